This design comes from an exercise in tuning for small area, a short achievable clock period and few clock cycles per item on the open sky130 flow, not from production work.
Where RTL was checked, it was by simulation tests only, not by an equivalence proof against the original.
Runs are listed by start time; runs that overlapped did not see each other's results, and the first one shown may already differ from the original design.
Not every run is shown, and edits may drop behaviour that the tests do not exercise.
For runs 4, 9, 14, 16 and 19, only the layout was checked, not whether the RTL still works.

==> design.v <==
module full_adder(x, y, cin, s, cout);
	input x,y,cin;
	output s,cout;
   assign s = (x^y) ^ cin;
   assign cout = (y&cin)| (x&y) | (x&cin);
endmodule  
module add_sub #(parameter N=32) (opA, opB, cin, sum, cout, ovfl);
	input [N-1:0] opA, opB;
	input cin;
	output [N-1:0] sum;
	output cout, ovfl;
	wire [N-1:0] carry;
	wire overflow;
	genvar i;
	generate
	    for(i=0;i<N;i=i+1)
	    begin : loop_adder
		    if(i==0) begin
			    full_adder f(opA[i], opB[i], cin, sum[i], carry[i]);
		    end
		    else begin
			    full_adder f(opA[i], opB[i], carry[i-1], sum[i], carry[i]);
		    end
	    end
	endgenerate
	assign ovfl = carry[N-2] ^ carry[N-1];
	assign cout = carry[N-1];
endmodule
module multiply_32 #(parameter N=32) (clk, reset, enable, multiplier, multiplicand, ready, product_upper, product_lower); 
   input clk;
   input reset;  
   input enable;
   input [N-1:0] multiplier;  
   input [N-1:0] multiplicand;  
   output reg [N-1:0] product_upper;  
   output reg [N-1:0] product_lower;  
   output reg ready;  
   integer cycle_counter;
   reg [N-1:0] multiplicand_reg;
   reg [N*2:0] product_reg;  
   wire [N-1:0] adder_out;  
   wire adder_cout;  
   wire ovfl;
   add_sub add_sub0(product_reg[63:32], multiplicand_reg, 1'b0, adder_out, adder_cout, ovfl);
   always @(posedge clk)
   begin
      if(reset)  
      begin
         cycle_counter <= 0;
         multiplicand_reg <= {N{1'b0}};
         product_reg <= {65{1'b0}};  
         ready <= 0;
         product_upper <= {N{1'b0}};
         product_lower <= {N{1'b0}};
      end
      else if (enable)  
      begin
          if (cycle_counter == 0) begin
              ready <= 0;
              product_reg <= {{(N+1){1'b0}}, multiplier};  
              multiplicand_reg <= multiplicand;
              cycle_counter <= cycle_counter + 1;
          end
          else
          begin
             if (product_reg[0] == 1)
             begin
                 product_reg <= {adder_cout, adder_out, product_reg[N-1:1]};
             end
             else
             begin
                 product_reg <= product_reg >> 1;
             end
             cycle_counter <= cycle_counter + 1;
             if (cycle_counter == 33)  
             begin
                 product_upper <= product_reg[63:N];
                 product_lower <= product_reg[N-1:0];
                 ready <= 1;
                 cycle_counter <= 0;
             end
          end
      end
   end
endmodule  
==> run.sh <==
#!/bin/bash
# synth_recipe.tcl (not shown) runs the flow's synth.tcl, then flattens the netlist and writes it again
# the make line also repeats each setting of config.mk as NAME=value (left out here)
make -C /OpenROAD-flow-scripts/flow DESIGN_CONFIG=/design/flow/config.mk WORK_HOME=/design/flow/orfs CLKGATE_MAP_FILE= SYNTH_SCRIPT=/design/flow/synth_recipe.tcl finish
==> config.mk <==
export PLATFORM = sky130hd
export DESIGN_NAME = multiply_32
export DESIGN_NICKNAME = multiply_32
export VERILOG_FILES = /design/flow/design.v
export SDC_FILE = /design/flow/constraint.sdc
export NUM_CORES = 4
export LEC_CHECK = 0
export CAP_MARGIN = 20
export CORE_MARGIN = 2
export CORE_UTILIZATION = 40
export SLEW_MARGIN = 20
==> constraint.sdc <==
create_clock -name core_clock -period 14.0 [get_ports {clk}]
set_input_delay 2.8000 -clock core_clock [delete_from_list [all_inputs] [get_ports {clk}]]
set_output_delay 2.8000 -clock core_clock [all_outputs]
set_load 0.01 [all_outputs]
==> results of run 1 <==
[synthesized netlist by cell type (3+ instances only)]
master / number / share of area (%)
buf_6: 10 / 1.4
a221o_1: 31 / 3.8
xor2_1: 24 / 2.6
nand2_1: 201 / 9.2
nand4_1: 14 / 1.1
and4_1: 7 / 0.75
nor2_1: 70 / 3.2
and3_1: 7 / 0.53
dfxtp_1: 193 / 47
buf_4: 3 / 0.27
buf_2: 15 / 0.91
fa_1: 31 / 7.5
and2_1: 31 / 2.4
ha_1: 4 / 0.61
nand3_1: 10 / 0.61
nor4_1: 4 / 0.30
a22oi_1: 31 / 2.8
mux2_2: 31 / 4.2
xnor2_1: 5 / 0.53
a21oi_1: 98 / 6.0
inv_1: 3 / 0.14
clkbuf_1: 32 / 1.5
[worst paths after layout]
check / startpoint / slack [ns] / to / depth (start not counted)
worst max-delay path: product_reg[32] / 0.61 / product_reg[62] / 35
worst min-delay path: product_lower[25] / 0.45 / product_lower[25] / 2
worst max register to register: product_reg[32] / 0.61 / product_reg[62] / 35
worst min register to register: product_lower[25] / 0.45 / product_lower[25] / 2
[worst max-delay path, delay by kind of cell, from the launching register on]
family | cells | cell delay [ns]
AO/OA/AOI/OAI | 1 | 0.14
adder cells (fa/ha/maj) | 32 | 12.38
AND/OR/NAND/NOR | 1 | 0.07
flip-flops | 1 | 0.34
multiplexers | 1 | 0.27
[logic make-up (layout without fill, tap and decap cells)]
group / after synthesis / after routing / synth area share, %
simple gates: 361 / 361 / 19.9
buf+inv: 64 / 176 / 4.20
xor+xnor: 29 / 29 / 3.09
fa+ha+maj: 35 / 35 / 8.15
mux: 33 / 33 / 4.49
flops: 193 / 193 / 47.0
compound gates: 166 / 166 / 13.2
[area by class of cell]
type	count	share of cell area [%]
Tap cell	270	3.31
Clock buffer	21	4.61
Multi-Input combinational cell	624	39.3
Sequential cell	193	37.9
Timing Repair Buffer	141	13.6
Clock inverter	11	1.24
Inverter	3	0.110
[metal layers]
metal,GRT usage [%],vias to the layer above,part of all wire [%]
met5,0,-,0.059
li1,-,3196,-
met2,28.2,123,46
met4,3.89,2,0.67
met1,24.6,3049,49
met3,3.92,11,4.1
[through the flow]
| step | hold slack, ns | instances |
|---|---|---|
| final | 0.448 | 1263 |
| after detailed placement | 0.444 | 1231 |
| after CTS | 0.453 | 1263 |
| after floorplan | 0.436 | 881 |
| after global placement | 0.439 | 1231 |
| after global routing | 0.466 | 1263 |
==> run summary, run 1 <==
# TYPE chip_impl_metric gauge
chip_impl_info{name="run_status",value="complete, no violations"} 1
chip_impl_metric{name="final-setup-viol-count",unit=""} 0
chip_impl_metric{name="leftover_overflow_at_the_end_of_global_routing",unit=""} 0
chip_impl_metric{name="num-fill-cells",unit=""} 1926
chip_impl_metric{name="setup_tns",unit="ns"} 0
chip_impl_info{name="worst_path_most_repeated_cell",value="fa_1"} 1
chip_impl_metric{name="clock_latency",unit="ns"} 0.43
chip_impl_info{name="crit_slowest_cell",value="fa_1"} 1
chip_impl_metric{name="final_core_util",unit="%"} 50.5
chip_impl_metric{name="critical_path.max_fanout",unit=""} 4
chip_impl_metric{name="grt_pass1_vias",unit=""} 6223
chip_impl_metric{name="period_share",unit="%"} 95.7
chip_impl_metric{name="arrival",unit="ns"} 13.67
chip_impl_metric{name="critical-path-max-stage-delay",unit="ns"} 0.42
chip_impl_info{name="worstSetupPathType",value="reg2reg"} 1
chip_impl_metric{name="cts.path.max_buffers",unit=""} 2
chip_impl_metric{name="final_cell_area",unit="sq um"} 10200
chip_impl_metric{name="floorplan.initialDensity",unit="%"} 40.6
chip_impl_metric{name="maxCapViolations",unit=""} 0
chip_impl_metric{name="io_pins",unit=""} 132
chip_impl_metric{name="vias",unit=""} 6381
chip_impl_metric{name="finalCriticalPeriod",unit="ns"} 13.39
chip_impl_metric{name="final.setup.worst_slack",unit="ns"} 0.607
chip_impl_metric{name="syn-mean-instance-area",unit="sq um"} 9.34
chip_impl_metric{name="seq_area_frac_synth",unit="%"} 47.0
chip_impl_metric{name="critPathRequiredTime",unit="ns"} 14.27
chip_impl_metric{name="fraction_of_registers_with_async_set_or_reset_after_synthesis",unit="%"} 0
chip_impl_metric{name="synth_cells",unit=""} 881
chip_impl_metric{name="seq_area",unit="sq um"} 3860
chip_impl_metric{name="synth_seq_cells",unit=""} 193
chip_impl_metric{name="dpl-instance-area",unit="sq um"} 9610
chip_impl_info{name="final_cell_mix",value="201 x nand2_1, 192 x dfxtp_1, 130 x clkdlybuf4s50_1"} 1
chip_impl_metric{name="cts_post_setup_buffers_inserted",unit=""} 0
chip_impl_metric{name="tightest_slew",unit="ns"} 1.01
chip_impl_metric{name="clock_sink_count",unit=""} 193
chip_impl_metric{name="largest_register_ffs",unit=""} 64
chip_impl_metric{name="worst_clock_skew",unit="ns"} 0.0115
chip_impl_metric{name="place_hpwl",unit="mm"} 12.0
chip_impl_metric{name="multi_input_comb_area",unit="sq um"} 4020
chip_impl_metric{name="grt_antenna_before_repair",unit=""} 1
chip_impl_metric{name="synth_edf_count",unit=""} 0
chip_impl_metric{name="yosys.cell_types.count",unit=""} 42
chip_impl_metric{name="max_freq",unit="MHz"} 74.7
chip_impl_metric{name="die_height",unit="um"} 147
chip_impl_metric{name="die_span_in_x",unit="um"} 147
chip_impl_info{name="holdCritPathClass",value="reg2reg"} 1
chip_impl_info{name="synth-main-ff-cell",value="dfxtp_1"} 1
chip_impl_metric{name="route.detailed.vias_per_inst",unit=""} 5.05
chip_impl_metric{name="maxSlewHeadroom",unit="%"} 33.0
chip_impl_metric{name="detail_route.wl_per_cell",unit="um"} 14.8
chip_impl_metric{name="ys.warnings.count",unit=""} 1
chip_impl_metric{name="drive_gt1_share",unit="%"} 8.46
chip_impl_info{name="crit_path_start_kind",value="register"} 1
chip_impl_metric{name="synth.cell_area",unit="sq um"} 8220
chip_impl_metric{name="timing_max_transition_violations_final",unit=""} 0
chip_impl_metric{name="post_cts.resized_instances",unit=""} 0
chip_impl_metric{name="detail_route.drc_violations",unit=""} 0
chip_impl_metric{name="place.gp.congestion",unit=""} 0.774
chip_impl_metric{name="clkTransAtPathRegs",unit="ns"} 0.07
chip_impl_metric{name="diodes",unit=""} 0
chip_impl_metric{name="fp.coreArea",unit="sq um"} 20200
chip_impl_info{name="layout.cells.most_common",value="nand2_1"} 1
chip_impl_metric{name="grt_first_pass_wirelength",unit="mm"} 31.2
chip_impl_metric{name="drt_iter0_drc",unit=""} 294
chip_impl_info{name="endpoint_kind",value="register"} 1
chip_impl_metric{name="grt.total_usage",unit="%"} 17.6
chip_impl_metric{name="drt-total-wl",unit="mm"} 18.7
chip_impl_metric{name="cts_hold_repair.buffers",unit=""} 0
chip_impl_metric{name="num_rows",unit=""} 52
chip_impl_metric{name="ant_nets",unit=""} 0
chip_impl_metric{name="detail_route.first_pass.iterations",unit=""} 4
chip_impl_metric{name="placement.setup.worst_slack",unit="ns"} 0.634
chip_impl_metric{name="floorplan.die_area",unit="sq um"} 21700
chip_impl_metric{name="flow.area_growth_from_synthesis",unit="%"} 24.2
chip_impl_metric{name="placement.io_buffers",unit=""} 131
chip_impl_metric{name="hold_violations",unit=""} 0
chip_impl_metric{name="htree_num_levels",unit=""} 4
chip_impl_info{name="cts_tree",value="built"} 1
chip_impl_metric{name="cts-buffers-inserted",unit=""} 17
chip_impl_metric{name="num-nets-final",unit=""} 1082
chip_impl_info{name="rsz_0062_raised_after_global_routing",value="false"} 1
chip_impl_metric{name="largest_net_degree_at_the_start_of_global_routing",unit=""} 73
chip_impl_info{name="root_buffer",value="clkbuf_16"} 1
Testbench counts, summed over its fixed seeds: cycles 81,600, items 2,400.
Power of run 1 is not shown: the default activity estimate is doubtful for this run.
--- run 2: outline of the changes from run 1 ---
design.v: 85 -> 2774 lines; modules unchanged: 2
  multiply_32: edited, 57 -> 2725 lines, shown in part
  half_adder_n: new, 6 lines
  ha_sum_n: new, 5 lines
  ha_carry_n: new, 5 lines
  booth_sel: new, 5 lines
==> module multiply_32 as of run 2, first 46 of 2725 lines <==
module multiply_32 #(parameter N=32) (clk, reset, enable, multiplier, multiplicand, ready, product_upper, product_lower);
   input clk;
   input reset;
   input enable;
   input [N-1:0] multiplier;
   input [N-1:0] multiplicand;
   output reg ready;
   output [N-1:0] product_upper;
   output [N-1:0] product_lower;
   wire [31:0] a = multiplicand;
   wire [31:0] b = multiplier;
   wire neg_0 = b[1];
   wire one_0 = b[0] ^ 1'b0;
   wire two_0 = (b[1] & ~b[0] & ~1'b0) | (~b[1] & b[0] & 1'b0);
   wire pp_0_0;
   booth_sel bs_0_0 (one_0, two_0, neg_0, a[0], 1'b0, pp_0_0);
   wire pp_0_1;
   booth_sel bs_0_1 (one_0, two_0, neg_0, a[1], a[0], pp_0_1);
   wire pp_0_2;
   booth_sel bs_0_2 (one_0, two_0, neg_0, a[2], a[1], pp_0_2);
   wire pp_0_3;
   booth_sel bs_0_3 (one_0, two_0, neg_0, a[3], a[2], pp_0_3);
   wire pp_0_4;
   booth_sel bs_0_4 (one_0, two_0, neg_0, a[4], a[3], pp_0_4);
   wire pp_0_5;
   booth_sel bs_0_5 (one_0, two_0, neg_0, a[5], a[4], pp_0_5);
   wire pp_0_6;
   booth_sel bs_0_6 (one_0, two_0, neg_0, a[6], a[5], pp_0_6);
   wire pp_0_7;
   booth_sel bs_0_7 (one_0, two_0, neg_0, a[7], a[6], pp_0_7);
   wire pp_0_8;
   booth_sel bs_0_8 (one_0, two_0, neg_0, a[8], a[7], pp_0_8);
   wire pp_0_9;
   booth_sel bs_0_9 (one_0, two_0, neg_0, a[9], a[8], pp_0_9);
   wire pp_0_10;
   booth_sel bs_0_10 (one_0, two_0, neg_0, a[10], a[9], pp_0_10);
   wire pp_0_11;
   booth_sel bs_0_11 (one_0, two_0, neg_0, a[11], a[10], pp_0_11);
   wire pp_0_12;
   booth_sel bs_0_12 (one_0, two_0, neg_0, a[12], a[11], pp_0_12);
   wire pp_0_13;
   booth_sel bs_0_13 (one_0, two_0, neg_0, a[13], a[12], pp_0_13);
   wire pp_0_14;
   booth_sel bs_0_14 (one_0, two_0, neg_0, a[14], a[13], pp_0_14);
   wire pp_0_15;
   booth_sel bs_0_15 (one_0, two_0, neg_0, a[15], a[14], pp_0_15);
==> module half_adder_n as of run 2 <==
module half_adder_n (xn, yn, sn, cn);
   input xn, yn;
   output sn, cn;
   ha_sum_n s (xn, yn, sn);
   ha_carry_n c (xn, yn, cn);
endmodule
==> module ha_sum_n as of run 2 <==
module ha_sum_n (xn, yn, sn);
   input xn, yn;
   output sn;
   assign sn = ~(xn ^ yn);
endmodule
==> module ha_carry_n as of run 2 <==
module ha_carry_n (xn, yn, cn);
   input xn, yn;
   output cn;
   assign cn = xn | yn;
endmodule
==> module booth_sel as of run 2 <==
module booth_sel (one, two, neg, aj, ajm1, ppn);
   input one, two, neg, aj, ajm1;
   output ppn;
   assign ppn = ~(((one & aj) | (two & ajm1)) ^ neg);
endmodule
--- a/config.mk
+++ b/config.mk
@@ -9,3 +9,5 @@
 export CORE_MARGIN = 2
 export CORE_UTILIZATION = 40
 export SLEW_MARGIN = 20
+export SYNTH_HIERARCHICAL = 1
+export SYNTH_MINIMUM_KEEP_SIZE = 0
==> run 2 against run 1 <==
  * Sequential share of layout area decreased by 27 points
  * Wire length increased to 5.7 times the previous value
  * Cell area increased to 3.3 times the previous value
  * First-iteration DRC count increased to 8.4 times the previous value
  * Global-route usage increased by 10 points
  * Critical path depth decreased by 21
  * Die area increased to 3.5 times the previous value
  * Cell count increased to 2.9 times the previous value
  * Count of clock-buffer cells in the layout decreased by 4
  * Still clean
  * Fmax increased by 68%
==> run summary, run 2 <==
# TYPE chip_impl_metric gauge
chip_impl_metric{name="die_height",unit="um"} 276
chip_impl_metric{name="flow.area_growth_from_synthesis",unit="%"} 13.2
chip_impl_metric{name="final.setup.worst_slack",unit="ns"} 6.05
chip_impl_metric{name="ant_nets",unit=""} 0
chip_impl_metric{name="fraction_of_registers_with_async_set_or_reset_after_synthesis",unit="%"} 0
chip_impl_metric{name="grt_first_pass_wirelength",unit="mm"} 160
chip_impl_metric{name="synth_cells",unit=""} 2439
chip_impl_metric{name="hold_violations",unit=""} 0
chip_impl_info{name="synth_top_cells_by_area",value="fa_1 32%, a22oi_2 22%, xor2_1 17%, edfxtp_1 13%, ha_1 3.0%"} 1
chip_impl_metric{name="placement.io_buffers",unit=""} 131
chip_impl_metric{name="diodes",unit=""} 0
chip_impl_metric{name="detail_route.first_pass.iterations",unit=""} 16
chip_impl_metric{name="drive_gt1_share",unit="%"} 27.7
chip_impl_metric{name="synth_largest_type_area_fraction",unit="%"} 31.9
chip_impl_metric{name="tightest_slew",unit="ns"} 0.988
chip_impl_metric{name="io_pins",unit=""} 132
chip_impl_metric{name="largest_register_ffs",unit=""} 126
chip_impl_metric{name="vias",unit=""} 23100
chip_impl_info{name="worstSetupPathType",value="in2reg"} 1
chip_impl_metric{name="cts_post_setup_buffers_inserted",unit=""} 0
chip_impl_metric{name="final-setup-viol-count",unit=""} 0
chip_impl_metric{name="synth.cell_area",unit="sq um"} 29600
chip_impl_info{name="crit_path_start_kind",value="input port"} 1
chip_impl_info{name="worst_path_most_repeated_cell",value="fa_1"} 1
chip_impl_metric{name="period_share",unit="%"} 56.8
chip_impl_metric{name="dpl-instance-area",unit="sq um"} 32900
chip_impl_metric{name="leftover_overflow_at_the_end_of_global_routing",unit=""} 0
chip_impl_metric{name="hold-path-cell-count",unit=""} 2
chip_impl_metric{name="maxSlewHeadroom",unit="%"} 32.4
chip_impl_metric{name="floorplan.initialDensity",unit="%"} 40.5
chip_impl_metric{name="seq_area_frac_synth",unit="%"} 12.8
chip_impl_metric{name="critical-path-max-stage-delay",unit="ns"} 0.59
chip_impl_metric{name="place.gp.congestion",unit=""} 0.946
chip_impl_metric{name="synth_mux_area_share",unit="%"} 0.0676
chip_impl_metric{name="synth_seq_cells",unit=""} 127
chip_impl_metric{name="final_core_util",unit="%"} 45.9
chip_impl_metric{name="clkTransAtPathRegs",unit="ns"} 0.07
chip_impl_metric{name="post_synth_fa_ha_maj_area_fraction",unit="%"} 34.9
chip_impl_metric{name="cts-buffers-inserted",unit=""} 17
chip_impl_info{name="yosys.area.top_type",value="fa_1"} 1
chip_impl_metric{name="cts_hold_repair.buffers",unit=""} 0
chip_impl_metric{name="r2r_cells",unit=""} 2
chip_impl_info{name="synth-main-ff-cell",value="edfxtp_1"} 1
chip_impl_metric{name="place_hpwl",unit="mm"} 70.5
chip_impl_metric{name="syn-mean-instance-area",unit="sq um"} 12.1
chip_impl_metric{name="placement.setup.worst_slack",unit="ns"} 5.63
chip_impl_metric{name="maxCapViolations",unit=""} 0
chip_impl_metric{name="synth_edf_count",unit=""} 126
chip_impl_info{name="holdCritPathClass",value="reg2reg"} 1
chip_impl_info{name="final_cell_mix",value="550 x xor2_1, 528 x a22oi_2, 472 x fa_1"} 1
chip_impl_metric{name="detail_route.wl_per_cell",unit="um"} 29.5
chip_impl_metric{name="fp.coreArea",unit="sq um"} 73100
chip_impl_metric{name="post_cts.resized_instances",unit=""} 0
chip_impl_metric{name="floorplan.die_area",unit="sq um"} 76200
chip_impl_metric{name="drt-total-wl",unit="mm"} 107
chip_impl_info{name="yosys.cell_count.top_type",value="xor2_1"} 1
chip_impl_metric{name="synthXorXnorAreaFrac",unit="%"} 18.8
chip_impl_info{name="endpoint_kind",value="register"} 1
chip_impl_info{name="ys_top_cells_by_count",value="565 x xor2_1, 528 x a22oi_2, 472 x fa_1, 126 x edfxtp_1, 97 x nand2_1"} 1
chip_impl_metric{name="ys.warnings.count",unit=""} 7
chip_impl_metric{name="arrival",unit="ns"} 8.14
chip_impl_info{name="critical_path.cell_chain",value="buf_2 > buf_4 > inv_1 > or3_1 > o21ai_4 > buf_4 > a22oi_2 > xor2_1 > fa_1 > fa_1 > fa_1 > fa_1 > fa_1 > fa_1"} 1
chip_impl_metric{name="critPathRequiredTime",unit="ns"} 14.18
chip_impl_metric{name="synth_compound_gate_area_share",unit="%"} 27.6
chip_impl_info{name="crit_slowest_cell",value="buf_4"} 1
chip_impl_metric{name="grt_antenna_before_repair",unit=""} 0
chip_impl_metric{name="cp_num_cells",unit=""} 14
chip_impl_metric{name="cts.path.max_buffers",unit=""} 2
chip_impl_metric{name="clock_sink_count",unit=""} 127
chip_impl_metric{name="die_span_in_x",unit="um"} 276
chip_impl_metric{name="detail_route.drc_violations",unit=""} 0
chip_impl_metric{name="final_cell_area",unit="sq um"} 33500
chip_impl_info{name="cts_tree",value="built"} 1
chip_impl_metric{name="grt_pass1_vias",unit=""} 24600
chip_impl_metric{name="drt_iter0_drc",unit=""} 2465
chip_impl_metric{name="num_rows",unit=""} 99
chip_impl_info{name="layout.cells.most_common",value="xor2_1"} 1
chip_impl_metric{name="max_freq",unit="MHz"} 126
chip_impl_metric{name="clock_latency",unit="ns"} 0.45
chip_impl_info{name="crit_family",value="adder cells"} 1
chip_impl_metric{name="yosys.cell_types.count",unit=""} 68
chip_impl_metric{name="htree_num_levels",unit=""} 4
chip_impl_metric{name="grt.total_usage",unit="%"} 27.9
chip_impl_info{name="dominant_combinational_cell_family_by_area_after_synthesis",value="adder cells"} 1
chip_impl_metric{name="synth_simple_gate_area_share",unit="%"} 4.73
chip_impl_metric{name="crit_buf_inv",unit=""} 4
chip_impl_metric{name="critical_path.max_fanout",unit=""} 39
chip_impl_info{name="largestRegisters",value="r: 126 flops, ready: 1 flops"} 1
chip_impl_info{name="rsz_0062_raised_after_global_routing",value="false"} 1
chip_impl_metric{name="timing_max_transition_violations_final",unit=""} 0
chip_impl_metric{name="worst_clock_skew",unit="ns"} 0
chip_impl_metric{name="setup_tns",unit="ns"} 0
chip_impl_metric{name="largest_net_degree_at_the_start_of_global_routing",unit=""} 83
chip_impl_metric{name="finalCriticalPeriod",unit="ns"} 7.95
chip_impl_metric{name="route.detailed.vias_per_inst",unit=""} 6.36
chip_impl_metric{name="num-nets-final",unit=""} 3280
chip_impl_info{name="run_status",value="complete, no violations"} 1
chip_impl_info{name="root_buffer",value="clkbuf_16"} 1
==> run 2: stage by stage <==
step           cells  hold slack (ns)
2_1_floorplan   2470            0.503
3_5_place_dp    3609            0.482
3_3_place_gp    3609            0.451
5_1_grt         3642            0.527
4_1_cts         3641            0.497
6_report        3642            0.490
==> run 2: worst register-to-register path: cells and delay by family, from the launching register on <==
family	cells	cell delay (ns)
simple gates	2	0.16
flops	1	0.31
==> run 2: cells by family after synthesis <==
group	Yosys count
DFF	127
buffers and inverters	76
other	1
and+or+nand+nor	282
AOI/OAI and AO/OA	771
xor gates and xnor gates	637
adders and majority gates	543
muxes	2
==> run 2: metal layers <==
layer / GRT usage [%] / wire (um)
met1: 36.7 / 43300
met2: 45.1 / 50000
met3: 6.00 / 9840
met5: 0 / 0
met4: 10.7 / 4230
==> run 2: cell type report <==
type                    count  area [sq um]
fillers                  6680         39600
clock buffers              17           425
repair buffers            215          1710
flip-flops and latches    127          3800
well taps                 959          1200
clock inverters            15           139
inverters                  42           158
multi-input cells        2267         26100
==> run 2: path summary, 6_finish.rpt <==
kind | startpoint | to | slack [ns]
worst max register to register | ready | ready | 13.42
worst max-delay path | multiplier[27] | r[64] | 6.05
worst min-delay path | ready | ready | 0.49
worst min register to register | ready | ready | 0.49
==> run 2: modules after synthesis, one instance, submodules excluded, excerpt <==
module,flip-flops and latches,cells inside,cell area (sq um),copies in the design
multiply_32,127,835,8360,1
ha_sum_n,0,1,8.76,38
ha_carry_n,0,1,6.26,38
booth_sel,0,2,21.3,528
full_adder,0,1,20.0,472
Testbench counts for the RTL of run 2, summed over its fixed seeds: cycles 2,400, items 2,400.
Power of run 2 is not shown: the default activity estimate is doubtful for this run.
## Run 3: large edit since run 2, in outline
design.v: 2774 -> 3881 lines; modules unchanged: 5
  multiply_32: edited, 2725 -> 3837 lines, shown in part
  removed: booth_sel
==> module multiply_32 as of run 3, first 52 of 3837 lines <==
module multiply_32 #(parameter N=32) (clk, reset, enable, multiplier, multiplicand, ready, product_upper, product_lower);
   input clk;
   input reset;
   input enable;
   input [N-1:0] multiplier;
   input [N-1:0] multiplicand;
   output reg ready;
   output [N-1:0] product_upper;
   output [N-1:0] product_lower;
   wire [31:0] a = multiplicand;
   wire [31:0] b = multiplier;
   wire pp_0_0 = ~(b[0] & a[0]);
   wire pp_0_1 = ~(b[0] & a[1]);
   wire pp_0_2 = ~(b[0] & a[2]);
   wire pp_0_3 = ~(b[0] & a[3]);
   wire pp_0_4 = ~(b[0] & a[4]);
   wire pp_0_5 = ~(b[0] & a[5]);
   wire pp_0_6 = ~(b[0] & a[6]);
   wire pp_0_7 = ~(b[0] & a[7]);
   wire pp_0_8 = ~(b[0] & a[8]);
   wire pp_0_9 = ~(b[0] & a[9]);
   wire pp_0_10 = ~(b[0] & a[10]);
   wire pp_0_11 = ~(b[0] & a[11]);
   wire pp_0_12 = ~(b[0] & a[12]);
   wire pp_0_13 = ~(b[0] & a[13]);
   wire pp_0_14 = ~(b[0] & a[14]);
   wire pp_0_15 = ~(b[0] & a[15]);
   wire pp_0_16 = ~(b[0] & a[16]);
   wire pp_0_17 = ~(b[0] & a[17]);
   wire pp_0_18 = ~(b[0] & a[18]);
   wire pp_0_19 = ~(b[0] & a[19]);
   wire pp_0_20 = ~(b[0] & a[20]);
   wire pp_0_21 = ~(b[0] & a[21]);
   wire pp_0_22 = ~(b[0] & a[22]);
   wire pp_0_23 = ~(b[0] & a[23]);
   wire pp_0_24 = ~(b[0] & a[24]);
   wire pp_0_25 = ~(b[0] & a[25]);
   wire pp_0_26 = ~(b[0] & a[26]);
   wire pp_0_27 = ~(b[0] & a[27]);
   wire pp_0_28 = ~(b[0] & a[28]);
   wire pp_0_29 = ~(b[0] & a[29]);
   wire pp_0_30 = ~(b[0] & a[30]);
   wire pp_0_31 = ~(b[0] & a[31]);
   wire pp_1_0 = ~(b[1] & a[0]);
   wire pp_1_1 = ~(b[1] & a[1]);
   wire pp_1_2 = ~(b[1] & a[2]);
   wire pp_1_3 = ~(b[1] & a[3]);
   wire pp_1_4 = ~(b[1] & a[4]);
   wire pp_1_5 = ~(b[1] & a[5]);
   wire pp_1_6 = ~(b[1] & a[6]);
   wire pp_1_7 = ~(b[1] & a[7]);
   wire pp_1_8 = ~(b[1] & a[8]);
==> run 3 against run 2 <==
  * Still clean on timing, DRC and antenna
  * Count of clock-buffer cells in the layout is the same
  * Via count rose by 1.0%
  * Synthesized cell count is 17% higher
  * Setup slack improved by 0.0028 ns
  * Area after synthesis rose by 2.9%
  * Die area up 2.8%
  * Cell area fell by 0.69%
  * Critical endpoint is now product_upper[30]
  * Highest routed layer is now met5
==> run summary, run 3 <==
# TYPE chip_impl_metric gauge
chip_impl_metric{name="drt_iter0_drc",unit=""} 2568
chip_impl_metric{name="final-setup-viol-count",unit=""} 0
chip_impl_metric{name="critical_path.max_fanout",unit=""} 10
chip_impl_metric{name="drt-total-wl",unit="mm"} 108
chip_impl_info{name="critical_path.cell_chain",value="ha_1 > nand4_1 > a21oi_1 > o21ai_0 > buf_4 > a2111oi_0 > o31ai_1 > o21ai_1 > xnor2_1 > clkdlybuf4s50_1"} 1
chip_impl_info{name="crit_slowest_cell",value="a2111oi_0"} 1
chip_impl_info{name="crit_path_start_kind",value="register"} 1
chip_impl_metric{name="num-fill-cells",unit=""} 6961
chip_impl_info{name="synth-main-ff-cell",value="edfxtp_1"} 1
chip_impl_metric{name="critPathRequiredTime",unit="ns"} 11.20
chip_impl_metric{name="seq_area_frac_synth",unit="%"} 12.3
chip_impl_metric{name="drive_gt1_share",unit="%"} 3.96
chip_impl_metric{name="period_share",unit="%"} 56.8
chip_impl_metric{name="detail_route.wl_per_cell",unit="um"} 27.9
chip_impl_metric{name="maxSlewHeadroom",unit="%"} 27.5
chip_impl_info{name="ys_top_cells_by_count",value="1,089 x nand2_1, 900 x fa_1, 217 x clkbuf_1, 124 x edfxtp_1, 86 x a21oi_1"} 1
chip_impl_info{name="rsz_0062_raised_after_global_routing",value="false"} 1
chip_impl_metric{name="largest_register_ffs",unit=""} 124
chip_impl_metric{name="floorplan.die_area",unit="sq um"} 78400
chip_impl_info{name="layout.cells.most_common",value="nand2_1"} 1
chip_impl_metric{name="fraction_of_registers_with_async_set_or_reset_after_synthesis",unit="%"} 0
chip_impl_info{name="largestRegisters",value="r: 124 flops, ready: 1 flops"} 1
chip_impl_metric{name="fp.coreArea",unit="sq um"} 75700
chip_impl_info{name="holdCritPathClass",value="reg2reg"} 1
chip_impl_metric{name="synth.cell_area",unit="sq um"} 30500
chip_impl_info{name="crit_family",value="compound AO/OA/AOI/OAI gates"} 1
chip_impl_info{name="critPathLaunch",value="r[67]"} 1
chip_impl_metric{name="flow.area_growth_from_synthesis",unit="%"} 9.26
chip_impl_info{name="root_buffer",value="clkbuf_16"} 1
chip_impl_metric{name="synth_largest_type_area_fraction",unit="%"} 59.1
chip_impl_info{name="cts_tree",value="built"} 1
chip_impl_metric{name="htree_num_levels",unit=""} 4
chip_impl_metric{name="maxCapViolations",unit=""} 0
chip_impl_metric{name="place.gp.congestion",unit=""} 0.944
chip_impl_metric{name="ant_nets",unit=""} 0
chip_impl_metric{name="largest_net_degree_at_the_start_of_global_routing",unit=""} 75
chip_impl_info{name="yosys.cell_count.top_type",value="nand2_1"} 1
chip_impl_metric{name="synth_cells",unit=""} 2865
chip_impl_metric{name="setup_tns",unit="ns"} 0
chip_impl_metric{name="place_hpwl",unit="mm"} 72.5
chip_impl_metric{name="leftover_overflow_at_the_end_of_global_routing",unit=""} 0
chip_impl_info{name="worstSetupPathType",value="reg2out"} 1
chip_impl_metric{name="num-nets-final",unit=""} 3892
chip_impl_info{name="endpoint_kind",value="output port"} 1
chip_impl_metric{name="route.detailed.vias_per_inst",unit=""} 6.07
chip_impl_metric{name="hold_violations",unit=""} 0
chip_impl_metric{name="detail_route.first_pass.iterations",unit=""} 7
chip_impl_info{name="run_status",value="complete, no violations"} 1
chip_impl_metric{name="max_freq",unit="MHz"} 126
chip_impl_metric{name="cts.path.max_buffers",unit=""} 2
chip_impl_metric{name="cts_hold_repair.buffers",unit=""} 0
chip_impl_metric{name="die_height",unit="um"} 280
chip_impl_metric{name="clock_latency",unit="ns"} 0.49
chip_impl_metric{name="grt_pass1_vias",unit=""} 26800
chip_impl_info{name="final_cell_mix",value="1,089 x nand2_1, 900 x fa_1, 130 x clkdlybuf4s50_1"} 1
chip_impl_metric{name="critical-path-max-stage-delay",unit="ns"} 0.92
chip_impl_metric{name="synth_seq_cells",unit=""} 125
chip_impl_metric{name="placement.io_buffers",unit=""} 131
chip_impl_metric{name="detail_route.drc_violations",unit=""} 0
chip_impl_metric{name="yosys.cell_types.count",unit=""} 57
chip_impl_metric{name="worst_clock_skew",unit="ns"} 0
chip_impl_metric{name="clock_sink_count",unit=""} 125
chip_impl_metric{name="post_cts.resized_instances",unit=""} 0
chip_impl_metric{name="vias",unit=""} 23400
chip_impl_info{name="regToRegStartpoint",value="ready"} 1
chip_impl_metric{name="syn-mean-instance-area",unit="sq um"} 10.6
chip_impl_metric{name="tightest_slew",unit="ns"} 1.08
chip_impl_metric{name="cts_post_setup_buffers_inserted",unit=""} 0
chip_impl_metric{name="cts-buffers-inserted",unit=""} 17
chip_impl_info{name="yosys.area.top_type",value="fa_1"} 1
chip_impl_metric{name="timing_max_transition_violations_final",unit=""} 0
chip_impl_metric{name="grt_antenna_before_repair",unit=""} 2
chip_impl_metric{name="seq_area",unit="sq um"} 3740
chip_impl_metric{name="die_span_in_x",unit="um"} 280
chip_impl_metric{name="clkTransAtPathRegs",unit="ns"} 0.07
chip_impl_metric{name="io_pins",unit=""} 132
chip_impl_metric{name="arrival",unit="ns"} 5.15
chip_impl_metric{name="grt_first_pass_wirelength",unit="mm"} 165
chip_impl_metric{name="multi_input_comb_area",unit="sq um"} 25800
chip_impl_metric{name="floorplan.initialDensity",unit="%"} 40.3
chip_impl_metric{name="finalCriticalPeriod",unit="ns"} 7.95
chip_impl_info{name="hold_start",value="ready"} 1
chip_impl_metric{name="crit_buf_inv",unit=""} 2
chip_impl_metric{name="ys.warnings.count",unit=""} 7
chip_impl_metric{name="num_rows",unit=""} 101
chip_impl_metric{name="synth_edf_count",unit=""} 124
chip_impl_metric{name="grt.total_usage",unit="%"} 28.7
chip_impl_info{name="synth_top_cells_by_area",value="fa_1 59%, nand2_1 13%, edfxtp_1 12%, clkbuf_1 2.7%, ha_1 2.5%"} 1
## run 3: changes by cell type after synthesis, sizes merged, moves of 10 or more
cell / before / now
fa: 472 / 900
nand2: 98 / 1090
nand2b: 17 / 6
inv: 42 / 20
o21ai: 53 / 43
xor2: 565 / 24
clkbuf: 30 / 217
a22oi: 528 / 2
nand3: 26 / 9
nor2: 42 / 32
## run 3: worst reg2reg max path, delay by kind of cell, from the launching register on
family	cells	cell delay (ns)
simple gates	2	0.14
flops	1	0.31
## run 3: layout make-up
cell class,instances,area share [%]
clock buffer,17,1.28
sequential,125,11.2
timing repair buffer,201,5.52
antenna,1,0.00752
inverter,20,0.225
tap,978,3.68
clock inverter,15,0.519
multi-input combinational,2498,77.5
## run 3: per-module statistics from Yosys, one instance, submodules excluded, a selection
module	cells inside	cell area, sq um
multiply_32	1905	12000
full_adder	1	20.0
ha_sum_n	1	8.76
ha_carry_n	1	6.26
## run 3: stage by stage
| stage | utilization (%) | hold slack [ns] | setup slack [ns] | cell area (sq um) | cells |
|---|---|---|---|---|---|
| CTS | 44.0 | 0.491 | 6.26 | 33300 | 3854 |
| finish | 44.0 | 0.486 | 6.05 | 33300 | 3855 |
| global route | 44.0 | 0.506 | 5.94 | 33300 | 3854 |
| detailed placement | 43.2 | 0.474 | 5.80 | 32700 | 3822 |
| floorplan | - | 0.503 | 6.74 | 30500 | 2865 |
| global placement | 43.2 | 0.455 | 5.91 | 32700 | 3822 |
## run 3: logic make-up (layout without fill, tap and decap cells)
group	count (synthesis)	after routing	synth area share, %
AND/OR/NAND/NOR	1226	1226	15.9
adder cells (fa/ha/maj)	962	962	61.7
buffers and inverters	242	253	3.00
AO/OA/AOI/OAI	221	221	4.55
flip-flops	125	125	12.3
XOR/XNOR	89	89	2.56
other	0	1	0
## run 3: final timing paths
| kind | to | slack (ns) | depth (start not counted) |
|---|---|---|---|
| worst min-delay path | ready | 0.49 | 2 |
| worst max register to register | ready | 13.44 | 2 |
| worst max-delay path | product_upper[30] | 6.05 | 10 |
| worst min register to register | ready | 0.49 | 2 |
## run 3: metal layers
metal | vias up | track usage, % | part of all wire (%)
met5 | - | 0 | 0.016
met4 | 4 | 14.9 | 5.9
met3 | 379 | 7.91 | 13
met2 | 1809 | 45.0 | 46
met1 | 12200 | 36.4 | 35
li1 | 8949 | - | -
Testbench counts for the RTL of run 3, summed over its fixed seeds: cycles 2,400, items 2,400.
Power of run 3 is not shown: the default activity estimate is doubtful for this run.
==> run 4: too many edits to list; what changed since run 3 <==
design.v: 3881 -> 5012 lines; modules unchanged: 5
  multiply_32: edited, 3837 -> 4933 lines, shown in part
  cpa_aoi21: new, 5 lines
  cpa_inv: new, 5 lines
  cpa_nand2: new, 5 lines
  cpa_nor2: new, 5 lines
  cpa_oai21: new, 5 lines
  cpa_xnor2: new, 5 lines
  cpa_xor2: new, 5 lines
==> module multiply_32, changes in run 4, first 53 of 4839 lines <==
@@ -1035,2803 +1035,3899 @@
    wire pp_31_31 = ~(b[31] & a[31]);
    wire t1;
    wire t2;
-   full_adder fa0 (pp_0_28, pp_1_27, pp_2_26, t1, t2);
+   full_adder fa0 (pp_0_2, pp_1_1, pp_2_0, t1, t2);
    wire t3;
    wire t4;
-   full_adder fa1 (pp_0_29, pp_1_28, pp_2_27, t3, t4);
+   full_adder fa1 (pp_0_3, pp_1_2, pp_2_1, t3, t4);
    wire t5;
    wire t6;
-   full_adder fa2 (pp_3_26, pp_4_25, pp_5_24, t5, t6);
+   full_adder fa2 (pp_3_0, t2, t3, t5, t6);
    wire t7;
    wire t8;
-   full_adder fa3 (pp_0_30, pp_1_29, pp_2_28, t7, t8);
+   full_adder fa3 (pp_0_4, pp_1_3, pp_2_2, t7, t8);
    wire t9;
    wire t10;
-   full_adder fa4 (pp_3_27, pp_4_26, pp_5_25, t9, t10);
+   full_adder fa4 (pp_3_1, pp_4_0, t4, t9, t10);
    wire t11;
    wire t12;
-   full_adder fa5 (pp_6_24, pp_7_23, pp_8_22, t11, t12);
+   full_adder fa5 (t7, t6, t9, t11, t12);
    wire t13;
    wire t14;
-   full_adder fa6 (pp_0_31, pp_1_30, pp_2_29, t13, t14);
+   full_adder fa6 (pp_0_5, pp_1_4, pp_2_3, t13, t14);
    wire t15;
    wire t16;
-   full_adder fa7 (pp_3_28, pp_4_27, pp_5_26, t15, t16);
+   full_adder fa7 (pp_3_2, pp_4_1, pp_5_0, t15, t16);
    wire t17;
    wire t18;
-   full_adder fa8 (pp_6_25, pp_7_24, pp_8_23, t17, t18);
+   full_adder fa8 (t8, t13, t15, t17, t18);
    wire t19;
    wire t20;
-   full_adder fa9 (pp_9_22, pp_10_21, pp_11_20, t19, t20);
+   full_adder fa9 (t10, t17, t12, t19, t20);
    wire t21;
    wire t22;
-   full_adder fa10 (pp_1_31, pp_2_30, pp_3_29, t21, t22);
+   full_adder fa10 (pp_0_6, pp_1_5, pp_2_4, t21, t22);
    wire t23;
    wire t24;
-   full_adder fa11 (pp_4_28, pp_5_27, pp_6_26, t23, t24);
+   full_adder fa11 (pp_3_3, pp_4_2, pp_5_1, t23, t24);
    wire t25;
    wire t26;
-   full_adder fa12 (pp_7_25, pp_8_24, pp_9_23, t25, t26);
==> module cpa_aoi21 as of run 4 <==
module cpa_aoi21 (a1, a2, b1, y);
   input a1, a2, b1;
   output y;
   assign y = ~((a1 & a2) | b1);
endmodule
==> module cpa_inv as of run 4 <==
module cpa_inv (a, y);
   input a;
   output y;
   assign y = ~a;
endmodule
==> module cpa_nand2 as of run 4 <==
module cpa_nand2 (a, b, y);
   input a, b;
   output y;
   assign y = ~(a & b);
endmodule
==> module cpa_nor2 as of run 4 <==
module cpa_nor2 (a, b, y);
   input a, b;
   output y;
   assign y = ~(a | b);
endmodule
==> module cpa_oai21 as of run 4 <==
module cpa_oai21 (a1, a2, b1, y);
   input a1, a2, b1;
   output y;
   assign y = ~((a1 | a2) & b1);
endmodule
==> module cpa_xnor2 as of run 4 <==
module cpa_xnor2 (a, b, y);
   input a, b;
   output y;
   assign y = ~(a ^ b);
endmodule
==> module cpa_xor2 as of run 4 <==
module cpa_xor2 (a, b, y);
   input a, b;
   output y;
   assign y = a ^ b;
endmodule
removed: run.sh
==> flow/run.sh (new file) <==
#!/bin/bash
set -e
cp standard.sh standard_sh_copy.txt
export BUFFER_PORTS_ARGS="-buffer_cell sky130_fd_sc_hd__buf_2"
bash standard.sh > standard.log 2>&1
==> standard.sh (new file) <==
#!/bin/bash
# synth_recipe.tcl (not shown) runs the flow's synth.tcl, then flattens the netlist and writes it again
# the make line also repeats each setting of config.mk as NAME=value (left out here)
make -C /OpenROAD-flow-scripts/flow DESIGN_CONFIG=/design/flow/config.mk WORK_HOME=/design/flow/orfs CLKGATE_MAP_FILE= SYNTH_SCRIPT=/design/flow/synth_recipe.tcl "${@:-finish}"
==> run 4 against run 3 <==
  * Area after synthesis increased by 3.2%
  * Setup slack better by 0.28 ns
  * Cell count increased by 0.70%
  * Worst hold slack worse by 0.0044 ns
  * Critical endpoint is now r[57]
  * Largest cell class unchanged
==> run summary, run 4 <==
# TYPE chip_impl_metric gauge
chip_impl_info{name="run_status",value="complete, no violations"} 1
chip_impl_metric{name="floorplan.die_area",unit="sq um"} 80900
chip_impl_metric{name="final-setup-viol-count",unit=""} 0
chip_impl_metric{name="seq_area",unit="sq um"} 3500
chip_impl_metric{name="syn-mean-instance-area",unit="sq um"} 10.9
chip_impl_metric{name="post_cts.resized_instances",unit=""} 0
chip_impl_info{name="yosys.area.top_type",value="fa_1"} 1
chip_impl_info{name="endpoint_kind",value="register"} 1
chip_impl_metric{name="critPathRequiredTime",unit="ns"} 14.19
chip_impl_metric{name="hold-path-cell-count",unit=""} 1
chip_impl_metric{name="drt-total-wl",unit="mm"} 103
chip_impl_metric{name="placement.io_buffers",unit=""} 131
chip_impl_metric{name="floorplan.initialDensity",unit="%"} 40.5
chip_impl_metric{name="die_height",unit="um"} 284
chip_impl_info{name="min_delay_worst_endpoint",value="ready"} 1
chip_impl_metric{name="leftover_overflow_at_the_end_of_global_routing",unit=""} 0
chip_impl_info{name="root_buffer",value="clkbuf_16"} 1
chip_impl_metric{name="synth_edf_count",unit=""} 116
chip_impl_metric{name="num-fill-cells",unit=""} 7553
chip_impl_info{name="largestRegisters",value="r: 116 flops, ready: 1 flops"} 1
chip_impl_metric{name="max_freq",unit="MHz"} 130
chip_impl_metric{name="critical_path.max_fanout",unit=""} 32
chip_impl_metric{name="fp.coreArea",unit="sq um"} 77600
chip_impl_metric{name="arrival",unit="ns"} 7.86
chip_impl_metric{name="final_core_util",unit="%"} 41.0
chip_impl_metric{name="fraction_of_registers_with_async_set_or_reset_after_synthesis",unit="%"} 0
chip_impl_info{name="rsz_0062_raised_after_global_routing",value="false"} 1
chip_impl_metric{name="finalCriticalPeriod",unit="ns"} 7.67
chip_impl_metric{name="detail_route.drc_violations",unit=""} 0
chip_impl_metric{name="flow.area_growth_from_synthesis",unit="%"} 1.25
chip_impl_metric{name="yosys.cell_types.count",unit=""} 15
chip_impl_info{name="crit_path_start_kind",value="input port"} 1
chip_impl_metric{name="synth_seq_cells",unit=""} 117
chip_impl_metric{name="seq_area_frac_synth",unit="%"} 11.1
chip_impl_metric{name="m1WireLength",unit="mm"} 38.7
chip_impl_info{name="hold_start",value="ready"} 1
chip_impl_metric{name="grt_pass1_vias",unit=""} 24400
chip_impl_metric{name="cts-buffers-inserted",unit=""} 17
chip_impl_metric{name="cts.path.max_buffers",unit=""} 2
chip_impl_metric{name="ant_nets",unit=""} 0
chip_impl_metric{name="maxSlewHeadroom",unit="%"} 24.1
chip_impl_metric{name="htree_num_levels",unit=""} 4
chip_impl_info{name="worst_r2r_endpoint",value="ready"} 1
chip_impl_metric{name="r2r_setup_slack",unit="ns"} 13.39
chip_impl_metric{name="r2r_cells",unit=""} 1
chip_impl_info{name="top_layer",value="met5"} 1
chip_impl_metric{name="setup_tns",unit="ns"} 0
chip_impl_metric{name="detail_route.wl_per_cell",unit="um"} 26.6
chip_impl_metric{name="largest_net_degree_at_the_start_of_global_routing",unit=""} 67
chip_impl_metric{name="clock_sink_count",unit=""} 117
chip_impl_info{name="final_cell_mix",value="1,147 x nand2_1, 909 x fa_1, 130 x buf_2"} 1
chip_impl_metric{name="wl_met3",unit="mm"} 13.1
chip_impl_metric{name="period_share",unit="%"} 54.8
chip_impl_metric{name="detail_route.first_pass.iterations",unit=""} 5
chip_impl_metric{name="worst_clock_skew",unit="ns"} 0
chip_impl_info{name="cts_tree",value="built"} 1
chip_impl_info{name="layout.cells.most_common",value="nand2_1"} 1
chip_impl_metric{name="synth_cells",unit=""} 2896
chip_impl_metric{name="cts_hold_repair.buffers",unit=""} 0
chip_impl_metric{name="num_rows",unit=""} 102
chip_impl_metric{name="clkTransAtPathRegs",unit="ns"} 0.07
chip_impl_metric{name="largest_register_ffs",unit=""} 116
chip_impl_metric{name="cts_post_setup_buffers_inserted",unit=""} 0
chip_impl_metric{name="num-nets-final",unit=""} 3804
chip_impl_metric{name="clock_latency",unit="ns"} 0.43
chip_impl_metric{name="drt_iter0_drc",unit=""} 1991
chip_impl_info{name="ys_top_cells_by_count",value="1,147 x nand2_1, 909 x fa_1, 153 x buf_6, 116 x edfxtp_1, 114 x nor2_1"} 1
chip_impl_metric{name="multi_input_comb_area",unit="sq um"} 25400
chip_impl_metric{name="place.gp.congestion",unit=""} 0.913
chip_impl_metric{name="hold_violations",unit=""} 0
chip_impl_metric{name="synth.cell_area",unit="sq um"} 31400
chip_impl_metric{name="met2_length",unit="mm"} 46.6
chip_impl_metric{name="grt_first_pass_wirelength",unit="mm"} 156
chip_impl_metric{name="timing_max_transition_violations_final",unit=""} 0
chip_impl_info{name="synth-main-ff-cell",value="edfxtp_1"} 1
chip_impl_metric{name="maxCapViolations",unit=""} 0
chip_impl_metric{name="grt_antenna_before_repair",unit=""} 7
chip_impl_metric{name="drive_gt1_share",unit="%"} 10.3
chip_impl_info{name="yosys.cell_count.top_type",value="nand2_1"} 1
chip_impl_metric{name="ys.warnings.count",unit=""} 7
chip_impl_metric{name="grt.total_usage",unit="%"} 26.4
chip_impl_metric{name="place_hpwl",unit="mm"} 72.2
chip_impl_info{name="synth_top_cells_by_area",value="fa_1 58%, nand2_1 14%, edfxtp_1 11%, buf_6 5.5%, a21oi_2 2.7%"} 1
chip_impl_metric{name="die_span_in_x",unit="um"} 284
chip_impl_metric{name="tightest_slew",unit="ns"} 1.14
chip_impl_metric{name="vias",unit=""} 21900
chip_impl_info{name="worstSetupPathType",value="in2reg"} 1
chip_impl_metric{name="synth_largest_type_area_fraction",unit="%"} 57.9
chip_impl_info{name="holdCritPathClass",value="reg2reg"} 1
chip_impl_metric{name="io_pins",unit=""} 132
chip_impl_metric{name="route.detailed.vias_per_inst",unit=""} 5.64
chip_impl_info{name="regToRegStartpoint",value="ready"} 1
run 4: changes by cell type after synthesis, moves of 64 or more:
cell | before | now
a21oi_1 | 86 | 0
a21oi_2 | 1 | 96
buf_4 | 0 | 64
buf_6 | 0 | 153
clkbuf_1 | 217 | 0
nor2_1 | 32 | 114
run 4: worst max path at each step:
stage             to  cells after the start  slack (ns)       startpoint
6_report       r[57]                     10        6.33   multiplier[13]
5_1_grt        r[57]                     10        6.24   multiplier[13]
4_1_cts        r[57]                     10        6.43   multiplier[13]
3_5_place_dp   r[57]                     10        5.95   multiplier[13]
3_3_place_gp   r[59]                     10        6.01   multiplier[13]
2_1_floorplan  r[11]                     11        6.84  multiplicand[0]
run 4: per-stage QoR:
step | cell area [sq um] | std cells | hold slack, ns | worst slack, ns
floorplan | 31400 | 2896 | 0.525 | 6.84
global placement | 31300 | 3849 | 0.461 | 6.01
detailed placement | 31300 | 3849 | 0.474 | 5.95
CTS | 31800 | 3881 | 0.487 | 6.43
global route | 31800 | 3882 | 0.519 | 6.24
finish | 31800 | 3882 | 0.481 | 6.33
run 4: logic make-up (layout without fill, tap and decap cells):
| kind of cell | Yosys count | in the layout | synth area share [%] |
|---|---|---|---|
| compound gates | 160 | 160 | 3.71 |
| xor+xnor | 134 | 134 | 3.73 |
| fa+ha+maj | 909 | 909 | 57.9 |
| buf+inv | 294 | 239 | 8.08 |
| flops | 117 | 117 | 11.1 |
| other cells | 0 | 1 | 0 |
| simple gates | 1282 | 1282 | 15.5 |
run 4: metal layers:
layer / GRT usage (%) / vias to the layer above
met5: 0 / -
met2: 41.3 / 1547
li1: - / 8565
met3: 7.22 / 310
met1: 35.3 / 11500
met4: 10.2 / 2
run 4: per-module statistics from Yosys (local to each module, per instance), a selection:
| module | cell area [sq um] | flip-flops and latches | times used |
|---|---|---|---|
| cpa_aoi21 | 8.76 | 0 | 96 |
| cpa_inv | 3.75 | 0 | 38 |
| cpa_nand2 | 3.75 | 0 | 123 |
| cpa_nor2 | 3.75 | 0 | 114 |
| cpa_oai21 | 5.00 | 0 | 63 |
| cpa_xnor2 | 8.76 | 0 | 41 |
| cpa_xor2 | 8.76 | 0 | 72 |
| full_adder | 20.0 | 0 | 909 |
| ha_carry_n | 6.26 | 0 | 21 |
| ha_sum_n | 8.76 | 0 | 21 |
| multiply_32 | 9760 | 117 | 1 |
run 4: area by class of cell:
class                           count  share of cell area, %
Timing Repair Buffer              169                   2.96
Antenna cell                        1                0.00786
Tap cell                         1040                   4.09
Inverter                           38                  0.448
Clock inverter                     12                  0.334
Clock buffer                       20                   1.37
Multi-Input combinational cell   2485                   79.8
Sequential cell                   117                   11.0
run 4: worst max-delay path, stage by stage:
cell     delay, ns
buf_2         0.84
nand2_1       0.19
fa_1          0.55
fa_1          0.48
fa_1          0.46
fa_1          0.57
fa_1          0.44
fa_1          0.52
fa_1          0.49
fa_1          0.49
Power of run 4 is not shown: the default activity estimate is doubtful for this run.
==> run 5: too many edits to list; what changed since run 4 <==
design.v: 5012 -> 5026 lines; modules unchanged: 12
  multiply_32: edited, 4933 -> 4947 lines, shown in part
==> module multiply_32, changes in run 5, first 52 of 5219 lines <==
@@ -1167,2668 +1167,2668 @@
    full_adder fa43 (t68, t83, t85, t87, t88);
    wire t89;
    wire t90;
-   full_adder fa44 (t70, t87, t72, t89, t90);
+   full_adder fa44 (pp_0_11, pp_1_10, pp_2_9, t89, t90);
    wire t91;
    wire t92;
-   full_adder fa45 (pp_0_11, pp_1_10, pp_2_9, t91, t92);
+   full_adder fa45 (pp_3_8, pp_4_7, pp_5_6, t91, t92);
    wire t93;
    wire t94;
-   full_adder fa46 (pp_3_8, pp_4_7, pp_5_6, t93, t94);
+   full_adder fa46 (pp_6_5, pp_7_4, pp_8_3, t93, t94);
    wire t95;
    wire t96;
-   full_adder fa47 (pp_6_5, pp_7_4, pp_8_3, t95, t96);
+   full_adder fa47 (pp_9_2, pp_10_1, pp_11_0, t95, t96);
    wire t97;
    wire t98;
-   full_adder fa48 (pp_9_2, pp_10_1, pp_11_0, t97, t98);
+   full_adder fa48 (t74, t76, t78, t97, t98);
    wire t99;
    wire t100;
-   full_adder fa49 (t74, t76, t78, t99, t100);
+   full_adder fa49 (t89, t91, t93, t99, t100);
    wire t101;
    wire t102;
-   full_adder fa50 (t91, t93, t95, t101, t102);
+   full_adder fa50 (t95, t80, t82, t101, t102);
    wire t103;
    wire t104;
-   full_adder fa51 (t97, t80, t82, t103, t104);
+   full_adder fa51 (t97, t99, t84, t103, t104);
    wire t105;
    wire t106;
-   full_adder fa52 (t99, t101, t84, t105, t106);
+   full_adder fa52 (t86, t101, t103, t105, t106);
    wire t107;
    wire t108;
-   full_adder fa53 (t86, t103, t105, t107, t108);
+   full_adder fa53 (pp_0_12, pp_1_11, pp_2_10, t107, t108);
    wire t109;
    wire t110;
-   full_adder fa54 (pp_0_12, pp_1_11, pp_2_10, t109, t110);
+   full_adder fa54 (pp_3_9, pp_4_8, pp_5_7, t109, t110);
    wire t111;
    wire t112;
-   full_adder fa55 (pp_3_9, pp_4_8, pp_5_7, t111, t112);
+   full_adder fa55 (pp_6_6, pp_7_5, pp_8_4, t111, t112);
    wire t113;
    wire t114;
==> flow/run.sh (replaced) <==
#!/bin/bash
set -e
export DONT_BUFFER_PORTS=1
export PRE_GLOBAL_PLACE_TCL=$PWD/flow/io_buffers.tcl
bash standard.sh > standard.log 2>&1
==> flow/io_buffers.tcl (new file) <==
buffer_ports -inputs -buffer_cell sky130_fd_sc_hd__buf_6
buffer_ports -outputs -buffer_cell sky130_fd_sc_hd__buf_2
==> run 5 against run 4 <==
  * Cell count shrank 3.7%
  * Die area grew 0.70%
  * Via count shrank 2.6%
  * Global-route usage grew 0.23 points
  * Critical path type is now reg2out
==> run summary, run 5 <==
# TYPE chip_impl_metric gauge
chip_impl_info{name="run_status",value="complete, no violations"} 1
chip_impl_metric{name="cts_hold_repair.buffers",unit=""} 0
chip_impl_metric{name="grt_first_pass_wirelength",unit="mm"} 157
chip_impl_metric{name="synth_cells",unit=""} 2910
chip_impl_metric{name="worst_clock_skew",unit="ns"} 0
chip_impl_info{name="layout.cells.most_common",value="nand2_1"} 1
chip_impl_metric{name="floorplan.initialDensity",unit="%"} 40.2
chip_impl_metric{name="finalCriticalPeriod",unit="ns"} 7.01
chip_impl_info{name="synth-main-ff-cell",value="edfxtp_1"} 1
chip_impl_metric{name="num-fill-cells",unit=""} 7538
chip_impl_metric{name="ys.warnings.count",unit=""} 7
chip_impl_metric{name="clkTransAtPathRegs",unit="ns"} 0.06
chip_impl_metric{name="detail_route.wl_per_cell",unit="um"} 28.1
chip_impl_metric{name="cts.path.max_buffers",unit=""} 2
chip_impl_metric{name="place.gp.congestion",unit=""} 0.973
chip_impl_metric{name="die_span_in_x",unit="um"} 285
chip_impl_metric{name="tightest_slew",unit="ns"} 1.10
chip_impl_metric{name="grt_pass1_vias",unit=""} 23500
chip_impl_metric{name="critPathRequiredTime",unit="ns"} 11.20
chip_impl_metric{name="cts_post_setup_buffers_inserted",unit=""} 0
chip_impl_metric{name="synth_seq_cells",unit=""} 123
chip_impl_metric{name="yosys.cell_types.count",unit=""} 15
chip_impl_info{name="final_cell_mix",value="1,148 x nand2_1, 908 x fa_1, 122 x edfxtp_1"} 1
chip_impl_metric{name="route.detailed.vias_per_inst",unit=""} 5.71
chip_impl_metric{name="max_freq",unit="MHz"} 143
chip_impl_metric{name="largest_net_degree_at_the_start_of_global_routing",unit=""} 124
chip_impl_info{name="cts_tree",value="built"} 1
chip_impl_metric{name="detail_route.drc_violations",unit=""} 0
chip_impl_metric{name="arrival",unit="ns"} 4.21
chip_impl_metric{name="timing_max_transition_violations_final",unit=""} 0
chip_impl_metric{name="period_share",unit="%"} 50.1
chip_impl_metric{name="htree_num_levels",unit=""} 4
chip_impl_metric{name="synth.cell_area",unit="sq um"} 31700
chip_impl_info{name="synth_top_cells_by_area",value="fa_1 57%, nand2_1 14%, edfxtp_1 12%, buf_6 5.4%, a21oi_2 2.7%"} 1
chip_impl_metric{name="drt_iter0_drc",unit=""} 2266
chip_impl_metric{name="cts-buffers-inserted",unit=""} 17
chip_impl_metric{name="placement.io_buffers",unit=""} 131
chip_impl_metric{name="drive_gt1_share",unit="%"} 4.84
chip_impl_metric{name="num-nets-final",unit=""} 3649
chip_impl_metric{name="grt_antenna_before_repair",unit=""} 4
chip_impl_info{name="yosys.area.top_type",value="fa_1"} 1
chip_impl_metric{name="flow.area_growth_from_synthesis",unit="%"} -1.43
chip_impl_metric{name="clock_sink_count",unit=""} 123
chip_impl_metric{name="post_cts.resized_instances",unit=""} 0
chip_impl_metric{name="diodes",unit=""} 0
chip_impl_metric{name="drt-total-wl",unit="mm"} 105
chip_impl_info{name="root_buffer",value="clkbuf_16"} 1
chip_impl_metric{name="setup_tns",unit="ns"} 0
chip_impl_metric{name="critical_path.max_fanout",unit=""} 7
chip_impl_info{name="crit_path_start_kind",value="register"} 1
chip_impl_metric{name="final-setup-viol-count",unit=""} 0
chip_impl_metric{name="synth_edf_count",unit=""} 122
chip_impl_info{name="endpoint_kind",value="output port"} 1
chip_impl_metric{name="syn-mean-instance-area",unit="sq um"} 10.9
chip_impl_metric{name="ant_nets",unit=""} 0
chip_impl_metric{name="synth_largest_type_area_fraction",unit="%"} 57.4
chip_impl_info{name="rsz_0062_raised_after_global_routing",value="false"} 1
chip_impl_info{name="largestRegisters",value="r: 122 flops, ready: 1 flops"} 1
chip_impl_metric{name="grt.total_usage",unit="%"} 26.7
chip_impl_metric{name="leftover_overflow_at_the_end_of_global_routing",unit=""} 0
chip_impl_metric{name="fraction_of_registers_with_async_set_or_reset_after_synthesis",unit="%"} 0
chip_impl_metric{name="maxSlewHeadroom",unit="%"} 26.5
chip_impl_metric{name="detail_route.first_pass.iterations",unit=""} 6
chip_impl_metric{name="place_hpwl",unit="mm"} 76.7
chip_impl_info{name="yosys.cell_count.top_type",value="nand2_1"} 1
chip_impl_metric{name="vias",unit=""} 21300
chip_impl_info{name="holdCritPathClass",value="reg2reg"} 1
chip_impl_metric{name="clock_latency",unit="ns"} 0.44
chip_impl_metric{name="maxCapViolations",unit=""} 0
chip_impl_metric{name="io_pins",unit=""} 132
chip_impl_metric{name="seq_area_frac_synth",unit="%"} 11.6
chip_impl_metric{name="fp.coreArea",unit="sq um"} 78700
chip_impl_metric{name="floorplan.die_area",unit="sq um"} 81400
chip_impl_metric{name="num_rows",unit=""} 103
chip_impl_metric{name="largest_register_ffs",unit=""} 122
chip_impl_metric{name="hold_violations",unit=""} 0
chip_impl_info{name="worstSetupPathType",value="reg2out"} 1
chip_impl_info{name="ys_top_cells_by_count",value="1,148 x nand2_1, 908 x fa_1, 153 x buf_6, 122 x edfxtp_1, 114 x nor2_1"} 1
chip_impl_metric{name="die_height",unit="um"} 285
[run 5: cell families after synthesis]
kind of cell	count (synthesis)	synth area share, %
fa+ha+maj	908	57.4
buf+inv	295	8.04
flops	123	11.6
xor+xnor	136	3.76
compound gates	164	3.78
simple gates	1284	15.4
[run 5: modules after synthesis, one instance, submodules excluded, a selection]
module	copies in the design	cells inside	cell area [sq um]
ha_carry_n	22	1	6.26
ha_sum_n	22	1	8.76
cpa_nor2	114	1	3.75
full_adder	908	1	20.0
multiply_32	1	1404	9940
cpa_inv	39	1	3.75
cpa_xnor2	41	1	8.76
cpa_oai21	64	1	5.00
cpa_aoi21	99	1	8.76
cpa_xor2	73	1	8.76
cpa_nand2	124	1	3.75
[run 5: path summary, 6_finish.rpt]
| kind | startpoint | end | slack (ns) | depth (start not counted) |
|---|---|---|---|---|
| max | r[1] | product_upper[17] | 6.99 | 9 |
| min | ready | ready | 0.56 | 1 |
| max reg2reg | ready | ready | 13.35 | 1 |
| min reg2reg | ready | ready | 0.56 | 1 |
[run 5: area by class of cell]
| class | count | area, sq um | share of cell area, % |
|---|---|---|---|
| Multi-Input combinational cell | 2492 | 25400 | 81.5 |
| Clock inverter | 13 | 190 | 0.609 |
| Clock buffer | 19 | 433 | 1.39 |
| Inverter | 39 | 146 | 0.469 |
| Sequential cell | 123 | 3680 | 11.8 |
| Tap cell | 1050 | 1310 | 4.21 |
| Timing Repair Buffer | 1 | 7.51 | 0.0241 |
[run 5: metal layers]
metal  wire (um)  global-route usage [%]
met5          31                       0
met1       40000                    35.2
met3       13900                    9.34
met4        3990                    9.10
met2       47200                    41.1
[run 5: stage by stage]
stage	instances	hold slack (ns)	instance area, sq um	setup WS, ns	util, %
after CTS	3737	0.559	31200	7.01	39.6
after detailed placement	3705	0.544	30600	7.13	38.9
after global placement	3705	0.538	30600	7.14	38.9
final	3737	0.555	31200	6.99	39.6
after global routing	3737	0.580	31200	6.90	39.6
after floorplan	2910	0.525	31700	7.10	-
[run 5: critical path, cell delays in order, from the launching register on]
cell and delay, ns:
edfxtp_1 0.42, nor2_1 0.59, nand2_1 0.47, nor2_1 0.66, inv_1 0.08, o21ai_1 0.53
inv_1 0.09, o21ai_1 0.50, a21oi_2 0.12, xnor2_1 0.29
Testbench counts for the RTL of run 5, summed over its fixed seeds: cycles 2,400, items 2,400.
Power of run 5 is not shown: the default activity estimate is doubtful for this run.
==> inputs of run 6 (changes only) <==
==> flow/run.sh (replaced) <==
#!/bin/bash
set -e
export DONT_BUFFER_PORTS=1
export PRE_GLOBAL_PLACE_TCL=$PWD/flow/io_buffers.tcl
export SETUP_SLACK_MARGIN=7.5
bash standard.sh > standard.log 2>&1
==> run 6 against run 5 <==
  * Critical path type unchanged
  * Largest cell class unchanged
  * Non-clock buffer count rose by 1
  * Utilization grew 0.46 points
  * Count of clock-buffer cells in the layout fell by 2
  * Worst hold slack worse by 0.0018 ns
==> run summary, run 6 <==
# TYPE chip_impl_metric gauge
chip_impl_metric{name="largest_net_degree_at_the_start_of_global_routing",unit=""} 124
chip_impl_info{name="worst_r2r_endpoint",value="ready"} 1
chip_impl_metric{name="cts.path.max_buffers",unit=""} 2
chip_impl_metric{name="flow.area_growth_from_synthesis",unit="%"} -0.285
chip_impl_metric{name="final_cell_area",unit="sq um"} 31600
chip_impl_metric{name="drt_iter0_drc",unit=""} 2020
chip_impl_metric{name="fp.coreArea",unit="sq um"} 78700
chip_impl_metric{name="hold_violations",unit=""} 0
chip_impl_metric{name="detail_route.first_pass.iterations",unit=""} 5
chip_impl_metric{name="tightest_slew",unit="ns"} 0.708
chip_impl_metric{name="num_rows",unit=""} 103
chip_impl_metric{name="placedCellCount",unit=""} 3705
chip_impl_info{name="synth-main-ff-cell",value="edfxtp_1"} 1
chip_impl_metric{name="synth_cells",unit=""} 2910
chip_impl_metric{name="place.gp.congestion",unit=""} 0.901
chip_impl_metric{name="die_height",unit="um"} 285
chip_impl_metric{name="grt_pass1_vias",unit=""} 24000
chip_impl_metric{name="detail_route.drc_violations",unit=""} 0
chip_impl_metric{name="layoutNonFillerInstCount",unit=""} 3738
chip_impl_metric{name="grt_first_pass_wirelength",unit="mm"} 157
chip_impl_metric{name="floorplan.die_area",unit="sq um"} 81400
chip_impl_metric{name="ys.warnings.count",unit=""} 7
chip_impl_metric{name="diodes",unit=""} 0
chip_impl_metric{name="drt-total-wl",unit="mm"} 104
chip_impl_metric{name="worst_clock_skew",unit="ns"} 0
chip_impl_metric{name="dpl-instance-area",unit="sq um"} 30900
chip_impl_metric{name="yosys.cell_types.count",unit=""} 15
chip_impl_metric{name="critPathRequiredTime",unit="ns"} 11.20
chip_impl_metric{name="finalCriticalPeriod",unit="ns"} 6.37
chip_impl_metric{name="fraction_of_registers_with_async_set_or_reset_after_synthesis",unit="%"} 0
chip_impl_metric{name="critical_path.max_fanout",unit=""} 3
chip_impl_metric{name="final.setup.worst_slack",unit="ns"} 7.63
chip_impl_metric{name="clkTransAtPathRegs",unit="ns"} 0.07
chip_impl_metric{name="clock_latency",unit="ns"} 0.48
chip_impl_metric{name="die_span_in_x",unit="um"} 285
chip_impl_info{name="root_buffer",value="clkbuf_16"} 1
chip_impl_info{name="cts_tree",value="built"} 1
chip_impl_metric{name="final-setup-viol-count",unit=""} 0
chip_impl_metric{name="r2r_cells",unit=""} 1
chip_impl_info{name="run_status",value="complete, no violations"} 1
chip_impl_metric{name="floorplan.initialDensity",unit="%"} 40.2
chip_impl_info{name="yosys.area.top_type",value="fa_1"} 1
chip_impl_metric{name="htree_num_levels",unit=""} 4
chip_impl_metric{name="syn-mean-instance-area",unit="sq um"} 10.9
chip_impl_info{name="critPathLaunch",value="r[68]"} 1
chip_impl_info{name="crit_path_start_kind",value="register"} 1
chip_impl_info{name="synth_top_cells_by_area",value="fa_1 57%, nand2_1 14%, edfxtp_1 12%, buf_6 5.4%, a21oi_2 2.7%"} 1
chip_impl_info{name="regToRegStartpoint",value="ready"} 1
chip_impl_info{name="ys_top_cells_by_count",value="1,148 x nand2_1, 908 x fa_1, 153 x buf_6, 122 x edfxtp_1, 114 x nor2_1"} 1
chip_impl_metric{name="arrival",unit="ns"} 3.57
chip_impl_metric{name="maxCapViolations",unit=""} 0
chip_impl_info{name="layout.cells.most_common",value="nand2_1"} 1
chip_impl_info{name="rsz_0062_raised_after_global_routing",value="false"} 1
chip_impl_metric{name="synth_largest_type_area_fraction",unit="%"} 57.4
chip_impl_metric{name="synth_seq_cells",unit=""} 123
chip_impl_metric{name="grt.total_usage",unit="%"} 26.6
chip_impl_metric{name="timing_max_transition_violations_final",unit=""} 0
chip_impl_info{name="worstSetupPathType",value="reg2out"} 1
chip_impl_metric{name="place_hpwl",unit="mm"} 72.9
chip_impl_info{name="worst_setup_path_endpoint",value="product_upper[15]"} 1
chip_impl_metric{name="cts-buffers-inserted",unit=""} 17
chip_impl_info{name="largestRegisters",value="r: 122 flops, ready: 1 flops"} 1
chip_impl_metric{name="leftover_overflow_at_the_end_of_global_routing",unit=""} 0
chip_impl_metric{name="placement.setup.worst_slack",unit="ns"} 7.29
chip_impl_metric{name="num-nets-final",unit=""} 3650
chip_impl_metric{name="io_pins",unit=""} 132
chip_impl_metric{name="r2r_setup_slack",unit="ns"} 13.35
chip_impl_metric{name="drive_gt1_share",unit="%"} 9.75
chip_impl_metric{name="detail_route.wl_per_cell",unit="um"} 27.9
chip_impl_metric{name="ant_nets",unit=""} 0
chip_impl_metric{name="period_share",unit="%"} 45.5
chip_impl_info{name="holdCritPathClass",value="reg2reg"} 1
chip_impl_metric{name="maxSlewHeadroom",unit="%"} 52.6
chip_impl_metric{name="setup_tns",unit="ns"} 0
chip_impl_metric{name="placement.io_buffers",unit=""} 131
chip_impl_metric{name="largest_register_ffs",unit=""} 122
chip_impl_metric{name="num-fill-cells",unit=""} 7488
chip_impl_metric{name="clock_sink_count",unit=""} 123
chip_impl_metric{name="synth_edf_count",unit=""} 122
chip_impl_info{name="endpoint_kind",value="output port"} 1
chip_impl_metric{name="synth.cell_area",unit="sq um"} 31700
chip_impl_metric{name="grt_antenna_before_repair",unit=""} 0
chip_impl_info{name="final_cell_mix",value="1,139 x nand2_1, 805 x fa_1, 122 x edfxtp_1"} 1
chip_impl_metric{name="seq_area_frac_synth",unit="%"} 11.6
chip_impl_metric{name="max_freq",unit="MHz"} 157
chip_impl_metric{name="hold-path-cell-count",unit=""} 1
chip_impl_metric{name="vias",unit=""} 21100
chip_impl_info{name="yosys.cell_count.top_type",value="nand2_1"} 1
chip_impl_metric{name="route.detailed.vias_per_inst",unit=""} 5.66
==> run 6: cell counts after synthesis <==
Identical to the previous run, type by type.
==> run 6: kinds of logic (layout without fill, tap and decap cells) <==
group | count (synthesis) | in the layout | share of synthesized area [%]
XOR/XNOR | 136 | 136 | 3.76
AND/OR/NAND/NOR | 1284 | 1284 | 15.4
buffers and inverters | 295 | 73 | 8.04
flip-flops | 123 | 123 | 11.6
AO/OA/AOI/OAI | 164 | 164 | 3.78
adder cells (fa/ha/maj) | 908 | 908 | 57.4
==> run 6: through the flow <==
stage / util (%) / hold slack (ns)
final: 40.1 / 0.553
after global routing: 40.1 / 0.570
after CTS: 40.0 / 0.557
after detailed placement: 39.2 / 0.541
after global placement: 39.2 / 0.538
after floorplan: - / 0.525
==> run 6: layout make-up <==
| class | count | area [sq um] | area share (%) |
|---|---|---|---|
| multi-input combinational | 2492 | 25800 | 81.8 |
| timing repair buffer | 2 | 27.5 | 0.0872 |
| clock buffer | 17 | 425 | 1.35 |
| sequential | 123 | 3680 | 11.7 |
| tap | 1050 | 1310 | 4.16 |
| clock inverter | 15 | 156 | 0.495 |
| inverter | 39 | 146 | 0.464 |
==> run 6: worst min path at each step <==
stage	start	to	slack (ns)
2_1_floorplan	ready	ready	0.53
6_report	ready	ready	0.55
4_1_cts	ready	ready	0.56
3_3_place_gp	ready	ready	0.54
3_5_place_dp	ready	ready	0.54
5_1_grt	ready	ready	0.57
==> run 6: routing by layer <==
layer  GRT usage, %  up-vias  wire [um]
met4           9.76        0       3570
met2           41.6     1418      47900
met5              0        -          0
met3           10.0      239      13800
li1               -     8286          -
met1           33.9    11200      39100
==> run 6: worst max-delay path: stages (launching register included) <==
cell and delay, ns:
edfxtp_1 0.46, fa_1 0.57, nand2_1 0.14, nand2_1 0.33, nor2_2 0.26, nand2_1 0.15
nor2_1 0.24, nand2_1 0.08, o21ai_1 0.39, a21oi_2 0.12, xnor2_1 0.32
==> run 6: repair_timing <==
action	CTS	global route
setup buffers	0	1
pin swaps	0	1
gates resized for setup	6	16
hold buffers	0	0
setup endpoints to repair	11	25
endpoints found under the hold margin	0	0
==> run 6: Yosys stat by module (local to each module, per instance), excerpt <==
module      cells  flops+latches
cpa_xnor2       1              0
ha_carry_n      1              0
ha_sum_n        1              0
cpa_aoi21       1              0
full_adder      1              0
cpa_oai21       1              0
cpa_nand2       1              0
cpa_inv         1              0
Power of run 6 is not shown: the default activity estimate is doubtful for this run.
==> inputs of run 7 (changes only) <==
==> flow/run.sh (replaced) <==
#!/bin/bash
set -e
export BUFFER_PORTS_ARGS="-buffer_cell sky130_fd_sc_hd__buf_2"
export SKIP_BUFFER_REMOVAL=1
export SETUP_SLACK_MARGIN=7.5
bash standard.sh > standard.log 2>&1
removed: flow/io_buffers.tcl
==> run 7 against run 6 <==
  * Die area unchanged
  * Cell area up 9.4%
  * Global-route usage up 0.48 points
  * Critical path depth up 1
  * Clock skew unchanged
  * Sequential share of layout area down 1.0 points
  * Setup slack worse by 0.099 ns
  * Utilization up 3.8 points
==> run summary, run 7 <==
# TYPE chip_impl_metric gauge
chip_impl_info{name="run_status",value="complete, no violations"} 1
chip_impl_metric{name="diodes",unit=""} 0
chip_impl_metric{name="fraction_of_registers_with_async_set_or_reset_after_synthesis",unit="%"} 0
chip_impl_metric{name="detail_route.wl_per_cell",unit="um"} 28.7
chip_impl_metric{name="grt_pass1_vias",unit=""} 24600
chip_impl_info{name="cts_tree",value="built"} 1
chip_impl_metric{name="period_share",unit="%"} 46.2
chip_impl_metric{name="num-nets-final",unit=""} 3872
chip_impl_metric{name="grt.total_usage",unit="%"} 27.1
chip_impl_metric{name="clock_sink_count",unit=""} 123
chip_impl_metric{name="arrival",unit="ns"} 6.71
chip_impl_info{name="min_delay_worst_endpoint",value="ready"} 1
chip_impl_metric{name="critPathRequiredTime",unit="ns"} 14.24
chip_impl_metric{name="io_pins",unit=""} 132
chip_impl_info{name="largestRegisters",value="r: 122 flops, ready: 1 flops"} 1
chip_impl_metric{name="setup_tns",unit="ns"} 0
chip_impl_metric{name="vias",unit=""} 22700
chip_impl_metric{name="hold-path-cell-count",unit=""} 1
chip_impl_metric{name="num_rows",unit=""} 103
chip_impl_metric{name="largest_net_degree_at_the_start_of_global_routing",unit=""} 67
chip_impl_metric{name="multi_input_comb_area",unit="sq um"} 25900
chip_impl_metric{name="max_freq",unit="MHz"} 155
chip_impl_metric{name="final-setup-viol-count",unit=""} 0
chip_impl_metric{name="r2r_cells",unit=""} 1
chip_impl_metric{name="cts.path.max_buffers",unit=""} 2
chip_impl_metric{name="num-fill-cells",unit=""} 7196
chip_impl_metric{name="drive_gt1_share",unit="%"} 17.9
chip_impl_metric{name="synth_seq_cells",unit=""} 123
chip_impl_info{name="worst_r2r_endpoint",value="ready"} 1
chip_impl_info{name="endpoint_kind",value="register"} 1
chip_impl_metric{name="maxSlewHeadroom",unit="%"} 44.5
chip_impl_metric{name="layoutNonFillerInstCount",unit=""} 3960
chip_impl_metric{name="final_core_util",unit="%"} 43.9
chip_impl_metric{name="floorplan.die_area",unit="sq um"} 81400
chip_impl_metric{name="timing_max_transition_violations_final",unit=""} 0
chip_impl_metric{name="synthXorXnorAreaFrac",unit="%"} 3.76
chip_impl_info{name="dominant_combinational_cell_family_by_area_after_synthesis",value="adder cells"} 1
chip_impl_info{name="layout.cells.most_common",value="nand2_1"} 1
chip_impl_metric{name="drt_iter0_drc",unit=""} 2450
chip_impl_metric{name="ys.warnings.count",unit=""} 7
chip_impl_metric{name="grt_first_pass_wirelength",unit="mm"} 160
chip_impl_metric{name="synth_largest_type_area_fraction",unit="%"} 57.4
chip_impl_metric{name="seq_area_frac_synth",unit="%"} 11.6
chip_impl_metric{name="synth.cell_area",unit="sq um"} 31700
chip_impl_info{name="regToRegStartpoint",value="ready"} 1
chip_impl_metric{name="place.gp.congestion",unit=""} 0.924
chip_impl_metric{name="tightest_slew",unit="ns"} 0.833
chip_impl_metric{name="clkTransAtPathRegs",unit="ns"} 0.07
chip_impl_metric{name="r2r_setup_slack",unit="ns"} 13.40
chip_impl_metric{name="hold_violations",unit=""} 0
chip_impl_info{name="rsz_0062_raised_after_global_routing",value="true"} 1
chip_impl_metric{name="grt_antenna_before_repair",unit=""} 2
chip_impl_metric{name="post_synth_fa_ha_maj_area_fraction",unit="%"} 57.4
chip_impl_metric{name="synth_simple_gate_area_share",unit="%"} 15.4
chip_impl_info{name="synth-main-ff-cell",value="edfxtp_1"} 1
chip_impl_info{name="ys_top_cells_by_count",value="1,148 x nand2_1, 908 x fa_1, 153 x buf_6, 122 x edfxtp_1, 114 x nor2_1"} 1
chip_impl_metric{name="maxCapViolations",unit=""} 0
chip_impl_metric{name="cts-buffers-inserted",unit=""} 17
chip_impl_metric{name="htree_num_levels",unit=""} 4
chip_impl_metric{name="largest_register_ffs",unit=""} 122
chip_impl_info{name="final_cell_mix",value="1,137 x nand2_1, 767 x fa_1, 141 x fa_2"} 1
chip_impl_metric{name="place_hpwl",unit="mm"} 72.1
chip_impl_metric{name="placement.io_buffers",unit=""} 131
chip_impl_metric{name="route.detailed.vias_per_inst",unit=""} 5.73
chip_impl_metric{name="detail_route.drc_violations",unit=""} 0
chip_impl_metric{name="synth_cells",unit=""} 2910
chip_impl_metric{name="synth_mux_area_share",unit="%"} 0
chip_impl_metric{name="flow.area_growth_from_synthesis",unit="%"} 9.11
chip_impl_metric{name="detail_route.first_pass.iterations",unit=""} 6
chip_impl_metric{name="synth_compound_gate_area_share",unit="%"} 3.78
chip_impl_metric{name="synth_edf_count",unit=""} 122
chip_impl_info{name="synth_top_cells_by_area",value="fa_1 57%, nand2_1 14%, edfxtp_1 12%, buf_6 5.4%, a21oi_2 2.7%"} 1
chip_impl_info{name="hold_start",value="ready"} 1
chip_impl_info{name="worstSetupPathType",value="in2reg"} 1
chip_impl_metric{name="die_span_in_x",unit="um"} 285
chip_impl_info{name="holdCritPathClass",value="reg2reg"} 1
chip_impl_metric{name="syn-mean-instance-area",unit="sq um"} 10.9
chip_impl_metric{name="leftover_overflow_at_the_end_of_global_routing",unit=""} 0
chip_impl_metric{name="fp.coreArea",unit="sq um"} 78700
chip_impl_metric{name="placedCellCount",unit=""} 3855
chip_impl_metric{name="critical_path.max_fanout",unit=""} 7
chip_impl_metric{name="yosys.cell_types.count",unit=""} 15
chip_impl_metric{name="worst_clock_skew",unit="ns"} 0
chip_impl_metric{name="floorplan.initialDensity",unit="%"} 40.2
chip_impl_metric{name="finalCriticalPeriod",unit="ns"} 6.47
chip_impl_metric{name="seq_area",unit="sq um"} 3680
chip_impl_metric{name="clock_latency",unit="ns"} 0.49
chip_impl_metric{name="die_height",unit="um"} 285
chip_impl_info{name="yosys.cell_count.top_type",value="nand2_1"} 1
chip_impl_info{name="root_buffer",value="clkbuf_16"} 1
chip_impl_info{name="yosys.area.top_type",value="fa_1"} 1
chip_impl_info{name="crit_path_start_kind",value="input port"} 1
chip_impl_info{name="critPathLaunch",value="multiplicand[10]"} 1
chip_impl_metric{name="drt-total-wl",unit="mm"} 114
chip_impl_metric{name="ant_nets",unit=""} 0
## run 7: per-stage QoR
stage / hold WS [ns] / setup WS (ns) / instance area (sq um)
after global routing: 0.490 / 7.46 / 34600
after global placement: 0.459 / 6.47 / 31700
after CTS: 0.479 / 7.50 / 32900
final: 0.477 / 7.53 / 34600
after detailed placement: 0.464 / 6.45 / 31700
after floorplan: 0.525 / 7.47 / 32000
## run 7: final cells by class
class,count,area share (%)
clock buffer,17,1.23
tap,1050,3.80
timing repair buffer,224,8.36
multi-input combinational,2492,75.0
sequential,123,10.7
inverter,39,0.424
clock inverter,15,0.500
## run 7: routing by layer
layer  global-route usage, %  routed length (um)  vias to the layer above
met4                    10.8                6620                        6
met3                    10.1               17000                      382
li1                        -                   -                     8755
met1                    34.1               39800                    11800
met5                       0                  61                        -
met2                    42.6               50400                     1743
## run 7: worst max-delay path, cell delays in order
cell     delay, ns
buf_4         0.14
buf_12        0.14
buf_8         0.17
nand2_1       0.09
fa_2          0.37
fa_1          0.48
fa_1          0.57
fa_1          0.45
fa_2          0.59
fa_1          0.44
fa_1          0.45
## run 7: modules after synthesis, one instance, submodules excluded, a selection
module / flops+latches / copies in the design / cells / area, sq um
cpa_nand2: 0 / 124 / 1 / 3.75
multiply_32: 123 / 1 / 1404 / 9940
full_adder: 0 / 908 / 1 / 20.0
ha_sum_n: 0 / 22 / 1 / 8.76
cpa_nor2: 0 / 114 / 1 / 3.75
cpa_inv: 0 / 39 / 1 / 3.75
ha_carry_n: 0 / 22 / 1 / 6.26
cpa_aoi21: 0 / 99 / 1 / 8.76
cpa_oai21: 0 / 64 / 1 / 5.00
cpa_xnor2: 0 / 41 / 1 / 8.76
cpa_xor2: 0 / 73 / 1 / 8.76
## run 7: worst max path at each step
| stage | to | slack [ns] | depth (start not counted) |
|---|---|---|---|
| global route | product_upper[3] | 7.46 | 11 |
| CTS | r[73] | 7.50 | 9 |
| global placement | r[55] | 6.47 | 9 |
| floorplan | r[73] | 7.47 | 10 |
| detailed placement | r[73] | 6.45 | 9 |
| finish | r[73] | 7.53 | 11 |
## run 7: kinds of logic after synthesis
logic type | count (synthesis)
adders and majority gates | 908
and+or+nand+nor | 1284
buffers and inverters | 295
xor gates and xnor gates | 136
AOI/OAI and AO/OA | 164
DFF | 123
## run 7: timing repair
action | in CTS | in global routing
pin swaps | 0 | 30
endpoints found under the hold margin | 0 | 0
setup buffers | 3 | 46
cloned | 1 | 23
endpoints found under the setup margin | 81 | 61
hold buffers | 0 | 0
gates resized for setup | 149 | 206
Power of run 7 is not shown: the default activity estimate is doubtful for this run.
==> inputs of run 8 (changes only) <==
==> flow/run.sh (replaced) <==
#!/bin/bash
set -e
export BUFFER_PORTS_ARGS="-buffer_cell sky130_fd_sc_hd__buf_2"
export SKIP_BUFFER_REMOVAL=1
export SETUP_SLACK_MARGIN=8.5
bash standard.sh > standard.log 2>&1
==> run 8 against run 7 <==
  * Setup slack got worse by 0.11 ns
  * Highest routed layer unchanged
  * Non-clock buffer count increased by 415
  * Still clean on timing, DRC and antenna
  * Cell count is 11% higher
  * Die area is the same
  * Area after synthesis unchanged
  * Largest cell class unchanged
==> run summary, run 8 <==
# TYPE chip_impl_metric gauge
chip_impl_info{name="run_status",value="complete, no violations"} 1
chip_impl_metric{name="place_hpwl",unit="mm"} 72.3
chip_impl_metric{name="clock_latency",unit="ns"} 0.45
chip_impl_metric{name="largest_register_ffs",unit=""} 122
chip_impl_metric{name="leftover_overflow_at_the_end_of_global_routing",unit=""} 0
chip_impl_metric{name="flow.area_growth_from_synthesis",unit="%"} 41.2
chip_impl_metric{name="drt-total-wl",unit="mm"} 156
chip_impl_metric{name="synth_cells",unit=""} 2910
chip_impl_metric{name="arrival",unit="ns"} 6.76
chip_impl_metric{name="max_freq",unit="MHz"} 152
chip_impl_metric{name="die_height",unit="um"} 285
chip_impl_metric{name="io_pins",unit=""} 132
chip_impl_info{name="hold_start",value="ready"} 1
chip_impl_info{name="layout.cells.most_common",value="nand2_1"} 1
chip_impl_metric{name="drive_gt1_share",unit="%"} 54.0
chip_impl_metric{name="grt.total_usage",unit="%"} 37.7
chip_impl_metric{name="r2r_setup_slack",unit="ns"} 13.39
chip_impl_info{name="root_buffer",value="clkbuf_16"} 1
chip_impl_metric{name="crit_buf_inv",unit=""} 2
chip_impl_metric{name="critical_path.max_fanout",unit=""} 6
chip_impl_metric{name="grt_pass1_vias",unit=""} 29200
chip_impl_metric{name="grt_first_pass_wirelength",unit="mm"} 213
chip_impl_metric{name="die_span_in_x",unit="um"} 285
chip_impl_info{name="endpoint_kind",value="register"} 1
chip_impl_info{name="worstSetupPathType",value="in2reg"} 1
chip_impl_metric{name="timing_max_transition_violations_final",unit=""} 0
chip_impl_metric{name="placement.io_buffers",unit=""} 131
chip_impl_metric{name="worst_clock_skew",unit="ns"} 0
chip_impl_metric{name="vias",unit=""} 27300
chip_impl_info{name="synth_top_cells_by_area",value="fa_1 57%, nand2_1 14%, edfxtp_1 12%, buf_6 5.4%, a21oi_2 2.7%"} 1
chip_impl_info{name="cts_tree",value="built"} 1
chip_impl_metric{name="seq_area_frac_synth",unit="%"} 11.6
chip_impl_metric{name="floorplan.initialDensity",unit="%"} 40.2
chip_impl_metric{name="finalCriticalPeriod",unit="ns"} 6.57
chip_impl_metric{name="fraction_of_registers_with_async_set_or_reset_after_synthesis",unit="%"} 0
chip_impl_metric{name="ant_nets",unit=""} 0
chip_impl_info{name="ys_top_cells_by_count",value="1,148 x nand2_1, 908 x fa_1, 153 x buf_6, 122 x edfxtp_1, 114 x nor2_1"} 1
chip_impl_metric{name="htree_num_levels",unit=""} 4
chip_impl_metric{name="synth.cell_area",unit="sq um"} 31700
chip_impl_metric{name="cts_hold_repair.buffers",unit=""} 0
chip_impl_info{name="regToRegStartpoint",value="ready"} 1
chip_impl_metric{name="drt_iter0_drc",unit=""} 4442
chip_impl_metric{name="detail_route.wl_per_cell",unit="um"} 35.7
chip_impl_metric{name="detail_route.drc_violations",unit=""} 0
chip_impl_info{name="critPathLaunch",value="multiplicand[25]"} 1
chip_impl_info{name="critical_path.cell_chain",value="buf_12 > buf_16 > nand2_4 > fa_1 > fa_2 > fa_1 > fa_1 > fa_2 > fa_2 > fa_2"} 1
chip_impl_metric{name="synth_seq_cells",unit=""} 123
chip_impl_metric{name="final_core_util",unit="%"} 56.8
chip_impl_metric{name="synth_largest_type_area_fraction",unit="%"} 57.4
chip_impl_metric{name="cts.path.max_buffers",unit=""} 2
chip_impl_metric{name="grt_antenna_before_repair",unit=""} 15
chip_impl_metric{name="fp.coreArea",unit="sq um"} 78700
chip_impl_info{name="worst_path_most_repeated_cell",value="fa_2"} 1
chip_impl_metric{name="clock_sink_count",unit=""} 123
chip_impl_metric{name="num_rows",unit=""} 103
chip_impl_metric{name="ys.warnings.count",unit=""} 7
chip_impl_metric{name="final-setup-viol-count",unit=""} 0
chip_impl_metric{name="period_share",unit="%"} 47.0
chip_impl_info{name="crit_path_start_kind",value="input port"} 1
chip_impl_metric{name="largest_net_degree_at_the_start_of_global_routing",unit=""} 74
chip_impl_info{name="crit_slowest_cell",value="fa_1"} 1
chip_impl_metric{name="tightest_slew",unit="ns"} 1.01
chip_impl_metric{name="setup_tns",unit="ns"} 0
chip_impl_metric{name="route.detailed.vias_per_inst",unit=""} 6.22
chip_impl_info{name="rsz_0062_raised_after_global_routing",value="true"} 1
chip_impl_metric{name="syn-mean-instance-area",unit="sq um"} 10.9
chip_impl_metric{name="floorplan.die_area",unit="sq um"} 81400
chip_impl_info{name="largestRegisters",value="r: 122 flops, ready: 1 flops"} 1
chip_impl_metric{name="clkTransAtPathRegs",unit="ns"} 0.07
chip_impl_metric{name="critPathRequiredTime",unit="ns"} 14.19
chip_impl_metric{name="hold_violations",unit=""} 0
chip_impl_info{name="holdCritPathClass",value="reg2reg"} 1
chip_impl_info{name="synth-main-ff-cell",value="edfxtp_1"} 1
chip_impl_metric{name="synth_edf_count",unit=""} 122
chip_impl_info{name="yosys.cell_count.top_type",value="nand2_1"} 1
chip_impl_metric{name="critical-path-max-stage-delay",unit="ns"} 0.61
chip_impl_metric{name="yosys.cell_types.count",unit=""} 15
chip_impl_metric{name="detail_route.first_pass.iterations",unit=""} 8
chip_impl_metric{name="maxSlewHeadroom",unit="%"} 32.5
chip_impl_info{name="yosys.area.top_type",value="fa_1"} 1
chip_impl_info{name="crit_family",value="adder cells"} 1
chip_impl_metric{name="cts-buffers-inserted",unit=""} 17
chip_impl_metric{name="place.gp.congestion",unit=""} 0.908
chip_impl_info{name="final_cell_mix",value="880 x nand2_1, 616 x fa_2, 292 x fa_1"} 1
chip_impl_metric{name="num-nets-final",unit=""} 4287
chip_impl_metric{name="maxCapViolations",unit=""} 0
[run 8: cell type report]
| type | instances | area, sq um |
|---|---|---|
| antenna | 5 | 12.5 |
| inverter | 39 | 149 |
| timing repair buffer | 639 | 9500 |
| multi-input combinational | 2492 | 29500 |
| tap | 1050 | 1310 |
| clock inverter | 15 | 153 |
| fill | 5815 | 34000 |
| clock buffer | 17 | 425 |
| sequential | 123 | 3680 |
[run 8: through the flow]
step                      cells  setup slack [ns]  hold slack, ns  cell area (sq um)
after floorplan            2910              7.49           0.525              34000
after global placement     3881              6.51           0.463              33300
after detailed placement   3881              6.47           0.472              33300
after CTS                  4296              7.60           0.484              42600
after global routing       4377              7.39           0.521              44700
final                      4380              7.43           0.480              44700
[run 8: Yosys stat by module (local to each module, per instance), excerpt]
module | cells inside | flops+latches | cell area [sq um]
cpa_aoi21 | 1 | 0 | 8.76
cpa_xor2 | 1 | 0 | 8.76
full_adder | 1 | 0 | 20.0
cpa_oai21 | 1 | 0 | 5.00
ha_carry_n | 1 | 0 | 6.26
ha_sum_n | 1 | 0 | 8.76
cpa_nand2 | 1 | 0 | 3.75
cpa_xnor2 | 1 | 0 | 8.76
multiply_32 | 1404 | 123 | 9940
cpa_nor2 | 1 | 0 | 3.75
cpa_inv | 1 | 0 | 3.75
[run 8: kinds of logic (layout without fill, tap and decap cells)]
kind of cell	count (synthesis)	after routing	synth area share [%]
xor gates and xnor gates	136	136	3.76
buffers and inverters	295	710	8.04
AOI/OAI and AO/OA	164	164	3.78
DFF	123	123	11.6
and+or+nand+nor	1284	1284	15.4
adders and majority gates	908	908	57.4
other	0	5	0
[run 8: routing by layer]
| metal | share of wire, % | track usage (%) | up-vias | wire length (um) |
|---|---|---|---|---|
| li1 | - | - | 9644 | - |
| met1 | 30 | 42.1 | 13600 | 46900 |
| met2 | 41 | 54.3 | 2877 | 64000 |
| met3 | 19 | 21.6 | 1070 | 28900 |
| met4 | 10 | 25.9 | 30 | 15800 |
| met5 | 0.40 | 0.233 | - | 632 |
[run 8: path summary, 6_finish.rpt]
path,to,depth (start not counted)
hold / removal,ready,1
hold reg to reg,ready,1
setup / recovery,r[75],10
setup reg to reg,ready,1
[run 8: what timing repair did]
| item | CTS | global route |
|---|---|---|
| gates cloned | 87 | 4 |
| buffers inserted | 296 | 75 |
| resized for setup | 913 | 307 |
| endpoints found under the setup margin | 156 | 149 |
| pin swaps | 287 | 301 |
Power of run 8 is not shown: the default activity estimate is doubtful for this run.
==> run 9: too many edits to list; what changed since run 8 <==
design.v: 5026 -> 4047 lines; modules unchanged: 12
  multiply_32: edited, 4947 -> 3957 lines, shown in part
  half_adder: new, 6 lines
  booth_sel: new, 5 lines
==> module multiply_32 as of run 9, first 46 of 3957 lines <==
module multiply_32 #(parameter N=32) (clk, reset, enable, multiplier, multiplicand, ready, product_upper, product_lower);
   input clk;
   input reset;
   input enable;
   input [N-1:0] multiplier;
   input [N-1:0] multiplicand;
   output reg ready;
   output [N-1:0] product_upper;
   output [N-1:0] product_lower;
   wire [31:0] a = multiplicand;
   wire [31:0] b = multiplier;
   wire neg_0 = b[1];
   wire one_0 = b[0] ^ 1'b0;
   wire two_0 = (b[1] & ~b[0] & ~1'b0) | (~b[1] & b[0] & 1'b0);
   wire negn_0 = ~b[1];
   wire pp_0_0;
   booth_sel bs_0_0 (one_0, two_0, neg_0, a[0], 1'b0, pp_0_0);
   wire pp_0_1;
   booth_sel bs_0_1 (one_0, two_0, neg_0, a[1], a[0], pp_0_1);
   wire pp_0_2;
   booth_sel bs_0_2 (one_0, two_0, neg_0, a[2], a[1], pp_0_2);
   wire pp_0_3;
   booth_sel bs_0_3 (one_0, two_0, neg_0, a[3], a[2], pp_0_3);
   wire pp_0_4;
   booth_sel bs_0_4 (one_0, two_0, neg_0, a[4], a[3], pp_0_4);
   wire pp_0_5;
   booth_sel bs_0_5 (one_0, two_0, neg_0, a[5], a[4], pp_0_5);
   wire pp_0_6;
   booth_sel bs_0_6 (one_0, two_0, neg_0, a[6], a[5], pp_0_6);
   wire pp_0_7;
   booth_sel bs_0_7 (one_0, two_0, neg_0, a[7], a[6], pp_0_7);
   wire pp_0_8;
   booth_sel bs_0_8 (one_0, two_0, neg_0, a[8], a[7], pp_0_8);
   wire pp_0_9;
   booth_sel bs_0_9 (one_0, two_0, neg_0, a[9], a[8], pp_0_9);
   wire pp_0_10;
   booth_sel bs_0_10 (one_0, two_0, neg_0, a[10], a[9], pp_0_10);
   wire pp_0_11;
   booth_sel bs_0_11 (one_0, two_0, neg_0, a[11], a[10], pp_0_11);
   wire pp_0_12;
   booth_sel bs_0_12 (one_0, two_0, neg_0, a[12], a[11], pp_0_12);
   wire pp_0_13;
   booth_sel bs_0_13 (one_0, two_0, neg_0, a[13], a[12], pp_0_13);
   wire pp_0_14;
   booth_sel bs_0_14 (one_0, two_0, neg_0, a[14], a[13], pp_0_14);
   wire pp_0_15;
==> module half_adder as of run 9 <==
module half_adder (a, b, s, c);
   input a, b;
   output s, c;
   assign s = a ^ b;
   assign c = a & b;
endmodule
==> module booth_sel as of run 9 <==
module booth_sel (one, two, neg, aj, ajm1, ppn);
   input one, two, neg, aj, ajm1;
   output ppn;
   assign ppn = ~(((one & aj) | (two & ajm1)) ^ neg);
endmodule
==> flow/run.sh (replaced) <==
#!/bin/bash
set -e
export BUFFER_PORTS_ARGS="-buffer_cell sky130_fd_sc_hd__buf_2"
export SKIP_BUFFER_REMOVAL=1
export SETUP_SLACK_MARGIN=7.5
bash standard.sh > standard.log 2>&1
==> run 9 against run 8 <==
  * Clock skew did not move
  * Critical path depth up 5
  * Sequential share of layout area grew 1.4 points
  * Count of clock-buffer cells in the layout up 3
  * Non-clock buffer count decreased by 210
  * Via count is 12% lower
  * Area after synthesis decreased by 6.8%
  * Cell count is 11% lower
  * Fmax decreased by 0.49%
  * Global-route usage is 5.1 points lower
  * Utilization down 5.2 points
  * Synthesized cell count decreased by 14%
==> run summary, run 9 <==
# TYPE chip_impl_metric gauge
chip_impl_metric{name="period_share",unit="%"} 47.2
chip_impl_metric{name="max_freq",unit="MHz"} 151
chip_impl_metric{name="ys.warnings.count",unit=""} 7
chip_impl_metric{name="clock_latency",unit="ns"} 0.43
chip_impl_metric{name="globalRouteMet2Util",unit="%"} 49.9
chip_impl_metric{name="htree_num_levels",unit=""} 4
chip_impl_metric{name="synth_seq_cells",unit=""} 121
chip_impl_info{name="yosys.area.top_type",value="fa_1"} 1
chip_impl_info{name="yosys.cell_count.top_type",value="xor2_1"} 1
chip_impl_metric{name="detail_route.drc_violations",unit=""} 0
chip_impl_metric{name="drt_iter0_drc",unit=""} 2742
chip_impl_metric{name="arrival",unit="ns"} 6.78
chip_impl_metric{name="synth_mux_area_share",unit="%"} 0
chip_impl_info{name="root_buffer",value="clkbuf_16"} 1
chip_impl_metric{name="synth_compound_gate_area_share",unit="%"} 26.4
chip_impl_metric{name="grt_pass1_vias",unit=""} 24600
chip_impl_metric{name="vias",unit=""} 24000
chip_impl_metric{name="route.detailed.vias_per_inst",unit=""} 6.18
chip_impl_metric{name="critPathRequiredTime",unit="ns"} 14.17
chip_impl_info{name="run_status",value="complete, no violations"} 1
chip_impl_metric{name="num-nets-final",unit=""} 3470
chip_impl_metric{name="finalCriticalPeriod",unit="ns"} 6.61
chip_impl_metric{name="globalRouteMet1Util",unit="%"} 42.4
chip_impl_metric{name="drive_gt1_share",unit="%"} 47.5
chip_impl_metric{name="seq_area_frac_synth",unit="%"} 12.3
chip_impl_metric{name="maxCapViolations",unit=""} 0
chip_impl_metric{name="detail_route.first_pass.iterations",unit=""} 7
chip_impl_info{name="worstSetupPathType",value="in2reg"} 1
chip_impl_info{name="grt_most_used_layer",value="met2"} 1
chip_impl_info{name="synth-main-ff-cell",value="edfxtp_1"} 1
chip_impl_metric{name="hold_slack",unit="ns"} 0.478
chip_impl_metric{name="clkTransAtPathRegs",unit="ns"} 0.06
chip_impl_metric{name="final-setup-viol-count",unit=""} 0
chip_impl_metric{name="drt-total-wl",unit="mm"} 125
chip_impl_info{name="min_delay_worst_endpoint",value="ready"} 1
chip_impl_info{name="worst_r2r_endpoint",value="ready"} 1
chip_impl_metric{name="syn-mean-instance-area",unit="sq um"} 11.8
chip_impl_info{name="cts_tree",value="built"} 1
chip_impl_metric{name="critical_path.max_fanout",unit=""} 8
chip_impl_metric{name="synth_edf_count",unit=""} 120
chip_impl_metric{name="grt_first_pass_wirelength",unit="mm"} 177
chip_impl_metric{name="flow.area_growth_from_synthesis",unit="%"} 27.5
chip_impl_metric{name="diodes",unit=""} 0
chip_impl_metric{name="placedCellCount",unit=""} 3629
chip_impl_metric{name="grt_antenna_before_repair",unit=""} 1
chip_impl_metric{name="floorplan.initialDensity",unit="%"} 40.5
chip_impl_metric{name="floorplan.die_area",unit="sq um"} 76000
chip_impl_metric{name="largest_register_ffs",unit=""} 120
chip_impl_metric{name="hold_violations",unit=""} 0
chip_impl_info{name="crit_path_start_kind",value="input port"} 1
chip_impl_metric{name="setup_tns",unit="ns"} 0
chip_impl_metric{name="detail_route.wl_per_cell",unit="um"} 32.3
chip_impl_metric{name="leftover_overflow_at_the_end_of_global_routing",unit=""} 0
chip_impl_info{name="hold_start",value="ready"} 1
chip_impl_metric{name="synth_simple_gate_area_share",unit="%"} 4.67
chip_impl_info{name="largestRegisters",value="r: 120 flops, ready: 1 flops"} 1
chip_impl_info{name="layout.cells.most_common",value="xor2_1"} 1
chip_impl_metric{name="fp.coreArea",unit="sq um"} 73000
chip_impl_metric{name="hold-path-cell-count",unit=""} 2
chip_impl_metric{name="groute.layer.met3.usage",unit="%"} 9.11
chip_impl_metric{name="largest_net_degree_at_the_start_of_global_routing",unit=""} 67
chip_impl_metric{name="synth_cells",unit=""} 2495
chip_impl_metric{name="die_span_in_x",unit="um"} 276
chip_impl_metric{name="synthXorXnorAreaFrac",unit="%"} 20.2
chip_impl_metric{name="clock_sink_count",unit=""} 121
chip_impl_metric{name="tightest_slew",unit="ns"} 0.873
chip_impl_metric{name="io_pins",unit=""} 132
chip_impl_metric{name="die_height",unit="um"} 276
chip_impl_metric{name="cts.path.max_buffers",unit=""} 2
chip_impl_metric{name="synth.cell_area",unit="sq um"} 29500
chip_impl_info{name="dominant_combinational_cell_family_by_area_after_synthesis",value="adder cells"} 1
chip_impl_metric{name="place.gp.congestion",unit=""} 1.02
chip_impl_metric{name="maxSlewHeadroom",unit="%"} 41.8
chip_impl_info{name="synth_top_cells_by_area",value="fa_1 33%, a22oi_2 22%, xor2_1 18%, edfxtp_1 12%, a21oi_2 2.8%"} 1
chip_impl_metric{name="worst_clock_skew",unit="ns"} 0
chip_impl_metric{name="ant_nets",unit=""} 0
chip_impl_info{name="ys_top_cells_by_count",value="617 x xor2_1, 528 x a22oi_2, 481 x fa_1, 150 x nand2_1, 120 x edfxtp_1"} 1
chip_impl_metric{name="num_rows",unit=""} 99
chip_impl_info{name="holdCritPathClass",value="reg2reg"} 1
chip_impl_metric{name="place_hpwl",unit="mm"} 71.9
chip_impl_info{name="final_cell_mix",value="572 x xor2_1, 528 x a22oi_2, 256 x fa_1"} 1
chip_impl_metric{name="cts-buffers-inserted",unit=""} 17
chip_impl_metric{name="cts_hold_repair.buffers",unit=""} 0
chip_impl_info{name="regToRegStartpoint",value="ready"} 1
chip_impl_metric{name="yosys.cell_types.count",unit=""} 21
chip_impl_metric{name="post_synth_fa_ha_maj_area_fraction",unit="%"} 33.3
chip_impl_metric{name="placement.io_buffers",unit=""} 131
chip_impl_metric{name="timing_max_transition_violations_final",unit=""} 0
chip_impl_metric{name="synth_largest_type_area_fraction",unit="%"} 32.6
chip_impl_metric{name="r2r_setup_slack",unit="ns"} 13.44
chip_impl_info{name="endpoint_kind",value="register"} 1
chip_impl_metric{name="fraction_of_registers_with_async_set_or_reset_after_synthesis",unit="%"} 0
chip_impl_info{name="rsz_0062_raised_after_global_routing",value="true"} 1
chip_impl_metric{name="layoutNonFillerInstCount",unit=""} 3878
chip_impl_metric{name="r2r_cells",unit=""} 2
chip_impl_metric{name="grt.total_usage",unit="%"} 32.6
## run 9: cell count changes in the layout (fill, tap and decap cells not counted), moves of 75 or more
| cell | previous run | this run |
|---|---|---|
| nand2_1 | 880 | 150 |
| a22oi_2 | 0 | 528 |
| xor2_1 | 65 | 572 |
| fa_2 | 616 | 225 |
| nand2_2 | 149 | 0 |
| nand2_4 | 118 | 0 |
| buf_6 | 104 | 9 |
| buf_16 | 95 | 16 |
| inv_1 | 30 | 108 |
| buf_12 | 149 | 74 |
## run 9: worst max-delay path by stage
| stage | start | endpoint | slack (ns) | depth (start not counted) |
|---|---|---|---|---|
| floorplan | multiplier[24] | r[85] | 7.04 | 10 |
| global placement | multiplier[23] | r[85] | 6.19 | 13 |
| detailed placement | multiplier[23] | r[85] | 6.15 | 13 |
| CTS | multiplier[5] | r[53] | 7.45 | 12 |
| global route | multiplier[11] | r[57] | 7.35 | 15 |
| finish | multiplier[13] | r[55] | 7.39 | 15 |
## run 9: per-stage QoR
step                      area, sq um  setup slack (ns)  utilization, %
after global placement          32600              6.19            44.7
after floorplan                 30700              7.04               -
final                           37600              7.39            51.6
after CTS                       36300              7.45            49.7
after global routing            37600              7.35            51.6
after detailed placement        32700              6.15            44.8
## run 9: area by class of cell
cell class / count / area (sq um)
flip-flops and latches: 121 / 3620
fillers: 6151 / 35300
multi-input cells: 2228 / 26500
repair buffers: 429 / 5350
well taps: 959 / 1200
inverters: 109 / 409
clock buffers: 20 / 437
clock inverters: 12 / 150
## run 9: critical path, cell delays in order
cell	delay [ns]
buf_12	0.10
buf_12	0.13
nand3b_1	0.21
o21ai_4	0.10
buf_12	0.14
buf_12	0.11
buf_16	0.14
a22oi_2	0.08
xor2_2	0.23
fa_2	0.42
fa_2	0.52
fa_2	0.38
fa_2	0.41
fa_2	0.56
fa_2	0.43
## run 9: metal layers
layer | vias up | routed length [um]
li1 | 9517 | -
met1 | 12300 | 47800
met2 | 1716 | 56200
met3 | 427 | 14500
met4 | 2 | 6620
met5 | - | 13
## run 9: repair_timing
| item | CTS | global route |
|---|---|---|
| cloned | 50 | 9 |
| pin swaps | 35 | 107 |
| buffers inserted | 76 | 82 |
| setup endpoints to repair | 95 | 34 |
| hold endpoints to repair | 0 | 0 |
| resized for setup | 180 | 88 |
## run 9: cell families (layout without fill, tap and decap cells)
logic type               count (synthesis)  after routing
AO/OA/AOI/OAI                          693            693
XOR/XNOR                               681            681
adder cells (fa/ha/maj)                497            497
AND/OR/NAND/NOR                        325            325
buffers and inverters                  177            570
flip-flops                             121            121
other                                    1             32
## run 9: Yosys stat by module (local to each module, per instance), a selection
module / flip-flops and latches / copies in the design
booth_sel: 0 / 528
cpa_aoi21: 0 / 93
cpa_inv: 0 / 93
cpa_nand2: 0 / 116
cpa_nor2: 0 / 115
cpa_oai21: 0 / 57
cpa_xor2: 0 / 74
full_adder: 0 / 481
ha_carry_n: 0 / 29
ha_sum_n: 0 / 29
half_adder: 0 / 16
multiply_32: 121 / 1
Power of run 9 is not shown: the default activity estimate is doubtful for this run.
==> inputs of run 10 (changes only) <==
==> design.v: back to that of run 5 <==
--- a/config.mk
+++ b/config.mk
@@ -7,7 +7,9 @@
 export LEC_CHECK = 0
 export CAP_MARGIN = 20
 export CORE_MARGIN = 2
-export CORE_UTILIZATION = 40
+export CORE_UTILIZATION = 60
+export CTS_BUF_LIST = sky130_fd_sc_hd__clkbuf_4 sky130_fd_sc_hd__clkbuf_8
+export PLACE_DENSITY = 0.7
 export SLEW_MARGIN = 20
 export SYNTH_HIERARCHICAL = 1
 export SYNTH_MINIMUM_KEEP_SIZE = 0
==> run 10 against run 9 <==
  * Still clean on timing, DRC and antenna
  * Cell area decreased by 15%
  * Die area shrank 28%
  * Clock skew unchanged
  * Via count down 5.8%
  * Non-clock buffer count is 287 lower
  * Count of clock-buffer cells in the layout fell by 3
  * Flip-flop and latch count increased by 2
  * Area after synthesis grew 7.3%
  * Worst hold slack better by 0.0040 ns
  * Critical endpoint is now r[73]
==> run summary, run 10 <==
# TYPE chip_impl_metric gauge
chip_impl_metric{name="floorplan.die_area",unit="sq um"} 54600
chip_impl_info{name="worstSetupPathType",value="in2reg"} 1
chip_impl_metric{name="fp.coreArea",unit="sq um"} 52300
chip_impl_metric{name="yosys.cell_types.count",unit=""} 15
chip_impl_metric{name="die_height",unit="um"} 234
chip_impl_info{name="holdCritPathClass",value="reg2reg"} 1
chip_impl_metric{name="maxCapViolations",unit=""} 0
chip_impl_metric{name="synth_mux_area_share",unit="%"} 0
chip_impl_metric{name="critical-path-max-stage-delay",unit="ns"} 0.59
chip_impl_info{name="crit_path_start_kind",value="input port"} 1
chip_impl_metric{name="grt_pass1_vias",unit=""} 25300
chip_impl_info{name="rsz_0062_raised_after_global_routing",value="true"} 1
chip_impl_metric{name="vias",unit=""} 22600
chip_impl_info{name="largestRegisters",value="r: 122 flops, ready: 1 flops"} 1
chip_impl_info{name="critical_path.cell_chain",value="buf_6 > nand2_1 > fa_1 > fa_1 > fa_1 > fa_1 > fa_1 > fa_1 > fa_1"} 1
chip_impl_metric{name="synth_cells",unit=""} 2910
chip_impl_info{name="final_cell_mix",value="1,139 x nand2_1, 803 x fa_1, 122 x edfxtp_1"} 1
chip_impl_info{name="endpoint_kind",value="register"} 1
chip_impl_metric{name="finalCriticalPeriod",unit="ns"} 6.52
chip_impl_metric{name="r2r_setup_slack",unit="ns"} 13.39
chip_impl_metric{name="route.detailed.vias_per_inst",unit=""} 6.41
chip_impl_metric{name="htree_num_levels",unit=""} 4
chip_impl_metric{name="detail_route.wl_per_cell",unit="um"} 28.6
chip_impl_metric{name="largest_net_degree_at_the_start_of_global_routing",unit=""} 74
chip_impl_metric{name="num_rows",unit=""} 84
chip_impl_metric{name="detail_route.first_pass.iterations",unit=""} 6
chip_impl_info{name="hold_start",value="ready"} 1
chip_impl_info{name="cts_tree",value="built"} 1
chip_impl_metric{name="critical_path.max_fanout",unit=""} 32
chip_impl_metric{name="drive_gt1_share",unit="%"} 14.3
chip_impl_metric{name="flow.area_growth_from_synthesis",unit="%"} 1.58
chip_impl_info{name="worst_r2r_endpoint",value="ready"} 1
chip_impl_info{name="synth-main-ff-cell",value="edfxtp_1"} 1
chip_impl_metric{name="placement.io_buffers",unit=""} 131
chip_impl_metric{name="num-nets-final",unit=""} 3790
chip_impl_metric{name="io_pins",unit=""} 132
chip_impl_metric{name="synth_seq_cells",unit=""} 123
chip_impl_metric{name="drt_iter0_drc",unit=""} 2420
chip_impl_metric{name="hold_violations",unit=""} 0
chip_impl_metric{name="layoutNonFillerInstCount",unit=""} 3519
chip_impl_metric{name="clock_sink_count",unit=""} 123
chip_impl_metric{name="detail_route.drc_violations",unit=""} 0
chip_impl_metric{name="synth_compound_gate_area_share",unit="%"} 3.78
chip_impl_metric{name="place.gp.congestion",unit=""} 0.932
chip_impl_info{name="regToRegStartpoint",value="ready"} 1
chip_impl_metric{name="worst_clock_skew",unit="ns"} 0
chip_impl_info{name="worst_path_most_repeated_cell",value="fa_1"} 1
chip_impl_metric{name="leftover_overflow_at_the_end_of_global_routing",unit=""} 0
chip_impl_info{name="synth_top_cells_by_area",value="fa_1 57%, nand2_1 14%, edfxtp_1 12%, buf_6 5.4%, a21oi_2 2.7%"} 1
chip_impl_metric{name="arrival",unit="ns"} 6.84
chip_impl_info{name="yosys.area.top_type",value="fa_1"} 1
chip_impl_metric{name="cts_hold_repair.buffers",unit=""} 0
chip_impl_metric{name="maxSlewHeadroom",unit="%"} 50.0
chip_impl_metric{name="placedCellCount",unit=""} 3483
chip_impl_metric{name="hold-path-cell-count",unit=""} 1
chip_impl_metric{name="die_span_in_x",unit="um"} 234
chip_impl_metric{name="grt_first_pass_wirelength",unit="mm"} 153
chip_impl_metric{name="largest_register_ffs",unit=""} 122
chip_impl_metric{name="clock_latency",unit="ns"} 0.56
chip_impl_metric{name="grt.total_usage",unit="%"} 39.5
chip_impl_metric{name="tightest_slew",unit="ns"} 0.750
chip_impl_metric{name="timing_max_transition_violations_final",unit=""} 0
chip_impl_metric{name="critPathRequiredTime",unit="ns"} 14.32
chip_impl_metric{name="syn-mean-instance-area",unit="sq um"} 10.9
chip_impl_metric{name="r2r_cells",unit=""} 1
chip_impl_info{name="layout.cells.most_common",value="nand2_1"} 1
chip_impl_info{name="min_delay_worst_endpoint",value="ready"} 1
chip_impl_metric{name="synth_edf_count",unit=""} 122
chip_impl_metric{name="cts.path.max_buffers",unit=""} 2
chip_impl_info{name="run_status",value="complete, no violations"} 1
chip_impl_metric{name="seq_area_frac_synth",unit="%"} 11.6
chip_impl_metric{name="synth_simple_gate_area_share",unit="%"} 15.4
chip_impl_metric{name="final-setup-viol-count",unit=""} 0
chip_impl_info{name="ys_top_cells_by_count",value="1,148 x nand2_1, 908 x fa_1, 153 x buf_6, 122 x edfxtp_1, 114 x nor2_1"} 1
chip_impl_metric{name="synth_largest_type_area_fraction",unit="%"} 57.4
chip_impl_metric{name="cts_post_setup_buffers_inserted",unit=""} 0
chip_impl_metric{name="fraction_of_registers_with_async_set_or_reset_after_synthesis",unit="%"} 0
chip_impl_metric{name="synthXorXnorAreaFrac",unit="%"} 3.76
chip_impl_metric{name="grt_antenna_before_repair",unit=""} 3
chip_impl_metric{name="period_share",unit="%"} 46.6
chip_impl_metric{name="ys.warnings.count",unit=""} 7
chip_impl_metric{name="drt-total-wl",unit="mm"} 101
chip_impl_metric{name="cts-buffers-inserted",unit=""} 17
chip_impl_info{name="root_buffer",value="clkbuf_8"} 1
chip_impl_info{name="yosys.cell_count.top_type",value="nand2_1"} 1
chip_impl_info{name="dominant_combinational_cell_family_by_area_after_synthesis",value="adder cells"} 1
chip_impl_metric{name="post_synth_fa_ha_maj_area_fraction",unit="%"} 57.4
chip_impl_metric{name="clkTransAtPathRegs",unit="ns"} 0.09
chip_impl_metric{name="place_hpwl",unit="mm"} 71.4
chip_impl_info{name="crit_slowest_cell",value="fa_1"} 1
chip_impl_metric{name="ant_nets",unit=""} 0
chip_impl_metric{name="setup_tns",unit="ns"} 0
chip_impl_metric{name="synth.cell_area",unit="sq um"} 31700
chip_impl_metric{name="max_freq",unit="MHz"} 153
chip_impl_metric{name="floorplan.initialDensity",unit="%"} 60.5
-- run 10: worst max-delay path by stage --
stage / from / endpoint / slack, ns
2_1_floorplan: multiplicand[18] / r[73] / 7.47
3_3_place_gp: multiplicand[9] / r[73] / 6.51
3_5_place_dp: multiplier[11] / r[73] / 6.50
4_1_cts: multiplier[9] / r[73] / 7.45
5_1_grt: r[65] / product_upper[10] / 7.48
6_report: multiplier[9] / r[73] / 7.48
-- run 10: through the flow --
step	cell area (sq um)	hold slack [ns]	setup WS (ns)	util (%)
after floorplan	32000	0.525	7.47	-
after global placement	31100	0.458	6.51	59.5
after detailed placement	31100	0.466	6.50	59.5
after CTS	31800	0.487	7.45	60.7
after global routing	32200	0.510	7.48	61.5
final	32200	0.482	7.48	61.5
-- run 10: layout make-up --
type,instances,area [sq um]
timing repair buffer,142,1230
tap,688,861
antenna,3,7.51
fill,4196,20200
multi-input combinational,2492,25800
clock inverter,15,164
inverter,39,146
clock buffer,17,234
sequential,123,3680
-- run 10: worst max-delay path, delay by kind of cell --
kind                       cells  cell delay [ns]
adders and majority gates      7             3.56
buffers and inverters          1             0.32
and+or+nand+nor                1             0.13
-- run 10: cell families (layout without fill, tap and decap cells) --
| logic type | after synthesis | in the layout |
|---|---|---|
| adder cells (fa/ha/maj) | 908 | 908 |
| other | 0 | 3 |
| AO/OA/AOI/OAI | 164 | 164 |
| AND/OR/NAND/NOR | 1284 | 1284 |
| buffers and inverters | 295 | 213 |
| flip-flops | 123 | 123 |
| XOR/XNOR | 136 | 136 |
-- run 10: per-layer routing --
layer | vias up | routed length [um] | global-route usage, %
li1 | 8582 | - | -
met1 | 11600 | 33900 | 48.8
met2 | 1903 | 45300 | 59.3
met3 | 513 | 14500 | 15.7
met4 | 2 | 7060 | 23.1
met5 | - | 13 | 0
-- run 10: modules after synthesis (local to each module, per instance), excerpt --
module	flip-flops and latches	area [sq um]	times used
cpa_nand2	0	3.75	124
cpa_nor2	0	3.75	114
cpa_xnor2	0	8.76	41
cpa_aoi21	0	8.76	99
full_adder	0	20.0	908
ha_sum_n	0	8.76	22
cpa_inv	0	3.75	39
ha_carry_n	0	6.26	22
cpa_xor2	0	8.76	73
cpa_oai21	0	5.00	64
multiply_32	123	9940	1
-- run 10: what timing repair did --
item	in CTS	in global routing
endpoints found under the setup margin	64	67
gates cloned	0	1
resized for setup	81	99
Testbench counts for the RTL of run 10, summed over its fixed seeds: cycles 2,400, items 2,400.
Power of run 10 is not shown: the default activity estimate is doubtful for this run.
==> inputs of run 11 (changes only) <==
--- a/config.mk
+++ b/config.mk
@@ -7,9 +7,9 @@
 export LEC_CHECK = 0
 export CAP_MARGIN = 20
 export CORE_MARGIN = 2
-export CORE_UTILIZATION = 60
+export CORE_UTILIZATION = 70
 export CTS_BUF_LIST = sky130_fd_sc_hd__clkbuf_4 sky130_fd_sc_hd__clkbuf_8
-export PLACE_DENSITY = 0.7
+export PLACE_DENSITY = 0.8
 export SLEW_MARGIN = 20
 export SYNTH_HIERARCHICAL = 1
 export SYNTH_MINIMUM_KEEP_SIZE = 0
==> run 11 against run 10 <==
  * Fmax fell by 1.2%
  * Cell count is 2.2% lower
  * Largest cell class unchanged
  * Register-to-register slack about the same
  * Via count increased by 7.0%
==> run summary, run 11 <==
# TYPE chip_impl_metric gauge
chip_impl_metric{name="arrival",unit="ns"} 3.80
chip_impl_metric{name="cts.path.max_buffers",unit=""} 2
chip_impl_info{name="root_buffer",value="clkbuf_8"} 1
chip_impl_metric{name="placement.io_buffers",unit=""} 131
chip_impl_metric{name="finalCriticalPeriod",unit="ns"} 6.60
chip_impl_metric{name="drt_iter0_drc",unit=""} 4019
chip_impl_info{name="synth_top_cells_by_area",value="fa_1 57%, nand2_1 14%, edfxtp_1 12%, buf_6 5.4%, a21oi_2 2.7%"} 1
chip_impl_metric{name="place_hpwl",unit="mm"} 69.7
chip_impl_metric{name="die_height",unit="um"} 217
chip_impl_metric{name="clock_latency",unit="ns"} 0.55
chip_impl_metric{name="synth_edf_count",unit=""} 122
chip_impl_metric{name="syn-mean-instance-area",unit="sq um"} 10.9
chip_impl_metric{name="max_freq",unit="MHz"} 151
chip_impl_metric{name="placement.setup.worst_slack",unit="ns"} 6.41
chip_impl_info{name="synth-main-ff-cell",value="edfxtp_1"} 1
chip_impl_info{name="layout.cells.most_common",value="nand2_1"} 1
chip_impl_info{name="worst_path_most_repeated_cell",value="nand2_1"} 1
chip_impl_metric{name="num_rows",unit=""} 77
chip_impl_metric{name="die_span_in_x",unit="um"} 217
chip_impl_metric{name="setup_tns",unit="ns"} 0
chip_impl_metric{name="grt.total_usage",unit="%"} 45.6
chip_impl_metric{name="cts_hold_repair.buffers",unit=""} 0
chip_impl_metric{name="route.detailed.vias_per_inst",unit=""} 7.01
chip_impl_info{name="crit_family",value="simple AND/OR/NAND/NOR gates"} 1
chip_impl_metric{name="synth_seq_cells",unit=""} 123
chip_impl_metric{name="floorplan.initialDensity",unit="%"} 71.3
chip_impl_metric{name="vias",unit=""} 24100
chip_impl_metric{name="critical-path-max-stage-delay",unit="ns"} 0.56
chip_impl_metric{name="clock_sink_count",unit=""} 123
chip_impl_metric{name="critPathRequiredTime",unit="ns"} 11.20
chip_impl_metric{name="synth.cell_area",unit="sq um"} 31700
chip_impl_metric{name="period_share",unit="%"} 47.2
chip_impl_metric{name="num-nets-final",unit=""} 3809
chip_impl_metric{name="floorplan.die_area",unit="sq um"} 47000
chip_impl_metric{name="grt_pass1_vias",unit=""} 26300
chip_impl_info{name="largestRegisters",value="r: 122 flops, ready: 1 flops"} 1
chip_impl_metric{name="seq_area_frac_synth",unit="%"} 11.6
chip_impl_metric{name="fp.coreArea",unit="sq um"} 44400
chip_impl_metric{name="crit_buf_inv",unit=""} 1
chip_impl_metric{name="detail_route.first_pass.iterations",unit=""} 13
chip_impl_metric{name="num-fill-cells",unit=""} 2806
chip_impl_metric{name="place.gp.congestion",unit=""} 1.03
chip_impl_metric{name="hold_violations",unit=""} 0
chip_impl_metric{name="timing_max_transition_violations_final",unit=""} 0
chip_impl_metric{name="grt_antenna_before_repair",unit=""} 6
chip_impl_info{name="rsz_0062_raised_after_global_routing",value="true"} 1
chip_impl_metric{name="worst_clock_skew",unit="ns"} 0
chip_impl_info{name="holdCritPathClass",value="reg2reg"} 1
chip_impl_metric{name="drt-total-wl",unit="mm"} 112
chip_impl_metric{name="critical_path.max_fanout",unit=""} 3
chip_impl_metric{name="ys.warnings.count",unit=""} 7
chip_impl_metric{name="grt_first_pass_wirelength",unit="mm"} 154
chip_impl_metric{name="final-setup-viol-count",unit=""} 0
chip_impl_metric{name="detail_route.drc_violations",unit=""} 0
chip_impl_metric{name="layoutNonFillerInstCount",unit=""} 3442
chip_impl_info{name="final_cell_mix",value="1,141 x nand2_1, 802 x fa_1, 122 x edfxtp_1"} 1
chip_impl_info{name="yosys.cell_count.top_type",value="nand2_1"} 1
chip_impl_info{name="yosys.area.top_type",value="fa_1"} 1
chip_impl_info{name="endpoint_kind",value="output port"} 1
chip_impl_metric{name="flow.area_growth_from_synthesis",unit="%"} 4.82
chip_impl_metric{name="drive_gt1_share",unit="%"} 14.8
chip_impl_metric{name="maxCapViolations",unit=""} 0
chip_impl_metric{name="detail_route.wl_per_cell",unit="um"} 32.4
chip_impl_metric{name="htree_num_levels",unit=""} 4
chip_impl_metric{name="placedCellCount",unit=""} 3380
chip_impl_metric{name="final.setup.worst_slack",unit="ns"} 7.40
chip_impl_metric{name="io_pins",unit=""} 132
chip_impl_info{name="critical_path.cell_chain",value="fa_1 > nand2_1 > nand2_1 > nor2_2 > nand2_1 > nor2_1 > nand2_1 > o21ai_4 > a21oi_2 > xnor2_1 > buf_2"} 1
chip_impl_info{name="run_status",value="complete, no violations"} 1
chip_impl_metric{name="clkTransAtPathRegs",unit="ns"} 0.12
chip_impl_info{name="cts_tree",value="built"} 1
chip_impl_info{name="crit_slowest_cell",value="fa_1"} 1
chip_impl_metric{name="synth_largest_type_area_fraction",unit="%"} 57.4
chip_impl_metric{name="largest_register_ffs",unit=""} 122
chip_impl_metric{name="maxSlewHeadroom",unit="%"} 34.0
chip_impl_metric{name="r2r_setup_slack",unit="ns"} 13.39
chip_impl_metric{name="largest_net_degree_at_the_start_of_global_routing",unit=""} 63
chip_impl_metric{name="synth_cells",unit=""} 2910
chip_impl_metric{name="tightest_slew",unit="ns"} 0.991
chip_impl_info{name="crit_path_start_kind",value="register"} 1
chip_impl_info{name="ys_top_cells_by_count",value="1,148 x nand2_1, 908 x fa_1, 153 x buf_6, 122 x edfxtp_1, 114 x nor2_1"} 1
chip_impl_info{name="worstSetupPathType",value="reg2out"} 1
chip_impl_metric{name="ant_nets",unit=""} 0
chip_impl_metric{name="yosys.cell_types.count",unit=""} 15
chip_impl_metric{name="leftover_overflow_at_the_end_of_global_routing",unit=""} 0
chip_impl_metric{name="fraction_of_registers_with_async_set_or_reset_after_synthesis",unit="%"} 0
chip_impl_metric{name="cts-buffers-inserted",unit=""} 17
[run 11: cell count changes in the layout (fill, tap and decap cells not counted), sizes merged]
cell / previous run / this run
clkbuf: 19 / 43
buf: 140 / 135
clkinv: 6 / 7
clkinvlp: 2 / 4
inv: 44 / 41
[run 11: repair_timing]
item                       4_1_cts  5_1_grt
gates cloned                     0       25
pin swaps                        0       16
setup endpoints to repair       70       43
resized for setup              135      175
setup buffers                    0        2
[run 11: final timing paths]
check / start / to / depth (start not counted)
worst min-delay path: ready / ready / 1
worst max-delay path: r[65] / product_upper[5] / 11
worst min register to register: ready / ready / 1
worst max register to register: ready / ready / 1
[run 11: per-stage QoR]
step | area (sq um) | util, % | hold slack (ns)
floorplan | 32000 | - | 0.525
global placement | 31000 | 69.7 | 0.458
detailed placement | 31000 | 69.7 | 0.470
CTS | 31800 | 71.6 | 0.490
global route | 33200 | 74.7 | 0.510
finish | 33200 | 74.7 | 0.488
[run 11: cell families (layout without fill, tap and decap cells)]
family	Yosys count	count (layout)	share of synthesized area, %
AO/OA/AOI/OAI	164	164	3.78
XOR/XNOR	136	136	3.76
adder cells (fa/ha/maj)	908	908	57.4
buffers and inverters	295	232	8.04
flip-flops	123	123	11.6
other	0	3	0
AND/OR/NAND/NOR	1284	1284	15.4
[run 11: cell type report]
| type | instances | area [sq um] | area share [%] |
|---|---|---|---|
| Multi-Input combinational cell | 2492 | 25800 | 77.7 |
| Sequential cell | 123 | 3680 | 11.1 |
| Timing Repair Buffer | 161 | 2420 | 7.30 |
| Tap cell | 592 | 741 | 2.23 |
| Clock buffer | 17 | 234 | 0.705 |
| Clock inverter | 15 | 150 | 0.452 |
| Inverter | 39 | 146 | 0.441 |
| Antenna cell | 3 | 7.51 | 0.0226 |
[run 11: modules after synthesis (local to each module, per instance), a selection]
module       cells  flip-flops and latches
multiply_32   1404                     123
cpa_xor2         1                       0
cpa_aoi21        1                       0
cpa_xnor2        1                       0
ha_carry_n       1                       0
cpa_oai21        1                       0
cpa_nor2         1                       0
cpa_inv          1                       0
[run 11: layer usage]
metal  vias up  routed length, um  track usage [%]
li1       8643                  -                -
met1     11700              31900             54.8
met2      2759              45400             65.8
met3      1006              22400             23.8
met4        16              11400             26.8
met5         -                421             2.60
Power of run 11 is not shown: the default activity estimate is doubtful for this run.
==> inputs of run 12 (changes only) <==
--- a/config.mk
+++ b/config.mk
@@ -7,9 +7,9 @@
 export LEC_CHECK = 0
 export CAP_MARGIN = 20
 export CORE_MARGIN = 2
-export CORE_UTILIZATION = 70
+export CORE_UTILIZATION = 50
 export CTS_BUF_LIST = sky130_fd_sc_hd__clkbuf_4 sky130_fd_sc_hd__clkbuf_8
-export PLACE_DENSITY = 0.8
+export PLACE_DENSITY = 0.65
 export SLEW_MARGIN = 20
 export SYNTH_HIERARCHICAL = 1
 export SYNTH_MINIMUM_KEEP_SIZE = 0
==> run 12 against run 11 <==
  * Via count fell by 6.2%
  * Wire length fell by 4.4%
  * Still clean
  * Sequential share of layout area increased by 0.24 points
  * Non-clock buffer count shrank 13
  * Highest routed layer unchanged
==> run summary, run 12 <==
# TYPE chip_impl_metric gauge
chip_impl_info{name="run_status",value="complete, no violations"} 1
chip_impl_metric{name="hold_slack",unit="ns"} 0.491
chip_impl_metric{name="place_hpwl",unit="mm"} 72.9
chip_impl_metric{name="floorplan.die_area",unit="sq um"} 65400
chip_impl_info{name="rsz_0062_raised_after_global_routing",value="true"} 1
chip_impl_metric{name="grt_first_pass_wirelength",unit="mm"} 160
chip_impl_metric{name="largest_net_degree_at_the_start_of_global_routing",unit=""} 70
chip_impl_metric{name="fraction_of_registers_with_async_set_or_reset_after_synthesis",unit="%"} 0
chip_impl_info{name="root_buffer",value="clkbuf_8"} 1
chip_impl_metric{name="arrival",unit="ns"} 6.87
chip_impl_info{name="worstSetupPathType",value="in2reg"} 1
chip_impl_info{name="crit_family",value="adder cells"} 1
chip_impl_metric{name="place.gp.congestion",unit=""} 0.952
chip_impl_metric{name="cts_hold_repair.buffers",unit=""} 0
chip_impl_metric{name="finalCriticalPeriod",unit="ns"} 6.60
chip_impl_info{name="yosys.cell_count.top_type",value="nand2_1"} 1
chip_impl_metric{name="layoutNonFillerInstCount",unit=""} 3683
chip_impl_metric{name="num_rows",unit=""} 92
chip_impl_metric{name="cts.path.max_buffers",unit=""} 2
chip_impl_metric{name="die_span_in_x",unit="um"} 256
chip_impl_info{name="layout.cells.most_common",value="nand2_1"} 1
chip_impl_info{name="hold_start",value="ready"} 1
chip_impl_metric{name="placedCellCount",unit=""} 3642
chip_impl_metric{name="synth_seq_cells",unit=""} 123
chip_impl_metric{name="setup_tns",unit="ns"} 0
chip_impl_info{name="critical_path.cell_chain",value="buf_6 > nand2_1 > fa_1 > fa_1 > fa_1 > fa_1 > fa_1 > fa_1 > fa_1"} 1
chip_impl_info{name="cts_tree",value="built"} 1
chip_impl_metric{name="synth_cells",unit=""} 2910
chip_impl_metric{name="num-fill-cells",unit=""} 5555
chip_impl_metric{name="period_share",unit="%"} 47.2
chip_impl_metric{name="ant_nets",unit=""} 0
chip_impl_info{name="synth_top_cells_by_area",value="fa_1 57%, nand2_1 14%, edfxtp_1 12%, buf_6 5.4%, a21oi_2 2.7%"} 1
chip_impl_metric{name="synth_largest_type_area_fraction",unit="%"} 57.4
chip_impl_metric{name="route.detailed.vias_per_inst",unit=""} 6.14
chip_impl_info{name="worst_r2r_endpoint",value="ready"} 1
chip_impl_metric{name="flow.area_growth_from_synthesis",unit="%"} 2.62
chip_impl_metric{name="vias",unit=""} 22600
chip_impl_metric{name="num-nets-final",unit=""} 3796
chip_impl_info{name="ys_top_cells_by_count",value="1,148 x nand2_1, 908 x fa_1, 153 x buf_6, 122 x edfxtp_1, 114 x nor2_1"} 1
chip_impl_metric{name="cts-buffers-inserted",unit=""} 17
chip_impl_info{name="synth-main-ff-cell",value="edfxtp_1"} 1
chip_impl_info{name="crit_path_start_kind",value="input port"} 1
chip_impl_info{name="worst_path_most_repeated_cell",value="fa_1"} 1
chip_impl_metric{name="leftover_overflow_at_the_end_of_global_routing",unit=""} 0
chip_impl_metric{name="r2r_cells",unit=""} 1
chip_impl_metric{name="ys.warnings.count",unit=""} 7
chip_impl_metric{name="critPathRequiredTime",unit="ns"} 14.27
chip_impl_metric{name="maxCapViolations",unit=""} 0
chip_impl_metric{name="syn-mean-instance-area",unit="sq um"} 10.9
chip_impl_metric{name="drt_iter0_drc",unit=""} 2414
chip_impl_info{name="crit_slowest_cell",value="fa_1"} 1
chip_impl_metric{name="grt_pass1_vias",unit=""} 26000
chip_impl_info{name="regToRegStartpoint",value="ready"} 1
chip_impl_metric{name="seq_area_frac_synth",unit="%"} 11.6
chip_impl_info{name="largestRegisters",value="r: 122 flops, ready: 1 flops"} 1
chip_impl_info{name="final_cell_mix",value="1,138 x nand2_1, 802 x fa_1, 122 x edfxtp_1"} 1
chip_impl_info{name="min_delay_worst_endpoint",value="ready"} 1
chip_impl_metric{name="io_pins",unit=""} 132
chip_impl_metric{name="detail_route.wl_per_cell",unit="um"} 29.0
chip_impl_metric{name="synth.cell_area",unit="sq um"} 31700
chip_impl_info{name="yosys.area.top_type",value="fa_1"} 1
chip_impl_metric{name="tightest_slew",unit="ns"} 0.824
chip_impl_metric{name="final-setup-viol-count",unit=""} 0
chip_impl_metric{name="detail_route.drc_violations",unit=""} 0
chip_impl_metric{name="clkTransAtPathRegs",unit="ns"} 0.09
chip_impl_metric{name="max_freq",unit="MHz"} 151
chip_impl_metric{name="largest_register_ffs",unit=""} 122
chip_impl_metric{name="placement.io_buffers",unit=""} 131
chip_impl_info{name="holdCritPathClass",value="reg2reg"} 1
chip_impl_metric{name="clock_sink_count",unit=""} 123
chip_impl_info{name="endpoint_kind",value="register"} 1
chip_impl_metric{name="hold-path-cell-count",unit=""} 1
chip_impl_metric{name="crit_buf_inv",unit=""} 1
chip_impl_metric{name="critical_path.max_fanout",unit=""} 32
chip_impl_metric{name="hold_violations",unit=""} 0
chip_impl_metric{name="timing_max_transition_violations_final",unit=""} 0
chip_impl_metric{name="floorplan.initialDensity",unit="%"} 50.4
chip_impl_metric{name="critical-path-max-stage-delay",unit="ns"} 0.60
chip_impl_metric{name="htree_num_levels",unit=""} 4
chip_impl_metric{name="die_height",unit="um"} 256
chip_impl_metric{name="r2r_setup_slack",unit="ns"} 13.39
chip_impl_metric{name="detail_route.first_pass.iterations",unit=""} 5
chip_impl_metric{name="maxSlewHeadroom",unit="%"} 45.0
chip_impl_metric{name="drt-total-wl",unit="mm"} 107
chip_impl_metric{name="clock_latency",unit="ns"} 0.57
chip_impl_metric{name="fp.coreArea",unit="sq um"} 62900
chip_impl_metric{name="grt.total_usage",unit="%"} 33.8
chip_impl_metric{name="grt_antenna_before_repair",unit=""} 3
chip_impl_metric{name="synth_edf_count",unit=""} 122
chip_impl_metric{name="drive_gt1_share",unit="%"} 14.7
chip_impl_metric{name="worst_clock_skew",unit="ns"} 0
chip_impl_metric{name="yosys.cell_types.count",unit=""} 15
## run 12: cell count changes in the layout (fill, tap and decap cells not counted), sizes merged
cell | before | now
clkbuf | 43 | 29
inv | 41 | 44
buf | 135 | 137
clkinv | 7 | 5
clkinvlp | 4 | 2
## run 12: kinds of logic after synthesis
family          synth area share (%)
flops                           11.6
xor+xnor                        3.76
fa+ha+maj                       57.4
simple gates                    15.4
buf+inv                         8.04
compound gates                  3.78
## run 12: worst max path at each step
stage | depth (start not counted) | startpoint | endpoint | slack, ns
finish | 9 | multiplier[9] | r[76] | 7.40
global route | 9 | multiplier[27] | r[76] | 7.42
CTS | 10 | multiplier[31] | r[76] | 7.44
detailed placement | 9 | multiplicand[17] | r[57] | 6.38
global placement | 9 | multiplier[14] | r[76] | 6.43
floorplan | 10 | multiplicand[18] | r[73] | 7.47
## run 12: through the flow
stage / setup slack, ns / instance area [sq um] / utilization [%]
after floorplan: 7.47 / 32000 / -
after global placement: 6.43 / 31300 / 49.9
after detailed placement: 6.38 / 31300 / 49.9
after CTS: 7.44 / 32100 / 51.0
after global routing: 7.42 / 32500 / 51.7
final: 7.40 / 32500 / 51.7
## run 12: layout make-up
class | instances | area [sq um] | area share [%]
antenna | 3 | 7.51 | 0.0231
inverter | 39 | 146 | 0.450
tap | 846 | 1060 | 3.26
clock buffer | 18 | 248 | 0.762
clock inverter | 14 | 161 | 0.497
timing repair buffer | 148 | 1330 | 4.10
sequential | 123 | 3680 | 11.3
multi-input combinational | 2492 | 25900 | 79.6
## run 12: repair_timing
item | CTS | global route
resized for setup | 96 | 98
cloned | 0 | 3
pin swaps | 0 | 6
setup buffers | 0 | 3
setup endpoints to repair | 69 | 65
## run 12: per-module statistics from Yosys (local to each module, per instance), excerpt
module	flops+latches	area (sq um)
multiply_32	123	9940
full_adder	0	20.0
cpa_aoi21	0	8.76
cpa_xnor2	0	8.76
cpa_xor2	0	8.76
ha_sum_n	0	8.76
ha_carry_n	0	6.26
cpa_oai21	0	5.00
cpa_inv	0	3.75
cpa_nand2	0	3.75
cpa_nor2	0	3.75
## run 12: layer usage
layer  up-vias  part of all wire [%]  GRT usage, %
met3       490                    15          14.4
met2      1857                    45          52.0
met1     11700                    34          41.0
li1       8591                     -             -
met4         2                   5.9          17.0
met5         -                 0.012             0
Power of run 12 is not shown: the default activity estimate is doubtful for this run.
==> inputs of run 13 (changes only) <==
==> flow/run.sh (replaced) <==
#!/bin/bash
set -e
export BUFFER_PORTS_ARGS="-buffer_cell sky130_fd_sc_hd__buf_2"
export SKIP_BUFFER_REMOVAL=1
export SETUP_SLACK_MARGIN=7.8
bash standard.sh > standard.log 2>&1
--- a/config.mk
+++ b/config.mk
@@ -7,9 +7,9 @@
 export LEC_CHECK = 0
 export CAP_MARGIN = 20
 export CORE_MARGIN = 2
-export CORE_UTILIZATION = 50
-export CTS_BUF_LIST = sky130_fd_sc_hd__clkbuf_4 sky130_fd_sc_hd__clkbuf_8
-export PLACE_DENSITY = 0.65
+export CORE_UTILIZATION = 60
+export CTS_BUF_LIST = sky130_fd_sc_hd__clkbuf_8 sky130_fd_sc_hd__clkbuf_16
+export PLACE_DENSITY = 0.7
 export SLEW_MARGIN = 20
 export SYNTH_HIERARCHICAL = 1
 export SYNTH_MINIMUM_KEEP_SIZE = 0
==> run 13 against run 12 <==
  * Still clean on timing, DRC and antenna
  * Area after synthesis unchanged
  * Utilization increased by 18 points
  * Flip-flop and latch count unchanged
  * Count of clock-buffer cells in the layout unchanged
  * Critical path type unchanged
  * Critical endpoint is now r[73]
  * Largest cell class unchanged
==> run summary, run 13 <==
# TYPE chip_impl_metric gauge
chip_impl_metric{name="clock_latency",unit="ns"} 0.49
chip_impl_metric{name="yosys.cell_types.count",unit=""} 15
chip_impl_metric{name="largest_net_degree_at_the_start_of_global_routing",unit=""} 71
chip_impl_metric{name="critical_path.max_fanout",unit=""} 6
chip_impl_metric{name="vias",unit=""} 24800
chip_impl_info{name="regToRegStartpoint",value="ready"} 1
chip_impl_info{name="yosys.area.top_type",value="fa_1"} 1
chip_impl_metric{name="r2r_cells",unit=""} 1
chip_impl_metric{name="clock_sink_count",unit=""} 123
chip_impl_metric{name="floorplan.die_area",unit="sq um"} 54600
chip_impl_metric{name="critPathRequiredTime",unit="ns"} 14.24
chip_impl_metric{name="fp.coreArea",unit="sq um"} 52300
chip_impl_metric{name="drt_iter0_drc",unit=""} 4090
chip_impl_metric{name="detail_route.drc_violations",unit=""} 0
chip_impl_metric{name="arrival",unit="ns"} 6.70
chip_impl_info{name="synth_top_cells_by_area",value="fa_1 57%, nand2_1 14%, edfxtp_1 12%, buf_6 5.4%, a21oi_2 2.7%"} 1
chip_impl_metric{name="ys.warnings.count",unit=""} 7
chip_impl_metric{name="synth_largest_type_area_fraction",unit="%"} 57.4
chip_impl_metric{name="detail_route.first_pass.iterations",unit=""} 13
chip_impl_metric{name="final-setup-viol-count",unit=""} 0
chip_impl_info{name="hold_start",value="ready"} 1
chip_impl_metric{name="cts_hold_repair.buffers",unit=""} 0
chip_impl_metric{name="htree_num_levels",unit=""} 4
chip_impl_info{name="run_status",value="complete, no violations"} 1
chip_impl_info{name="worstSetupPathType",value="in2reg"} 1
chip_impl_metric{name="period_share",unit="%"} 46.2
chip_impl_metric{name="m1WireLength",unit="mm"} 37.5
chip_impl_metric{name="leftover_overflow_at_the_end_of_global_routing",unit=""} 0
chip_impl_metric{name="syn-mean-instance-area",unit="sq um"} 10.9
chip_impl_metric{name="grt.total_usage",unit="%"} 47.3
chip_impl_metric{name="fraction_of_registers_with_async_set_or_reset_after_synthesis",unit="%"} 0
chip_impl_metric{name="wl_met3",unit="mm"} 22.7
chip_impl_metric{name="clkTransAtPathRegs",unit="ns"} 0.07
chip_impl_metric{name="maxCapViolations",unit=""} 0
chip_impl_metric{name="synth.cell_area",unit="sq um"} 31700
chip_impl_metric{name="hold_violations",unit=""} 0
chip_impl_info{name="crit_path_start_kind",value="input port"} 1
chip_impl_info{name="cts_tree",value="built"} 1
chip_impl_metric{name="placement.io_buffers",unit=""} 131
chip_impl_info{name="largestRegisters",value="r: 122 flops, ready: 1 flops"} 1
chip_impl_info{name="worst_r2r_endpoint",value="ready"} 1
chip_impl_metric{name="grt_pass1_vias",unit=""} 27200
chip_impl_metric{name="synth_seq_cells",unit=""} 123
chip_impl_info{name="root_buffer",value="clkbuf_16"} 1
chip_impl_metric{name="met2_length",unit="mm"} 51.8
chip_impl_metric{name="floorplan.initialDensity",unit="%"} 60.5
chip_impl_metric{name="die_height",unit="um"} 234
chip_impl_metric{name="synth_cells",unit=""} 2910
chip_impl_info{name="rsz_0062_raised_after_global_routing",value="true"} 1
chip_impl_metric{name="place_hpwl",unit="mm"} 71.2
chip_impl_metric{name="grt_first_pass_wirelength",unit="mm"} 178
chip_impl_info{name="final_cell_mix",value="1,062 x nand2_1, 562 x fa_1, 346 x fa_2"} 1
chip_impl_metric{name="synth_edf_count",unit=""} 122
chip_impl_metric{name="ant_nets",unit=""} 0
chip_impl_metric{name="num_rows",unit=""} 84
chip_impl_metric{name="seq_area_frac_synth",unit="%"} 11.6
chip_impl_metric{name="cts-buffers-inserted",unit=""} 17
chip_impl_info{name="holdCritPathClass",value="reg2reg"} 1
chip_impl_metric{name="setup_tns",unit="ns"} 0
chip_impl_info{name="top_layer",value="met5"} 1
chip_impl_metric{name="maxSlewHeadroom",unit="%"} 45.9
chip_impl_info{name="yosys.cell_count.top_type",value="nand2_1"} 1
chip_impl_metric{name="place.gp.congestion",unit=""} 0.955
chip_impl_metric{name="r2r_setup_slack",unit="ns"} 13.39
chip_impl_metric{name="tightest_slew",unit="ns"} 0.812
chip_impl_metric{name="route.detailed.vias_per_inst",unit=""} 6.81
chip_impl_metric{name="max_freq",unit="MHz"} 155
chip_impl_metric{name="drt-total-wl",unit="mm"} 126
chip_impl_metric{name="finalCriticalPeriod",unit="ns"} 6.46
chip_impl_info{name="synth-main-ff-cell",value="edfxtp_1"} 1
chip_impl_info{name="min_delay_worst_endpoint",value="ready"} 1
chip_impl_metric{name="cts.path.max_buffers",unit=""} 2
chip_impl_metric{name="hold-path-cell-count",unit=""} 1
chip_impl_metric{name="largest_register_ffs",unit=""} 122
chip_impl_info{name="layout.cells.most_common",value="nand2_1"} 1
chip_impl_info{name="endpoint_kind",value="register"} 1
chip_impl_metric{name="num-nets-final",unit=""} 3908
chip_impl_info{name="ys_top_cells_by_count",value="1,148 x nand2_1, 908 x fa_1, 153 x buf_6, 122 x edfxtp_1, 114 x nor2_1"} 1
chip_impl_metric{name="detail_route.wl_per_cell",unit="um"} 34.6
chip_impl_metric{name="num-fill-cells",unit=""} 3554
chip_impl_metric{name="drive_gt1_share",unit="%"} 29.2
chip_impl_metric{name="worst_clock_skew",unit="ns"} 0
chip_impl_metric{name="io_pins",unit=""} 132
chip_impl_metric{name="grt_antenna_before_repair",unit=""} 6
chip_impl_metric{name="flow.area_growth_from_synthesis",unit="%"} 15.5
chip_impl_metric{name="timing_max_transition_violations_final",unit=""} 0
chip_impl_metric{name="die_span_in_x",unit="um"} 234
[run 13: cell counts after synthesis]
No cell type changed its count.
[run 13: per-module statistics from Yosys, one instance, submodules excluded, excerpt]
module	cells inside	cell area (sq um)	copies in the design	flops+latches
multiply_32	1404	9940	1	123
full_adder	1	20.0	908	0
cpa_aoi21	1	8.76	99	0
cpa_xnor2	1	8.76	41	0
cpa_xor2	1	8.76	73	0
ha_sum_n	1	8.76	22	0
ha_carry_n	1	6.26	22	0
cpa_oai21	1	5.00	64	0
cpa_inv	1	3.75	39	0
cpa_nand2	1	3.75	124	0
cpa_nor2	1	3.75	114	0
[run 13: metrics by stage]
stage	setup WS [ns]	hold WS, ns	cell area [sq um]	std cells	util, %
6_report	7.54	0.485	36600	3640	69.9
5_1_grt	7.55	0.504	36600	3635	69.8
4_1_cts	7.64	0.489	35800	3608	68.4
3_5_place_dp	6.50	0.474	31800	3488	60.7
3_3_place_gp	6.48	0.459	31800	3488	60.7
2_1_floorplan	7.49	0.525	32900	2910	-
[run 13: how the worst max path moves through the flow]
stage | startpoint | end | cells past startpoint
finish | multiplier[22] | r[73] | 11
global route | multiplier[22] | r[73] | 11
CTS | multiplier[25] | r[73] | 11
detailed placement | multiplicand[21] | r[73] | 10
global placement | multiplicand[13] | r[73] | 10
floorplan | multiplier[9] | r[73] | 9
[run 13: logic make-up (layout without fill, tap and decap cells)]
| family | count (synthesis) | count (layout) | share of synthesized area (%) |
|---|---|---|---|
| XOR/XNOR | 136 | 136 | 3.76 |
| flip-flops | 123 | 123 | 11.6 |
| buffers and inverters | 295 | 331 | 8.04 |
| AO/OA/AOI/OAI | 164 | 164 | 3.78 |
| AND/OR/NAND/NOR | 1284 | 1284 | 15.4 |
| adder cells (fa/ha/maj) | 908 | 908 | 57.4 |
| other | 0 | 6 | 0 |
[run 13: layout make-up]
class	count	area (sq um)	area share [%]
repair buffers	260	4390	12.0
diodes	6	15.0	0.0411
well taps	688	861	2.35
clock inverters	14	171	0.469
inverters	39	146	0.400
flip-flops and latches	123	3680	10.1
multi-input cells	2492	26900	73.5
clock buffers	18	439	1.20
[run 13: per-layer routing]
layer	vias up	GRT usage, %
met5	-	7.41
met4	24	35.3
met3	980	26.0
met2	2567	66.5
met1	12400	53.7
li1	8866	-
[run 13: critical path: stages]
cell,delay (ns)
buf_8,0.17
buf_12,0.19
buf_12,0.13
nand2_1,0.07
fa_2,0.56
fa_2,0.45
fa_2,0.55
fa_2,0.49
fa_2,0.40
fa_2,0.41
fa_2,0.46
[run 13: what timing repair did]
action,CTS,global route
pin swaps,68,80
gates cloned,45,7
setup buffers,43,19
resized for setup,414,110
setup endpoints to repair,113,75
Power of run 13 is not shown: the default activity estimate is doubtful for this run.
==> inputs of run 14 (changes only) <==
--- a/design.v
+++ b/design.v
@@ -4536,440 +4536,420 @@
    wire t2199;
    cpa_nor2 u2199 (t2145, t2198, t2199);
    wire t2200;
-   cpa_inv u2200 (t1864, t2200);
+   cpa_oai21 u2200 (t2147, t2083, t2146, t2200);
    wire t2201;
-   cpa_oai21 u2201 (t2147, t2200, t2146, t2201);
+   cpa_nor2 u2201 (t2147, t2139, t2201);
    wire t2202;
-   cpa_nor2 u2202 (t2147, t2139, t2202);
+   cpa_inv u2202 (t2084, t2202);
    wire t2203;
-   cpa_inv u2203 (t2084, t2203);
+   cpa_oai21 u2203 (t2149, t2202, t2148, t2203);
    wire t2204;
-   cpa_oai21 u2204 (t2149, t2203, t2148, t2204);
+   cpa_nor2 u2204 (t2149, t2141, t2204);
    wire t2205;
-   cpa_nor2 u2205 (t2149, t2141, t2205);
+   cpa_oai21 u2205 (t2151, t2142, t2150, t2205);
    wire t2206;
-   cpa_oai21 u2206 (t2151, t2142, t2150, t2206);
+   cpa_nor2 u2206 (t2151, t2143, t2206);
    wire t2207;
-   cpa_nor2 u2207 (t2151, t2143, t2207);
+   cpa_oai21 u2207 (t2153, t2144, t2152, t2207);
    wire t2208;
-   cpa_oai21 u2208 (t2153, t2144, t2152, t2208);
+   cpa_nor2 u2208 (t2153, t2145, t2208);
    wire t2209;
-   cpa_nor2 u2209 (t2153, t2145, t2209);
+   cpa_oai21 u2209 (t2155, t2146, t2154, t2209);
    wire t2210;
-   cpa_oai21 u2210 (t2155, t2146, t2154, t2210);
+   cpa_nor2 u2210 (t2155, t2147, t2210);
    wire t2211;
-   cpa_nor2 u2211 (t2155, t2147, t2211);
+   cpa_oai21 u2211 (t2157, t2148, t2156, t2211);
    wire t2212;
-   cpa_oai21 u2212 (t2157, t2148, t2156, t2212);
+   cpa_nor2 u2212 (t2157, t2149, t2212);
    wire t2213;
-   cpa_nor2 u2213 (t2157, t2149, t2213);
+   cpa_oai21 u2213 (t2159, t2150, t2158, t2213);
    wire t2214;
-   cpa_oai21 u2214 (t2159, t2150, t2158, t2214);
+   cpa_nor2 u2214 (t2159, t2151, t2214);
    wire t2215;
-   cpa_nor2 u2215 (t2159, t2151, t2215);
+   cpa_oai21 u2215 (t2161, t2152, t2160, t2215);
    wire t2216;
-   cpa_oai21 u2216 (t2161, t2152, t2160, t2216);
+   cpa_nor2 u2216 (t2161, t2153, t2216);
    wire t2217;
-   cpa_nor2 u2217 (t2161, t2153, t2217);
+   cpa_oai21 u2217 (t2163, t2154, t2162, t2217);
    wire t2218;
-   cpa_oai21 u2218 (t2163, t2154, t2162, t2218);
+   cpa_nor2 u2218 (t2163, t2155, t2218);
    wire t2219;
-   cpa_nor2 u2219 (t2163, t2155, t2219);
+   cpa_oai21 u2219 (t2165, t2156, t2164, t2219);
    wire t2220;
-   cpa_oai21 u2220 (t2165, t2156, t2164, t2220);
+   cpa_nor2 u2220 (t2165, t2157, t2220);
    wire t2221;
-   cpa_nor2 u2221 (t2165, t2157, t2221);
+   cpa_oai21 u2221 (t2167, t2158, t2166, t2221);
    wire t2222;
-   cpa_oai21 u2222 (t2167, t2158, t2166, t2222);
+   cpa_nor2 u2222 (t2167, t2159, t2222);
    wire t2223;
-   cpa_nor2 u2223 (t2167, t2159, t2223);
+   cpa_oai21 u2223 (t2169, t2160, t2168, t2223);
    wire t2224;
-   cpa_oai21 u2224 (t2169, t2160, t2168, t2224);
+   cpa_nor2 u2224 (t2169, t2161, t2224);
    wire t2225;
-   cpa_nor2 u2225 (t2169, t2161, t2225);
+   cpa_oai21 u2225 (t2171, t2162, t2170, t2225);
    wire t2226;
-   cpa_oai21 u2226 (t2171, t2162, t2170, t2226);
+   cpa_nor2 u2226 (t2171, t2163, t2226);
    wire t2227;
-   cpa_nor2 u2227 (t2171, t2163, t2227);
+   cpa_oai21 u2227 (t2173, t2164, t2172, t2227);
    wire t2228;
-   cpa_oai21 u2228 (t2173, t2164, t2172, t2228);
+   cpa_nor2 u2228 (t2173, t2165, t2228);
    wire t2229;
-   cpa_nor2 u2229 (t2173, t2165, t2229);
+   cpa_oai21 u2229 (t2175, t2166, t2174, t2229);
    wire t2230;
-   cpa_oai21 u2230 (t2175, t2166, t2174, t2230);
+   cpa_nor2 u2230 (t2175, t2167, t2230);
    wire t2231;
-   cpa_nor2 u2231 (t2175, t2167, t2231);
+   cpa_oai21 u2231 (t2177, t2168, t2176, t2231);
    wire t2232;
-   cpa_oai21 u2232 (t2177, t2168, t2176, t2232);
+   cpa_nor2 u2232 (t2177, t2169, t2232);
    wire t2233;
-   cpa_nor2 u2233 (t2177, t2169, t2233);
+   cpa_oai21 u2233 (t2179, t2170, t2178, t2233);
    wire t2234;
-   cpa_oai21 u2234 (t2179, t2170, t2178, t2234);
+   cpa_nor2 u2234 (t2179, t2171, t2234);
    wire t2235;
-   cpa_nor2 u2235 (t2179, t2171, t2235);
+   cpa_oai21 u2235 (t2181, t2172, t2180, t2235);
    wire t2236;
-   cpa_oai21 u2236 (t2181, t2172, t2180, t2236);
+   cpa_nor2 u2236 (t2181, t2173, t2236);
    wire t2237;
-   cpa_nor2 u2237 (t2181, t2173, t2237);
+   cpa_oai21 u2237 (t2183, t2174, t2182, t2237);
    wire t2238;
-   cpa_oai21 u2238 (t2183, t2174, t2182, t2238);
+   cpa_nor2 u2238 (t2183, t2175, t2238);
    wire t2239;
-   cpa_nor2 u2239 (t2183, t2175, t2239);
+   cpa_oai21 u2239 (t2185, t2176, t2184, t2239);
    wire t2240;
-   cpa_oai21 u2240 (t2185, t2176, t2184, t2240);
+   cpa_nor2 u2240 (t2185, t2177, t2240);
    wire t2241;
-   cpa_nor2 u2241 (t2185, t2177, t2241);
+   cpa_oai21 u2241 (t2187, t2178, t2186, t2241);
    wire t2242;
-   cpa_oai21 u2242 (t2187, t2178, t2186, t2242);
+   cpa_nor2 u2242 (t2187, t2179, t2242);
    wire t2243;
-   cpa_nor2 u2243 (t2187, t2179, t2243);
+   cpa_oai21 u2243 (t2189, t2180, t2188, t2243);
    wire t2244;
-   cpa_oai21 u2244 (t2189, t2180, t2188, t2244);
+   cpa_nor2 u2244 (t2189, t2181, t2244);
    wire t2245;
-   cpa_nor2 u2245 (t2189, t2181, t2245);
+   cpa_inv u2245 (t2199, t2245);
    wire t2246;
-   cpa_inv u2246 (t2199, t2246);
+   cpa_oai21 u2246 (t2245, t2134, t2144, t2246);
    wire t2247;
-   cpa_inv u2247 (t1861, t2247);
+   cpa_aoi21 u2247 (t2201, t2192, t2200, t2247);
    wire t2248;
-   cpa_oai21 u2248 (t2246, t2247, t2144, t2248);
+   cpa_aoi21 u2248 (t2204, t2135, t2203, t2248);
    wire t2249;
-   cpa_inv u2249 (t2076, t2249);
+   cpa_aoi21 u2249 (t2206, t2136, t2205, t2249);
    wire t2250;
-   cpa_aoi21 u2250 (t2202, t2249, t2201, t2250);
+   cpa_inv u2250 (t2190, t2250);
    wire t2251;
-   cpa_aoi21 u2251 (t2205, t2135, t2204, t2251);
+   cpa_aoi21 u2251 (t2208, t2250, t2207, t2251);
    wire t2252;
-   cpa_aoi21 u2252 (t2207, t2136, t2206, t2252);
+   cpa_inv u2252 (t2193, t2252);
    wire t2253;
-   cpa_inv u2253 (t2190, t2253);
+   cpa_aoi21 u2253 (t2210, t2252, t2209, t2253);
    wire t2254;
-   cpa_aoi21 u2254 (t2209, t2253, t2208, t2254);
+   cpa_inv u2254 (t2195, t2254);
    wire t2255;
-   cpa_inv u2255 (t2193, t2255);
+   cpa_aoi21 u2255 (t2212, t2254, t2211, t2255);
    wire t2256;
-   cpa_aoi21 u2256 (t2211, t2255, t2210, t2256);
+   cpa_aoi21 u2256 (t2214, t2197, t2213, t2256);
    wire t2257;
-   cpa_inv u2257 (t2195, t2257);
+   cpa_inv u2257 (t2144, t2257);
    wire t2258;
-   cpa_aoi21 u2258 (t2213, t2257, t2212, t2258);
+   cpa_aoi21 u2258 (t2216, t2257, t2215, t2258);
    wire t2259;
-   cpa_aoi21 u2259 (t2215, t2197, t2214, t2259);
+   cpa_nand2 u2259 (t2216, t2199, t2259);
    wire t2260;
-   cpa_inv u2260 (t2144, t2260);
+   cpa_aoi21 u2260 (t2218, t2200, t2217, t2260);
    wire t2261;
-   cpa_aoi21 u2261 (t2217, t2260, t2216, t2261);
+   cpa_nand2 u2261 (t2218, t2201, t2261);
    wire t2262;
-   cpa_nand2 u2262 (t2217, t2199, t2262);
+   cpa_aoi21 u2262 (t2220, t2203, t2219, t2262);
    wire t2263;
-   cpa_aoi21 u2263 (t2219, t2201, t2218, t2263);
+   cpa_nand2 u2263 (t2220, t2204, t2263);
    wire t2264;
-   cpa_nand2 u2264 (t2219, t2202, t2264);
+   cpa_aoi21 u2264 (t2222, t2205, t2221, t2264);
    wire t2265;
-   cpa_aoi21 u2265 (t2221, t2204, t2220, t2265);
+   cpa_nand2 u2265 (t2222, t2206, t2265);
    wire t2266;
-   cpa_nand2 u2266 (t2221, t2205, t2266);
+   cpa_aoi21 u2266 (t2224, t2207, t2223, t2266);
    wire t2267;
-   cpa_aoi21 u2267 (t2223, t2206, t2222, t2267);
+   cpa_nand2 u2267 (t2224, t2208, t2267);
    wire t2268;
-   cpa_nand2 u2268 (t2223, t2207, t2268);
+   cpa_aoi21 u2268 (t2226, t2209, t2225, t2268);
    wire t2269;
-   cpa_aoi21 u2269 (t2225, t2208, t2224, t2269);
+   cpa_nand2 u2269 (t2226, t2210, t2269);
    wire t2270;
-   cpa_nand2 u2270 (t2225, t2209, t2270);
+   cpa_aoi21 u2270 (t2228, t2211, t2227, t2270);
    wire t2271;
-   cpa_aoi21 u2271 (t2227, t2210, t2226, t2271);
+   cpa_nand2 u2271 (t2228, t2212, t2271);
    wire t2272;
-   cpa_nand2 u2272 (t2227, t2211, t2272);
+   cpa_aoi21 u2272 (t2230, t2213, t2229, t2272);
    wire t2273;
-   cpa_aoi21 u2273 (t2229, t2212, t2228, t2273);
+   cpa_nand2 u2273 (t2230, t2214, t2273);
    wire t2274;
-   cpa_nand2 u2274 (t2229, t2213, t2274);
+   cpa_aoi21 u2274 (t2232, t2215, t2231, t2274);
    wire t2275;
-   cpa_aoi21 u2275 (t2231, t2214, t2230, t2275);
+   cpa_nand2 u2275 (t2232, t2216, t2275);
    wire t2276;
-   cpa_nand2 u2276 (t2231, t2215, t2276);
+   cpa_aoi21 u2276 (t2234, t2217, t2233, t2276);
    wire t2277;
-   cpa_aoi21 u2277 (t2233, t2216, t2232, t2277);
+   cpa_nand2 u2277 (t2234, t2218, t2277);
    wire t2278;
-   cpa_nand2 u2278 (t2233, t2217, t2278);
+   cpa_aoi21 u2278 (t2236, t2219, t2235, t2278);
    wire t2279;
-   cpa_aoi21 u2279 (t2235, t2218, t2234, t2279);
+   cpa_nand2 u2279 (t2236, t2220, t2279);
    wire t2280;
-   cpa_nand2 u2280 (t2235, t2219, t2280);
+   cpa_aoi21 u2280 (t2238, t2221, t2237, t2280);
    wire t2281;
-   cpa_aoi21 u2281 (t2237, t2220, t2236, t2281);
+   cpa_nand2 u2281 (t2238, t2222, t2281);
    wire t2282;
-   cpa_nand2 u2282 (t2237, t2221, t2282);
+   cpa_aoi21 u2282 (t2240, t2223, t2239, t2282);
    wire t2283;
-   cpa_aoi21 u2283 (t2239, t2222, t2238, t2283);
+   cpa_nand2 u2283 (t2240, t2224, t2283);
    wire t2284;
-   cpa_nand2 u2284 (t2239, t2223, t2284);
+   cpa_aoi21 u2284 (t2242, t2225, t2241, t2284);
    wire t2285;
-   cpa_aoi21 u2285 (t2241, t2224, t2240, t2285);
+   cpa_nand2 u2285 (t2242, t2226, t2285);
    wire t2286;
-   cpa_nand2 u2286 (t2241, t2225, t2286);
+   cpa_aoi21 u2286 (t2244, t2227, t2243, t2286);
    wire t2287;
-   cpa_aoi21 u2287 (t2243, t2226, t2242, t2287);
+   cpa_nand2 u2287 (t2244, t2228, t2287);
    wire t2288;
-   cpa_nand2 u2288 (t2243, t2227, t2288);
+   cpa_oai21 u2288 (t2259, t2134, t2258, t2288);
    wire t2289;
-   cpa_aoi21 u2289 (t2245, t2228, t2244, t2289);
+   cpa_oai21 u2289 (t2261, t2076, t2260, t2289);
    wire t2290;
-   cpa_nand2 u2290 (t2245, t2229, t2290);
+   cpa_inv u2290 (t2135, t2290);
    wire t2291;
-   cpa_inv u2291 (t1861, t2291);
+   cpa_oai21 u2291 (t2263, t2290, t2262, t2291);
    wire t2292;
-   cpa_oai21 u2292 (t2262, t2291, t2261, t2292);
+   cpa_oai21 u2292 (t2265, t2196, t2264, t2292);
    wire t2293;
-   cpa_oai21 u2293 (t2264, t2076, t2263, t2293);
+   cpa_oai21 u2293 (t2267, t2190, t2266, t2293);
    wire t2294;
-   cpa_inv u2294 (t2135, t2294);
+   cpa_oai21 u2294 (t2269, t2193, t2268, t2294);
    wire t2295;
-   cpa_oai21 u2295 (t2266, t2294, t2265, t2295);
+   cpa_oai21 u2295 (t2271, t2195, t2270, t2295);
    wire t2296;
-   cpa_inv u2296 (t2136, t2296);
+   cpa_inv u2296 (t2197, t2296);
    wire t2297;
-   cpa_oai21 u2297 (t2268, t2296, t2267, t2297);
+   cpa_oai21 u2297 (t2273, t2296, t2272, t2297);
    wire t2298;
-   cpa_oai21 u2298 (t2270, t2190, t2269, t2298);
+   cpa_inv u2298 (t2246, t2298);
    wire t2299;
-   cpa_oai21 u2299 (t2272, t2193, t2271, t2299);
+   cpa_oai21 u2299 (t2275, t2298, t2274, t2299);
    wire t2300;
-   cpa_oai21 u2300 (t2274, t2195, t2273, t2300);
+   cpa_oai21 u2300 (t2277, t2247, t2276, t2300);
    wire t2301;
-   cpa_inv u2301 (t2197, t2301);
+   cpa_oai21 u2301 (t2279, t2248, t2278, t2301);
    wire t2302;
-   cpa_oai21 u2302 (t2276, t2301, t2275, t2302);
+   cpa_oai21 u2302 (t2281, t2249, t2280, t2302);
    wire t2303;
-   cpa_inv u2303 (t2248, t2303);
+   cpa_oai21 u2303 (t2283, t2251, t2282, t2303);
    wire t2304;
-   cpa_oai21 u2304 (t2278, t2303, t2277, t2304);
+   cpa_oai21 u2304 (t2285, t2253, t2284, t2304);
    wire t2305;
-   cpa_oai21 u2305 (t2280, t2250, t2279, t2305);
+   cpa_oai21 u2305 (t2287, t2255, t2286, t2305);
    wire t2306;
-   cpa_oai21 u2306 (t2282, t2251, t2281, t2306);
+   cpa_nor2 u2306 (r[3], t2134, t2306);
    wire t2307;
-   cpa_oai21 u2307 (t2284, t2252, t2283, t2307);
+   cpa_nor2 u2307 (r[5], t2076, t2307);
    wire t2308;
-   cpa_oai21 u2308 (t2286, t2254, t2285, t2308);
+   cpa_nor2 u2308 (r[7], t2290, t2308);
    wire t2309;
-   cpa_oai21 u2309 (t2288, t2256, t2287, t2309);
+   cpa_nor2 u2309 (r[9], t2196, t2309);
    wire t2310;
-   cpa_oai21 u2310 (t2290, t2258, t2289, t2310);
+   cpa_nor2 u2310 (t1805, t2190, t2310);
    wire t2311;
-   cpa_inv u2311 (t1861, t2311);
+   cpa_aoi21 u2311 (t1868, t2252, t1867, t2311);
    wire t2312;
-   cpa_nor2 u2312 (r[3], t2311, t2312);
+   cpa_aoi21 u2312 (t1874, t2254, t1873, t2312);
    wire t2313;
-   cpa_nor2 u2313 (r[5], t2076, t2313);
+   cpa_aoi21 u2313 (t1880, t2197, t1879, t2313);
    wire t2314;
-   cpa_inv u2314 (t2135, t2314);
+   cpa_aoi21 u2314 (t1886, t2246, t1885, t2314);
    wire t2315;
-   cpa_nor2 u2315 (r[7], t2314, t2315);
+   cpa_inv u2315 (t2247, t2315);
    wire t2316;
-   cpa_inv u2316 (t2136, t2316);
+   cpa_aoi21 u2316 (t1892, t2315, t1891, t2316);
    wire t2317;
-   cpa_nor2 u2317 (r[9], t2316, t2317);
+   cpa_inv u2317 (t2248, t2317);
    wire t2318;
-   cpa_nor2 u2318 (t1805, t2190, t2318);
+   cpa_aoi21 u2318 (t1898, t2317, t1897, t2318);
    wire t2319;
-   cpa_inv u2319 (t2193, t2319);
+   cpa_inv u2319 (t2249, t2319);
    wire t2320;
-   cpa_aoi21 u2320 (t1868, t2319, t1867, t2320);
+   cpa_aoi21 u2320 (t1904, t2319, t1903, t2320);
    wire t2321;
-   cpa_inv u2321 (t2195, t2321);
+   cpa_inv u2321 (t2251, t2321);
    wire t2322;
-   cpa_aoi21 u2322 (t1874, t2321, t1873, t2322);
+   cpa_aoi21 u2322 (t1910, t2321, t1909, t2322);
    wire t2323;
-   cpa_aoi21 u2323 (t1880, t2197, t1879, t2323);
+   cpa_inv u2323 (t2253, t2323);
    wire t2324;
-   cpa_aoi21 u2324 (t1886, t2248, t1885, t2324);
+   cpa_aoi21 u2324 (t1916, t2323, t1915, t2324);
    wire t2325;
-   cpa_inv u2325 (t2250, t2325);
+   cpa_inv u2325 (t2255, t2325);
    wire t2326;
-   cpa_aoi21 u2326 (t1892, t2325, t1891, t2326);
+   cpa_aoi21 u2326 (t1922, t2325, t1921, t2326);
    wire t2327;
-   cpa_inv u2327 (t2251, t2327);
+   cpa_inv u2327 (t2256, t2327);
    wire t2328;
-   cpa_aoi21 u2328 (t1898, t2327, t1897, t2328);
+   cpa_aoi21 u2328 (t1928, t2327, t1927, t2328);
    wire t2329;
-   cpa_inv u2329 (t2252, t2329);
+   cpa_aoi21 u2329 (t1934, t2288, t1933, t2329);
    wire t2330;
-   cpa_aoi21 u2330 (t1904, t2329, t1903, t2330);
+   cpa_aoi21 u2330 (t1940, t2289, t1939, t2330);
    wire t2331;
-   cpa_inv u2331 (t2254, t2331);
+   cpa_aoi21 u2331 (t1946, t2291, t1945, t2331);
    wire t2332;
-   cpa_aoi21 u2332 (t1910, t2331, t1909, t2332);
+   cpa_aoi21 u2332 (t1952, t2292, t1951, t2332);
    wire t2333;
-   cpa_inv u2333 (t2256, t2333);
+   cpa_aoi21 u2333 (t1958, t2293, t1957, t2333);
    wire t2334;
-   cpa_aoi21 u2334 (t1916, t2333, t1915, t2334);
+   cpa_aoi21 u2334 (t1964, t2294, t1963, t2334);
    wire t2335;
-   cpa_inv u2335 (t2258, t2335);
+   cpa_aoi21 u2335 (t1970, t2295, t1969, t2335);
    wire t2336;
-   cpa_aoi21 u2336 (t1922, t2335, t1921, t2336);
+   cpa_aoi21 u2336 (t1976, t2297, t1975, t2336);
    wire t2337;
-   cpa_inv u2337 (t2259, t2337);
+   cpa_aoi21 u2337 (t1982, t2299, t1981, t2337);
    wire t2338;
-   cpa_aoi21 u2338 (t1928, t2337, t1927, t2338);
+   cpa_aoi21 u2338 (t1988, t2300, t1987, t2338);
    wire t2339;
-   cpa_aoi21 u2339 (t1934, t2292, t1933, t2339);
+   cpa_aoi21 u2339 (t1994, t2301, t1993, t2339);
    wire t2340;
-   cpa_aoi21 u2340 (t1940, t2293, t1939, t2340);
+   cpa_aoi21 u2340 (t2000, t2302, t1999, t2340);
    wire t2341;
-   cpa_aoi21 u2341 (t1946, t2295, t1945, t2341);
+   cpa_aoi21 u2341 (t2006, t2303, t2005, t2341);
    wire t2342;
-   cpa_aoi21 u2342 (t1952, t2297, t1951, t2342);
+   cpa_aoi21 u2342 (t2012, t2304, t2011, t2342);
    wire t2343;
-   cpa_aoi21 u2343 (t1958, t2298, t1957, t2343);
+   cpa_aoi21 u2343 (t2018, t2305, t2017, t2343);
    wire t2344;
-   cpa_aoi21 u2344 (t1964, t2299, t1963, t2344);
+   cpa_inv u2344 (r[0], t2344);
    wire t2345;
-   cpa_aoi21 u2345 (t1970, t2300, t1969, t2345);
+   cpa_xnor2 u2345 (r[3], t1861, t2345);
    wire t2346;
-   cpa_aoi21 u2346 (t1976, t2302, t1975, t2346);
+   cpa_xnor2 u2346 (r[4], t2306, t2346);
    wire t2347;
-   cpa_aoi21 u2347 (t1982, t2304, t1981, t2347);
+   cpa_xor2 u2347 (r[5], t2076, t2347);
    wire t2348;
-   cpa_aoi21 u2348 (t1988, t2305, t1987, t2348);
+   cpa_xnor2 u2348 (r[6], t2307, t2348);
    wire t2349;
-   cpa_aoi21 u2349 (t1994, t2306, t1993, t2349);
+   cpa_xnor2 u2349 (r[7], t2135, t2349);
    wire t2350;
-   cpa_aoi21 u2350 (t2000, t2307, t1999, t2350);
+   cpa_xnor2 u2350 (r[8], t2308, t2350);
    wire t2351;
-   cpa_aoi21 u2351 (t2006, t2308, t2005, t2351);
+   cpa_xnor2 u2351 (r[9], t2136, t2351);
    wire t2352;
-   cpa_aoi21 u2352 (t2012, t2309, t2011, t2352);
+   cpa_xnor2 u2352 (r[10], t2309, t2352);
    wire t2353;
-   cpa_aoi21 u2353 (t2018, t2310, t2017, t2353);
+   cpa_xor2 u2353 (t1805, t2190, t2353);
    wire t2354;
-   cpa_inv u2354 (r[0], t2354);
+   cpa_xor2 u2354 (t1866, t2310, t2354);
    wire t2355;
-   cpa_xnor2 u2355 (r[3], t1861, t2355);
+   cpa_xnor2 u2355 (t1869, t2193, t2355);
    wire t2356;
-   cpa_xnor2 u2356 (r[4], t2312, t2356);
+   cpa_xnor2 u2356 (t1872, t2311, t2356);
    wire t2357;
-   cpa_xor2 u2357 (r[5], t2076, t2357);
+   cpa_xnor2 u2357 (t1875, t2195, t2357);
    wire t2358;
-   cpa_xnor2 u2358 (r[6], t2313, t2358);
+   cpa_xnor2 u2358 (t1878, t2312, t2358);
    wire t2359;
-   cpa_xnor2 u2359 (r[7], t2135, t2359);
+   cpa_xor2 u2359 (t1881, t2197, t2359);
    wire t2360;
-   cpa_xnor2 u2360 (r[8], t2315, t2360);
+   cpa_xnor2 u2360 (t1884, t2313, t2360);
    wire t2361;
-   cpa_xnor2 u2361 (r[9], t2136, t2361);
+   cpa_xor2 u2361 (t1887, t2246, t2361);
    wire t2362;
-   cpa_xnor2 u2362 (r[10], t2317, t2362);
+   cpa_xnor2 u2362 (t1890, t2314, t2362);
    wire t2363;
-   cpa_xor2 u2363 (t1805, t2190, t2363);
+   cpa_xnor2 u2363 (t1893, t2247, t2363);
    wire t2364;
-   cpa_xor2 u2364 (t1866, t2318, t2364);
+   cpa_xnor2 u2364 (t1896, t2316, t2364);
    wire t2365;
-   cpa_xnor2 u2365 (t1869, t2193, t2365);
+   cpa_xnor2 u2365 (t1899, t2248, t2365);
    wire t2366;
-   cpa_xnor2 u2366 (t1872, t2320, t2366);
+   cpa_xnor2 u2366 (t1902, t2318, t2366);
    wire t2367;
-   cpa_xnor2 u2367 (t1875, t2195, t2367);
+   cpa_xnor2 u2367 (t1905, t2249, t2367);
    wire t2368;
-   cpa_xnor2 u2368 (t1878, t2322, t2368);
+   cpa_xnor2 u2368 (t1908, t2320, t2368);
    wire t2369;
-   cpa_xor2 u2369 (t1881, t2197, t2369);
+   cpa_xnor2 u2369 (t1911, t2251, t2369);
    wire t2370;
-   cpa_xnor2 u2370 (t1884, t2323, t2370);
+   cpa_xnor2 u2370 (t1914, t2322, t2370);
    wire t2371;
-   cpa_xor2 u2371 (t1887, t2248, t2371);
+   cpa_xnor2 u2371 (t1917, t2253, t2371);
    wire t2372;
-   cpa_xnor2 u2372 (t1890, t2324, t2372);
+   cpa_xnor2 u2372 (t1920, t2324, t2372);
    wire t2373;
-   cpa_xnor2 u2373 (t1893, t2250, t2373);
+   cpa_xnor2 u2373 (t1923, t2255, t2373);
    wire t2374;
-   cpa_xnor2 u2374 (t1896, t2326, t2374);
+   cpa_xnor2 u2374 (t1926, t2326, t2374);
    wire t2375;
-   cpa_xnor2 u2375 (t1899, t2251, t2375);
+   cpa_xnor2 u2375 (t1929, t2256, t2375);
    wire t2376;
-   cpa_xnor2 u2376 (t1902, t2328, t2376);
+   cpa_xnor2 u2376 (t1932, t2328, t2376);
    wire t2377;
-   cpa_xnor2 u2377 (t1905, t2252, t2377);
+   cpa_xor2 u2377 (t1935, t2288, t2377);
    wire t2378;
-   cpa_xnor2 u2378 (t1908, t2330, t2378);
+   cpa_xnor2 u2378 (t1938, t2329, t2378);
    wire t2379;
-   cpa_xnor2 u2379 (t1911, t2254, t2379);
+   cpa_xor2 u2379 (t1941, t2289, t2379);
    wire t2380;
-   cpa_xnor2 u2380 (t1914, t2332, t2380);
+   cpa_xnor2 u2380 (t1944, t2330, t2380);
    wire t2381;
-   cpa_xnor2 u2381 (t1917, t2256, t2381);
+   cpa_xor2 u2381 (t1947, t2291, t2381);
    wire t2382;
-   cpa_xnor2 u2382 (t1920, t2334, t2382);
+   cpa_xnor2 u2382 (t1950, t2331, t2382);
    wire t2383;
-   cpa_xnor2 u2383 (t1923, t2258, t2383);
+   cpa_xor2 u2383 (t1953, t2292, t2383);
    wire t2384;
-   cpa_xnor2 u2384 (t1926, t2336, t2384);
+   cpa_xnor2 u2384 (t1956, t2332, t2384);
    wire t2385;
-   cpa_xnor2 u2385 (t1929, t2259, t2385);
+   cpa_xor2 u2385 (t1959, t2293, t2385);
    wire t2386;
-   cpa_xnor2 u2386 (t1932, t2338, t2386);
+   cpa_xnor2 u2386 (t1962, t2333, t2386);
    wire t2387;
-   cpa_xor2 u2387 (t1935, t2292, t2387);
+   cpa_xor2 u2387 (t1965, t2294, t2387);
    wire t2388;
-   cpa_xnor2 u2388 (t1938, t2339, t2388);
+   cpa_xnor2 u2388 (t1968, t2334, t2388);
    wire t2389;
-   cpa_xor2 u2389 (t1941, t2293, t2389);
+   cpa_xor2 u2389 (t1971, t2295, t2389);
    wire t2390;
-   cpa_xnor2 u2390 (t1944, t2340, t2390);
+   cpa_xnor2 u2390 (t1974, t2335, t2390);
    wire t2391;
-   cpa_xor2 u2391 (t1947, t2295, t2391);
+   cpa_xor2 u2391 (t1977, t2297, t2391);
    wire t2392;
-   cpa_xnor2 u2392 (t1950, t2341, t2392);
+   cpa_xnor2 u2392 (t1980, t2336, t2392);
    wire t2393;
-   cpa_xor2 u2393 (t1953, t2297, t2393);
+   cpa_xor2 u2393 (t1983, t2299, t2393);
    wire t2394;
-   cpa_xnor2 u2394 (t1956, t2342, t2394);
+   cpa_xnor2 u2394 (t1986, t2337, t2394);
    wire t2395;
-   cpa_xor2 u2395 (t1959, t2298, t2395);
+   cpa_xor2 u2395 (t1989, t2300, t2395);
    wire t2396;
-   cpa_xnor2 u2396 (t1962, t2343, t2396);
+   cpa_xnor2 u2396 (t1992, t2338, t2396);
    wire t2397;
-   cpa_xor2 u2397 (t1965, t2299, t2397);
+   cpa_xor2 u2397 (t1995, t2301, t2397);
    wire t2398;
-   cpa_xnor2 u2398 (t1968, t2344, t2398);
+   cpa_xnor2 u2398 (t1998, t2339, t2398);
    wire t2399;
-   cpa_xor2 u2399 (t1971, t2300, t2399);
+   cpa_xor2 u2399 (t2001, t2302, t2399);
    wire t2400;
-   cpa_xnor2 u2400 (t1974, t2345, t2400);
+   cpa_xnor2 u2400 (t2004, t2340, t2400);
    wire t2401;
-   cpa_xor2 u2401 (t1977, t2302, t2401);
+   cpa_xor2 u2401 (t2007, t2303, t2401);
    wire t2402;
-   cpa_xnor2 u2402 (t1980, t2346, t2402);
+   cpa_xnor2 u2402 (t2010, t2341, t2402);
    wire t2403;
-   cpa_xor2 u2403 (t1983, t2304, t2403);
+   cpa_xor2 u2403 (t2013, t2304, t2403);
    wire t2404;
-   cpa_xnor2 u2404 (t1986, t2347, t2404);
+   cpa_xnor2 u2404 (t2016, t2342, t2404);
    wire t2405;
-   cpa_xor2 u2405 (t1989, t2305, t2405);
+   cpa_xor2 u2405 (t2019, t2305, t2405);
    wire t2406;
-   cpa_xnor2 u2406 (t1992, t2348, t2406);
-   wire t2407;
-   cpa_xor2 u2407 (t1995, t2306, t2407);
-   wire t2408;
-   cpa_xnor2 u2408 (t1998, t2349, t2408);
-   wire t2409;
-   cpa_xor2 u2409 (t2001, t2307, t2409);
-   wire t2410;
-   cpa_xnor2 u2410 (t2004, t2350, t2410);
-   wire t2411;
-   cpa_xor2 u2411 (t2007, t2308, t2411);
-   wire t2412;
-   cpa_xnor2 u2412 (t2010, t2351, t2412);
-   wire t2413;
-   cpa_xor2 u2413 (t2013, t2309, t2413);
-   wire t2414;
-   cpa_xnor2 u2414 (t2016, t2352, t2414);
-   wire t2415;
-   cpa_xor2 u2415 (t2019, t2310, t2415);
-   wire t2416;
-   cpa_inv u2416 (t2353, t2416);
-   wire [63:0] prod = {t2416, t2415, t2414, t2413, t2412, t2411, t2410, t2409, t2408, t2407, t2406, t2405, t2404, t2403, t2402, t2401, t2400, t2399, t2398, t2397, t2396, t2395, t2394, t2393, t2392, t2391, t2390, t2389, t2388, t2387, t2386, t2385, t2384, t2383, t2382, t2381, t2380, t2379, t2378, t2377, t2376, t2375, t2374, t2373, t2372, t2371, t2370, t2369, t2368, t2367, t2366, t2365, t2364, t2363, t2362, t2361, t2360, t2359, t2358, t2357, t2356, t2355, t1863, t2354};
+   cpa_inv u2406 (t2343, t2406);
+   wire [63:0] prod = {t2406, t2405, t2404, t2403, t2402, t2401, t2400, t2399, t2398, t2397, t2396, t2395, t2394, t2393, t2392, t2391, t2390, t2389, t2388, t2387, t2386, t2385, t2384, t2383, t2382, t2381, t2380, t2379, t2378, t2377, t2376, t2375, t2374, t2373, t2372, t2371, t2370, t2369, t2368, t2367, t2366, t2365, t2364, t2363, t2362, t2361, t2360, t2359, t2358, t2357, t2356, t2355, t2354, t2353, t2352, t2351, t2350, t2349, t2348, t2347, t2346, t2345, t1863, t2344};
    assign product_upper = prod[2*N-1:N];
    assign product_lower = prod[N-1:0];
 endmodule
@@ -4979,6 +4959,17 @@
    ha_sum_n s (xn, yn, sn);
    ha_carry_n c (xn, yn, cn);
 endmodule
+module half_adder (a, b, s, c);
+   input a, b;
+   output s, c;
+   assign s = a ^ b;
+   assign c = a & b;
+endmodule
+module booth_sel (one, two, neg, aj, ajm1, ppn);
+   input one, two, neg, aj, ajm1;
+   output ppn;
+   assign ppn = ~(((one & aj) | (two & ajm1)) ^ neg);
+endmodule
 module ha_sum_n (xn, yn, sn);
    input xn, yn;
    output sn;
==> flow/run.sh (replaced) <==
#!/bin/bash
set -e
export BUFFER_PORTS_ARGS="-buffer_cell sky130_fd_sc_hd__buf_2"
export SKIP_BUFFER_REMOVAL=1
export SETUP_SLACK_MARGIN=7.5
bash standard.sh > standard.log 2>&1
--- a/config.mk
+++ b/config.mk
@@ -8,7 +8,7 @@
 export CAP_MARGIN = 20
 export CORE_MARGIN = 2
 export CORE_UTILIZATION = 60
-export CTS_BUF_LIST = sky130_fd_sc_hd__clkbuf_8 sky130_fd_sc_hd__clkbuf_16
+export CTS_BUF_LIST = sky130_fd_sc_hd__clkbuf_4 sky130_fd_sc_hd__clkbuf_8
 export PLACE_DENSITY = 0.7
 export SLEW_MARGIN = 20
 export SYNTH_HIERARCHICAL = 1
==> run 14 against run 13 <==
  * Still clean on timing, DRC and antenna
  * Global-route usage shrank 7.5 points
  * Setup slack lost 0.033 ns
  * Die area shrank 0.12%
  * Cell area shrank 11%
  * Count of clock-buffer cells in the layout shrank 1
  * Synthesized cell count shrank 0.34%
  * Clock skew is the same
  * Area after synthesis shrank 0.12%
  * Cell count shrank 3.1%
  * Fmax shrank 0.50%
  * Via count shrank 7.3%
  * Largest cell class unchanged
  * Highest routed layer unchanged
==> run summary, run 14 <==
# TYPE chip_impl_metric gauge
chip_impl_info{name="run_status",value="complete, no violations"} 1
chip_impl_metric{name="drt-total-wl",unit="mm"} 104
chip_impl_info{name="rsz_0062_raised_after_global_routing",value="true"} 1
chip_impl_metric{name="crit_buf_inv",unit=""} 1
chip_impl_info{name="min_delay_worst_endpoint",value="ready"} 1
chip_impl_info{name="root_buffer",value="clkbuf_8"} 1
chip_impl_info{name="holdCritPathClass",value="reg2reg"} 1
chip_impl_metric{name="finalCriticalPeriod",unit="ns"} 6.50
chip_impl_metric{name="r2r_cells",unit=""} 1
chip_impl_metric{name="grt_first_pass_wirelength",unit="mm"} 155
chip_impl_metric{name="critPathRequiredTime",unit="ns"} 14.30
chip_impl_metric{name="maxCapViolations",unit=""} 0
chip_impl_metric{name="detail_route.first_pass.iterations",unit=""} 9
chip_impl_metric{name="grt_pass1_vias",unit=""} 25600
chip_impl_metric{name="num-fill-cells",unit=""} 4063
chip_impl_metric{name="max_freq",unit="MHz"} 154
chip_impl_info{name="largestRegisters",value="r: 122 flops, ready: 1 flops"} 1
chip_impl_info{name="yosys.area.top_type",value="fa_1"} 1
chip_impl_metric{name="clock_sink_count",unit=""} 123
chip_impl_metric{name="synth_cells",unit=""} 2900
chip_impl_metric{name="drive_gt1_share",unit="%"} 14.7
chip_impl_metric{name="largest_net_degree_at_the_start_of_global_routing",unit=""} 73
chip_impl_metric{name="cts.path.max_buffers",unit=""} 2
chip_impl_metric{name="ant_nets",unit=""} 0
chip_impl_metric{name="dpl-instance-area",unit="sq um"} 31100
chip_impl_info{name="crit_family",value="adder cells"} 1
chip_impl_metric{name="drt_iter0_drc",unit=""} 3074
chip_impl_metric{name="floorplan.die_area",unit="sq um"} 54600
chip_impl_metric{name="r2r_setup_slack",unit="ns"} 13.39
chip_impl_metric{name="cts-buffers-inserted",unit=""} 17
chip_impl_metric{name="detail_route.wl_per_cell",unit="um"} 29.4
chip_impl_metric{name="tightest_slew",unit="ns"} 0.972
chip_impl_metric{name="synth_seq_cells",unit=""} 123
chip_impl_info{name="worstSetupPathType",value="in2reg"} 1
chip_impl_metric{name="clock_latency",unit="ns"} 0.56
chip_impl_metric{name="fraction_of_registers_with_async_set_or_reset_after_synthesis",unit="%"} 0
chip_impl_metric{name="detail_route.drc_violations",unit=""} 0
chip_impl_metric{name="synth.cell_area",unit="sq um"} 31600
chip_impl_metric{name="largest_register_ffs",unit=""} 122
chip_impl_info{name="yosys.cell_count.top_type",value="nand2_1"} 1
chip_impl_metric{name="seq_area_frac_synth",unit="%"} 11.6
chip_impl_metric{name="route.detailed.vias_per_inst",unit=""} 6.52
chip_impl_metric{name="num-nets-final",unit=""} 3797
chip_impl_metric{name="num_rows",unit=""} 84
chip_impl_info{name="critical_path.cell_chain",value="clkbuf_8 > nand2_1 > fa_1 > fa_1 > fa_1 > fa_1 > fa_1 > fa_1 > fa_2"} 1
chip_impl_metric{name="floorplan.initialDensity",unit="%"} 60.4
chip_impl_metric{name="final_cell_area",unit="sq um"} 32400
chip_impl_metric{name="io_pins",unit=""} 132
chip_impl_metric{name="vias",unit=""} 23000
chip_impl_metric{name="place_hpwl",unit="mm"} 71.3
chip_impl_metric{name="flow.area_growth_from_synthesis",unit="%"} 2.56
chip_impl_metric{name="ys.warnings.count",unit=""} 7
chip_impl_metric{name="htree_num_levels",unit=""} 4
chip_impl_info{name="synth_top_cells_by_area",value="fa_1 57%, nand2_1 14%, edfxtp_1 12%, buf_6 5.4%, a21oi_2 2.7%"} 1
chip_impl_metric{name="fp.coreArea",unit="sq um"} 52300
chip_impl_metric{name="synth_largest_type_area_fraction",unit="%"} 57.5
chip_impl_metric{name="worst_clock_skew",unit="ns"} 0
chip_impl_metric{name="hold_violations",unit=""} 0
chip_impl_metric{name="place.gp.congestion",unit=""} 0.954
chip_impl_metric{name="yosys.cell_types.count",unit=""} 15
chip_impl_metric{name="die_height",unit="um"} 234
chip_impl_info{name="crit_path_start_kind",value="input port"} 1
chip_impl_info{name="layout.cells.most_common",value="nand2_1"} 1
chip_impl_metric{name="placement.io_buffers",unit=""} 131
chip_impl_info{name="hold_start",value="ready"} 1
chip_impl_metric{name="clkTransAtPathRegs",unit="ns"} 0.09
chip_impl_metric{name="die_span_in_x",unit="um"} 234
chip_impl_metric{name="synth_edf_count",unit=""} 122
chip_impl_metric{name="period_share",unit="%"} 46.4
chip_impl_info{name="regToRegStartpoint",value="ready"} 1
chip_impl_metric{name="hold-path-cell-count",unit=""} 1
chip_impl_metric{name="hold_slack",unit="ns"} 0.493
chip_impl_metric{name="cts_hold_repair.buffers",unit=""} 0
chip_impl_metric{name="setup_tns",unit="ns"} 0
chip_impl_metric{name="syn-mean-instance-area",unit="sq um"} 10.9
chip_impl_metric{name="maxSlewHeadroom",unit="%"} 35.2
chip_impl_metric{name="critical-path-max-stage-delay",unit="ns"} 0.59
chip_impl_info{name="final_cell_mix",value="1,139 x nand2_1, 800 x fa_1, 122 x edfxtp_1"} 1
chip_impl_info{name="worst_r2r_endpoint",value="ready"} 1
chip_impl_metric{name="grt.total_usage",unit="%"} 39.8
chip_impl_info{name="ys_top_cells_by_count",value="1,148 x nand2_1, 908 x fa_1, 153 x buf_6, 122 x edfxtp_1, 114 x nor2_1"} 1
chip_impl_info{name="crit_slowest_cell",value="fa_1"} 1
chip_impl_metric{name="critical_path.max_fanout",unit=""} 32
chip_impl_metric{name="leftover_overflow_at_the_end_of_global_routing",unit=""} 0
chip_impl_info{name="cts_tree",value="built"} 1
chip_impl_info{name="synth-main-ff-cell",value="edfxtp_1"} 1
chip_impl_metric{name="grt_antenna_before_repair",unit=""} 5
chip_impl_metric{name="timing_max_transition_violations_final",unit=""} 0
chip_impl_info{name="endpoint_kind",value="register"} 1
chip_impl_info{name="worst_path_most_repeated_cell",value="fa_1"} 1
chip_impl_metric{name="arrival",unit="ns"} 6.80
chip_impl_metric{name="final-setup-viol-count",unit=""} 0
## run 14: cell types whose count changed in the layout (fill, tap and decap cells not counted), sizes merged
cell and change:
buf -80, clkinvlp -4, clkbuf +3, bufbuf -25, clkinv -1, inv -4
diode -3
## run 14: logic make-up (layout without fill, tap and decap cells)
group | count (synthesis) | count (layout) | share of synthesized area (%)
simple gates | 1284 | 1284 | 15.4
fa+ha+maj | 908 | 908 | 57.5
buf+inv | 285 | 220 | 7.93
compound gates | 164 | 164 | 3.79
xor+xnor | 136 | 136 | 3.77
flops | 123 | 123 | 11.6
other cells | 0 | 3 | 0
## run 14: timing repair
item / 4_1_cts / 5_1_grt
setup buffers: 0 / 7
pin swaps: 0 / 2
cloned: 0 / 6
setup endpoints to repair: 64 / 65
resized for setup: 99 / 99
## run 14: layout make-up
class | instances | area, sq um | share of cell area, %
timing repair buffer | 159 | 1560 | 4.81
clock buffer | 17 | 234 | 0.721
antenna | 3 | 7.51 | 0.0231
clock inverter | 15 | 199 | 0.613
inverter | 29 | 109 | 0.336
multi-input combinational | 2492 | 25800 | 79.5
sequential | 123 | 3680 | 11.4
tap | 688 | 861 | 2.65
## run 14: through the flow
step	instances	utilization [%]	setup slack [ns]
after CTS	3510	60.9	7.47
after global routing	3525	62.0	7.44
after floorplan	2900	-	7.47
final	3526	62.0	7.50
after detailed placement	3478	59.5	6.46
after global placement	3478	59.5	6.50
## run 14: per-module statistics from Yosys, one instance, submodules excluded, a selection
module,flops+latches,copies in the design,cells
ha_sum_n,0,22,1
cpa_inv,0,29,1
cpa_xor2,0,73,1
ha_carry_n,0,22,1
cpa_oai21,0,64,1
full_adder,0,908,1
## run 14: how the worst max path moves through the flow
stage	from	end	depth (start not counted)
floorplan	multiplicand[18]	r[73]	10
finish	multiplicand[17]	r[87]	9
CTS	r[62]	product_upper[7]	11
global route	r[58]	product_upper[7]	12
global placement	multiplier[14]	r[87]	9
detailed placement	multiplier[23]	r[87]	9
## run 14: layer usage
metal,global-route usage (%),vias to the layer above,routed length [um]
met5,5.88,-,453
met4,21.9,10,7090
met3,17.1,582,16700
met2,58.5,2103,45300
met1,49.5,11700,34100
li1,-,8604,-
Power of run 14 is not shown: the default activity estimate is doubtful for this run.
==> inputs of run 15 (changes only) <==
==> design.v: back to that of run 5 <==
--- a/config.mk
+++ b/config.mk
@@ -5,11 +5,11 @@
 export SDC_FILE = /design/flow/constraint.sdc
 export NUM_CORES = 4
 export LEC_CHECK = 0
-export CAP_MARGIN = 20
+export CAP_MARGIN = 0
 export CORE_MARGIN = 2
 export CORE_UTILIZATION = 60
 export CTS_BUF_LIST = sky130_fd_sc_hd__clkbuf_4 sky130_fd_sc_hd__clkbuf_8
 export PLACE_DENSITY = 0.7
-export SLEW_MARGIN = 20
+export SLEW_MARGIN = 0
 export SYNTH_HIERARCHICAL = 1
 export SYNTH_MINIMUM_KEEP_SIZE = 0
==> run 15 against run 14 <==
  * Worst hold slack lost 0.011 ns
  * Via count shrank 1.9%
  * Wire length shrank 2.7%
  * Cell area shrank 0.84%
  * Largest cell class unchanged
  * Critical path depth is the same
==> run summary, run 15 <==
# TYPE chip_impl_metric gauge
chip_impl_info{name="run_status",value="complete, no violations"} 1
chip_impl_metric{name="cts.path.max_buffers",unit=""} 2
chip_impl_metric{name="ant_nets",unit=""} 0
chip_impl_metric{name="grt_first_pass_wirelength",unit="mm"} 153
chip_impl_metric{name="die_span_in_x",unit="um"} 234
chip_impl_metric{name="drt_iter0_drc",unit=""} 2420
chip_impl_metric{name="io_pins",unit=""} 132
chip_impl_metric{name="cts_hold_repair.buffers",unit=""} 0
chip_impl_metric{name="maxCapViolations",unit=""} 0
chip_impl_info{name="hold_start",value="ready"} 1
chip_impl_metric{name="timing_max_transition_violations_final",unit=""} 0
chip_impl_metric{name="worst_clock_skew",unit="ns"} 0
chip_impl_metric{name="clock_latency",unit="ns"} 0.56
chip_impl_metric{name="setup_tns",unit="ns"} 0
chip_impl_info{name="endpoint_kind",value="register"} 1
chip_impl_metric{name="final_core_util",unit="%"} 61.5
chip_impl_metric{name="finalCriticalPeriod",unit="ns"} 6.52
chip_impl_metric{name="floorplan.die_area",unit="sq um"} 54600
chip_impl_metric{name="drive_gt1_share",unit="%"} 14.3
chip_impl_info{name="largestRegisters",value="r: 122 flops, ready: 1 flops"} 1
chip_impl_metric{name="maxSlewHeadroom",unit="%"} 50.0
chip_impl_metric{name="die_height",unit="um"} 234
chip_impl_info{name="root_buffer",value="clkbuf_8"} 1
chip_impl_metric{name="grt_pass1_vias",unit=""} 25300
chip_impl_info{name="worstSetupPathType",value="in2reg"} 1
chip_impl_metric{name="route.detailed.vias_per_inst",unit=""} 6.41
chip_impl_metric{name="num-fill-cells",unit=""} 4196
chip_impl_metric{name="largest_register_ffs",unit=""} 122
chip_impl_metric{name="final-setup-viol-count",unit=""} 0
chip_impl_metric{name="hold_violations",unit=""} 0
chip_impl_metric{name="synth_edf_count",unit=""} 122
chip_impl_metric{name="period_share",unit="%"} 46.6
chip_impl_metric{name="cts-buffers-inserted",unit=""} 17
chip_impl_info{name="cts_tree",value="built"} 1
chip_impl_metric{name="detail_route.drc_violations",unit=""} 0
chip_impl_metric{name="place.gp.congestion",unit=""} 0.932
chip_impl_metric{name="critical_path.max_fanout",unit=""} 32
chip_impl_metric{name="grt.total_usage",unit="%"} 39.5
chip_impl_info{name="rsz_0062_raised_after_global_routing",value="true"} 1
chip_impl_metric{name="synth_cells",unit=""} 2910
chip_impl_metric{name="clock_sink_count",unit=""} 123
chip_impl_metric{name="place_hpwl",unit="mm"} 71.4
chip_impl_metric{name="synth_seq_cells",unit=""} 123
chip_impl_metric{name="num-nets-final",unit=""} 3790
chip_impl_metric{name="hold_slack",unit="ns"} 0.482
chip_impl_metric{name="drt-total-wl",unit="mm"} 101
chip_impl_metric{name="critPathRequiredTime",unit="ns"} 14.32
chip_impl_metric{name="arrival",unit="ns"} 6.84
chip_impl_metric{name="max_freq",unit="MHz"} 153
chip_impl_metric{name="syn-mean-instance-area",unit="sq um"} 10.9
chip_impl_info{name="yosys.area.top_type",value="fa_1"} 1
chip_impl_metric{name="vias",unit=""} 22600
chip_impl_metric{name="placement.io_buffers",unit=""} 131
chip_impl_info{name="critPathLaunch",value="multiplier[9]"} 1
chip_impl_info{name="holdCritPathClass",value="reg2reg"} 1
chip_impl_metric{name="leftover_overflow_at_the_end_of_global_routing",unit=""} 0
chip_impl_metric{name="clkTransAtPathRegs",unit="ns"} 0.09
chip_impl_metric{name="placedCellCount",unit=""} 3483
chip_impl_metric{name="seq_area_frac_synth",unit="%"} 11.6
chip_impl_metric{name="largest_net_degree_at_the_start_of_global_routing",unit=""} 74
chip_impl_metric{name="synth_largest_type_area_fraction",unit="%"} 57.4
chip_impl_metric{name="tightest_slew",unit="ns"} 0.750
chip_impl_info{name="ys_top_cells_by_count",value="1,148 x nand2_1, 908 x fa_1, 153 x buf_6, 122 x edfxtp_1, 114 x nor2_1"} 1
chip_impl_metric{name="fraction_of_registers_with_async_set_or_reset_after_synthesis",unit="%"} 0
chip_impl_info{name="synth_top_cells_by_area",value="fa_1 57%, nand2_1 14%, edfxtp_1 12%, buf_6 5.4%, a21oi_2 2.7%"} 1
chip_impl_info{name="yosys.cell_count.top_type",value="nand2_1"} 1
chip_impl_metric{name="fp.coreArea",unit="sq um"} 52300
chip_impl_metric{name="num_rows",unit=""} 84
chip_impl_metric{name="detail_route.first_pass.iterations",unit=""} 6
chip_impl_metric{name="grt_antenna_before_repair",unit=""} 3
chip_impl_info{name="final_cell_mix",value="1,139 x nand2_1, 803 x fa_1, 122 x edfxtp_1"} 1
chip_impl_metric{name="cts_post_setup_buffers_inserted",unit=""} 0
chip_impl_metric{name="htree_num_levels",unit=""} 4
chip_impl_metric{name="detail_route.wl_per_cell",unit="um"} 28.6
chip_impl_info{name="regToRegStartpoint",value="ready"} 1
chip_impl_metric{name="floorplan.initialDensity",unit="%"} 60.5
chip_impl_info{name="synth-main-ff-cell",value="edfxtp_1"} 1
chip_impl_info{name="crit_path_start_kind",value="input port"} 1
chip_impl_metric{name="ys.warnings.count",unit=""} 7
chip_impl_metric{name="flow.area_growth_from_synthesis",unit="%"} 1.58
chip_impl_info{name="layout.cells.most_common",value="nand2_1"} 1
chip_impl_metric{name="synth.cell_area",unit="sq um"} 31700
chip_impl_metric{name="layoutNonFillerInstCount",unit=""} 3519
chip_impl_metric{name="yosys.cell_types.count",unit=""} 15
run 15: changes by cell type after synthesis:
cell	previous run	this run
inv_1	29	39
run 15: Yosys stat by module, one instance, submodules excluded, a selection:
| module | cells | cell area [sq um] | times used | flops+latches |
|---|---|---|---|---|
| cpa_oai21 | 1 | 5.00 | 64 | 0 |
| cpa_aoi21 | 1 | 8.76 | 99 | 0 |
| multiply_32 | 1404 | 9940 | 1 | 123 |
| cpa_xnor2 | 1 | 8.76 | 41 | 0 |
| full_adder | 1 | 20.0 | 908 | 0 |
| ha_carry_n | 1 | 6.26 | 22 | 0 |
run 15: final timing paths:
path | slack (ns) | to | cells after the start
worst min-delay path | 0.48 | ready | 1
worst max-delay path | 7.48 | r[73] | 9
worst max register to register | 13.39 | ready | 1
worst min register to register | 0.48 | ready | 1
run 15: area by class of cell:
cell class / instances / area (sq um) / share of cell area, %
timing repair buffer: 142 / 1230 / 3.83
antenna: 3 / 7.51 / 0.0233
inverter: 39 / 146 / 0.455
multi-input combinational: 2492 / 25800 / 80.3
clock inverter: 15 / 164 / 0.510
clock buffer: 17 / 234 / 0.727
tap: 688 / 861 / 2.68
sequential: 123 / 3680 / 11.5
run 15: cells by family after synthesis:
group,count (synthesis),synth area share (%)
xor gates and xnor gates,136,3.76
buffers and inverters,295,8.04
adders and majority gates,908,57.4
DFF,123,11.6
AOI/OAI and AO/OA,164,3.78
and+or+nand+nor,1284,15.4
run 15: critical path: stages:
cell and delay (ns):
buf_6 0.32, nand2_1 0.13, fa_1 0.50, fa_1 0.59, fa_1 0.46, fa_1 0.56, fa_1 0.44, fa_1 0.58
fa_1 0.43
run 15: routing by layer:
metal	up-vias	share of wire (%)	GRT usage, %
li1	8582	-	-
met1	11600	34	48.8
met5	-	0.013	0
met2	1903	45	59.3
met4	2	7.0	23.1
met3	513	14	15.7
run 15: repair_timing:
| action | CTS | global route |
|---|---|---|
| cloned | 0 | 1 |
| hold endpoints to repair | 0 | 0 |
| endpoints found under the setup margin | 64 | 67 |
| pin swaps | 0 | 0 |
| gates resized for setup | 81 | 99 |
run 15: metrics by stage:
stage / area (sq um) / setup slack [ns]
final: 32200 / 7.48
after global routing: 32200 / 7.48
after CTS: 31800 / 7.45
after detailed placement: 31100 / 6.50
after global placement: 31100 / 6.51
after floorplan: 32000 / 7.47
Testbench counts for the RTL of run 15, summed over its fixed seeds: cycles 2,400, items 2,400.
Power of run 15 is not shown: the default activity estimate is doubtful for this run.
--- run 16: outline of the changes from run 15 ---
design.v: 5026 -> 5021 lines; modules unchanged: 12
  multiply_32: edited, 4947 -> 4931 lines, shown in part
  half_adder: new, 6 lines
  booth_sel: new, 5 lines
==> module multiply_32, changes in run 16, first 53 of 5064 lines <==
@@ -1140,2695 +1140,2695 @@
    full_adder fa34 (t65, t52, t67, t69, t70);
    wire t71;
    wire t72;
-   full_adder fa35 (t54, t69, t56, t71, t72);
+   full_adder fa35 (pp_0_10, pp_1_9, pp_2_8, t71, t72);
    wire t73;
    wire t74;
-   full_adder fa36 (pp_0_10, pp_1_9, pp_2_8, t73, t74);
+   full_adder fa36 (pp_3_7, pp_4_6, pp_5_5, t73, t74);
    wire t75;
    wire t76;
-   full_adder fa37 (pp_3_7, pp_4_6, pp_5_5, t75, t76);
+   full_adder fa37 (pp_6_4, pp_7_3, pp_8_2, t75, t76);
    wire t77;
    wire t78;
-   full_adder fa38 (pp_6_4, pp_7_3, pp_8_2, t77, t78);
+   full_adder fa38 (pp_9_1, pp_10_0, t58, t77, t78);
    wire t79;
    wire t80;
-   full_adder fa39 (pp_9_1, pp_10_0, t58, t79, t80);
+   full_adder fa39 (t60, t62, t71, t79, t80);
    wire t81;
    wire t82;
-   full_adder fa40 (t60, t62, t73, t81, t82);
+   full_adder fa40 (t73, t75, t64, t81, t82);
    wire t83;
    wire t84;
-   full_adder fa41 (t75, t77, t64, t83, t84);
+   full_adder fa41 (t66, t77, t79, t83, t84);
    wire t85;
    wire t86;
-   full_adder fa42 (t66, t79, t81, t85, t86);
+   full_adder fa42 (t68, t81, t83, t85, t86);
    wire t87;
    wire t88;
-   full_adder fa43 (t68, t83, t85, t87, t88);
+   full_adder fa43 (pp_0_11, pp_1_10, pp_2_9, t87, t88);
    wire t89;
    wire t90;
-   full_adder fa44 (pp_0_11, pp_1_10, pp_2_9, t89, t90);
+   full_adder fa44 (pp_3_8, pp_4_7, pp_5_6, t89, t90);
    wire t91;
    wire t92;
-   full_adder fa45 (pp_3_8, pp_4_7, pp_5_6, t91, t92);
+   full_adder fa45 (pp_6_5, pp_7_4, pp_8_3, t91, t92);
    wire t93;
    wire t94;
-   full_adder fa46 (pp_6_5, pp_7_4, pp_8_3, t93, t94);
+   full_adder fa46 (pp_9_2, pp_10_1, pp_11_0, t93, t94);
    wire t95;
    wire t96;
-   full_adder fa47 (pp_9_2, pp_10_1, pp_11_0, t95, t96);
==> module half_adder as of run 16 <==
module half_adder (a, b, s, c);
   input a, b;
   output s, c;
   assign s = a ^ b;
   assign c = a & b;
endmodule
==> module booth_sel as of run 16 <==
module booth_sel (one, two, neg, aj, ajm1, ppn);
   input one, two, neg, aj, ajm1;
   output ppn;
   assign ppn = ~(((one & aj) | (two & ajm1)) ^ neg);
endmodule
--- a/config.mk
+++ b/config.mk
@@ -5,11 +5,11 @@
 export SDC_FILE = /design/flow/constraint.sdc
 export NUM_CORES = 4
 export LEC_CHECK = 0
-export CAP_MARGIN = 0
+export CAP_MARGIN = 20
 export CORE_MARGIN = 2
 export CORE_UTILIZATION = 60
 export CTS_BUF_LIST = sky130_fd_sc_hd__clkbuf_4 sky130_fd_sc_hd__clkbuf_8
 export PLACE_DENSITY = 0.7
-export SLEW_MARGIN = 0
+export SLEW_MARGIN = 20
 export SYNTH_HIERARCHICAL = 1
 export SYNTH_MINIMUM_KEEP_SIZE = 0
==> run 16 against run 15 <==
  * Setup slack improved by 0.0091 ns
  * First-iteration DRC count rose by 18%
  * Area after synthesis up 0.11%
  * Clock skew is the same
  * Cell count grew 0.11%
  * Flip-flop and latch count up 2
  * Critical path depth is the same
  * Wire length increased by 4.6%
==> run summary, run 16 <==
# TYPE chip_impl_metric gauge
chip_impl_metric{name="clkTransAtPathRegs",unit="ns"} 0.10
chip_impl_metric{name="cts_hold_repair.buffers",unit=""} 0
chip_impl_metric{name="grt_antenna_before_repair",unit=""} 3
chip_impl_metric{name="htree_num_levels",unit=""} 4
chip_impl_metric{name="synth_cells",unit=""} 2905
chip_impl_metric{name="floorplan.die_area",unit="sq um"} 54700
chip_impl_metric{name="clock_sink_count",unit=""} 125
chip_impl_metric{name="synth_compound_gate_area_share",unit="%"} 3.82
chip_impl_info{name="largestRegisters",value="r: 124 flops, ready: 1 flops"} 1
chip_impl_metric{name="r2r_setup_slack",unit="ns"} 13.39
chip_impl_info{name="grt_most_used_layer",value="met2"} 1
chip_impl_metric{name="yosys.cell_types.count",unit=""} 15
chip_impl_metric{name="synth_simple_gate_area_share",unit="%"} 15.4
chip_impl_info{name="final_cell_mix",value="1,143 x nand2_1, 825 x fa_1, 124 x edfxtp_1"} 1
chip_impl_metric{name="num-nets-final",unit=""} 3795
chip_impl_info{name="run_status",value="complete, no violations"} 1
chip_impl_metric{name="cts.path.max_buffers",unit=""} 2
chip_impl_metric{name="largest_register_ffs",unit=""} 124
chip_impl_metric{name="max_freq",unit="MHz"} 154
chip_impl_metric{name="r2r_cells",unit=""} 1
chip_impl_info{name="layout.cells.most_common",value="nand2_1"} 1
chip_impl_metric{name="layoutNonFillerInstCount",unit=""} 3523
chip_impl_metric{name="largest_net_degree_at_the_start_of_global_routing",unit=""} 85
chip_impl_metric{name="clock_latency",unit="ns"} 0.58
chip_impl_metric{name="route.detailed.vias_per_inst",unit=""} 6.53
chip_impl_metric{name="tightest_slew",unit="ns"} 0.873
chip_impl_metric{name="maxSlewHeadroom",unit="%"} 41.8
chip_impl_metric{name="post_synth_fa_ha_maj_area_fraction",unit="%"} 57.3
chip_impl_metric{name="finalCriticalPeriod",unit="ns"} 6.51
chip_impl_metric{name="detail_route.first_pass.iterations",unit=""} 6
chip_impl_metric{name="synth_mux_area_share",unit="%"} 0
chip_impl_metric{name="detail_route.drc_violations",unit=""} 0
chip_impl_metric{name="globalRouteMet1Util",unit="%"} 48.9
chip_impl_metric{name="fp.coreArea",unit="sq um"} 52400
chip_impl_metric{name="drive_gt1_share",unit="%"} 13.7
chip_impl_metric{name="arrival",unit="ns"} 6.84
chip_impl_metric{name="placedCellCount",unit=""} 3477
chip_impl_metric{name="num-fill-cells",unit=""} 4152
chip_impl_info{name="worst_r2r_endpoint",value="ready"} 1
chip_impl_metric{name="leftover_overflow_at_the_end_of_global_routing",unit=""} 0
chip_impl_metric{name="final-setup-viol-count",unit=""} 0
chip_impl_metric{name="critPathRequiredTime",unit="ns"} 14.33
chip_impl_info{name="worst_setup_path_endpoint",value="r[56]"} 1
chip_impl_metric{name="period_share",unit="%"} 46.5
chip_impl_metric{name="vias",unit=""} 23000
chip_impl_info{name="crit_path_start_kind",value="input port"} 1
chip_impl_metric{name="placement.io_buffers",unit=""} 131
chip_impl_metric{name="detail_route.wl_per_cell",unit="um"} 29.9
chip_impl_metric{name="flow.area_growth_from_synthesis",unit="%"} 2.23
chip_impl_metric{name="dpl-instance-area",unit="sq um"} 31100
chip_impl_metric{name="synth.cell_area",unit="sq um"} 31700
chip_impl_metric{name="critical_path.max_fanout",unit=""} 32
chip_impl_info{name="regToRegStartpoint",value="ready"} 1
chip_impl_metric{name="hold_violations",unit=""} 0
chip_impl_metric{name="io_pins",unit=""} 132
chip_impl_metric{name="final_cell_area",unit="sq um"} 32400
chip_impl_metric{name="synthXorXnorAreaFrac",unit="%"} 3.81
chip_impl_metric{name="groute.layer.met3.usage",unit="%"} 18.6
chip_impl_metric{name="syn-mean-instance-area",unit="sq um"} 10.9
chip_impl_info{name="rsz_0062_raised_after_global_routing",value="false"} 1
chip_impl_metric{name="fraction_of_registers_with_async_set_or_reset_after_synthesis",unit="%"} 0
chip_impl_info{name="synth_top_cells_by_area",value="fa_1 57%, nand2_1 14%, edfxtp_1 12%, buf_6 5.4%, a21oi_2 2.8%"} 1
chip_impl_metric{name="worst_clock_skew",unit="ns"} 0
chip_impl_info{name="cts_tree",value="built"} 1
chip_impl_metric{name="ys.warnings.count",unit=""} 7
chip_impl_metric{name="place_hpwl",unit="mm"} 71.2
chip_impl_info{name="hold_start",value="ready"} 1
chip_impl_metric{name="grt_pass1_vias",unit=""} 25700
chip_impl_info{name="holdCritPathClass",value="reg2reg"} 1
chip_impl_metric{name="timing_max_transition_violations_final",unit=""} 0
chip_impl_metric{name="floorplan.initialDensity",unit="%"} 60.5
chip_impl_info{name="ys_top_cells_by_count",value="1,149 x nand2_1, 907 x fa_1, 153 x buf_6, 124 x edfxtp_1, 114 x nor2_1"} 1
chip_impl_metric{name="drt_iter0_drc",unit=""} 2864
chip_impl_metric{name="grt.total_usage",unit="%"} 40.5
chip_impl_metric{name="cts-buffers-inserted",unit=""} 17
chip_impl_info{name="yosys.area.top_type",value="fa_1"} 1
chip_impl_info{name="yosys.cell_count.top_type",value="nand2_1"} 1
chip_impl_info{name="synth-main-ff-cell",value="edfxtp_1"} 1
chip_impl_info{name="dominant_combinational_cell_family_by_area_after_synthesis",value="adder cells"} 1
chip_impl_metric{name="ant_nets",unit=""} 0
chip_impl_metric{name="die_span_in_x",unit="um"} 234
chip_impl_metric{name="die_height",unit="um"} 234
chip_impl_metric{name="place.gp.congestion",unit=""} 0.948
chip_impl_metric{name="seq_area_frac_synth",unit="%"} 11.8
chip_impl_info{name="endpoint_kind",value="register"} 1
chip_impl_metric{name="num_rows",unit=""} 84
chip_impl_metric{name="synth_edf_count",unit=""} 124
chip_impl_info{name="worstSetupPathType",value="in2reg"} 1
chip_impl_metric{name="maxCapViolations",unit=""} 0
chip_impl_info{name="critPathLaunch",value="multiplicand[11]"} 1
chip_impl_info{name="root_buffer",value="clkbuf_8"} 1
chip_impl_metric{name="synth_seq_cells",unit=""} 125
chip_impl_metric{name="globalRouteMet2Util",unit="%"} 59.7
chip_impl_metric{name="grt_first_pass_wirelength",unit="mm"} 156
chip_impl_metric{name="drt-total-wl",unit="mm"} 105
chip_impl_metric{name="setup_tns",unit="ns"} 0
chip_impl_metric{name="synth_largest_type_area_fraction",unit="%"} 57.3
[run 16: changes by cell type after synthesis, sizes merged]
cell / before / now
a21oi: 99 / 100
edfxtp: 122 / 124
fa: 908 / 907
inv: 39 / 27
nand2: 1148 / 1149
o21ai: 64 / 65
or2: 22 / 23
xnor2: 63 / 65
[run 16: how the worst min path moves through the flow]
| stage | end | slack, ns | depth (start not counted) |
|---|---|---|---|
| after floorplan | ready | 0.53 | 1 |
| after global placement | ready | 0.46 | 1 |
| after detailed placement | ready | 0.47 | 1 |
| after CTS | ready | 0.49 | 1 |
| after global routing | ready | 0.51 | 1 |
| final | ready | 0.49 | 1 |
[run 16: cell type report]
class	count	area, sq um	area share [%]
clock buffer	18	248	0.764
timing repair buffer	153	1530	4.73
multi-input combinational	2497	25800	79.6
clock inverter	14	133	0.409
inverter	27	101	0.313
antenna	1	2.50	0.00772
sequential	125	3740	11.5
tap	688	861	2.66
[run 16: logic make-up after synthesis]
kind of cell	after synthesis
flip-flops	125
XOR/XNOR	138
adder cells (fa/ha/maj)	907
AO/OA/AOI/OAI	166
buffers and inverters	283
AND/OR/NAND/NOR	1286
[run 16: layer usage]
layer / wire (um) / up-vias
li1: - / 8595
met5: 32 / -
met2: 45900 / 2206
met1: 33900 / 11600
met4: 7400 / 4
met3: 18200 / 587
[run 16: what timing repair did]
action / 4_1_cts / 5_1_grt
setup endpoints to repair: 65 / 59
resized for setup: 115 / 104
cloned: 0 / 6
buffers inserted: 0 / 7
pin swaps: 0 / 4
[run 16: per-module statistics from Yosys (local to each module, per instance), excerpt]
module       cells inside  copies in the design  flops+latches  area [sq um]
cpa_inv                 1                    27              0          3.75
cpa_nand2               1                   125              0          3.75
cpa_nor2                1                   114              0          3.75
cpa_oai21               1                    65              0          5.00
cpa_xnor2               1                    42              0          8.76
cpa_xor2                1                    73              0          8.76
full_adder              1                   907              0          20.0
ha_carry_n              1                    23              0          6.26
ha_sum_n                1                    23              0          8.76
multiply_32          1406                     1            125         10000
[run 16: through the flow]
step	setup WS, ns	utilization (%)	hold WS [ns]
after floorplan	7.46	-	0.525
after detailed placement	6.40	59.3	0.469
after global routing	7.49	61.8	0.511
after global placement	6.45	59.3	0.462
after CTS	7.46	60.7	0.491
final	7.49	61.8	0.487
[run 16: critical path, stage by stage]
cell and delay [ns]:
buf_6 0.36, nand2_1 0.14, fa_1 0.62, fa_1 0.46
fa_2 0.59, fa_1 0.46, fa_2 0.36, fa_2 0.60
fa_1 0.46
Power of run 16 is not shown: the default activity estimate is doubtful for this run.
==> inputs of run 17 (changes only) <==
==> design.v: back to that of run 5 <==
--- a/config.mk
+++ b/config.mk
@@ -9,6 +9,7 @@
 export CORE_MARGIN = 2
 export CORE_UTILIZATION = 60
 export CTS_BUF_LIST = sky130_fd_sc_hd__clkbuf_4 sky130_fd_sc_hd__clkbuf_8
+export GPL_TIMING_DRIVEN = 0
 export PLACE_DENSITY = 0.7
 export SLEW_MARGIN = 20
 export SYNTH_HIERARCHICAL = 1
==> run 17 against run 16 <==
  * Cell count grew 7.0%
  * First-iteration DRC count fell by 12%
  * Utilization grew 4.9 points
  * Via count grew 2.0%
  * Critical path depth grew 1
  * Register-to-register slack is essentially flat
  * Count of clock-buffer cells in the layout decreased by 1
  * Fmax fell by 0.29%
  * Still clean
  * Highest routed layer unchanged
  * Area after synthesis down 0.11%
  * Global-route usage grew 3.3 points
==> run summary, run 17 <==
# TYPE chip_impl_metric gauge
chip_impl_info{name="run_status",value="complete, no violations"} 1
chip_impl_metric{name="worst_clock_skew",unit="ns"} 0
chip_impl_metric{name="placedCellCount",unit=""} 3730
chip_impl_metric{name="seq_area_frac_synth",unit="%"} 11.6
chip_impl_info{name="synth-main-ff-cell",value="edfxtp_1"} 1
chip_impl_metric{name="grt.total_usage",unit="%"} 43.8
chip_impl_metric{name="clock_sink_count",unit=""} 123
chip_impl_info{name="layout.cells.most_common",value="nand2_1"} 1
chip_impl_metric{name="maxCapViolations",unit=""} 0
chip_impl_metric{name="largest_register_ffs",unit=""} 122
chip_impl_metric{name="placement.io_buffers",unit=""} 131
chip_impl_metric{name="fraction_of_registers_with_async_set_or_reset_after_synthesis",unit="%"} 0
chip_impl_metric{name="vias",unit=""} 23500
chip_impl_metric{name="cts.path.max_buffers",unit=""} 2
chip_impl_metric{name="flow.area_growth_from_synthesis",unit="%"} 10.3
chip_impl_metric{name="largest_net_degree_at_the_start_of_global_routing",unit=""} 81
chip_impl_metric{name="critPathRequiredTime",unit="ns"} 14.36
chip_impl_metric{name="timing_max_transition_violations_final",unit=""} 0
chip_impl_metric{name="synth_edf_count",unit=""} 122
chip_impl_metric{name="maxSlewHeadroom",unit="%"} 54.6
chip_impl_metric{name="drive_gt1_share",unit="%"} 22.8
chip_impl_metric{name="setup_tns",unit="ns"} 0
chip_impl_metric{name="synth_largest_type_area_fraction",unit="%"} 57.4
chip_impl_metric{name="clock_latency",unit="ns"} 0.54
chip_impl_metric{name="arrival",unit="ns"} 6.90
chip_impl_metric{name="final-setup-viol-count",unit=""} 0
chip_impl_info{name="critical_path.cell_chain",value="clkbuf_4 > buf_6 > nand2_1 > fa_1 > fa_2 > fa_1 > fa_1 > fa_1 > fa_1 > fa_2"} 1
chip_impl_metric{name="clkTransAtPathRegs",unit="ns"} 0.08
chip_impl_info{name="yosys.cell_count.top_type",value="nand2_1"} 1
chip_impl_info{name="crit_path_start_kind",value="input port"} 1
chip_impl_metric{name="leftover_overflow_at_the_end_of_global_routing",unit=""} 0
chip_impl_metric{name="critical_path.max_fanout",unit=""} 10
chip_impl_metric{name="syn-mean-instance-area",unit="sq um"} 10.9
chip_impl_metric{name="num_rows",unit=""} 84
chip_impl_metric{name="floorplan.die_area",unit="sq um"} 54600
chip_impl_info{name="worst_path_most_repeated_cell",value="fa_1"} 1
chip_impl_metric{name="critical-path-max-stage-delay",unit="ns"} 0.73
chip_impl_metric{name="synth_seq_cells",unit=""} 123
chip_impl_info{name="worstSetupPathType",value="in2reg"} 1
chip_impl_metric{name="seq_area",unit="sq um"} 3680
chip_impl_metric{name="max_freq",unit="MHz"} 153
chip_impl_metric{name="grt_first_pass_wirelength",unit="mm"} 166
chip_impl_metric{name="num-fill-cells",unit=""} 4012
chip_impl_metric{name="die_height",unit="um"} 234
chip_impl_metric{name="yosys.cell_types.count",unit=""} 15
chip_impl_metric{name="route.detailed.vias_per_inst",unit=""} 6.22
chip_impl_metric{name="finalCriticalPeriod",unit="ns"} 6.53
chip_impl_info{name="ys_top_cells_by_count",value="1,148 x nand2_1, 908 x fa_1, 153 x buf_6, 122 x edfxtp_1, 114 x nor2_1"} 1
chip_impl_metric{name="grt_pass1_vias",unit=""} 25900
chip_impl_info{name="cts_tree",value="built"} 1
chip_impl_metric{name="hold_violations",unit=""} 0
chip_impl_metric{name="ys.warnings.count",unit=""} 7
chip_impl_metric{name="die_span_in_x",unit="um"} 234
chip_impl_metric{name="detail_route.first_pass.iterations",unit=""} 6
chip_impl_info{name="rsz_0062_raised_after_global_routing",value="true"} 1
chip_impl_metric{name="tightest_slew",unit="ns"} 0.681
chip_impl_metric{name="multi_input_comb_area",unit="sq um"} 26000
chip_impl_metric{name="num-nets-final",unit=""} 4044
chip_impl_metric{name="io_pins",unit=""} 132
chip_impl_info{name="yosys.area.top_type",value="fa_1"} 1
chip_impl_metric{name="synth_cells",unit=""} 2910
chip_impl_metric{name="grt_antenna_before_repair",unit=""} 3
chip_impl_info{name="largestRegisters",value="r: 122 flops, ready: 1 flops"} 1
chip_impl_metric{name="ant_nets",unit=""} 0
chip_impl_metric{name="fp.coreArea",unit="sq um"} 52300
chip_impl_metric{name="place.gp.congestion",unit=""} 1.02
chip_impl_info{name="crit_slowest_cell",value="fa_2"} 1
chip_impl_info{name="holdCritPathClass",value="reg2reg"} 1
chip_impl_metric{name="floorplan.initialDensity",unit="%"} 60.5
chip_impl_metric{name="synth.cell_area",unit="sq um"} 31700
chip_impl_metric{name="drt-total-wl",unit="mm"} 114
chip_impl_metric{name="cts_hold_repair.buffers",unit=""} 0
chip_impl_metric{name="htree_num_levels",unit=""} 4
chip_impl_info{name="final_cell_mix",value="1,137 x nand2_1, 762 x fa_1, 146 x fa_2"} 1
chip_impl_metric{name="period_share",unit="%"} 46.7
chip_impl_info{name="endpoint_kind",value="register"} 1
chip_impl_info{name="root_buffer",value="clkbuf_8"} 1
chip_impl_metric{name="layoutNonFillerInstCount",unit=""} 3771
chip_impl_metric{name="cts-buffers-inserted",unit=""} 17
chip_impl_metric{name="place_hpwl",unit="mm"} 93.6
chip_impl_metric{name="detail_route.drc_violations",unit=""} 0
chip_impl_metric{name="drt_iter0_drc",unit=""} 2524
chip_impl_info{name="synth_top_cells_by_area",value="fa_1 57%, nand2_1 14%, edfxtp_1 12%, buf_6 5.4%, a21oi_2 2.7%"} 1
chip_impl_metric{name="detail_route.wl_per_cell",unit="um"} 30.1
run 17: changes by cell type in the layout (fill, tap and decap cells not counted), sizes merged:
| cell | delta |
|---|---|
| a21oi | -1 |
| buf | +224 |
| bufinv | +2 |
| clkbuf | +18 |
| clkinv | +2 |
| clkinvlp | +1 |
| edfxtp | -2 |
| fa | +1 |
| inv | +8 |
| nand2 | -1 |
| o21ai | -1 |
| or2 | -1 |
| xnor2 | -2 |
run 17: worst max-delay path, delay by kind of cell:
kind	cells	cell delay (ns)
buf+inv	2	0.41
fa+ha+maj	7	3.59
simple gates	1	0.09
run 17: final timing paths:
check	startpoint	to	slack (ns)	cells past startpoint
setup / recovery	multiplier[8]	r[77]	7.47	10
setup reg to reg	ready	ready	13.39	1
hold reg to reg	ready	ready	0.48	1
hold / removal	ready	ready	0.48	1
run 17: cell type report:
type	instances	area share, %
multi-input cells	2492	74.3
flip-flops and latches	123	10.5
plain buffers	256	8.29
repair buffers	140	2.78
well taps	688	2.46
clock buffers	17	0.670
clock inverters	15	0.498
inverters	39	0.419
diodes	1	0.00716
run 17: routing by layer:
layer	global-route usage, %	part of all wire [%]	vias up
li1	-	-	9101
met1	54.6	35	12000
met2	64.5	44	1859
met3	17.8	14	451
met4	26.5	7.2	4
met5	0	0.020	-
run 17: cell families (layout without fill, tap and decap cells):
logic type      count (synthesis)  in the layout  synth area share (%)
compound gates                164            164                  3.78
xor+xnor                      136            136                  3.76
fa+ha+maj                     908            908                  57.4
buf+inv                       295            467                  8.04
flops                         123            123                  11.6
other cells                     0              1                     0
simple gates                 1284           1284                  15.4
run 17: per-stage QoR:
step	utilization (%)	hold slack [ns]	worst slack, ns	instance area [sq um]
6_report	66.7	0.484	7.47	34900
4_1_cts	65.4	0.486	7.44	34200
3_5_place_dp	64.1	0.467	6.62	33600
5_1_grt	66.7	0.518	7.45	34900
3_3_place_gp	64.0	0.458	6.67	33500
2_1_floorplan	-	0.525	7.47	32000
run 17: what timing repair did:
item                                   4_1_cts  5_1_grt
endpoints found under the hold margin        0        0
setup buffers                                0        8
pin swaps                                    2       21
setup endpoints to repair                   49       65
gates resized for setup                     84      176
run 17: Yosys stat by module (local to each module, per instance), excerpt:
module	times used	flip-flops and latches	cell area, sq um
cpa_nor2	114	0	3.75
cpa_inv	39	0	3.75
full_adder	908	0	20.0
cpa_nand2	124	0	3.75
cpa_xnor2	41	0	8.76
ha_sum_n	22	0	8.76
cpa_xor2	73	0	8.76
cpa_oai21	64	0	5.00
ha_carry_n	22	0	6.26
cpa_aoi21	99	0	8.76
Testbench counts for the RTL of run 17, summed over its fixed seeds: cycles 2,400, items 2,400.
Power of run 17 is not shown: the default activity estimate is doubtful for this run.
==> inputs of run 18 (changes only) <==
==> flow/run.sh (replaced) <==
#!/bin/bash
set -e
export BUFFER_PORTS_ARGS="-buffer_cell sky130_fd_sc_hd__buf_2"
export SKIP_BUFFER_REMOVAL=1
export SETUP_SLACK_MARGIN=7.3
bash standard.sh > standard.log 2>&1
--- a/config.mk
+++ b/config.mk
@@ -9,7 +9,6 @@
 export CORE_MARGIN = 2
 export CORE_UTILIZATION = 60
 export CTS_BUF_LIST = sky130_fd_sc_hd__clkbuf_4 sky130_fd_sc_hd__clkbuf_8
-export GPL_TIMING_DRIVEN = 0
 export PLACE_DENSITY = 0.7
 export SLEW_MARGIN = 20
 export SYNTH_HIERARCHICAL = 1
==> run 18 against run 17 <==
  * Worst hold slack barely moved
  * Still clean
  * Largest cell class unchanged
  * Utilization fell by 6.1 points
  * Count of clock-buffer cells in the layout rose by 2
  * Critical endpoint is now r[89]
==> run summary, run 18 <==
# TYPE chip_impl_metric gauge
chip_impl_info{name="run_status",value="complete, no violations"} 1
chip_impl_metric{name="vias",unit=""} 22900
chip_impl_metric{name="floorplan.die_area",unit="sq um"} 54600
chip_impl_metric{name="leftover_overflow_at_the_end_of_global_routing",unit=""} 0
chip_impl_metric{name="place_hpwl",unit="mm"} 70.9
chip_impl_metric{name="hold_slack",unit="ns"} 0.485
chip_impl_metric{name="ys.warnings.count",unit=""} 7
chip_impl_info{name="holdCritPathClass",value="reg2reg"} 1
chip_impl_metric{name="grt_antenna_before_repair",unit=""} 3
chip_impl_metric{name="finalCriticalPeriod",unit="ns"} 6.69
chip_impl_metric{name="drt_iter0_drc",unit=""} 2967
chip_impl_metric{name="num-nets-final",unit=""} 3789
chip_impl_metric{name="maxSlewHeadroom",unit="%"} 47.4
chip_impl_info{name="final_cell_mix",value="1,147 x nand2_1, 897 x fa_1, 122 x edfxtp_1"} 1
chip_impl_info{name="cts_tree",value="built"} 1
chip_impl_metric{name="syn-mean-instance-area",unit="sq um"} 10.9
chip_impl_metric{name="hold-path-cell-count",unit=""} 1
chip_impl_metric{name="critPathRequiredTime",unit="ns"} 14.30
chip_impl_metric{name="tightest_slew",unit="ns"} 0.789
chip_impl_metric{name="num_rows",unit=""} 84
chip_impl_metric{name="fp.coreArea",unit="sq um"} 52300
chip_impl_info{name="worst_r2r_endpoint",value="ready"} 1
chip_impl_metric{name="cts_post_setup_buffers_inserted",unit=""} 0
chip_impl_info{name="crit_path_start_kind",value="input port"} 1
chip_impl_metric{name="worst_clock_skew",unit="ns"} 0
chip_impl_metric{name="route.detailed.vias_per_inst",unit=""} 6.51
chip_impl_metric{name="drt-total-wl",unit="mm"} 104
chip_impl_metric{name="flow.area_growth_from_synthesis",unit="%"} 0.241
chip_impl_metric{name="detail_route.drc_violations",unit=""} 0
chip_impl_metric{name="crit_buf_inv",unit=""} 1
chip_impl_metric{name="die_span_in_x",unit="um"} 234
chip_impl_metric{name="critical_path.max_fanout",unit=""} 32
chip_impl_metric{name="placement.io_buffers",unit=""} 131
chip_impl_info{name="ys_top_cells_by_count",value="1,148 x nand2_1, 908 x fa_1, 153 x buf_6, 122 x edfxtp_1, 114 x nor2_1"} 1
chip_impl_metric{name="grt.total_usage",unit="%"} 40.5
chip_impl_metric{name="synth.cell_area",unit="sq um"} 31700
chip_impl_info{name="crit_family",value="adder cells"} 1
chip_impl_metric{name="r2r_cells",unit=""} 1
chip_impl_info{name="yosys.area.top_type",value="fa_1"} 1
chip_impl_metric{name="setup_tns",unit="ns"} 0
chip_impl_metric{name="htree_num_levels",unit=""} 4
chip_impl_metric{name="largest_register_ffs",unit=""} 122
chip_impl_metric{name="die_height",unit="um"} 234
chip_impl_metric{name="io_pins",unit=""} 132
chip_impl_metric{name="num-fill-cells",unit=""} 4216
chip_impl_info{name="worstSetupPathType",value="in2reg"} 1
chip_impl_metric{name="floorplan.initialDensity",unit="%"} 60.5
chip_impl_info{name="regToRegStartpoint",value="ready"} 1
chip_impl_metric{name="detail_route.first_pass.iterations",unit=""} 8
chip_impl_info{name="endpoint_kind",value="register"} 1
chip_impl_metric{name="hold_violations",unit=""} 0
chip_impl_metric{name="ant_nets",unit=""} 0
chip_impl_info{name="crit_slowest_cell",value="fa_1"} 1
chip_impl_metric{name="period_share",unit="%"} 47.8
chip_impl_metric{name="final-setup-viol-count",unit=""} 0
chip_impl_metric{name="arrival",unit="ns"} 6.99
chip_impl_metric{name="seq_area_frac_synth",unit="%"} 11.6
chip_impl_metric{name="fraction_of_registers_with_async_set_or_reset_after_synthesis",unit="%"} 0
chip_impl_info{name="root_buffer",value="clkbuf_8"} 1
chip_impl_metric{name="grt_pass1_vias",unit=""} 25600
chip_impl_info{name="largestRegisters",value="r: 122 flops, ready: 1 flops"} 1
chip_impl_metric{name="synth_seq_cells",unit=""} 123
chip_impl_metric{name="cts-buffers-inserted",unit=""} 17
chip_impl_metric{name="maxCapViolations",unit=""} 0
chip_impl_metric{name="clock_latency",unit="ns"} 0.55
chip_impl_metric{name="grt_first_pass_wirelength",unit="mm"} 156
chip_impl_metric{name="max_freq",unit="MHz"} 149
chip_impl_info{name="rsz_0062_raised_after_global_routing",value="true"} 1
chip_impl_metric{name="final_core_util",unit="%"} 60.7
chip_impl_metric{name="largest_net_degree_at_the_start_of_global_routing",unit=""} 63
chip_impl_metric{name="dpl-instance-area",unit="sq um"} 30900
chip_impl_info{name="worst_path_most_repeated_cell",value="fa_1"} 1
chip_impl_info{name="synth-main-ff-cell",value="edfxtp_1"} 1
chip_impl_metric{name="clock_sink_count",unit=""} 123
chip_impl_metric{name="yosys.cell_types.count",unit=""} 15
chip_impl_info{name="synth_top_cells_by_area",value="fa_1 57%, nand2_1 14%, edfxtp_1 12%, buf_6 5.4%, a21oi_2 2.7%"} 1
chip_impl_info{name="yosys.cell_count.top_type",value="nand2_1"} 1
chip_impl_metric{name="clkTransAtPathRegs",unit="ns"} 0.09
chip_impl_metric{name="drive_gt1_share",unit="%"} 10.3
chip_impl_metric{name="synth_edf_count",unit=""} 122
chip_impl_metric{name="place.gp.congestion",unit=""} 0.940
chip_impl_metric{name="critical-path-max-stage-delay",unit="ns"} 0.64
chip_impl_metric{name="timing_max_transition_violations_final",unit=""} 0
chip_impl_info{name="hold_start",value="ready"} 1
chip_impl_info{name="critical_path.cell_chain",value="clkbuf_8 > nand2_1 > fa_1 > fa_1 > fa_1 > fa_1 > fa_1 > fa_1 > fa_1"} 1
chip_impl_metric{name="detail_route.wl_per_cell",unit="um"} 29.5
chip_impl_info{name="min_delay_worst_endpoint",value="ready"} 1
chip_impl_metric{name="synth_cells",unit=""} 2910
chip_impl_info{name="layout.cells.most_common",value="nand2_1"} 1
chip_impl_metric{name="r2r_setup_slack",unit="ns"} 13.39
chip_impl_metric{name="final_cell_area",unit="sq um"} 31700
chip_impl_metric{name="synth_largest_type_area_fraction",unit="%"} 57.4
chip_impl_metric{name="cts.path.max_buffers",unit=""} 2
[run 18: cell count changes in the layout (fill, tap and decap cells not counted), moves of 6 or more]
cell / change
buf_6: -89
clkbuf_4: -31
buf_4: -85
fa_1: +135
buf_8: -30
o21ai_2: -6
fa_2: -135
nand2_2: -10
nand2_1: +10
o21ai_1: +10
buf_12: -19
[run 18: logic make-up (layout without fill, tap and decap cells)]
group / count (synthesis) / in the layout / share of synthesized area, %
simple gates: 1284 / 1284 / 15.4
flops: 123 / 123 / 11.6
xor+xnor: 136 / 136 / 3.76
fa+ha+maj: 908 / 908 / 57.4
compound gates: 164 / 164 / 3.78
other cells: 0 / 2 / 0
buf+inv: 295 / 212 / 8.04
[run 18: metrics by stage]
step / setup slack (ns) / instances
2_1_floorplan: 7.30 / 2910
3_3_place_gp: 6.39 / 3483
3_5_place_dp: 6.34 / 3483
4_1_cts: 7.30 / 3515
5_1_grt: 7.29 / 3516
6_report: 7.31 / 3517
[run 18: timing repair]
| action | 4_1_cts | 5_1_grt |
|---|---|---|
| setup endpoints to repair | 52 | 49 |
| gates resized for setup | 63 | 81 |
| hold buffers | 0 | 0 |
[run 18: final cells by class]
type	count	area [sq um]	share of cell area (%)
repair buffers	141	1160	3.64
clock buffers	19	249	0.784
flip-flops and latches	123	3680	11.6
multi-input cells	2492	25500	80.3
clock inverters	13	145	0.457
well taps	688	861	2.71
diodes	2	5.00	0.0158
inverters	39	146	0.461
[run 18: worst max path at each step]
stage                           startpoint  endpoint  slack, ns  depth (start not counted)
after CTS                   multiplier[12]     r[89]       7.30                          9
after detailed placement    multiplier[12]     r[73]       6.34                          9
after floorplan           multiplicand[20]     r[57]       7.30                          9
after global placement      multiplier[14]     r[73]       6.39                          9
final                       multiplier[18]     r[89]       7.31                          9
after global routing      multiplicand[24]     r[89]       7.29                         10
[run 18: per-module statistics from Yosys, one instance, submodules excluded, a selection]
module / area [sq um] / flip-flops and latches / copies in the design
multiply_32: 9940 / 123 / 1
cpa_aoi21: 8.76 / 0 / 99
cpa_xnor2: 8.76 / 0 / 41
cpa_inv: 3.75 / 0 / 39
cpa_nand2: 3.75 / 0 / 124
cpa_xor2: 8.76 / 0 / 73
ha_carry_n: 6.26 / 0 / 22
[run 18: layer usage]
layer,routed length [um],global-route usage [%],vias to the layer above
li1,-,-,8573
met3,17100,18.5,565
met2,46300,61.0,2064
met5,22,0.446,-
met4,7020,21.7,4
met1,33100,48.9,11700
Power of run 18 is not shown: the default activity estimate is doubtful for this run.
==> inputs of run 19 (changes only) <==
==> design.v: back to that of run 9 <==
==> flow/run.sh (replaced) <==
#!/bin/bash
set -e
export BUFFER_PORTS_ARGS="-buffer_cell sky130_fd_sc_hd__buf_2"
export SKIP_BUFFER_REMOVAL=1
export SETUP_SLACK_MARGIN=7.5
bash standard.sh > standard.log 2>&1
==> run 19 against run 18 <==
  * Critical path type unchanged
  * Area after synthesis down 6.8%
  * Cell count up 3.4%
  * Non-clock buffer count up 339
  * Via count up 11%
  * Critical endpoint is now r[62]
  * Still clean
==> run summary, run 19 <==
# TYPE chip_impl_metric gauge
chip_impl_info{name="run_status",value="complete, no violations"} 1
chip_impl_info{name="cts_tree",value="built"} 1
chip_impl_info{name="rsz_0062_raised_after_global_routing",value="true"} 1
chip_impl_metric{name="final-setup-viol-count",unit=""} 0
chip_impl_metric{name="synth_seq_cells",unit=""} 121
chip_impl_metric{name="critPathRequiredTime",unit="ns"} 14.22
chip_impl_metric{name="drt_iter0_drc",unit=""} 3549
chip_impl_metric{name="clock_sink_count",unit=""} 121
chip_impl_metric{name="fraction_of_registers_with_async_set_or_reset_after_synthesis",unit="%"} 0
chip_impl_metric{name="tightest_slew",unit="ns"} 0.953
chip_impl_metric{name="seq_area_frac_synth",unit="%"} 12.3
chip_impl_metric{name="die_height",unit="um"} 226
chip_impl_metric{name="critical_path.max_fanout",unit=""} 6
chip_impl_metric{name="largest_net_degree_at_the_start_of_global_routing",unit=""} 73
chip_impl_info{name="holdCritPathClass",value="reg2reg"} 1
chip_impl_metric{name="num_rows",unit=""} 81
chip_impl_metric{name="synth.cell_area",unit="sq um"} 29500
chip_impl_metric{name="finalCriticalPeriod",unit="ns"} 6.81
chip_impl_metric{name="flow.area_growth_from_synthesis",unit="%"} 27.3
chip_impl_metric{name="detail_route.drc_violations",unit=""} 0
chip_impl_metric{name="num-nets-final",unit=""} 3521
chip_impl_metric{name="ys.warnings.count",unit=""} 7
chip_impl_metric{name="synth_cells",unit=""} 2495
chip_impl_metric{name="critical-path-max-stage-delay",unit="ns"} 0.57
chip_impl_metric{name="synth_largest_type_area_fraction",unit="%"} 32.6
chip_impl_info{name="crit_slowest_cell",value="fa_2"} 1
chip_impl_metric{name="setup_tns",unit="ns"} 0
chip_impl_info{name="largestRegisters",value="r: 120 flops, ready: 1 flops"} 1
chip_impl_metric{name="num-fill-cells",unit=""} 3093
chip_impl_info{name="yosys.area.top_type",value="fa_1"} 1
chip_impl_metric{name="floorplan.initialDensity",unit="%"} 60.6
chip_impl_info{name="worstSetupPathType",value="in2reg"} 1
chip_impl_metric{name="vias",unit=""} 25500
chip_impl_info{name="worst_path_most_repeated_cell",value="fa_2"} 1
chip_impl_info{name="ys_top_cells_by_count",value="617 x xor2_1, 528 x a22oi_2, 481 x fa_1, 150 x nand2_1, 120 x edfxtp_1"} 1
chip_impl_metric{name="clock_latency",unit="ns"} 0.48
chip_impl_info{name="synth_top_cells_by_area",value="fa_1 33%, a22oi_2 22%, xor2_1 18%, edfxtp_1 12%, a21oi_2 2.8%"} 1
chip_impl_metric{name="arrival",unit="ns"} 7.03
chip_impl_metric{name="hold_violations",unit=""} 0
chip_impl_metric{name="maxSlewHeadroom",unit="%"} 36.5
chip_impl_metric{name="drt-total-wl",unit="mm"} 123
chip_impl_metric{name="fp.coreArea",unit="sq um"} 48700
chip_impl_metric{name="maxCapViolations",unit=""} 0
chip_impl_metric{name="grt_first_pass_wirelength",unit="mm"} 168
chip_impl_metric{name="ant_nets",unit=""} 0
chip_impl_metric{name="cts-buffers-inserted",unit=""} 17
chip_impl_metric{name="grt_pass1_vias",unit=""} 25200
chip_impl_metric{name="placement.io_buffers",unit=""} 131
chip_impl_metric{name="cts_hold_repair.buffers",unit=""} 0
chip_impl_info{name="endpoint_kind",value="register"} 1
chip_impl_metric{name="cts.path.max_buffers",unit=""} 2
chip_impl_info{name="yosys.cell_count.top_type",value="xor2_1"} 1
chip_impl_metric{name="worst_clock_skew",unit="ns"} 0
chip_impl_info{name="root_buffer",value="clkbuf_8"} 1
chip_impl_metric{name="period_share",unit="%"} 48.7
chip_impl_metric{name="detail_route.wl_per_cell",unit="um"} 33.9
chip_impl_metric{name="htree_num_levels",unit=""} 4
chip_impl_metric{name="place.gp.congestion",unit=""} 0.983
chip_impl_metric{name="die_span_in_x",unit="um"} 226
chip_impl_metric{name="floorplan.die_area",unit="sq um"} 51000
chip_impl_metric{name="place_hpwl",unit="mm"} 68.2
chip_impl_info{name="synth-main-ff-cell",value="edfxtp_1"} 1
chip_impl_metric{name="detail_route.first_pass.iterations",unit=""} 10
chip_impl_metric{name="route.detailed.vias_per_inst",unit=""} 7.01
chip_impl_metric{name="io_pins",unit=""} 132
chip_impl_metric{name="synth_edf_count",unit=""} 120
chip_impl_metric{name="grt.total_usage",unit="%"} 46.3
chip_impl_metric{name="yosys.cell_types.count",unit=""} 21
chip_impl_metric{name="drive_gt1_share",unit="%"} 48.4
chip_impl_info{name="critical_path.cell_chain",value="buf_6 > buf_16 > nand3b_1 > o21ai_4 > buf_12 > buf_12 > buf_4 > a22oi_2 > xor2_1 > fa_2 > fa_2 > fa_2 > fa_2 > fa_2 > fa_2"} 1
chip_impl_metric{name="largest_register_ffs",unit=""} 120
chip_impl_metric{name="leftover_overflow_at_the_end_of_global_routing",unit=""} 0
chip_impl_info{name="final_cell_mix",value="572 x xor2_1, 528 x a22oi_2, 258 x fa_1"} 1
chip_impl_metric{name="grt_antenna_before_repair",unit=""} 6
chip_impl_metric{name="clkTransAtPathRegs",unit="ns"} 0.08
chip_impl_info{name="crit_path_start_kind",value="input port"} 1
chip_impl_info{name="layout.cells.most_common",value="xor2_1"} 1
chip_impl_metric{name="syn-mean-instance-area",unit="sq um"} 11.8
chip_impl_metric{name="max_freq",unit="MHz"} 147
chip_impl_metric{name="timing_max_transition_violations_final",unit=""} 0
## run 19: changes by cell type after synthesis, moves of 13 or more
cell and delta:
a22oi_2 +528, buf_2 -39, buf_6 -150, fa_1 -427, ha_1 +16, inv_1 +69
nand2_1 -998, nand2b_1 +15, nand3b_1 +13, xor2_1 +544
## run 19: timing repair
item | in CTS | in global routing
resized for setup | 149 | 118
cloned | 42 | 14
buffers inserted | 60 | 151
endpoints found under the setup margin | 94 | 32
pin swaps | 6 | 110
hold endpoints to repair | 0 | 0
## run 19: cells by family after synthesis
logic type | after synthesis | share of synthesized area, %
buffers and inverters | 177 | 3.15
flip-flops | 121 | 12.3
AND/OR/NAND/NOR | 325 | 4.67
other | 1 | 0.0127
AO/OA/AOI/OAI | 693 | 26.4
XOR/XNOR | 681 | 20.2
adder cells (fa/ha/maj) | 497 | 33.3
## run 19: final cells by class
type,count,area [sq um],share of cell area (%)
antenna,1,2.50,0.00666
timing repair buffer,480,5850,15.6
sequential,121,3620,9.64
clock inverter,14,165,0.440
multi-input combinational,2228,26400,70.4
tap,664,831,2.21
inverter,109,409,1.09
clock buffer,18,241,0.643
## run 19: metrics by stage
stage / hold WS (ns) / util (%) / worst slack, ns / instances / cell area (sq um)
2_1_floorplan: 0.503 / - / 7.04 / 2526 / 30700
3_3_place_gp: 0.444 / 66.2 / 6.11 / 3335 / 32300
3_5_place_dp: 0.469 / 66.2 / 6.03 / 3335 / 32300
4_1_cts: 0.492 / 72.5 / 7.48 / 3469 / 35400
5_1_grt: 0.515 / 77.1 / 7.18 / 3635 / 37600
6_report: 0.484 / 77.1 / 7.19 / 3635 / 37600
## run 19: critical path, delay by kind of cell
kind,cells,cell delay [ns]
fa+ha+maj,6,2.66
buf+inv,5,0.77
xor+xnor,1,0.24
compound gates,2,0.24
simple gates,1,0.30
## run 19: path summary, 6_finish.rpt
check / start / endpoint / slack [ns] / depth (start not counted)
max: multiplier[11] / r[62] / 7.19 / 15
min: ready / ready / 0.48 / 2
max reg2reg: ready / ready / 13.44 / 2
min reg2reg: ready / ready / 0.48 / 2
## run 19: layer usage
metal	vias up	track usage [%]	wire [um]
met4	12	25.5	9690
met1	12600	59.1	42300
met3	730	19.8	20500
met2	2449	66.2	50600
met5	-	0	161
li1	9628	-	-
## run 19: Yosys stat by module (local to each module, per instance), a selection
module       area, sq um  flops+latches
cpa_xor2            8.76              0
ha_carry_n          6.26              0
cpa_nor2            3.75              0
cpa_aoi21           8.76              0
full_adder          20.0              0
ha_sum_n            8.76              0
half_adder          12.5              0
cpa_inv             3.75              0
cpa_nand2           3.75              0
booth_sel           21.3              0
cpa_xnor2           8.76              0
cpa_oai21           5.00              0
multiply_32         4750            121
Power of run 19 is not shown: the default activity estimate is doubtful for this run.

## port drivers added, routing unchanged
No port has a modelled driver above. Below, the same layouts with a new extraction and two added sets of constraints. Step 1 assumes that a clkbuf_16 drives the clock port and a buf_2 every other input. Step 2 times the ports against the registers' clock, not the clock port: input delays grow and output delays shrink by t, the midpoint of the rising clock arrivals with the driver on. Three values: no drivers, after step 1, after step 2; two values: the first two.
run	t (ns)	setup slack, ns	hold slack, ns	latest minus earliest clock arrival (ns)	slew violations	max-capacitance violations	cell pins on the clock port's net
run 1	0.465	0.607 / 0.607 / 0.607	0.448 / 0.448 / 0.448	0.013 / 0.013	0 / 0	0 / 0	1
run 2	0.512	6.048 / 6.085 / 5.573	0.490 / 0.490 / 0.490	0.020 / 0.020	0 / 0	0 / 0	1
run 3	0.550	6.050 / 5.987 / 5.745	0.486 / 0.486 / 0.486	0.010 / 0.011	0 / 0	0 / 0	1
run 4	0.489	6.331 / 6.362 / 5.873	0.481 / 0.481 / 0.481	0.020 / 0.020	0 / 0	0 / 0	1
run 5	0.502	6.992 / 6.768 / 6.267	0.555 / 0.555 / 0.555	0.016 / 0.017	0 / 124	0 / 1	1
run 6	0.542	7.631 / 6.848 / 6.306	0.553 / 0.554 / 0.554	0.021 / 0.021	0 / 124	0 / 1	1
run 7	0.549	7.532 / 7.524 / 6.975	0.477 / 0.477 / 0.477	0.016 / 0.016	0 / 0	0 / 0	1
run 8	0.522	7.425 / 7.290 / 6.768	0.480 / 0.480 / 0.480	0.020 / 0.020	0 / 0	0 / 0	1
run 9	0.487	7.393 / 7.398 / 6.911	0.478 / 0.478 / 0.478	0.015 / 0.014	0 / 0	0 / 0	1
run 10	0.619	7.477 / 7.475 / 6.856	0.482 / 0.482 / 0.482	0.028 / 0.029	0 / 0	0 / 0	1
run 11	0.613	7.398 / 7.288 / 6.675	0.488 / 0.488 / 0.488	0.047 / 0.047	0 / 0	0 / 0	1
run 12	0.627	7.396 / 7.385 / 6.758	0.491 / 0.491 / 0.491	0.032 / 0.032	0 / 0	0 / 0	1
run 13	0.561	7.535 / 7.381 / 6.820	0.485 / 0.485 / 0.485	0.027 / 0.026	0 / 0	0 / 0	1
run 14	0.607	7.503 / 7.478 / 6.887	0.493 / 0.493 / 0.493	0.015 / 0.015	0 / 0	0 / 0	1
run 15	0.619	7.477 / 7.475 / 6.856	0.482 / 0.482 / 0.482	0.028 / 0.029	0 / 0	0 / 0	1
run 16	0.643	7.486 / 7.497 / 6.854	0.487 / 0.487 / 0.487	0.034 / 0.035	0 / 0	0 / 0	1
run 17	0.610	7.467 / 7.458 / 6.886	0.484 / 0.484 / 0.484	0.034 / 0.034	0 / 0	0 / 0	1
run 18	0.605	7.307 / 7.328 / 6.723	0.484 / 0.484 / 0.484	0.026 / 0.027	0 / 0	0 / 0	1
run 19	0.530	7.187 / 7.208 / 6.678	0.484 / 0.484 / 0.484	0.029 / 0.029	0 / 0	0 / 0	1
After both steps every run listed still meets setup and hold. The drivers bring new slew violations in run 5 and run 6. With drivers on, capacitance violations rise in run 5 and run 6. The setup slack of run 6, which loses most, moves by -0.783 ns with the drivers and by -1.325 ns with both steps.
